What follows belongs to an exercise in optimizing a design on an open flow for small area, a short achievable clock period and few clock cycles; a production flow would make more cautious choices. Where RTL was checked, it was by simulation tests only, not by an equivalence proof against the original. Order is by start time. A run may have started before the one above it ended, and the first run may already hold edits. The series may have gaps, and a smaller design here may also do less where the tests do not look. The RTL of runs 3 to 8, 11, 12 and 18 to 21 was laid out without a check of its function. In runs 15 to 20, 22 and 23 the design's own scripts or RTL, not TritonCTS, make the clock network. No driver is modelled on the clock port, so clock power and skew are understated where the tree is cut down; a real chip needs a root buffer or a tree.

--- flow/run.sh ---
#!/bin/bash
# synth_recipe.tcl (not shown) runs the flow's synth.tcl, then flattens the netlist and writes it again
# the make line also repeats each setting of config.mk as NAME=value (left out here)
make -C /OpenROAD-flow-scripts/flow DESIGN_CONFIG=/design/flow/config.mk WORK_HOME=/design/flow/orfs CLKGATE_MAP_FILE= SYNTH_SCRIPT=/design/flow/synth_recipe.tcl finish
--- flow/config.mk ---
export PLATFORM = sky130hd
export DESIGN_NAME = huffman
export DESIGN_NICKNAME = huffman
export VERILOG_FILES = /design/flow/design.v
export SDC_FILE = /design/flow/constraint.sdc
export NUM_CORES = 4
export LEC_CHECK = 0
export CAP_MARGIN = 20
export CORE_MARGIN = 2
export CORE_UTILIZATION = 40
export SLEW_MARGIN = 20
--- flow/constraint.sdc ---
create_clock -name core_clock -period 6.0 [get_ports {clk}]
set_input_delay 1.2000 -clock core_clock [delete_from_list [all_inputs] [get_ports {clk}]]
set_output_delay 1.2000 -clock core_clock [all_outputs]
set_load 0.01 [all_outputs]
--- flow/design.v ---
`timescale 1ns/10ps
module CNT_counter(output reg CNT_valid,
                   output reg [7:0] CNT1_tmp,
                   output reg [7:0] CNT2_tmp,
                   output reg [7:0] CNT3_tmp,
                   output reg [7:0] CNT4_tmp,
                   output reg [7:0] CNT5_tmp,
                   output reg [7:0] CNT6_tmp,
                   input gray_valid,
                   input [7:0] gray_data,
                   input clk,
                   input reset);
    localparam TRUE  = 1'b1;
    localparam FALSE = 1'b0;
    reg [6:0] pixel_num [5:0];  
    reg gray_valid_tmp;
    wire send_CNT_flg = gray_valid_tmp & !gray_valid;
    always @(posedge clk) begin
        if (reset) begin
            gray_valid_tmp <= FALSE;
        end
        else begin
            gray_valid_tmp <= gray_valid;
        end
    end
    always @(posedge clk) begin
        if (reset) begin
            CNT_valid <= FALSE;
        end
        else if (send_CNT_flg) begin
            CNT_valid <= TRUE;
        end
        else begin
            CNT_valid <= FALSE;
        end
    end
    always @(posedge clk) begin
        if (reset || send_CNT_flg) begin
            pixel_num[0] <= 7'd0;
            pixel_num[1] <= 7'd0;
            pixel_num[2] <= 7'd0;
            pixel_num[3] <= 7'd0;
            pixel_num[4] <= 7'd0;
            pixel_num[5] <= 7'd0;
        end
        else if (gray_valid) begin
            case(gray_data)
                8'h01: begin
                    pixel_num[0] <= pixel_num[0] + 7'd1;
                end
                8'h02: begin
                    pixel_num[1] <= pixel_num[1] + 7'd1;
                end
                8'h03: begin
                    pixel_num[2] <= pixel_num[2] + 7'd1;
                end
                8'h04: begin
                    pixel_num[3] <= pixel_num[3] + 7'd1;
                end
                8'h05: begin
                    pixel_num[4] <= pixel_num[4] + 7'd1;
                end
                8'h06: begin
                    pixel_num[5] <= pixel_num[5] + 7'd1;
                end
                default begin
                end
            endcase
        end
        else begin
        end
    end
    always @(posedge clk) begin
        if (reset) begin
            CNT1_tmp <= 8'd0;
            CNT2_tmp <= 8'd0;
            CNT3_tmp <= 8'd0;
            CNT4_tmp <= 8'd0;
            CNT5_tmp <= 8'd0;
            CNT6_tmp <= 8'd0;
        end
        else if (send_CNT_flg) begin
            CNT1_tmp <= {1'b0, pixel_num[0]};
            CNT2_tmp <= {1'b0, pixel_num[1]};
            CNT3_tmp <= {1'b0, pixel_num[2]};
            CNT4_tmp <= {1'b0, pixel_num[3]};
            CNT5_tmp <= {1'b0, pixel_num[4]};
            CNT6_tmp <= {1'b0, pixel_num[5]};
        end
        else begin
            CNT1_tmp <= 8'd0;
            CNT2_tmp <= 8'd0;
            CNT3_tmp <= 8'd0;
            CNT4_tmp <= 8'd0;
            CNT5_tmp <= 8'd0;
            CNT6_tmp <= 8'd0;
        end
    end
endmodule
`timescale 1ns/10ps
module order_gen(output reg [2:0] order1,
                 output reg [2:0] order2,
                 output reg [2:0] order3,
                 output reg [2:0] order4,
                 output reg [2:0] order5,
                 output reg [2:0] order6,
                 output order_cmp_flg,
                 input [7:0] CNT1,
                 input [7:0] CNT2,
                 input [7:0] CNT3,
                 input [7:0] CNT4,
                 input [7:0] CNT5,
                 input [7:0] CNT6,
                 input start_order_flg,
                 input clk,
                 input reset);
localparam TRUE  = 1'b1;
localparam FALSE = 1'b0;
reg [2:0] order_ptr;
reg [7:0] order_sel;
assign order_cmp_flg = (order_ptr == 6);
reg [7:0] CNT_tmp [5:0];
always @(*) begin
    CNT_tmp[0] = CNT1;
    CNT_tmp[1] = CNT2;
    CNT_tmp[2] = CNT3;
    CNT_tmp[3] = CNT4;
    CNT_tmp[4] = CNT5;
    CNT_tmp[5] = CNT6;
end
always @(*) begin
    order_sel = CNT_tmp[order_ptr];
end
reg started_flg;
always @(posedge clk) begin
    if (reset || order_cmp_flg) begin
        started_flg <= FALSE;
    end
    else if (start_order_flg) begin
        started_flg <= TRUE;
    end
    else begin
        started_flg <= started_flg;
    end
end
always @(posedge clk) begin
    if (reset || start_order_flg) begin
        order1    <= 3'd0;
        order2    <= 3'd0;
        order3    <= 3'd0;
        order4    <= 3'd0;
        order5    <= 3'd0;
        order6    <= 3'd0;
        order_ptr <= 0;
    end
    else if (started_flg) begin
        order_ptr <= order_ptr + 1;
        if (CNT_tmp[0] < order_sel) begin
            order1 <= order1 + 1;
        end
        else if (CNT_tmp[0] == order_sel) begin
            if (order_ptr < 0) begin
                order1 <= order1 + 1;
            end
        end
        else begin
        end
        if (CNT_tmp[1] < order_sel) begin
            order2 <= order2 + 1;
        end
        else if (CNT_tmp[1] == order_sel) begin
            if (order_ptr < 1) begin
                order2 <= order2 + 1;
            end
        end
        else begin
        end
        if (CNT_tmp[2] < order_sel) begin
            order3 <= order3 + 1;
        end
        else if (CNT_tmp[2] == order_sel) begin
            if (order_ptr < 2) begin
                order3 <= order3 + 1;
            end
        end
        else begin
        end
        if (CNT_tmp[3] < order_sel) begin
            order4 <= order4 + 1;
        end
        else if (CNT_tmp[3] == order_sel) begin
            if (order_ptr < 3) begin
                order4 <= order4 + 1;
            end
        end
        else begin
        end
        if (CNT_tmp[4] < order_sel) begin
            order5 <= order5 + 1;
        end
        else if (CNT_tmp[4] == order_sel) begin
            if (order_ptr < 4) begin
                order5 <= order5 + 1;
            end
        end
        else begin
        end
        if (CNT_tmp[5] < order_sel) begin
            order6 <= order6 + 1;
        end
        else if (CNT_tmp[5] == order_sel) begin
            if (order_ptr < 5) begin
                order6 <= order6 + 1;
            end
        end
        else begin
        end
    end
    else begin
    end
end
endmodule
`timescale 1ns/10ps
module tree_mem(output reg [3:0] node_l_o,
                output reg [3:0] node_r_o,
                input [3:0] node_l_i,
                input [3:0] node_r_i,
                input [3:0] root_sel,
                input w_r,
                input clear,
                input clk,
                input reset);
localparam WRITE      = 1;
localparam READ       = 0;
localparam LEFT       = 1;
localparam RIGHT      = 0;
localparam NODE_EMPTY = 11;
wire [3:0] root_ptr = root_sel-4'd6;
reg [3:0] root_left[4:0];
reg [3:0] root_right[4:0];
always @(negedge clk) begin
    if (reset || clear) begin
        node_l_o      <= NODE_EMPTY;
        node_r_o      <= NODE_EMPTY;
        root_left[0]  <= NODE_EMPTY;  
        root_left[1]  <= NODE_EMPTY;  
        root_left[2]  <= NODE_EMPTY;  
        root_left[3]  <= NODE_EMPTY;  
        root_left[4]  <= NODE_EMPTY;  
        root_right[0] <= NODE_EMPTY;  
        root_right[1] <= NODE_EMPTY;  
        root_right[2] <= NODE_EMPTY;  
        root_right[3] <= NODE_EMPTY;  
        root_right[4] <= NODE_EMPTY;  
    end
    else begin
        case(w_r)
            WRITE: begin
                root_left[root_ptr]  <= node_l_i;
                root_right[root_ptr] <= node_r_i;
            end
            READ: begin
                node_l_o <= root_left[root_ptr];
                node_r_o <= root_right[root_ptr];
            end
        endcase
    end
end
endmodule
`timescale 1ns/10ps
module Combination(output reg [3:0] node_l,
                   output reg [3:0] node_r,
                   output reg [3:0] root_sel,
                   output reg w_r,
                   output reg cmb_cmp_flg,
                   input [2:0] order1,
                   input [2:0] order2,
                   input [2:0] order3,
                   input [2:0] order4,
                   input [2:0] order5,
                   input [2:0] order6,
                   input [7:0] CNT1,
                   input [7:0] CNT2,
                   input [7:0] CNT3,
                   input [7:0] CNT4,
                   input [7:0] CNT5,
                   input [7:0] CNT6,
                   input start_cmb_flg,
                   input clk,
                   input reset);
localparam TRUE       = 1'b1;
localparam FALSE      = 1'b0;
localparam WRITE      = 1;
localparam READ       = 0;
localparam LEFT       = 1;
localparam RIGHT      = 0;
localparam NODE_EMPTY = 11;
reg started_flg;
reg [2:0] time_counter,order_ptr , root_ptr;
wire [7:0] CNT[5:0];
assign CNT[0] = CNT1;
assign CNT[1] = CNT2;
assign CNT[2] = CNT3;
assign CNT[3] = CNT4;
assign CNT[4] = CNT5;
assign CNT[5] = CNT6;
always @(posedge clk) begin
    if (reset) begin
        cmb_cmp_flg <= FALSE;
    end
    else begin
        cmb_cmp_flg <= (time_counter > 3'd4);
    end
end
always @(posedge clk) begin
    if (reset) begin
        started_flg <= FALSE;
    end
    else if (start_cmb_flg) begin
        started_flg <= TRUE;
    end
    else if (time_counter > 3'd4) begin
        started_flg <= FALSE;
    end
    else begin
        started_flg <= started_flg;
    end
end
reg [7:0] CNT_tmp[5:0];
reg [3:0] node[5:0];
reg order_flg;
always @(posedge clk) begin
    if (reset || start_cmb_flg) begin
        order_flg    <= FALSE;
        node_l       <= NODE_EMPTY;
        node_r       <= NODE_EMPTY;
        root_sel     <= 4'd6;
        w_r          <= READ;
        time_counter <= 3'd4;
        order_ptr    <= 3'd0;
        root_ptr     <= 3'd4;
        CNT_tmp[order1] <= CNT[0];
        CNT_tmp[order2] <= CNT[1];
        CNT_tmp[order3] <= CNT[2];
        CNT_tmp[order4] <= CNT[3];
        CNT_tmp[order5] <= CNT[4];
        CNT_tmp[order6] <= CNT[5];
        node[order1]    <= 4'd0;
        node[order2]    <= 4'd1;
        node[order3]    <= 4'd2;
        node[order4]    <= 4'd3;
        node[order5]    <= 4'd4;
        node[order6]    <= 4'd5;
    end
    else if (started_flg) begin
        if (!order_flg) begin
            order_flg             <= TRUE;
            w_r                   <= WRITE;
            time_counter          <= time_counter - 3'd1;
            order_ptr             <= time_counter;
            root_ptr              <= root_ptr - 3'd1;
            CNT_tmp[time_counter] <= CNT_tmp[time_counter] + CNT_tmp[time_counter + 1'd1];
            node[time_counter]    <= {1'b0, root_ptr} + 4'd6;
            node_l                <= node[time_counter + 3'd1];
            node_r                <= node[time_counter];
            root_sel              <= root_ptr + 3'd6;
        end
        else begin
            w_r <= READ;
            if (order_ptr != 3'd0 && CNT_tmp[order_ptr] > CNT_tmp[order_ptr - 3'd1]) begin
                CNT_tmp[order_ptr - 3'd1] <= CNT_tmp[order_ptr];
                CNT_tmp[order_ptr]        <= CNT_tmp[order_ptr - 3'd1];
                node[order_ptr - 3'd1]    <= node[order_ptr];
                node[order_ptr]           <= node[order_ptr - 3'd1];
                order_ptr                 <= order_ptr - 3'd1;
            end
            else begin
                order_flg <= FALSE;
            end
        end
    end
    else begin
        node_l   <= NODE_EMPTY;
        node_r   <= NODE_EMPTY;
        root_sel <= 4'd6;
        w_r      <= READ;
    end
end
endmodule
`timescale 1ns/10ps
module decorder(output reg code_valid,
                output [47:0] HC,
                output [47:0] M,
                output reg [3:0] root_sel,
                input [3:0] node_l_sel,
                input [3:0] node_r_sel,
                input cmb_cmp_flg,
                input clk,
                input reset);
    localparam TRUE       = 1'b1;
    localparam FALSE      = 1'b0;
    localparam WRITE      = 1;
    localparam READ       = 0;
    localparam LEFT       = 1;
    localparam RIGHT      = 0;
    localparam NODE_EMPTY = 11;
    reg [7:0] HC_tmp[5:0];
    reg [7:0] M_tmp[5:0];
    assign HC = {HC_tmp[0], HC_tmp[1], HC_tmp[2], HC_tmp[3], HC_tmp[4], HC_tmp[5]};
    assign M  = {M_tmp[0], M_tmp[1], M_tmp[2], M_tmp[3], M_tmp[4], M_tmp[5]};
    reg cmb_cmp_flg_tmp;
    wire started_flg = cmb_cmp_flg && !cmb_cmp_flg_tmp;
    always @(posedge clk) begin
        cmb_cmp_flg_tmp <= cmb_cmp_flg;
    end
    reg [6:0] now_code, now_mask;
    reg [3:0] node_stack[3:0];
    reg [2:0] layer;
    reg [2:0] layer_stack[3:0];
    reg [2:0] stack_ptr;
    reg detect_l_w;
    always @(posedge clk) begin
        if (reset || started_flg) begin
            code_valid     <= FALSE;
            detect_l_w     <= RIGHT;
            root_sel       <= 4'd6;
            HC_tmp[0]      <= 8'd0;
            HC_tmp[1]      <= 8'd0;
            HC_tmp[2]      <= 8'd0;
            HC_tmp[3]      <= 8'd0;
            HC_tmp[4]      <= 8'd0;
            HC_tmp[5]      <= 8'd0;
            M_tmp[0]       <= 8'd0;
            M_tmp[1]       <= 8'd0;
            M_tmp[2]       <= 8'd0;
            M_tmp[3]       <= 8'd0;
            M_tmp[4]       <= 8'd0;
            M_tmp[5]       <= 8'd0;
            now_code       <= 7'b000_0000;
            now_mask       <= 7'b000_0000;
            node_stack[0]  <= 4'd0;
            node_stack[1]  <= 4'd0;
            node_stack[2]  <= 4'd0;
            node_stack[3]  <= 4'd0;
            layer          <= 3'd0;
            layer_stack[0] <= 3'd0;
            layer_stack[1] <= 3'd0;
            layer_stack[2] <= 3'd0;
            layer_stack[3] <= 3'd0;
            stack_ptr      <= 3'd0;
        end
        else if (cmb_cmp_flg_tmp && !code_valid) begin
            if (detect_l_w == LEFT) begin
                if (node_l_sel < 6) begin  
                    HC_tmp[node_l_sel] <= {now_code, 1'b1};
                    M_tmp[node_l_sel]  <= {now_mask, 1'b1};
                    if (stack_ptr == 0)begin
                        code_valid <= TRUE;
                    end
                    else begin
                        layer      <= layer_stack[stack_ptr-3'd1];
                        root_sel   <= node_stack[stack_ptr-3'd1];
                        detect_l_w <= LEFT;
                        now_code   <= now_code >> (layer-layer_stack[stack_ptr-3'd1]);
                        now_mask   <= now_mask >> (layer-layer_stack[stack_ptr-3'd1]);
                        stack_ptr  <= stack_ptr - 3'd1;
                    end
                end
                else begin
                    layer      <= layer + 3'd1;
                    root_sel   <= node_l_sel;
                    detect_l_w <= RIGHT;
                    now_code   <= {now_code[5:0], 1'b1};
                    now_mask   <= {now_mask[5:0], 1'b1};
                end
            end
            else begin
                if (node_r_sel < 6) begin  
                    detect_l_w         <= LEFT;
                    HC_tmp[node_r_sel] <= {now_code, 1'b0};
                    M_tmp[node_r_sel]  <= {now_mask, 1'b1};
                end
                else begin
                    layer                  <= layer + 3'd1;
                    root_sel               <= node_r_sel;
                    detect_l_w             <= RIGHT;
                    now_code               <= {now_code[5:0], 1'b0};
                    now_mask               <= {now_mask[5:0], 1'b1};
                    node_stack[stack_ptr]  <= root_sel;
                    layer_stack[stack_ptr] <= layer;
                    stack_ptr              <= stack_ptr+3'd1;
                end
            end
        end
        else begin
        end
    end
endmodule
`timescale 1ns/10ps
module huffman(clk,
               reset,
               gray_valid,
               gray_data,
               CNT_valid,
               CNT1,
               CNT2,
               CNT3,
               CNT4,
               CNT5,
               CNT6,
               code_valid,
               HC1,
               HC2,
               HC3,
               HC4,
               HC5,
               HC6,
               M1,
               M2,
               M3,
               M4,
               M5,
               M6);
    input clk;
    input reset;
    input gray_valid;
    input [7:0] gray_data;
    output CNT_valid;
    output [7:0] CNT1, CNT2, CNT3, CNT4, CNT5, CNT6;
    output code_valid;
    output [7:0] HC1, HC2, HC3, HC4, HC5, HC6;
    output [7:0] M1, M2, M3, M4, M5, M6;
    localparam TRUE  = 1'b1;
    localparam FALSE = 1'b0;
    localparam WRITE = 1;
    localparam READ  = 0;
    reg [7:0] CNT1_tmp, CNT2_tmp, CNT3_tmp, CNT4_tmp, CNT5_tmp, CNT6_tmp;
    always @(posedge clk) begin
        if (reset) begin
            CNT1_tmp <= 8'd0;
            CNT2_tmp <= 8'd0;
            CNT3_tmp <= 8'd0;
            CNT4_tmp <= 8'd0;
            CNT5_tmp <= 8'd0;
            CNT6_tmp <= 8'd0;
        end
        else if (CNT_valid) begin
            CNT1_tmp <= CNT1;
            CNT2_tmp <= CNT2;
            CNT3_tmp <= CNT3;
            CNT4_tmp <= CNT4;
            CNT5_tmp <= CNT5;
            CNT6_tmp <= CNT6;
        end
        else begin
        end
    end
    CNT_counter CNT_counter1(
    .CNT_valid(CNT_valid),
    .CNT1_tmp(CNT1),
    .CNT2_tmp(CNT2),
    .CNT3_tmp(CNT3),
    .CNT4_tmp(CNT4),
    .CNT5_tmp(CNT5),
    .CNT6_tmp(CNT6),
    .gray_valid(gray_valid),
    .gray_data(gray_data),
    .clk(clk),
    .reset(reset)
    );
    wire start_order_flg = CNT_valid;
    wire [2:0] order1;
    wire [2:0] order2;
    wire [2:0] order3;
    wire [2:0] order4;
    wire [2:0] order5;
    wire [2:0] order6;
    wire order_cmp_flg;
    order_gen order_gen1(
    .order1(order1),
    .order2(order2),
    .order3(order3),
    .order4(order4),
    .order5(order5),
    .order6(order6),
    .order_cmp_flg(order_cmp_flg),
    .CNT1(CNT1_tmp),
    .CNT2(CNT2_tmp),
    .CNT3(CNT3_tmp),
    .CNT4(CNT4_tmp),
    .CNT5(CNT5_tmp),
    .CNT6(CNT6_tmp),
    .start_order_flg(start_order_flg),
    .clk(clk),
    .reset(reset)
    );
    reg order_cmp_flg_tmp;
    always @(posedge clk) begin
        order_cmp_flg_tmp <= order_cmp_flg;
    end
    wire node_w_r, cmb_cmp_flg;
    wire start_cmb_flg = order_cmp_flg && !order_cmp_flg_tmp;
    wire [3:0] root_sel_dcd;
    wire [3:0] node_l_o, node_r_o, node_l_i, node_r_i, root_sel_cmb;
    wire [3:0] root_sel_i = cmb_cmp_flg ? root_sel_dcd : root_sel_cmb;
    wire w_r              = cmb_cmp_flg ? READ : node_w_r;
    tree_mem tree_mem1(
    .node_l_o(node_l_o),
    .node_r_o(node_r_o),
    .node_l_i(node_l_i),
    .node_r_i(node_r_i),
    .root_sel(root_sel_i),
    .w_r(w_r),
    .clear(start_cmb_flg),
    .clk(clk),
    .reset(reset)
    );
    Combination Combination1(
    .node_l(node_l_i),
    .node_r(node_r_i),
    .root_sel(root_sel_cmb),
    .w_r(node_w_r),
    .cmb_cmp_flg(cmb_cmp_flg),
    .order1(order1),
    .order2(order2),
    .order3(order3),
    .order4(order4),
    .order5(order5),
    .order6(order6),
    .CNT1(CNT1_tmp),
    .CNT2(CNT2_tmp),
    .CNT3(CNT3_tmp),
    .CNT4(CNT4_tmp),
    .CNT5(CNT5_tmp),
    .CNT6(CNT6_tmp),
    .start_cmb_flg(start_cmb_flg),
    .clk(clk),
    .reset(reset));
    decorder decorder1(
    .code_valid(code_valid),
    .HC({HC1, HC2, HC3, HC4, HC5, HC6}),
    .M({M1, M2, M3, M4, M5, M6}),
    .root_sel(root_sel_dcd),
    .node_l_sel(node_l_o),
    .node_r_sel(node_r_o),
    .cmb_cmp_flg(cmb_cmp_flg),
    .clk(clk),
    .reset(reset));
endmodule
==> results.toml, run 1 <==
[critical_path]
cp_slowest_stage_delay_ns = 0.54
path_delay_family = "simple AND/OR/NAND/NOR gates"
cp.required_ns = 3.29
crit_arrival_ns = 2.88
worstSetupEndpointType = "register"
cpMaxStageDelayCell = "dfxtp_1"
critical_path_class = "reg2reg"
critical_path.max_fanout = 9
start_kind = "register"
crit_chain = "inv_1 > ha_1 > nand3b_4 > nand2_1 > nor2_1 > and3_1 > nand2b_1"
critPathBufInv = 1

[layout]
utilization_pct = 47.5
flow.area_growth_from_synthesis_pct = 17.6
fin_nets = 2888
n_antenna_cell = 0
drive_above_1_share_pct = 10.9

[routing]
drt_pass1_iterations = 8
drtIter0Drc = 2095
wl_mm = 86.5
ant_nets = 0
drc_errors = 0
post_drt_wl_per_cell_microns = 23.5
vias = 21600
routed_via_density = 5.87

[floorplanning]
die_h_microns = 259
io_pins = 157
start_util_pct = 40.4
die_area_sq_um = 67100
core_sq_um = 64300
die_x_microns = 259
core.rowCount = 93

[place]
place_worst_setup_slack_ns = 0.113
hpwlAfterDp_mm = 63.7
place_congestion = 0.976
numPortBuffers = 150

[global_routing]
grt_max_degree = 44
overflow = 0
grt_pass1_wl_mm = 129
grtUsageTotal_pct = 25.2
grt_pass1_vias = 20600
antenna_found_initial = 0

[clock_network]
clkTransAtPathRegs_ns = 0.06
htreeDepth = 2
post_cts_buffers = 0
hold_buffers = 0
cts_root_buffer = "clkbuf_16"
cts.sinks = 471
numCtsBuffers = 51
cts_tree = "yes"
clk_latency_ns = 0.65
cts_buffer_depth = 3
cts_resized = 0

[synthesis]
synth_cell_type_count = 100
ys_warn_count = 8
yosys.area.top_type = "edfxtp_1"
ys_seq_area_share_pct = 45.0
ys_ff_latch = 471
synth_top_area_share_pct = 26.1
avgSynthCellArea_sq_um = 10.1
synth-edff-count = 226
synth.area.top_cells = "edfxtp_1 (26%), dfxtp_1 (19%), mux2i_1 (6.4%)"
async_reset_ff_share_pct = 0
syn_area_sq_um = 26000
synth-main-ff-cell = "dfxtp_1"
synthCells = 2584

[timing]
fin_worst_skew_ns = 0.0525
fin_ws_ns = 0.409
setup_viol = 0
worst-slew-pin-transition_ns = 1.11
relSlewSlack_pct = 25.3
drv_slew = 0
rsz0062_at_grt = "no"
fin_tns_setup_ns = 0
hold_viol_final = 0

[job]
timing.max_cap.violations = 0

[worst_hold_path]
hold_path_class = "reg2reg"

[outcome]
status = "finished clean"
[registers in the layout (all words and copies together) (netlist names), 12 cells and up, named ones only]
| name | flops |
|---|---|
| CNT_counter1.pixel_num | 42 |
| Combination1.node | 24 |
| tree_mem1.root_left | 32 |
| decorder1.HC_tmp | 48 |
| Combination1.CNT_tmp | 48 |
| tree_mem1.root_right | 32 |
| decorder1.node_stack | 12 |
| decorder1.M_tmp | 48 |
| decorder1.layer_stack | 12 |
[per-stage QoR]
stage	hold slack, ns	instances	cell area (sq um)
finish	0.486	3677	30600
global route	0.496	3677	30600
CTS	0.487	3676	30600
detailed placement	0.468	3511	28500
global placement	0.460	3511	28500
floorplan	0.326	2589	26000
[synth_stat cells (13+ instances only)]
| master | instances |
|---|---|
| nand4_1 | 27 |
| xor2_1 | 26 |
| and3_1 | 46 |
| o21ai_0 | 86 |
| nor3_1 | 41 |
| o31ai_1 | 13 |
| inv_1 | 52 |
| o211ai_1 | 37 |
| and2_1 | 142 |
| nand2_1 | 199 |
| mux2i_1 | 165 |
| nor2_1 | 297 |
| dfxtp_1 | 245 |
| xnor2_1 | 25 |
| a21oi_1 | 150 |
| buf_2 | 31 |
| mux4_2 | 66 |
| clkbuf_1 | 117 |
| nand3_1 | 62 |
| a211oi_1 | 36 |
| edfxtp_1 | 226 |
| ha_1 | 94 |
| or3_1 | 13 |
| o21a_1 | 23 |
| buf_1 | 13 |
| a221oi_1 | 15 |
| nand2b_1 | 58 |
| nor2b_1 | 33 |
| a31oi_1 | 19 |
| a222oi_1 | 13 |
[final timing paths]
kind                           startpoint                          to  slack, ns  cells past startpoint
max               order_gen1.order_ptr[0]  tree_mem1.root_right[1][3]       0.41                      7
min          CNT_counter1.pixel_num[4][6]    CNT_counter1.CNT5_tmp[6]       0.49                      1
max reg2reg       order_gen1.order_ptr[0]  tree_mem1.root_right[1][3]       0.41                      7
min reg2reg  CNT_counter1.pixel_num[4][6]    CNT_counter1.CNT5_tmp[6]       0.49                      1
[per-layer routing]
layer / part of all wire, % / track usage (%)
met1: 42 / 33.4
met2: 47 / 41.2
met3: 8.1 / 4.87
met4: 3.1 / 8.90
met5: 0 / 0
[cells in the final DEF, fill, tap and decap left out, types with 10 or more instances in the layout]
cell             count
a211oi_1            35
a21o_1              10
a21oi_1            150
a221oi_1            15
a222oi_1            13
a22o_1              12
a31oi_1             19
and2_1             142
and3_1              46
buf_4               95
clkbuf_16           53
clkdlybuf4s50_1    149
dfxtp_1            242
edfxtp_1           226
ha_1                94
inv_1              123
mux2_2              10
mux2i_1            164
mux4_2              66
nand2_1            199
nand2b_1            58
nand3_1             62
nand4_1             27
nor2_1             296
nor2b_1             33
nor3_1              41
o211ai_1            37
o21a_1              23
o21ai_0             86
o221ai_1            12
o31ai_1             13
or3_1               13
xnor2_1             25
xor2_1              26
[kinds of logic (layout without fill, tap and decap cells)]
group / count (synthesis) / count (layout) / synth area share (%)
AOI/OAI and AO/OA: 512 / 512 / 13.4
muxes: 246 / 246 / 12.8
and+or+nand+nor: 976 / 976 / 18.7
buffers and inverters: 231 / 464 / 3.80
DFF: 471 / 471 / 45.0
other: 1 / 6 / 0.0144
xor gates and xnor gates: 51 / 51 / 1.72
adders and majority gates: 96 / 96 / 4.68
[final cells by class]
cell class	count	area [sq um]
well taps	855	1070
repair buffers	246	2230
inverters	52	195
multi-input cells	1887	13400
flip-flops and latches	471	11700
clock buffers	64	1410
clock inverters	102	627
fillers	5917	33800
Testbench counts, summed over its fixed seeds: cycles 26,185.
Power of run 1 is not shown: the default activity estimate is doubtful for this run.
==> run 2, diff against run 1 <==
==> flow/design.v (replaced) <==
`timescale 1ns/10ps
module huffman(clk,
               reset,
               gray_valid,
               gray_data,
               CNT_valid,
               CNT1,
               CNT2,
               CNT3,
               CNT4,
               CNT5,
               CNT6,
               code_valid,
               HC1,
               HC2,
               HC3,
               HC4,
               HC5,
               HC6,
               M1,
               M2,
               M3,
               M4,
               M5,
               M6);
    input clk;
    input reset;
    input gray_valid;
    input [7:0] gray_data;
    output reg CNT_valid;
    output [7:0] CNT1, CNT2, CNT3, CNT4, CNT5, CNT6;
    output reg code_valid;
    output [7:0] HC1, HC2, HC3, HC4, HC5, HC6;
    output [7:0] M1, M2, M3, M4, M5, M6;
    reg gv_d;
    reg run;
    reg [6:0] cnt [0:5];
    reg [2:0] pos [0:5];
    reg [4:0] hc  [0:5];
    reg [4:0] mk  [0:5];
    wire active = CNT_valid | run;
    wire [4:0] gt;
    wire [4:0] sw;
    genvar g;
    generate
        for (g = 0; g < 5; g = g + 1) begin : cmp
            assign gt[g] = cnt[g] > cnt[g+1];
            if (g == 0) begin : f
                assign sw[g] = gt[g];
            end else begin : n
                assign sw[g] = gt[g] & ~gt[g-1];
            end
        end
    endgenerate
    wire merge = active & ~|gt;
    wire two_left = (pos[0][2:1] == 2'b00) & (pos[1][2:1] == 2'b00) &
                    (pos[2][2:1] == 2'b00) & (pos[3][2:1] == 2'b00) &
                    (pos[4][2:1] == 2'b00) & (pos[5][2:1] == 2'b00);
    wire last = merge & two_left;
    wire [6:0] sum = cnt[0] + cnt[1];
    always @(posedge clk) begin
        if (reset) begin
            gv_d       <= 1'b0;
            CNT_valid  <= 1'b0;
            run        <= 1'b0;
            code_valid <= 1'b0;
        end else begin
            gv_d       <= gray_valid;
            CNT_valid  <= gv_d & ~gray_valid;
            run        <= active & ~last;
            code_valid <= last;
        end
    end
    integer i;
    always @(posedge clk) begin
        for (i = 0; i < 6; i = i + 1) begin
            if (reset || last)
                cnt[i] <= 7'd0;
            else if (active) begin
                if (merge) begin
                    if (i == 0)
                        cnt[i] <= sum;
                    else if (i == 5)
                        cnt[i] <= 7'h7f;
                    else
                        cnt[i] <= cnt[(i+1)%6];
                end else if (i < 5 && sw[i%5])
                    cnt[i] <= cnt[(i+1)%6];
                else if (i > 0 && sw[(i+4)%5])
                    cnt[i] <= cnt[(i+5)%6];
            end else if (gray_valid && gray_data == 6 - i)
                cnt[i] <= cnt[i] + 7'd1;
        end
    end
    always @(posedge clk) begin
        for (i = 0; i < 6; i = i + 1) begin
            if (gray_valid) begin
                pos[i] <= 3'd5 - i;
                hc[i]  <= 5'd0;
                mk[i]  <= 5'd0;
            end else if (active) begin
                if (merge) begin
                    if (pos[i] != 3'd0)
                        pos[i] <= pos[i] - 3'd1;
                    if (pos[i][2:1] == 2'b00) begin
                        mk[i] <= {mk[i][3:0], 1'b1};
                        if (pos[i][0] == 1'b0)
                            hc[i] <= hc[i] | (~mk[i] & {mk[i][3:0], 1'b1});
                    end
                end else begin
                    if (pos[i] != 3'd5 && sw[pos[i]])
                        pos[i] <= pos[i] + 3'd1;
                    else if (pos[i] != 3'd0 && sw[pos[i] - 3'd1])
                        pos[i] <= pos[i] - 3'd1;
                end
            end
        end
    end
    assign CNT1 = {1'b0, cnt[5]};
    assign CNT2 = {1'b0, cnt[4]};
    assign CNT3 = {1'b0, cnt[3]};
    assign CNT4 = {1'b0, cnt[2]};
    assign CNT5 = {1'b0, cnt[1]};
    assign CNT6 = {1'b0, cnt[0]};
    assign HC1 = {3'b0, hc[0]};
    assign HC2 = {3'b0, hc[1]};
    assign HC3 = {3'b0, hc[2]};
    assign HC4 = {3'b0, hc[3]};
    assign HC5 = {3'b0, hc[4]};
    assign HC6 = {3'b0, hc[5]};
    assign M1 = {3'b0, mk[0]};
    assign M2 = {3'b0, mk[1]};
    assign M3 = {3'b0, mk[2]};
    assign M4 = {3'b0, mk[3]};
    assign M5 = {3'b0, mk[4]};
    assign M6 = {3'b0, mk[5]};
endmodule
==> run 2 against run 1 <==
Effect of this change:
- core utilization rose by 1.1 points
- flip-flop and latch count shrank 347
- die area down 65%
- worst setup slack better by 1.6 ns
- synthesized cell count shrank 56%
- worst hold slack lost 0.014 ns
- non-clock buffer count shrank 121
- critical endpoint is now run
- highest routed layer unchanged
==> results.toml, run 2 <==
[routing]
routed_via_density = 5.58
drc_errors = 0
wl_mm = 26.1
vias = 8406
post_drt_wl_per_cell_microns = 17.3
drtIter0Drc = 473
drt_pass1_iterations = 6
ant_nets = 0

[place]
numPortBuffers = 114
hpwlAfterDp_mm = 18.3
place_congestion = 0.911

[layout]
final_common_cell = "dfxtp_1"
fin_nets = 1296
fill_cells = 2119
reg_top3 = "cnt x42, hc x30, mk x30"
final_cell_mix = "dfxtp_1 (124), nor2_1 (119), clkdlybuf4s50_1 (113)"
drive_above_1_share_pct = 6.12
largest_reg_flops = 42
n_antenna_cell = 0
flow.area_growth_from_synthesis_pct = 19.9
top_register = "cnt"

[timing]
fin_worst_skew_ns = 0.0120
fin_tns_setup_ns = 0
hold_viol_final = 0
setup_viol = 0
worst-slew-pin-transition_ns = 1.04
relSlewSlack_pct = 30.8
max_freq_mhz = 250
rsz0062_at_grt = "no"
period_minus_slack_ns = 3.99
post-route-period-util_pct = 66.5
drv_slew = 0

[synthesis]
synth_cell_type_count = 77
synth_top_area_share_pct = 28.2
ys_seq_area_share_pct = 28.2
async_reset_ff_share_pct = 0
synthCells = 1127
yosysMostFrequentCell = "dfxtp_1"
ys_ff_latch = 124
synth_commonest_cells = "dfxtp_1 (124), nor2_1 (119), inv_1 (88)"
synth-main-ff-cell = "dfxtp_1"
syn_area_sq_um = 8790
synth.area.top_cells = "dfxtp_1 (28%), ha_1 (10%), mux2i_1 (5.9%)"
ys_warn_count = 5
synth-edff-count = 0
yosys.area.top_type = "dfxtp_1"
avgSynthCellArea_sq_um = 7.80

[floorplanning]
die_x_microns = 152
start_util_pct = 40.5
die_area_sq_um = 23200
core.rowCount = 54
die_h_microns = 152
io_pins = 157
core_sq_um = 21700

[critical_path]
cpMostUsedCell = "and3_1"
path_delay_family = "compound AO/OA/AOI/OAI gates"
start_kind = "register"
rr_startpoint = "cnt[4][4]"
critical_path_class = "reg2reg"
critPathBufInv = 2
cpMaxStageDelayCell = "a21o_1"
worstSetupEndpointType = "register"
cp_slowest_stage_delay_ns = 0.77
crit_chain = "inv_1 > ha_1 > a21oi_1 > o21ai_0 > o22ai_2 > and3_1 > and3_1 > a21o_1 > buf_4 > nor2_1"
worstRegToRegCells = 10
r2r_slack_ns = 2.01
critical_path.max_fanout = 21
r2r-end = "run"
crit_arrival_ns = 4.28
cp.required_ns = 6.29

[clock_network]
numCtsBuffers = 17
htreeDepth = 4
clkTransAtPathRegs_ns = 0.07
cts_tree = "yes"
cts_resized = 0
cts_buffer_depth = 2
post_cts_buffers = 0
cts_root_buffer = "clkbuf_16"
hold_buffers = 0
cts.sinks = 124
clk_latency_ns = 0.43

[global_routing]
overflow = 0
grt_pass1_wl_mm = 42.9
grt_pass1_vias = 8032
grt_max_degree = 63
antenna_found_initial = 0
grtUsageTotal_pct = 22.4

[worst_hold_path]
hold_path_class = "reg2reg"
min_to = "hc[2][1]"
worstHoldPathCells = 2
hold_start = "hc[2][1]"

[job]
timing.max_cap.violations = 0

[outcome]
status = "finished clean"
[run 2: cell count changes in the layout (fill, tap and decap cells not counted), moves of 37 or more]
cell      before  now
o21ai_0       86   49
nand2b_1      58    6
dfxtp_1      242  124
a21oi_1      150   82
edfxtp_1     226    0
buf_4         95   11
nand2_1      199   69
nor2_1       296  119
mux2i_1      164   52
and2_1       142    2
mux4_2        66    0
[run 2: stage by stage]
stage | hold WS [ns] | instance area (sq um) | setup slack [ns] | utilization (%) | instances
3_3_place_gp | 0.446 | 9950 | 2.06 | 45.9 | 1474
3_5_place_dp | 0.460 | 9950 | 2.02 | 45.9 | 1474
4_1_cts | 0.479 | 10500 | 2.02 | 48.6 | 1506
5_1_grt | 0.494 | 10500 | 1.77 | 48.6 | 1506
2_1_floorplan | 0.438 | 8950 | 3.09 | - | 1168
6_report | 0.472 | 10500 | 2.01 | 48.6 | 1506
[run 2: worst max path at each step]
stage / startpoint / endpoint / cells after the start
detailed placement: cnt[1][4] / run / 10
finish: cnt[4][4] / run / 10
floorplan: gray_valid / cnt[3][1] / 7
global route: cnt[1][4] / run / 10
CTS: cnt[4][4] / run / 10
global placement: gray_data[3] / cnt[3][6] / 7
[run 2: layout make-up]
cell class / instances / area [sq um] / share of cell area, %
Sequential cell: 124 / 2480 / 23.5
Clock inverter: 15 / 170 / 1.61
Multi-Input combinational cell: 857 / 5570 / 52.8
Tap cell: 280 / 350 / 3.32
Timing Repair Buffer: 125 / 1220 / 11.6
Clock buffer: 17 / 425 / 4.04
Inverter: 88 / 330 / 3.13
[run 2: worst min-delay path, stage by stage, from the launching register on]
cell	delay (ns)
dfxtp_1	0.33
a31oi_1	0.04
nor2_1	0.07
[run 2: logic make-up after synthesis]
group	Yosys count	share of synthesized area [%]
other	1	0.0427
xor gates and xnor gates	14	1.39
buffers and inverters	187	10.3
AOI/OAI and AO/OA	286	21.3
adders and majority gates	72	10.3
and+or+nand+nor	383	21.5
DFF	124	28.2
muxes	60	6.94
[run 2: layer usage]
layer  track usage (%)  routed length (microns)
met5                 0                        0
met4              6.94                      478
met3              3.90                     1440
met2              36.7                    12000
met1              30.2                    12200
Testbench counts for the RTL of run 2, summed over its fixed seeds: cycles 22,423.
Power of run 2 is not shown: the default activity estimate is doubtful for this run.
==> run 3, diff against run 2 <==
--- a/flow/design.v
+++ b/flow/design.v
@@ -55,5 +55,4 @@
     wire merge = active & ~|gt;
-    wire two_left = (pos[0][2:1] == 2'b00) & (pos[1][2:1] == 2'b00) &
-                    (pos[2][2:1] == 2'b00) & (pos[3][2:1] == 2'b00) &
-                    (pos[4][2:1] == 2'b00) & (pos[5][2:1] == 2'b00);
+    wire two_left = ~|{pos[0][2:1], pos[1][2:1], pos[2][2:1],
+                       pos[3][2:1], pos[4][2:1], pos[5][2:1]};
     wire last = merge & two_left;
@@ -94,2 +93,6 @@
     end
+    function [5:0] jdec(input [2:0] p);
+        jdec = {p[2] & ~p[1], p[1] & ~p[0], p[2] & p[0],
+                ~p[2] & p[1], ~p[1] & p[0], ~p[2] & ~p[0]};
+    endfunction
     always @(posedge clk) begin
@@ -97,3 +100,5 @@
             if (gray_valid) begin
-                pos[i] <= 3'd5 - i;
+                pos[i] <= (i == 0) ? 3'b100 : (i == 1) ? 3'b110 :
+                          (i == 2) ? 3'b111 : (i == 3) ? 3'b011 :
+                          (i == 4) ? 3'b001 : 3'b000;
                 hc[i]  <= 5'd0;
@@ -102,14 +107,14 @@
                 if (merge) begin
-                    if (pos[i] != 3'd0)
-                        pos[i] <= pos[i] - 3'd1;
-                    if (pos[i][2:1] == 2'b00) begin
+                    if (~pos[i][2] & ~pos[i][1]) begin
+                        pos[i] <= 3'b000;
                         mk[i] <= {mk[i][3:0], 1'b1};
-                        if (pos[i][0] == 1'b0)
+                        if (~pos[i][0])
                             hc[i] <= hc[i] | (~mk[i] & {mk[i][3:0], 1'b1});
-                    end
+                    end else
+                        pos[i] <= {~pos[i][0], pos[i][2], pos[i][1]};
                 end else begin
-                    if (pos[i] != 3'd5 && sw[pos[i]])
-                        pos[i] <= pos[i] + 3'd1;
-                    else if (pos[i] != 3'd0 && sw[pos[i] - 3'd1])
-                        pos[i] <= pos[i] - 3'd1;
+                    if (|(jdec(pos[i]) & {1'b0, sw}))
+                        pos[i] <= {pos[i][1], pos[i][0], ~pos[i][2]};
+                    else if (|(jdec(pos[i]) & {sw, 1'b0}))
+                        pos[i] <= {~pos[i][0], pos[i][2], pos[i][1]};
                 end
--- a/flow/config.mk
+++ b/flow/config.mk
@@ -7,5 +7,7 @@
 export LEC_CHECK = 0
+export ABC_CLOCK_PERIOD_IN_PS = 3500
 export CAP_MARGIN = 20
 export CORE_MARGIN = 2
-export CORE_UTILIZATION = 40
+export CORE_UTILIZATION = 50
+export SETUP_SLACK_MARGIN = 2.5
 export SLEW_MARGIN = 20
==> run 3 against run 2 <==
Effect of this change:
- core utilization increased by 14 points
- area after synthesis down 5.7%
- die area decreased by 24%
- flip-flop and latch count is the same
- largest cell class unchanged
==> results.toml, run 3 <==
[layout]
register_area_sq_um = 2480
reg_top3 = "cnt x42, hc x30, mk x30"
fill_cells = 1547
n_antenna_cell = 0
final_common_cell = "nor2_1"
stdcell_count = 1438
largest_reg_flops = 42
top_register = "cnt"
multi_input_area_sq_um = 5260
fin_nets = 1264
final_cell_mix = "nor2_1 (132), dfxtp_1 (123), a21oi_1 (116)"
drive_above_1_share_pct = 8.87
flow.area_growth_from_synthesis_pct = 23.2

[critical_path]
critical_path.max_fanout = 9
cp_slowest_stage_delay_ns = 0.54
critical_path_class = "reg2reg"
crit_arrival_ns = 3.73
start_kind = "register"
cp.required_ns = 6.34
worstSetupEndpointType = "register"
cpMaxStageDelayCell = "dfxtp_1"
crit_chain = "inv_1 > ha_1 > a21oi_1 > o21ai_0 > o21a_1 > nor2_1 > a21oi_2 > mux2i_1 > nand2_1 > a31oi_1"

[timing]
hold_viol_final = 0
max_freq_mhz = 295
post-route-period-util_pct = 56.5
rsz0062_at_grt = "yes"
period_minus_slack_ns = 3.39
drv_slew = 0
fin_tns_setup_ns = 0
setup_viol = 0
fin_worst_skew_ns = 0.0143
worst-slew-pin-transition_ns = 0.805
relSlewSlack_pct = 45.9

[synthesis]
yosys.area_share.simple_pct = 20.9
synth_cell_type_count = 78
ys_warn_count = 5
synthCells = 1111
synth_top_area_share_pct = 30.0
synth-main-ff-cell = "dfxtp_1"
yosys.area.top_type = "dfxtp_1"
synth.area.top_cells = "dfxtp_1 (30%), a21oi_1 (7.2%), ha_1 (7.1%)"
ys_ff_latch = 124
yosysMostFrequentCell = "nor2_1"
ys_seq_area_share_pct = 30.0
synth_commonest_cells = "nor2_1 (138), dfxtp_1 (124), a21oi_1 (119)"
synth.mux.area_fraction_pct = 2.66
synth-xor-area-share_pct = 0.845
synth-compound-area-share_pct = 27.9
synth-edff-count = 0
synth_top_family_by_area = "compound AO/OA/AOI/OAI gates"
syn_area_sq_um = 8290
avgSynthCellArea_sq_um = 7.46
synth_adder_area_share_pct = 7.34
async_reset_ff_share_pct = 0

[clock_network]
clk_latency_ns = 0.43
cts_tree = "yes"
clkTransAtPathRegs_ns = 0.06
numCtsBuffers = 17
cts.sinks = 124
hold_buffers = 0
cts_buffer_depth = 2
htreeDepth = 4
cts_root_buffer = "clkbuf_16"

[global_routing]
grt_pass1_vias = 7540
grt_pass1_wl_mm = 38.9
grtUsageTotal_pct = 26.7
overflow = 0
antenna_found_initial = 0
grt_max_degree = 76

[routing]
post_drt_wl_per_cell_microns = 16.8
drc_errors = 0
drt_pass1_iterations = 7
routed_via_density = 5.88
ant_nets = 0
drtIter0Drc = 848
vias = 8454
wl_mm = 24.2

[floorplanning]
core.rowCount = 47
start_util_pct = 50.5
die_area_sq_um = 17600
die_x_microns = 133
io_pins = 157
core_sq_um = 16400
die_h_microns = 133

[outcome]
status = "finished clean"

[worst_hold_path]
hold_path_class = "reg2reg"

[job]
timing.max_cap.violations = 0

[place]
dp_cells = 1397
place_congestion = 0.874
numPortBuffers = 114
hpwlAfterDp_mm = 16.8
run 3: cell types whose count changed after synthesis, moves of 7 or more:
| cell | delta |
|---|---|
| a21oi_1 | +37 |
| mux2i_1 | -30 |
| ha_1 | -24 |
| or3_1 | -22 |
| nor2_1 | +19 |
| a21o_1 | +13 |
| nand2_1 | +12 |
| nor3_1 | -12 |
| o22ai_1 | +10 |
| o21ai_0 | -9 |
| nand4_1 | -8 |
| a31oi_1 | +7 |
| mux2_2 | -7 |
run 3: layer usage:
metal,routed length (microns),GRT usage [%],up-vias
li1,-,-,4127
met5,0,0,-
met4,445,8.42,0
met3,1830,5.36,36
met2,11000,41.9,336
met1,11000,37.0,3955
run 3: kinds of logic (layout without fill, tap and decap cells):
family,count (synthesis),after routing
AOI/OAI and AO/OA,355,356
xor gates and xnor gates,8,8
adders and majority gates,48,48
buffers and inverters,183,247
DFF,124,124
muxes,22,22
other,1,42
and+or+nand+nor,370,371
run 3: timing repair:
item / 4_1_cts / 5_1_grt
setup buffers: 3 / 4
resized for setup: 6 / 26
endpoints found under the hold margin: 0 / 0
endpoints found under the setup margin: 73 / 58
gates cloned: 1 / 1
pin swaps: 2 / 2
run 3: layout make-up:
| cell class | instances | area share [%] |
|---|---|---|
| Multi-Input combinational cell | 847 | 51.5 |
| Inverter | 85 | 3.12 |
| Clock buffer | 18 | 4.20 |
| Tap cell | 220 | 2.70 |
| Sequential cell | 124 | 24.3 |
| Timing Repair Buffer | 130 | 12.3 |
| Clock inverter | 14 | 1.79 |
run 3: through the flow:
| step | utilization [%] | setup WS, ns | hold slack (ns) | instance area [sq um] |
|---|---|---|---|---|
| finish | 62.2 | 2.61 | 0.459 | 10200 |
| global route | 62.2 | 2.47 | 0.475 | 10200 |
| CTS | 61.3 | 2.46 | 0.463 | 10100 |
| detailed placement | 57.2 | 1.60 | 0.456 | 9390 |
| global placement | 57.2 | 1.72 | 0.448 | 9390 |
| floorplan | - | 2.87 | 0.438 | 8440 |
run 3: path summary, 6_finish.rpt:
| path | depth (start not counted) | start | endpoint | slack [ns] |
|---|---|---|---|---|
| min | 1 | gv_d | CNT_valid | 0.46 |
| max | 10 | cnt[2][4] | cnt[2][4] | 2.61 |
| min reg2reg | 1 | gv_d | CNT_valid | 0.46 |
| max reg2reg | 10 | cnt[2][4] | cnt[2][4] | 2.61 |
run 3: worst max-delay path: cells and delay by family, from the launching register on:
family                   cells  cell delay (ns)
AO/OA/AOI/OAI                5             1.54
adder cells (fa/ha/maj)      1             0.33
buffers and inverters        1             0.15
flip-flops                   1             0.54
multiplexers                 1             0.36
AND/OR/NAND/NOR              2             0.38
Power of run 3 is not shown: the default activity estimate is doubtful for this run.
==> run 4, diff against run 3 <==
--- a/flow/config.mk
+++ b/flow/config.mk
@@ -7,3 +7,3 @@
 export LEC_CHECK = 0
-export ABC_CLOCK_PERIOD_IN_PS = 3500
+export ABC_CLOCK_PERIOD_IN_PS = 2500
 export CAP_MARGIN = 20
@@ -11,3 +11,3 @@
 export CORE_UTILIZATION = 50
-export SETUP_SLACK_MARGIN = 2.5
+export SETUP_SLACK_MARGIN = 3.5
 export SLEW_MARGIN = 20
==> run 4 against run 3 <==
Effect of this change:
- still clean on timing, DRC and antenna
- register-to-register slack gained 0.40 ns
- global-route usage rose by 8.4 points
- maximum frequency is 14% higher
- worst hold slack better by 0.0030 ns
- via count rose by 24%
- synthesized cell count unchanged
- non-clock buffer count increased by 183
- critical endpoint is now cnt[1][4]
- highest routed layer unchanged
==> results.toml, run 4 <==
[layout]
utilization_pct = 83.0
fin_nets = 1451
final_common_cell = "buf_4"
n_antenna_cell = 0
flow.area_growth_from_synthesis_pct = 64.3
final_cell_mix = "buf_4 (132), nor2_1 (106), dlygate4sd2_1 (106)"
reg_top3 = "cnt x42, hc x30, mk x30"
stdcell_count = 1625
largest_reg_flops = 42
drive_above_1_share_pct = 39.0
top_register = "cnt"

[floorplanning]
start_util_pct = 50.5
die_area_sq_um = 17600
io_pins = 157
die_h_microns = 133
core_sq_um = 16400
die_x_microns = 133
core.rowCount = 47

[outcome]
status = "finished clean"

[worst_hold_path]
hold_path_class = "reg2reg"

[global_routing]
grtUsageTotal_pct = 35.1
antenna_found_initial = 0
met2_usage_pct = 56.9
grt_use_met1_pct = 44.8
top_usage_layer = "met2"
grt_pass1_vias = 9188
overflow = 0
grt_pass1_wl_mm = 49.5
use_met3_pct = 7.20
grt_max_degree = 76

[synthesis]
synth_top_area_share_pct = 30.0
async_reset_ff_share_pct = 0
synth-main-ff-cell = "dfxtp_1"
synth_cell_type_count = 78
synth_commonest_cells = "nor2_1 (138), dfxtp_1 (124), a21oi_1 (119)"
yosys.area.top_type = "dfxtp_1"
synth-edff-count = 0
avgSynthCellArea_sq_um = 7.46
ys_ff_latch = 124
ys_warn_count = 5
ys_seq_area_share_pct = 30.0
syn_area_sq_um = 8290
synth.area.top_cells = "dfxtp_1 (30%), a21oi_1 (7.2%), ha_1 (7.1%)"
synthCells = 1111
yosysMostFrequentCell = "nor2_1"

[timing]
period_minus_slack_ns = 2.99
hold_viol_final = 0
drv_slew = 0
relSlewSlack_pct = 45.1
worst-slew-pin-transition_ns = 0.823
rsz0062_at_grt = "yes"
post-route-period-util_pct = 49.8
max_freq_mhz = 335
fin_tns_setup_ns = 0
setup_viol = 0
holdWs_ns = 0.462
fin_worst_skew_ns = 0.0158

[critical_path]
cp.depth = 12
crit_path_end = "cnt[1][4]"
cpMaxStageDelayCell = "dfxtp_4"
r2r_slack_ns = 3.01
start_kind = "register"
cp_slowest_stage_delay_ns = 0.37
critPathLaunch = "cnt[1][5]"
critical_path.max_fanout = 8
critPathBufInv = 3
crit_chain = "buf_6 > ha_4 > nand4_1 > or2_1 > o21a_4 > a211oi_4 > buf_12 > and2_4 > buf_12 > o21ai_1 > a21o_1 > a31oi_1"
path_delay_family = "compound AO/OA/AOI/OAI gates"
worstSetupEndpointType = "register"
cpMostUsedCell = "buf_12"
crit_arrival_ns = 3.34
critical_path_class = "reg2reg"
r2r-end = "cnt[1][4]"
rr_startpoint = "cnt[1][5]"
worstRegToRegCells = 12
cp.required_ns = 6.36

[routing]
drtIter0Drc = 1217
vias = 10500
drc_errors = 0
wl_mm = 37.1
drt_pass1_iterations = 7
post_drt_wl_per_cell_microns = 22.8
ant_nets = 0
routed_via_density = 6.43

[clock_network]
clkTransAtPathRegs_ns = 0.07
cts_root_buffer = "clkbuf_16"
clk_latency_ns = 0.44
htreeDepth = 4
cts.sinks = 124
numCtsBuffers = 17
cts_tree = "yes"
cts_buffer_depth = 2

[place]
dp_cells = 1395
numPortBuffers = 114
place_congestion = 0.873
hpwlAfterDp_mm = 18.1

[job]
timing.max_cap.violations = 0
-- run 4: cell counts after synthesis --
No cell type changed its count.
-- run 4: tightest hold or removal path, stage by stage, from the launching register on --
cell and delay (ns):
dfxtp_1 0.32, a31oi_1 0.04, nor2_1 0.07
-- run 4: cell families after synthesis --
group | synth area share (%)
AO/OA/AOI/OAI | 27.9
XOR/XNOR | 0.845
adder cells (fa/ha/maj) | 7.34
buffers and inverters | 10.4
flip-flops | 30.0
multiplexers | 2.66
other | 0.0452
AND/OR/NAND/NOR | 20.9
-- run 4: how the worst min path moves through the flow --
stage,startpoint,to,cells past startpoint
after detailed placement,gv_d,CNT_valid,1
after global placement,hc[3][1],hc[3][1],2
final,hc[3][1],hc[3][1],2
after global routing,hc[4][1],hc[4][1],2
after floorplan,gv_d,CNT_valid,1
after CTS,gv_d,CNT_valid,1
-- run 4: cell type report --
class | count | area (sq um)
clock inverters | 15 | 171
repair buffers | 313 | 3000
well taps | 220 | 275
inverters | 85 | 337
flip-flops and latches | 124 | 2640
fillers | 985 | 2790
clock buffers | 17 | 425
multi-input cells | 851 | 6780
-- run 4: routing by layer --
layer  wire, microns  part of all wire [%]
met1           13400                    36
met2           16900                    46
met3            4030                    11
met4            2760                   7.5
met5               0                     0
-- run 4: repair_timing --
| action | 4_1_cts | 5_1_grt |
|---|---|---|
| pin swaps | 75 | 88 |
| setup endpoints to repair | 221 | 125 |
| gates cloned | 9 | 1 |
| setup buffers | 123 | 65 |
| hold buffers | 0 | 0 |
| gates resized for setup | 292 | 138 |
-- run 4: through the flow --
stage | area, sq um | worst slack [ns]
CTS | 12400 | 3.26
global placement | 9950 | 2.43
floorplan | 9150 | 3.24
detailed placement | 9950 | 2.40
finish | 13600 | 3.01
global route | 13600 | 3.00
Power of run 4 is not shown: the default activity estimate is doubtful for this run.
==> run 5, diff against run 4 <==
--- a/flow/design.v
+++ b/flow/design.v
@@ -38,5 +38,13 @@
     reg [2:0] pos [0:5];
-    reg [4:0] hc  [0:5];
-    reg [4:0] mk  [0:5];
-    wire active = CNT_valid | run;
+    reg [5:0] cw  [0:5];
+    wire [5:0] ab [0:5];
+    genvar q;
+    generate
+        for (q = 0; q < 6; q = q + 1) begin : msk
+            assign ab[q] = {1'b0, ab[q][5:1] | cw[q][5:1]};
+        end
+    endgenerate
+    reg ph;
+    reg [4:0] gtr;
+    wire active = run & ph;
     wire [4:0] gt;
@@ -48,5 +56,5 @@
             if (g == 0) begin : f
-                assign sw[g] = gt[g];
+                assign sw[g] = gtr[g];
             end else begin : n
-                assign sw[g] = gt[g] & ~gt[g-1];
+                assign sw[g] = gtr[g] & ~gtr[g-1];
             end
@@ -54,3 +62,3 @@
     endgenerate
-    wire merge = active & ~|gt;
+    wire merge = active & ~|gtr;
     wire two_left = ~|{pos[0][2:1], pos[1][2:1], pos[2][2:1],
@@ -64,2 +72,3 @@
             run        <= 1'b0;
+            ph         <= 1'b0;
             code_valid <= 1'b0;
@@ -68,3 +77,4 @@
             CNT_valid  <= gv_d & ~gray_valid;
-            run        <= active & ~last;
+            run        <= (CNT_valid | run) & ~last;
+            ph         <= CNT_valid | (run & ~ph);
             code_valid <= last;
@@ -73,2 +83,3 @@
     integer i;
+    always @(posedge clk) gtr <= gt;
     always @(posedge clk) begin
@@ -103,4 +114,3 @@
                           (i == 4) ? 3'b001 : 3'b000;
-                hc[i]  <= 5'd0;
-                mk[i]  <= 5'd0;
+                cw[i]  <= 6'd1;
             end else if (active) begin
@@ -109,5 +119,5 @@
                         pos[i] <= 3'b000;
-                        mk[i] <= {mk[i][3:0], 1'b1};
-                        if (~pos[i][0])
-                            hc[i] <= hc[i] | (~mk[i] & {mk[i][3:0], 1'b1});
+                        cw[i] <= (ab[i] & cw[i]) |
+                                 (~ab[i] & cw[i] & {6{~pos[i][0]}}) |
+                                 (~ab[i] & ~cw[i] & {cw[i][4:0], 1'b0});
                     end else
@@ -129,14 +139,14 @@
     assign CNT6 = {1'b0, cnt[0]};
-    assign HC1 = {3'b0, hc[0]};
-    assign HC2 = {3'b0, hc[1]};
-    assign HC3 = {3'b0, hc[2]};
-    assign HC4 = {3'b0, hc[3]};
-    assign HC5 = {3'b0, hc[4]};
-    assign HC6 = {3'b0, hc[5]};
-    assign M1 = {3'b0, mk[0]};
-    assign M2 = {3'b0, mk[1]};
-    assign M3 = {3'b0, mk[2]};
-    assign M4 = {3'b0, mk[3]};
-    assign M5 = {3'b0, mk[4]};
-    assign M6 = {3'b0, mk[5]};
+    assign HC1 = {3'b0, cw[0][4:0] & ab[0][4:0]};
+    assign HC2 = {3'b0, cw[1][4:0] & ab[1][4:0]};
+    assign HC3 = {3'b0, cw[2][4:0] & ab[2][4:0]};
+    assign HC4 = {3'b0, cw[3][4:0] & ab[3][4:0]};
+    assign HC5 = {3'b0, cw[4][4:0] & ab[4][4:0]};
+    assign HC6 = {3'b0, cw[5][4:0] & ab[5][4:0]};
+    assign M1 = {3'b0, ab[0][4:0]};
+    assign M2 = {3'b0, ab[1][4:0]};
+    assign M3 = {3'b0, ab[2][4:0]};
+    assign M4 = {3'b0, ab[3][4:0]};
+    assign M5 = {3'b0, ab[4][4:0]};
+    assign M6 = {3'b0, ab[5][4:0]};
 endmodule
==> run 5 against run 4 <==
Effect of this change:
- still clean
- flip-flop and latch count is 18 lower
- via count is 12% lower
- first-iteration DRC count is 33% lower
- sequential share of layout area is 1.4 points higher
- synthesized cell count is 2.8% higher
- final cell count is 7.1% lower
- routed wire length is 24% lower
- area after synthesis is 4.6% higher
- largest cell class unchanged
==> results.toml, run 5 <==
[outcome]
status = "finished clean"

[critical_path]
critical_path_class = "reg2out"
critPathLaunch = "cw[1][3]"
crit_path_end = "HC2[0]"
r2r_slack_ns = 3.55
worstSetupEndpointType = "output pin"
r2r-end = "cnt[5][6]"
rr_startpoint = "gtr[0]"
start_kind = "register"
cp.required_ns = 4.80
worstRegToRegCells = 6
crit_arrival_ns = 1.68
critical_path.max_fanout = 5

[layout]
fill_cells = 1531
fin_nets = 1340
reg_top3 = "cnt x42, cw x36, pos x18"
largest_reg_flops = 42
final_common_cell = "a21oi_1"
n_antenna_cell = 0
top_register = "cnt"
flow.area_growth_from_synthesis_pct = 28.1
drive_above_1_share_pct = 25.7
final_cell_mix = "a21oi_1 (94), o21ai_0 (91), buf_4 (70)"

[routing]
routed_via_density = 6.07
drc_errors = 0
ant_nets = 0
post_drt_wl_per_cell_microns = 18.8
drtIter0Drc = 819
wl_mm = 28.3
drt_pass1_iterations = 5
vias = 9172

[global_routing]
overflow = 0
grt_pass1_wl_mm = 43.0
grtUsageTotal_pct = 29.2
antenna_found_initial = 0
grt_pass1_vias = 8076
grt_max_degree = 50

[synthesis]
synth-main-ff-cell = "dfxtp_1"
ys_seq_area_share_pct = 24.5
async_reset_ff_share_pct = 0
avgSynthCellArea_sq_um = 7.59
synth_commonest_cells = "dfxtp_1 (106), a21oi_1 (94), o21ai_0 (93)"
synthCells = 1142
synth_cell_type_count = 91
ys_ff_latch = 106
synth_top_area_share_pct = 24.5
synth.area.top_cells = "dfxtp_1 (24%), ha_1 (6.8%), a21oi_1 (5.4%)"
yosysMostFrequentCell = "dfxtp_1"
syn_area_sq_um = 8670
ys_warn_count = 4
synth-edff-count = 0
yosys.area.top_type = "dfxtp_1"

[timing]
rsz0062_at_grt = "yes"
setup_viol = 0
fin_worst_skew_ns = 0.0145
hold_viol_final = 0
drv_slew = 0
relSlewSlack_pct = 58.4
fin_tns_setup_ns = 0
period_minus_slack_ns = 2.88
max_freq_mhz = 347
post-route-period-util_pct = 48.0
worst-slew-pin-transition_ns = 0.623

[floorplanning]
core_sq_um = 17100
start_util_pct = 50.7
io_pins = 157
die_area_sq_um = 18400
die_h_microns = 136
core.rowCount = 48
die_x_microns = 136

[place]
hpwlAfterDp_mm = 17.7
numPortBuffers = 114
place_congestion = 0.854

[clock_network]
clkTransAtPathRegs_ns = 0.07
numCtsBuffers = 9
cts_buffer_depth = 2
clk_latency_ns = 0.37
htreeDepth = 3
cts.sinks = 106
cts_tree = "yes"
cts_root_buffer = "clkbuf_16"

[worst_hold_path]
hold_path_class = "reg2reg"

[job]
timing.max_cap.violations = 0
## run 5: kinds of logic after synthesis
family                   count (synthesis)  synth area share [%]
AND/OR/NAND/NOR                        418                  27.6
AO/OA/AOI/OAI                          350                  26.9
buffers and inverters                  196                  11.3
flip-flops                             106                  24.5
adder cells (fa/ha/maj)                 48                  7.01
multiplexers                            21                  2.44
XOR/XNOR                                 2                 0.202
other                                    1                0.0432
## run 5: layer usage
metal / up-vias / wire length, microns / global-route usage (%)
met5: - / 0 / 0
met2: 403 / 13200 / 47.4
li1: 4387 / - / -
met3: 52 / 2130 / 4.79
met4: 0 / 673 / 9.43
met1: 4330 / 12300 / 39.7
## run 5: through the flow
step / utilization [%] / std cells / cell area (sq um) / hold slack (ns) / setup WS [ns]
5_1_grt: 64.9 / 1510 / 11100 / 0.471 / 3.04
6_report: 64.9 / 1510 / 11100 / 0.458 / 3.12
3_3_place_gp: 56.2 / 1406 / 9620 / 0.445 / 2.49
2_1_floorplan: - / 1183 / 8850 / 0.438 / 3.47
3_5_place_dp: 56.2 / 1406 / 9620 / 0.450 / 2.46
4_1_cts: 61.8 / 1479 / 10600 / 0.460 / 3.07
## run 5: critical path, cell delays in order, from the launching register on
cell,delay [ns]
dfxtp_2,0.34
or3_4,0.41
nor2_4,0.10
inv_2,0.06
nor2_4,0.09
inv_2,0.04
and2_1,0.14
buf_2,0.13
## run 5: final cells by class
| cell class | count | area [sq um] | area share (%) |
|---|---|---|---|
| Multi-Input combinational cell | 883 | 6090 | 54.8 |
| Clock inverter | 6 | 52.6 | 0.473 |
| Tap cell | 225 | 282 | 2.53 |
| Timing Repair Buffer | 209 | 1890 | 17.0 |
| Clock buffer | 9 | 225 | 2.03 |
| Inverter | 72 | 270 | 2.43 |
| Sequential cell | 106 | 2300 | 20.7 |
## run 5: what timing repair did
item	CTS	global route
pin swaps	32	27
gates resized for setup	406	115
buffers inserted	55	30
cloned	3	1
hold buffers	0	0
endpoints found under the setup margin	178	87
## run 5: worst min path at each step
stage / end / cells after the start / startpoint
5_1_grt: CNT_valid / 1 / gv_d
3_5_place_dp: CNT_valid / 1 / gv_d
6_report: CNT_valid / 1 / gv_d
4_1_cts: CNT_valid / 1 / gv_d
2_1_floorplan: CNT_valid / 1 / gv_d
3_3_place_gp: CNT_valid / 1 / gv_d
Power of run 5 is not shown: the default activity estimate is doubtful for this run.
==> run 6, diff against run 5 <==
--- a/flow/design.v
+++ b/flow/design.v
@@ -38,10 +38,4 @@
     reg [2:0] pos [0:5];
-    reg [5:0] cw  [0:5];
-    wire [5:0] ab [0:5];
-    genvar q;
-    generate
-        for (q = 0; q < 6; q = q + 1) begin : msk
-            assign ab[q] = {1'b0, ab[q][5:1] | cw[q][5:1]};
-        end
-    endgenerate
+    reg [4:0] hc  [0:5];
+    reg [4:0] mk  [0:5];
     reg ph;
@@ -114,3 +108,4 @@
                           (i == 4) ? 3'b001 : 3'b000;
-                cw[i]  <= 6'd1;
+                hc[i]  <= 5'd0;
+                mk[i]  <= 5'd0;
             end else if (active) begin
@@ -119,5 +114,5 @@
                         pos[i] <= 3'b000;
-                        cw[i] <= (ab[i] & cw[i]) |
-                                 (~ab[i] & cw[i] & {6{~pos[i][0]}}) |
-                                 (~ab[i] & ~cw[i] & {cw[i][4:0], 1'b0});
+                        mk[i] <= {mk[i][3:0], 1'b1};
+                        if (~pos[i][0])
+                            hc[i] <= hc[i] | (~mk[i] & {mk[i][3:0], 1'b1});
                     end else
@@ -139,14 +134,14 @@
     assign CNT6 = {1'b0, cnt[0]};
-    assign HC1 = {3'b0, cw[0][4:0] & ab[0][4:0]};
-    assign HC2 = {3'b0, cw[1][4:0] & ab[1][4:0]};
-    assign HC3 = {3'b0, cw[2][4:0] & ab[2][4:0]};
-    assign HC4 = {3'b0, cw[3][4:0] & ab[3][4:0]};
-    assign HC5 = {3'b0, cw[4][4:0] & ab[4][4:0]};
-    assign HC6 = {3'b0, cw[5][4:0] & ab[5][4:0]};
-    assign M1 = {3'b0, ab[0][4:0]};
-    assign M2 = {3'b0, ab[1][4:0]};
-    assign M3 = {3'b0, ab[2][4:0]};
-    assign M4 = {3'b0, ab[3][4:0]};
-    assign M5 = {3'b0, ab[4][4:0]};
-    assign M6 = {3'b0, ab[5][4:0]};
+    assign HC1 = {3'b0, hc[0]};
+    assign HC2 = {3'b0, hc[1]};
+    assign HC3 = {3'b0, hc[2]};
+    assign HC4 = {3'b0, hc[3]};
+    assign HC5 = {3'b0, hc[4]};
+    assign HC6 = {3'b0, hc[5]};
+    assign M1 = {3'b0, mk[0]};
+    assign M2 = {3'b0, mk[1]};
+    assign M3 = {3'b0, mk[2]};
+    assign M4 = {3'b0, mk[3]};
+    assign M5 = {3'b0, mk[4]};
+    assign M6 = {3'b0, mk[5]};
 endmodule
==> run 6 against run 5 <==
Effect of this change:
- first-iteration DRC count down 6.2%
- global-route usage up 0.41 points
- worst hold slack better by 0.0013 ns
- critical endpoint is now cnt[1][3]
==> results.toml, run 6 <==
[timing]
drv_slew = 0
worst-slew-pin-transition_ns = 0.809
rsz0062_at_grt = "yes"
setup_viol = 0
max_freq_mhz = 410
relSlewSlack_pct = 45.7
post-route-period-util_pct = 40.7
fin_worst_skew_ns = 0.0135
period_minus_slack_ns = 2.44
fin_tns_setup_ns = 0
hold_viol_final = 0
holdWs_ns = 0.459

[layout]
top_register = "cnt"
reg_top3 = "cnt x42, hc x30, mk x30"
stdcell_count = 1469
flow.area_growth_from_synthesis_pct = 21.8
drive_above_1_share_pct = 12.1
final_common_cell = "nor2_1"
largest_reg_flops = 42
final_cell_mix = "nor2_1 (127), a21oi_1 (112), dlygate4sd2_1 (103)"
fin_nets = 1290
n_antenna_cell = 0

[place]
dp_cells = 1421
place_congestion = 0.907
hpwlAfterDp_mm = 18.2
numPortBuffers = 114

[global_routing]
overflow = 0
grt_pass1_wl_mm = 43.2
grt_max_degree = 80
grt_pass1_vias = 7983
antenna_found_initial = 0
grtUsageTotal_pct = 29.7

[clock_network]
clkTransAtPathRegs_ns = 0.06
clk_latency_ns = 0.43
cts.sinks = 130
cts_root_buffer = "clkbuf_16"
htreeDepth = 4
cts_tree = "yes"
cts_buffer_depth = 2
numCtsBuffers = 17

[floorplanning]
start_util_pct = 50.7
die_area_sq_um = 18500
io_pins = 157
core_sq_um = 17200
die_x_microns = 136
core.rowCount = 48
die_h_microns = 136

[critical_path]
cp_slowest_stage_delay_ns = 0.46
r2r_slack_ns = 3.56
critical_path.max_fanout = 28
path_delay_family = "compound AO/OA/AOI/OAI gates"
start_kind = "register"
crit_arrival_ns = 2.76
critPathBufInv = 1
cp.required_ns = 6.32
critical_path_class = "reg2reg"
cpMaxStageDelayCell = "dfxtp_1"
worstSetupEndpointType = "register"
crit_chain = "and2_4 > buf_4 > o21ai_1 > o32a_1 > a21oi_1 > nor3_1"

[synthesis]
synth-compound-area-share_pct = 27.6
async_reset_ff_share_pct = 0
yosysMostFrequentCell = "nor2_1"
synth_adder_area_share_pct = 6.98
syn_area_sq_um = 8710
avgSynthCellArea_sq_um = 7.60
yosys.area.top_type = "dfxtp_1"
synth_commonest_cells = "nor2_1 (131), dfxtp_1 (130), a21oi_1 (113)"
synth-xor-area-share_pct = 0.503
synth-main-ff-cell = "dfxtp_1"
ys_seq_area_share_pct = 29.9
synth_top_family_by_area = "compound AO/OA/AOI/OAI gates"
synth_top_area_share_pct = 29.9
synth.area.top_cells = "dfxtp_1 (30%), ha_1 (6.7%), a21oi_1 (6.5%)"
synthCells = 1146
ys_warn_count = 5
synth-edff-count = 0
ys_ff_latch = 130
synth_cell_type_count = 82
synth.mux.area_fraction_pct = 2.35
yosys.area_share.simple_pct = 21.6

[routing]
drc_errors = 0
wl_mm = 27.3
drtIter0Drc = 768
drt_pass1_iterations = 5
ant_nets = 0
post_drt_wl_per_cell_microns = 18.6
routed_via_density = 6.09
vias = 8947

[job]
timing.max_cap.violations = 0

[worst_hold_path]
hold_path_class = "reg2reg"

[outcome]
status = "finished clean"
==> run 6: area by class of cell <==
| type | instances | area (sq um) |
|---|---|---|
| clock buffers | 18 | 439 |
| clock inverters | 14 | 139 |
| fillers | 1683 | 6560 |
| inverters | 88 | 332 |
| multi-input cells | 855 | 5470 |
| flip-flops and latches | 130 | 2710 |
| well taps | 225 | 282 |
| repair buffers | 139 | 1240 |
==> run 6: logic make-up (layout without fill, tap and decap cells) <==
| logic type | count (synthesis) | in the layout |
|---|---|---|
| compound gates | 366 | 367 |
| xor+xnor | 5 | 5 |
| fa+ha+maj | 48 | 48 |
| buf+inv | 203 | 259 |
| flops | 130 | 130 |
| mux | 20 | 20 |
| other cells | 1 | 42 |
| simple gates | 373 | 373 |
==> run 6: path summary, 6_finish.rpt <==
kind              from   endpoint  cells after the start
hold reg to reg   gv_d  CNT_valid                      1
setup reg to reg   run  cnt[1][3]                      6
setup / recovery   run  cnt[1][3]                      6
hold / removal    gv_d  CNT_valid                      1
==> run 6: routing by layer <==
metal | track usage, % | routed length (microns) | vias up
li1 | - | - | 4284
met1 | 40.9 | 12000 | 4189
met2 | 45.1 | 12100 | 419
met3 | 6.52 | 2550 | 55
met4 | 11.5 | 636 | 0
met5 | 0 | 0 | -
==> run 6: timing repair <==
| action | 4_1_cts | 5_1_grt |
|---|---|---|
| endpoints found under the setup margin | 160 | 58 |
| pin swaps | 10 | 8 |
| cloned | 2 | 0 |
| hold buffers | 0 | 0 |
| gates resized for setup | 189 | 23 |
| buffers inserted | 12 | 2 |
==> run 6: per-stage QoR <==
step | instance area (sq um) | util (%) | worst slack [ns]
3_5_place_dp | 9780 | 57.0 | 2.57
2_1_floorplan | 8940 | - | 3.34
4_1_cts | 10500 | 61.3 | 3.50
5_1_grt | 10600 | 61.8 | 3.45
3_3_place_gp | 9780 | 57.0 | 2.59
6_report | 10600 | 61.8 | 3.56
Power of run 6 is not shown: the default activity estimate is doubtful for this run.
==> run 7, diff against run 6 <==
--- a/flow/design.v
+++ b/flow/design.v
@@ -35,3 +35,7 @@
     reg gv_d;
-    reg run;
+    reg run;                 
+    reg ph;                  
+    reg [4:0] swr;           
+    reg mg;                  
+    reg lst;                 
     reg [6:0] cnt [0:5];
@@ -40,5 +44,2 @@
     reg [4:0] mk  [0:5];
-    reg ph;
-    reg [4:0] gtr;
-    wire active = run & ph;
     wire [4:0] gt;
@@ -50,5 +51,5 @@
             if (g == 0) begin : f
-                assign sw[g] = gtr[g];
+                assign sw[g] = gt[g];
             end else begin : n
-                assign sw[g] = gtr[g] & ~gtr[g-1];
+                assign sw[g] = gt[g] & ~gt[g-1];
             end
@@ -56,6 +57,5 @@
     endgenerate
-    wire merge = active & ~|gtr;
+    wire decide = CNT_valid | (run & ~ph);
     wire two_left = ~|{pos[0][2:1], pos[1][2:1], pos[2][2:1],
                        pos[3][2:1], pos[4][2:1], pos[5][2:1]};
-    wire last = merge & two_left;
     wire [6:0] sum = cnt[0] + cnt[1];
@@ -67,2 +67,5 @@
             ph         <= 1'b0;
+            swr        <= 5'd0;
+            mg         <= 1'b0;
+            lst        <= 1'b0;
             code_valid <= 1'b0;
@@ -71,5 +74,8 @@
             CNT_valid  <= gv_d & ~gray_valid;
-            run        <= (CNT_valid | run) & ~last;
-            ph         <= CNT_valid | (run & ~ph);
-            code_valid <= last;
+            run        <= (CNT_valid | run) & ~lst;
+            ph         <= decide;
+            swr        <= decide ? sw : 5'd0;
+            mg         <= decide & ~|gt;
+            lst        <= decide & ~|gt & two_left;
+            code_valid <= lst;
         end
@@ -77,20 +83,18 @@
     integer i;
-    always @(posedge clk) gtr <= gt;
     always @(posedge clk) begin
         for (i = 0; i < 6; i = i + 1) begin
-            if (reset || last)
+            if (reset || lst)
                 cnt[i] <= 7'd0;
-            else if (active) begin
-                if (merge) begin
-                    if (i == 0)
-                        cnt[i] <= sum;
-                    else if (i == 5)
-                        cnt[i] <= 7'h7f;
-                    else
-                        cnt[i] <= cnt[(i+1)%6];
-                end else if (i < 5 && sw[i%5])
+            else if (mg) begin
+                if (i == 0)
+                    cnt[i] <= sum;
+                else if (i == 5)
+                    cnt[i] <= 7'h7f;
+                else
                     cnt[i] <= cnt[(i+1)%6];
-                else if (i > 0 && sw[(i+4)%5])
-                    cnt[i] <= cnt[(i+5)%6];
-            end else if (gray_valid && gray_data == 6 - i)
+            end else if (i < 5 && swr[i%5])
+                cnt[i] <= cnt[(i+1)%6];
+            else if (i > 0 && swr[(i+4)%5])
+                cnt[i] <= cnt[(i+5)%6];
+            else if (gray_valid && gray_data == 6 - i)
                 cnt[i] <= cnt[i] + 7'd1;
@@ -110,18 +114,14 @@
                 mk[i]  <= 5'd0;
-            end else if (active) begin
-                if (merge) begin
-                    if (~pos[i][2] & ~pos[i][1]) begin
-                        pos[i] <= 3'b000;
-                        mk[i] <= {mk[i][3:0], 1'b1};
-                        if (~pos[i][0])
-                            hc[i] <= hc[i] | (~mk[i] & {mk[i][3:0], 1'b1});
-                    end else
-                        pos[i] <= {~pos[i][0], pos[i][2], pos[i][1]};
-                end else begin
-                    if (|(jdec(pos[i]) & {1'b0, sw}))
-                        pos[i] <= {pos[i][1], pos[i][0], ~pos[i][2]};
-                    else if (|(jdec(pos[i]) & {sw, 1'b0}))
-                        pos[i] <= {~pos[i][0], pos[i][2], pos[i][1]};
-                end
-            end
+            end else if (mg) begin
+                if (~pos[i][2] & ~pos[i][1]) begin
+                    pos[i] <= 3'b000;
+                    mk[i] <= {mk[i][3:0], 1'b1};
+                    if (~pos[i][0])
+                        hc[i] <= hc[i] | (~mk[i] & {mk[i][3:0], 1'b1});
+                end else
+                    pos[i] <= {~pos[i][0], pos[i][2], pos[i][1]};
+            end else if (|(jdec(pos[i]) & {1'b0, swr}))
+                pos[i] <= {pos[i][1], pos[i][0], ~pos[i][2]};
+            else if (|(jdec(pos[i]) & {swr, 1'b0}))
+                pos[i] <= {~pos[i][0], pos[i][2], pos[i][1]};
         end
==> run 7 against run 6 <==
Effect of this change:
- still clean on timing, DRC and antenna
- maximum frequency fell by 4.5%
- core utilization increased by 1.0 points
- critical path depth fell by 5
- global-route usage down 4.8 points
- routed wire length is 18% lower
- clock-buffer cell count up 1
- synthesized cell count down 7.2%
- final cell count fell by 6.1%
- sequential share of layout area up 1.2 points
- register-to-register slack improved by 0.21 ns
- final area is 2.9% lower
- critical path type is now reg2out
==> results.toml, run 7 <==
[outcome]
status = "finished clean"

[critical_path]
worstSetupEndpointType = "output pin"
critical_path_class = "reg2out"
cp.required_ns = 4.80
crit_arrival_ns = 1.36
cpMaxStageDelayCell = "clkdlybuf4s50_1"
start_kind = "register"
path_delay_family = "buffers and inverters"
crit_chain = "clkdlybuf4s50_1"
critical_path.max_fanout = 6
cp_slowest_stage_delay_ns = 0.55
critPathBufInv = 1

[floorplanning]
start_util_pct = 50.5
io_pins = 157
die_h_microns = 133
core.rowCount = 47
die_x_microns = 133
die_area_sq_um = 17600
core_sq_um = 16400

[synthesis]
yosysMostFrequentCell = "nor2_1"
syn_area_sq_um = 8290
synth_cell_type_count = 75
ys_seq_area_share_pct = 31.9
synth_commonest_cells = "nor2_1 (133), dfxtp_1 (132), a21oi_1 (93)"
async_reset_ff_share_pct = 0
synth-xor-area-share_pct = 3.06
synth_top_family_by_area = "compound AO/OA/AOI/OAI gates"
synth-compound-area-share_pct = 22.6
avgSynthCellArea_sq_um = 7.79
ys_ff_latch = 132
synth.area.top_cells = "dfxtp_1 (32%), ha_1 (7.1%), nor2_1 (6.0%)"
synth-main-ff-cell = "dfxtp_1"
synthCells = 1064
ys_warn_count = 5
synth-edff-count = 0
synth_adder_area_share_pct = 7.33
yosys.area_share.simple_pct = 20.2
synth.mux.area_fraction_pct = 4.12
yosys.area.top_type = "dfxtp_1"
synth_top_area_share_pct = 31.9

[place]
place_congestion = 0.838
place_area_sq_um = 9300
dp_cells = 1337
numPortBuffers = 114
hpwlAfterDp_mm = 14.5

[routing]
drt_pass1_iterations = 5
routed_via_density = 5.56
drtIter0Drc = 556
drc_errors = 0
ant_nets = 0
vias = 7676
wl_mm = 22.3
post_drt_wl_per_cell_microns = 16.1

[layout]
final_cell_mix = "nor2_1 (131), a21oi_1 (93), dfxtp_1 (92)"
register_area_sq_um = 2760
largest_reg_flops = 42
top_register = "cnt"
fill_cells = 1514
reg_top3 = "cnt x42, hc x30, mk x30"
drive_above_1_share_pct = 11.6
stdcell_count = 1380
final_common_cell = "nor2_1"
flow.area_growth_from_synthesis_pct = 24.3
utilization_pct = 62.8
n_antenna_cell = 0
multi_input_area_sq_um = 5090
finish.instance_area_sq_um = 10300
fin_nets = 1207

[global_routing]
met2_usage_pct = 39.0
grtUsageTotal_pct = 24.8
grt_pass1_wl_mm = 35.9
use_met3_pct = 4.71
grt_use_met1_pct = 35.2
grt_pass1_vias = 6872
antenna_found_initial = 0
grt_max_degree = 77
top_usage_layer = "met2"
overflow = 0

[timing]
worst-slew-pin-transition_ns = 1.06
period_minus_slack_ns = 2.56
setup_viol = 0
post-route-period-util_pct = 42.6
hold_viol_final = 0
drv_slew = 0
fin_tns_setup_ns = 0
relSlewSlack_pct = 29.3
rsz0062_at_grt = "yes"
fin_worst_skew_ns = 0.0125
max_freq_mhz = 391

[clock_network]
numCtsBuffers = 17
cts.sinks = 132
clkTransAtPathRegs_ns = 0.06
cts_root_buffer = "clkbuf_16"
hold_buffers = 0
clk_latency_ns = 0.42
cts_tree = "yes"
htreeDepth = 4
cts_buffer_depth = 2

[worst_hold_path]
hold_path_class = "reg2reg"

[job]
timing.max_cap.violations = 0
==> run 7: cells by family (layout without fill, tap and decap cells) <==
family / count (synthesis) / after routing
other: 1 / 42
buffers and inverters: 186 / 240
adder cells (fa/ha/maj): 48 / 48
flip-flops: 132 / 132
AND/OR/NAND/NOR: 342 / 343
AO/OA/AOI/OAI: 292 / 292
XOR/XNOR: 29 / 29
multiplexers: 34 / 34
==> run 7: final cells by class <==
cell class | count | area share (%)
multi-input combinational | 788 | 49.4
clock buffer | 19 | 4.39
tap | 220 | 2.67
clock inverter | 12 | 1.49
sequential | 132 | 26.7
inverter | 80 | 2.91
timing repair buffer | 129 | 12.4
==> run 7: final timing paths <==
kind	from	endpoint	slack (ns)	cells after the start
setup / recovery	cnt[0][6]	CNT6[6]	3.44	1
hold reg to reg	gv_d	CNT_valid	0.46	1
hold / removal	gv_d	CNT_valid	0.46	1
setup reg to reg	mg	hc[1][3]	3.77	5
==> run 7: timing repair <==
action | in CTS | in global routing
setup buffers | 6 | 3
gates resized for setup | 180 | 31
endpoints found under the setup margin | 163 | 49
gates cloned | 1 | 2
pin swaps | 4 | 9
==> run 7: stage by stage <==
| stage | hold slack (ns) | setup WS (ns) |
|---|---|---|
| CTS | 0.459 | 3.35 |
| finish | 0.455 | 3.44 |
| floorplan | 0.427 | 3.51 |
| detailed placement | 0.447 | 2.53 |
| global route | 0.466 | 3.41 |
| global placement | 0.440 | 2.57 |
==> run 7: metal layers <==
layer | share of wire (%) | up-vias
li1 | - | 3868
met1 | 49 | 3600
met3 | 4.6 | 17
met5 | 0 | -
met4 | 1.1 | 0
met2 | 46 | 191
Power of run 7 is not shown: the default activity estimate is doubtful for this run.
==> run 8, diff against run 7 <==
--- a/flow/config.mk
+++ b/flow/config.mk
@@ -7,3 +7,3 @@
 export LEC_CHECK = 0
-export ABC_CLOCK_PERIOD_IN_PS = 2500
+export ABC_CLOCK_PERIOD_IN_PS = 2000
 export CAP_MARGIN = 20
@@ -11,3 +11,3 @@
 export CORE_UTILIZATION = 50
-export SETUP_SLACK_MARGIN = 3.5
+export SETUP_SLACK_MARGIN = 4.0
 export SLEW_MARGIN = 20
==> run 8 against run 7 <==
Effect of this change:
- still clean
- via count rose by 9.3%
- final cell count up 7.2%
- area after synthesis unchanged
- sequential share of layout area is 2.1 points lower
- die area unchanged
- synthesized cell count stayed put
- maximum frequency up 11%
- global-route usage increased by 2.5 points
- first-iteration DRC count grew 17%
- critical endpoint is now cnt[4][5]
==> results.toml, run 8 <==
[timing]
setup_viol = 0
rsz0062_at_grt = "yes"
drv_slew = 0
max_freq_mhz = 434
relSlewSlack_pct = 39.3
worst-slew-pin-transition_ns = 0.910
fin_tns_setup_ns = 0
hold_viol_final = 0
post-route-period-util_pct = 38.4
fin_ws_ns = 3.70
period_minus_slack_ns = 2.30
holdWs_ns = 0.451
fin_worst_skew_ns = 0.00738

[synthesis]
synth_commonest_cells = "nor2_1 (133), dfxtp_1 (132), a21oi_1 (93)"
synthCells = 1064
synth.area.top_cells = "dfxtp_1 (32%), ha_1 (7.1%), nor2_1 (6.0%)"
synth-compound-area-share_pct = 22.6
ys_warn_count = 5
synth.mux.area_fraction_pct = 4.12
syn_area_sq_um = 8290
synth_top_family_by_area = "compound AO/OA/AOI/OAI gates"
ys_seq_area_share_pct = 31.9
async_reset_ff_share_pct = 0
synth_cell_type_count = 75
ys_ff_latch = 132
synth-edff-count = 0
synth-xor-area-share_pct = 3.06
synth_top_area_share_pct = 31.9
yosys.area_share.simple_pct = 20.2
avgSynthCellArea_sq_um = 7.79
yosysMostFrequentCell = "nor2_1"
synth_adder_area_share_pct = 7.33
yosys.area.top_type = "dfxtp_1"
synth-main-ff-cell = "dfxtp_1"

[critical_path]
critical_path.max_fanout = 6
cp.required_ns = 6.34
cpMostUsedCell = "buf_6"
start_kind = "input port"
path_delay_family = "buffers and inverters"
rr_startpoint = "mg"
crit_chain = "buf_6 > nor4b_4 > buf_4 > nand3b_1 > buf_6 > o211ai_4 > buf_6 > buf_16 > nor2_2 > nor3_2"
critPathBufInv = 5
crit_arrival_ns = 2.64
cp_slowest_stage_delay_ns = 0.26
r2r_slack_ns = 3.91
critical_path_class = "in2reg"
r2r-end = "cnt[1][0]"
cpMaxStageDelayCell = "nor4b_4"
worstRegToRegCells = 7
worstSetupEndpointType = "register"

[clock_network]
cts_root_buffer = "clkbuf_16"
htreeDepth = 4
clkTransAtPathRegs_ns = 0.06
cts_buffer_depth = 2
numCtsBuffers = 17
cts_tree = "yes"
cts.sinks = 132
hold_buffers = 0
clk_latency_ns = 0.42

[layout]
fin_nets = 1307
reg_top3 = "cnt x42, hc x30, mk x30"
largest_reg_flops = 42
top_register = "cnt"
drive_above_1_share_pct = 37.1
n_antenna_cell = 0
final_common_cell = "nor2_1"
flow.area_growth_from_synthesis_pct = 41.3
final_cell_mix = "nor2_1 (128), buf_6 (120), buf_4 (89)"

[place]
numPortBuffers = 114
place_worst_setup_slack_ns = 2.65
place_congestion = 0.821
hpwlAfterDp_mm = 14.5

[worst_hold_path]
min_to = "CNT_valid"
hold_start = "gv_d"
hold_path_class = "reg2reg"
worstHoldPathCells = 1

[routing]
vias = 8388
wl_mm = 25.2
drtIter0Drc = 651
drc_errors = 0
routed_via_density = 5.67
drt_pass1_iterations = 5
post_drt_wl_per_cell_microns = 17.0
ant_nets = 0

[floorplanning]
io_pins = 157
die_h_microns = 133
core_sq_um = 16400
die_x_microns = 133
die_area_sq_um = 17600
core.rowCount = 47
start_util_pct = 50.5

[global_routing]
grt_pass1_vias = 7494
grt_pass1_wl_mm = 38.8
grt_max_degree = 77
antenna_found_initial = 0
grtUsageTotal_pct = 27.3
overflow = 0

[outcome]
status = "finished clean"

[job]
timing.max_cap.violations = 0
## run 8: cell counts after synthesis
No cell type changed its count.
## run 8: layer usage
layer  track usage, %  vias up  routed length [microns]
met5                0        -                        0
met4             9.68        0                      540
li1                 -     4078                        -
met3             6.44       46                     1630
met1             36.6     3951                    11200
met2             43.0      313                    11800
## run 8: worst register-to-register path, delay by kind of cell, from the launching register on
family | cells | cell delay [ns]
flip-flops | 1 | 0.41
AND/OR/NAND/NOR | 3 | 0.90
buffers and inverters | 2 | 0.45
AO/OA/AOI/OAI | 2 | 0.26
## run 8: logic make-up (layout without fill, tap and decap cells)
family          Yosys count  count (layout)
flops                   132             132
xor+xnor                 29              29
fa+ha+maj                48              48
simple gates            342             344
buf+inv                 186             337
compound gates          292             294
other cells               1              42
mux                      34              34
## run 8: stage by stage
stage | area (sq um) | std cells | utilization [%]
6_report | 11700 | 1480 | 71.4
5_1_grt | 11700 | 1480 | 71.4
4_1_cts | 11300 | 1463 | 69.0
3_5_place_dp | 9370 | 1339 | 57.1
3_3_place_gp | 9370 | 1339 | 57.1
2_1_floorplan | 8530 | 1105 | -
## run 8: repair_timing
item,4_1_cts,5_1_grt
setup endpoints to repair,205,182
setup buffers,86,17
gates resized for setup,751,62
pin swaps,36,25
gates cloned,7,0
endpoints found under the hold margin,0,0
## run 8: worst max path at each step
stage                     cells past startpoint        end    startpoint
after floorplan                               6  cnt[1][0]  gray_data[4]
after global placement                        6  cnt[4][1]  gray_data[4]
after detailed placement                      6  cnt[4][1]  gray_data[4]
after CTS                                     9  cnt[4][1]  gray_data[3]
after global routing                         10  cnt[4][5]  gray_data[5]
final                                        10  cnt[4][5]  gray_data[5]
## run 8: final cells by class
type                    instances  area [sq um]
inverters                      80           308
fillers                      1314          4690
repair buffers                226          2300
flip-flops and latches        132          2880
clock buffers                  19           453
clock inverters                12           106
well taps                     220           275
multi-input cells             791          5390
Power of run 8 is not shown: the default activity estimate is doubtful for this run.
==> run 9, diff against run 8 <==
--- a/flow/design.v
+++ b/flow/design.v
@@ -40,2 +40,3 @@
     reg lst;                 
+    reg lsw;                 
     reg [6:0] cnt [0:5];
@@ -57,3 +58,4 @@
     endgenerate
-    wire decide = CNT_valid | (run & ~ph);
+    wire start = gv_d & ~gray_valid;
+    wire decide = start | (run & ~ph);
     wire two_left = ~|{pos[0][2:1], pos[1][2:1], pos[2][2:1],
@@ -70,2 +72,3 @@
             lst        <= 1'b0;
+            lsw        <= 1'b0;
             code_valid <= 1'b0;
@@ -73,8 +76,9 @@
             gv_d       <= gray_valid;
-            CNT_valid  <= gv_d & ~gray_valid;
-            run        <= (CNT_valid | run) & ~lst;
+            CNT_valid  <= start;
+            run        <= (start | run) & ~lst;
             ph         <= decide;
-            swr        <= decide ? sw : 5'd0;
-            mg         <= decide & ~|gt;
-            lst        <= decide & ~|gt & two_left;
+            swr        <= (decide & ~two_left) ? sw : 5'd0;
+            mg         <= decide & (~|gt | two_left);
+            lst        <= decide & two_left;
+            lsw        <= gt[0];
             code_valid <= lst;
@@ -118,3 +122,3 @@
                     mk[i] <= {mk[i][3:0], 1'b1};
-                    if (~pos[i][0])
+                    if (pos[i][0] == (lst & lsw))
                         hc[i] <= hc[i] | (~mk[i] & {mk[i][3:0], 1'b1});
==> flow/flow/run.sh (new file) <==
#!/bin/bash
# Standard layout, with plain buffers on the ports.
set -o pipefail
export BUFFER_PORTS_ARGS="-buffer_cell sky130_fd_sc_hd__buf_2"
cp standard.sh synth_recipe.tcl config.mk flow/ 2>/dev/null
bash standard.sh 2>&1 | tee standard.log
==> flow/flow/synth_recipe.tcl (new file) <==
proc synth {args} { yosys synth -nofsm -noshare {*}$args }
source $::env(SCRIPTS_DIR)/synth.tcl
# left out here: clear keep_hierarchy, flatten, clean up, hide names made inside functions, write 1_2_yosys.v
==> flow/flow/config.mk (new file) <==
export PLATFORM = sky130hd
export DESIGN_NAME = huffman
export DESIGN_NICKNAME = bench
export VERILOG_FILES = /design/flow/design.v
export SDC_FILE = /design/flow/constraint.sdc
export NUM_CORES = 4
export LEC_CHECK = 0
export ABC_CLOCK_PERIOD_IN_PS = 2500
export CAP_MARGIN = 20
export CORE_MARGIN = 2
export CORE_UTILIZATION = 50
export SETUP_SLACK_MARGIN = 3.5
export SLEW_MARGIN = 20
==> flow/flow/standard.sh (new file) <==
#!/bin/bash
# The standard flow's own layout of this design, on the ORFS make targets given (by default finish). After
# finish it leaves the final layout's DEF at /design/flow/out/final.def.
set -euo pipefail
make -C /OpenROAD-flow-scripts/flow DESIGN_CONFIG=/design/flow/config.mk WORK_HOME=/design/flow/orfs CLKGATE_MAP_FILE= SYNTH_SCRIPT=/design/flow/synth_recipe.tcl ABC_CLOCK_PERIOD_IN_PS=2500 CAP_MARGIN=20 CORE_MARGIN=2 CORE_UTILIZATION=50 SETUP_SLACK_MARGIN=3.5 SLEW_MARGIN=20 "${@:-finish}"
if [[ -f /design/flow/orfs/results/sky130hd/huffman/base/6_final.odb ]]; then
  : # left out here: write the final layout as DEF
fi
==> flow/standard.sh (new file) <==
#!/bin/bash
# synth_recipe.tcl (not shown) runs the flow's synth.tcl, then flattens the netlist and writes it again
# the make line also repeats each setting of config.mk as NAME=value (left out here)
make -C /OpenROAD-flow-scripts/flow DESIGN_CONFIG=/design/flow/config.mk WORK_HOME=/design/flow/orfs CLKGATE_MAP_FILE= SYNTH_SCRIPT=/design/flow/synth_recipe.tcl "${@:-finish}"
--- a/flow/config.mk
+++ b/flow/config.mk
@@ -7,3 +7,3 @@
 export LEC_CHECK = 0
-export ABC_CLOCK_PERIOD_IN_PS = 2000
+export ABC_CLOCK_PERIOD_IN_PS = 2500
 export CAP_MARGIN = 20
@@ -11,3 +11,3 @@
 export CORE_UTILIZATION = 50
-export SETUP_SLACK_MARGIN = 4.0
+export SETUP_SLACK_MARGIN = 3.5
 export SLEW_MARGIN = 20
removed: flow/run.sh
==> run 9 against run 8 <==
Effect of this change:
- global-route usage down 3.5 points
- final cell count down 6.7%
- still clean
- maximum frequency down 12%
- final area down 19%
- routed wire length down 18%
- critical path depth down 4
- largest cell class unchanged
- synthesized cell count up 0.47%
==> results.toml, run 9 <==
[critical_path]
cp.required_ns = 6.29
worstSetupEndpointType = "register"
r2r_slack_ns = 3.73
critical_path_class = "in2reg"
r2r-end = "cnt[4][0]"
worstRegToRegCells = 5
critical_path.max_fanout = 6
start_kind = "input port"
crit_arrival_ns = 2.90
rr_startpoint = "mg"

[clock_network]
htreeDepth = 4
clkTransAtPathRegs_ns = 0.06
cts_buffer_depth = 2
cts_tree = "yes"
cts.sinks = 133
clk_latency_ns = 0.42
cts_root_buffer = "clkbuf_16"
numCtsBuffers = 17

[floorplanning]
start_util_pct = 51.3
die_x_microns = 132
die_h_microns = 132
die_area_sq_um = 17300
core_sq_um = 15900
core.rowCount = 46
io_pins = 157

[routing]
wl_mm = 20.6
top_layer_used = "met4"
route.met2.wl_mm = 9.25
ant_nets = 0
vias = 7454
drtIter0Drc = 398
met3WireLength_mm = 1.13
drt_pass1_iterations = 5
wirelength_met1_mm = 9.88
post_drt_wl_per_cell_microns = 14.9
drc_errors = 0
routed_via_density = 5.40

[layout]
largest_reg_flops = 42
top_register = "cnt"
final_common_cell = "nor2_1"
reg_top3 = "cnt x42, hc x30, mk x30"
flow.area_growth_from_synthesis_pct = 15.8
final_cell_mix = "nor2_1 (146), dfxtp_1 (126), buf_2 (113)"
fin_nets = 1212
n_antenna_cell = 0
drive_above_1_share_pct = 17.3

[global_routing]
antenna_found_initial = 0
grt_pass1_wl_mm = 34.1
grt_pass1_vias = 6806
grtUsageTotal_pct = 23.8
grt_max_degree = 80
overflow = 0

[synthesis]
synth_cell_type_count = 68
avgSynthCellArea_sq_um = 7.62
ys_warn_count = 5
syn_area_sq_um = 8150
ys_seq_area_share_pct = 32.7
synth-edff-count = 0
ys_ff_latch = 133
yosys.area.top_type = "dfxtp_1"
async_reset_ff_share_pct = 0
yosysMostFrequentCell = "nor2_1"
synth.area.top_cells = "dfxtp_1 (33%), ha_1 (7.2%), nor2_1 (6.8%)"
synthCells = 1069
synth-main-ff-cell = "dfxtp_1"
synth_commonest_cells = "nor2_1 (147), dfxtp_1 (133), inv_1 (87)"
synth_top_area_share_pct = 32.7

[worst_hold_path]
hold_start = "run"
min_to = "run"
hold_path_class = "reg2reg"
worstHoldPathCells = 2

[place]
hpwlAfterDp_mm = 14.1
place_congestion = 0.827
numPortBuffers = 114

[timing]
fin_worst_skew_ns = 0.00849
max_freq_mhz = 383
post-route-period-util_pct = 43.5
relSlewSlack_pct = 29.4
drv_slew = 0
setup_viol = 0
period_minus_slack_ns = 2.61
fin_tns_setup_ns = 0
hold_viol_final = 0
rsz0062_at_grt = "yes"
worst-slew-pin-transition_ns = 1.05

[outcome]
status = "finished clean"

[job]
timing.max_cap.violations = 0
[run 9: how the worst max path moves through the flow]
stage,startpoint,endpoint,slack [ns],cells past startpoint
floorplan,gray_valid,cnt[5][0],3.14,6
global placement,gray_valid,cnt[2][0],2.82,6
detailed placement,gray_data[3],cnt[2][0],2.79,6
CTS,gray_data[4],cnt[2][2],3.37,7
global route,gray_data[4],cnt[5][6],3.37,6
finish,gray_data[4],cnt[5][6],3.39,6
[run 9: critical path: stages]
cell,delay (ns)
buf_6,0.09
or4b_4,0.56
or2_4,0.25
or3_4,0.42
a21oi_4,0.27
a21oi_1,0.10
[run 9: metal layers]
layer / up-vias / global-route usage [%]
met5: - / 0
met4: 0 / 7.97
met3: 25 / 5.32
met2: 209 / 37.6
met1: 3431 / 32.2
li1: 3789 / -
[run 9: final cells by class]
cell class / instances / area (sq um)
clock inverters: 13 / 158
multi-input cells: 785 / 4860
well taps: 216 / 270
fillers: 1554 / 6450
repair buffers: 127 / 693
flip-flops and latches: 133 / 2670
inverters: 89 / 338
clock buffers: 18 / 439
[run 9: stage by stage]
stage	hold WS (ns)	instances	util [%]	area (sq um)	worst slack, ns
6_report	0.455	1381	59.4	9430	3.39
2_1_floorplan	0.426	1110	-	8350	3.14
5_1_grt	0.477	1381	59.4	9430	3.37
3_3_place_gp	0.439	1341	54.4	8640	2.82
4_1_cts	0.454	1380	58.8	9340	3.37
3_5_place_dp	0.445	1341	54.4	8640	2.79
[run 9: logic make-up (layout without fill, tap and decap cells)]
logic type               Yosys count  count (layout)  share of synthesized area (%)
other                              1              42                         0.0460
flip-flops                       133             133                           32.7
adder cells (fa/ha/maj)           48              48                           7.46
AND/OR/NAND/NOR                  345             345                           19.1
AO/OA/AOI/OAI                    274             274                           21.1
buffers and inverters            192             247                           10.9
multiplexers                      33              33                           4.05
XOR/XNOR                          43              43                           4.62
[run 9: repair_timing]
item	in CTS	in global routing
gates resized for setup	12	24
setup endpoints to repair	47	53
buffers inserted	8	0
endpoints found under the hold margin	0	0
pin swaps	7	11
cloned	0	0
hold buffers	0	0
Testbench counts for the RTL of run 9, summed over its fixed seeds: cycles 24,688.
Power of run 9 is not shown: the default activity estimate is doubtful for this run.
==> run 10, diff against run 9 <==
==> flow/run.sh (new file) <==
#!/bin/bash
# synth_recipe.tcl (not shown) runs the flow's synth.tcl, then flattens the netlist and writes it again
# the make line also repeats each setting of config.mk as NAME=value (left out here)
make -C /OpenROAD-flow-scripts/flow DESIGN_CONFIG=/design/flow/config.mk WORK_HOME=/design/flow/orfs CLKGATE_MAP_FILE= SYNTH_SCRIPT=/design/flow/synth_recipe.tcl finish
removed: flow/flow/run.sh
removed: flow/flow/synth_recipe.tcl
removed: flow/flow/config.mk
removed: flow/flow/standard.sh
removed: flow/standard.sh
==> run 10 against run 9 <==
Effect of this change:
- still clean
- critical path depth stayed put
- flip-flop and latch count stayed put
- non-clock buffer count is 6 higher
- global-route usage is 0.51 points higher
- clock-buffer cell count stayed put
- synthesized cell count stayed put
- area after synthesis stayed put
- core utilization is 4.3 points higher
- first-iteration DRC count is 5.8% higher
- largest cell class unchanged
==> results.toml, run 10 <==
[global_routing]
grt_max_degree = 80
antenna_found_initial = 0
overflow = 0
grtUsageTotal_pct = 24.3
grt_pass1_vias = 6826
grt_pass1_wl_mm = 34.6

[timing]
period_minus_slack_ns = 2.61
hold_viol_final = 0
fin_tns_setup_ns = 0
drv_slew = 0
fin_worst_skew_ns = 0.00794
relSlewSlack_pct = 31.4
post-route-period-util_pct = 43.6
rsz0062_at_grt = "yes"
worst-slew-pin-transition_ns = 1.02
max_freq_mhz = 383
setup_viol = 0

[synthesis]
ys_ff_latch = 133
ys_seq_area_share_pct = 32.7
synth_top_area_share_pct = 32.7
avgSynthCellArea_sq_um = 7.62
synth_cell_type_count = 68
synth_commonest_cells = "nor2_1 (147), dfxtp_1 (133), inv_1 (87)"
ys_warn_count = 5
synth-edff-count = 0
yosys.area.top_type = "dfxtp_1"
async_reset_ff_share_pct = 0
synthCells = 1069
yosysMostFrequentCell = "nor2_1"
synth.area.top_cells = "dfxtp_1 (33%), ha_1 (7.2%), nor2_1 (6.8%)"
syn_area_sq_um = 8150
synth-main-ff-cell = "dfxtp_1"

[layout]
reg_top3 = "cnt x42, hc x30, mk x30"
fill_cells = 1457
fin_nets = 1219
n_antenna_cell = 0
register_area_sq_um = 2790
largest_reg_flops = 42
flow.area_growth_from_synthesis_pct = 24.2
final_common_cell = "nor2_1"
top_register = "cnt"
finish.instance_area_sq_um = 10100
final_cell_mix = "nor2_1 (144), dlygate4sd2_1 (104), dfxtp_1 (88)"
multi_input_area_sq_um = 4910
drive_above_1_share_pct = 11.8

[worst_hold_path]
hold_path_class = "reg2reg"
hold_start = "run"

[clock_network]
cts.sinks = 133
cts_root_buffer = "clkbuf_16"
cts_tree = "yes"
clk_latency_ns = 0.43
clkTransAtPathRegs_ns = 0.06
htreeDepth = 4
cts_buffer_depth = 2
numCtsBuffers = 17

[routing]
routed_via_density = 5.44
drc_errors = 0
post_drt_wl_per_cell_microns = 15.3
ant_nets = 0
drtIter0Drc = 421
drt_pass1_iterations = 5
wl_mm = 21.3
vias = 7563

[critical_path]
critPathLaunch = "gray_data[3]"
crit_chain = "buf_6 > or4b_4 > or2_4 > or3_4 > a21oi_4 > a21oi_1"
worstRegToRegCells = 7
worstSetupEndpointType = "register"
r2r_slack_ns = 3.76
crit_arrival_ns = 2.91
cp.required_ns = 6.30
crit_path_end = "cnt[5][4]"
cpMaxStageDelayCell = "or4b_4"
cp_slowest_stage_delay_ns = 0.53
rr_startpoint = "swr[2]"
critical_path.max_fanout = 6
r2r-end = "cnt[2][1]"
critical_path_class = "in2reg"
start_kind = "input port"

[floorplanning]
start_util_pct = 51.3
core.rowCount = 46
die_h_microns = 132
core_sq_um = 15900
die_x_microns = 132
die_area_sq_um = 17300
io_pins = 157

[place]
place_area_sq_um = 9210
numPortBuffers = 114
place_congestion = 0.864
hpwlAfterDp_mm = 14.3

[outcome]
status = "finished clean"

[job]
timing.max_cap.violations = 0
==> run 10: how the worst min path moves through the flow <==
stage / cells past startpoint / endpoint / slack, ns
floorplan: 2 / run / 0.43
global placement: 2 / run / 0.44
detailed placement: 2 / run / 0.44
CTS: 2 / run / 0.45
global route: 2 / run / 0.48
finish: 2 / run / 0.45
==> run 10: metal layers <==
layer | up-vias | wire [microns] | GRT usage [%]
met4 | 0 | 226 | 7.25
met1 | 3485 | 9760 | 32.7
met5 | - | 0 | 0
li1 | 3820 | - | -
met2 | 235 | 9970 | 39.3
met3 | 23 | 1350 | 5.09
==> run 10: stage by stage <==
| step | instances | hold slack, ns | worst slack [ns] | utilization (%) |
|---|---|---|---|---|
| 2_1_floorplan | 1110 | 0.426 | 3.14 | - |
| 3_3_place_gp | 1342 | 0.438 | 2.52 | 58.0 |
| 3_5_place_dp | 1342 | 0.444 | 2.51 | 58.0 |
| 4_1_cts | 1388 | 0.452 | 3.37 | 63.0 |
| 5_1_grt | 1389 | 0.478 | 3.35 | 63.7 |
| 6_report | 1389 | 0.454 | 3.39 | 63.7 |
==> run 10: layout make-up <==
| cell class | instances | area share, % |
|---|---|---|
| flip-flops and latches | 133 | 27.6 |
| multi-input cells | 786 | 48.6 |
| inverters | 89 | 3.34 |
| clock buffers | 18 | 4.24 |
| repair buffers | 133 | 11.9 |
| clock inverters | 14 | 1.63 |
| well taps | 216 | 2.67 |
==> run 10: timing repair <==
item / CTS / global route
setup buffers: 12 / 1
hold buffers: 0 / 0
setup endpoints to repair: 148 / 45
cloned: 2 / 0
pin swaps: 13 / 12
gates resized for setup: 205 / 27
==> run 10: critical path: cells and delay by family <==
family / cells / cell delay, ns
and+or+nand+nor: 3 / 1.23
AOI/OAI and AO/OA: 2 / 0.39
buffers and inverters: 1 / 0.09
==> run 10: cell families after synthesis <==
kind of cell	share of synthesized area, %
mux	4.05
compound gates	21.1
xor+xnor	4.62
flops	32.7
buf+inv	10.9
simple gates	19.1
other cells	0.0460
fa+ha+maj	7.46
Power of run 10 is not shown: the default activity estimate is doubtful for this run.
==> run 11, diff against run 10 <==
--- a/flow/design.v
+++ b/flow/design.v
@@ -44,3 +44,3 @@
     reg [4:0] hc  [0:5];
-    reg [4:0] mk  [0:5];
+    reg [2:0] ln  [0:5];     
     wire [4:0] gt;
@@ -86,3 +86,21 @@
     end
+    reg [6:0] eng [0:5];
     integer i;
+    always @(*) begin
+        for (i = 0; i < 6; i = i + 1) begin
+            if (mg) begin
+                if (i == 0)
+                    eng[i] = sum;
+                else if (i == 5)
+                    eng[i] = 7'h7f;
+                else
+                    eng[i] = cnt[(i+1)%6];
+            end else if (i < 5 && swr[i%5])
+                eng[i] = cnt[(i+1)%6];
+            else if (i > 0 && swr[(i+4)%5])
+                eng[i] = cnt[(i+5)%6];
+            else
+                eng[i] = cnt[i];
+        end
+    end
     always @(posedge clk) begin
@@ -91,15 +109,6 @@
                 cnt[i] <= 7'd0;
-            else if (mg) begin
-                if (i == 0)
-                    cnt[i] <= sum;
-                else if (i == 5)
-                    cnt[i] <= 7'h7f;
-                else
-                    cnt[i] <= cnt[(i+1)%6];
-            end else if (i < 5 && swr[i%5])
-                cnt[i] <= cnt[(i+1)%6];
-            else if (i > 0 && swr[(i+4)%5])
-                cnt[i] <= cnt[(i+5)%6];
             else if (gray_valid && gray_data == 6 - i)
                 cnt[i] <= cnt[i] + 7'd1;
+            else
+                cnt[i] <= eng[i];
         end
@@ -117,3 +126,3 @@
                 hc[i]  <= 5'd0;
-                mk[i]  <= 5'd0;
+                ln[i]  <= 3'b000;
             end else if (mg) begin
@@ -121,5 +130,5 @@
                     pos[i] <= 3'b000;
-                    mk[i] <= {mk[i][3:0], 1'b1};
+                    ln[i] <= {ln[i][1], ln[i][0], ~ln[i][2]};
                     if (pos[i][0] == (lst & lsw))
-                        hc[i] <= hc[i] | (~mk[i] & {mk[i][3:0], 1'b1});
+                        hc[i] <= hc[i] | jdec(ln[i]);
                 end else
@@ -144,8 +153,8 @@
     assign HC6 = {3'b0, hc[5]};
-    assign M1 = {3'b0, mk[0]};
-    assign M2 = {3'b0, mk[1]};
-    assign M3 = {3'b0, mk[2]};
-    assign M4 = {3'b0, mk[3]};
-    assign M5 = {3'b0, mk[4]};
-    assign M6 = {3'b0, mk[5]};
+    assign M1 = {3'b0, ln[0][2] & ~ln[0][1], ln[0][2] & ~ln[0][0], ln[0][2], ln[0][2] | ln[0][1], ln[0][2] | ln[0][0]};
+    assign M2 = {3'b0, ln[1][2] & ~ln[1][1], ln[1][2] & ~ln[1][0], ln[1][2], ln[1][2] | ln[1][1], ln[1][2] | ln[1][0]};
+    assign M3 = {3'b0, ln[2][2] & ~ln[2][1], ln[2][2] & ~ln[2][0], ln[2][2], ln[2][2] | ln[2][1], ln[2][2] | ln[2][0]};
+    assign M4 = {3'b0, ln[3][2] & ~ln[3][1], ln[3][2] & ~ln[3][0], ln[3][2], ln[3][2] | ln[3][1], ln[3][2] | ln[3][0]};
+    assign M5 = {3'b0, ln[4][2] & ~ln[4][1], ln[4][2] & ~ln[4][0], ln[4][2], ln[4][2] | ln[4][1], ln[4][2] | ln[4][0]};
+    assign M6 = {3'b0, ln[5][2] & ~ln[5][1], ln[5][2] & ~ln[5][0], ln[5][2], ln[5][2] | ln[5][1], ln[5][2] | ln[5][0]};
 endmodule
==> flow/flow/run.sh (new file) <==
#!/bin/bash
# The standard layout (standard.sh) with two changes:
#  - ports are buffered with a small plain buffer instead of a delay buffer;
#  - clock tree synthesis inserts no dummy loads.
# Each tool's full output stays in orfs/logs; this script's own output goes
# to standard.log.
set -o pipefail
export BUFFER_PORTS_ARGS="-buffer_cell ${PORT_BUF:-sky130_fd_sc_hd__buf_1}"
export CTS_ARGS="-sink_clustering_enable -repair_clock_nets -dont_use_dummy_load ${CTS_EXTRA:--buf_list sky130_fd_sc_hd__clkbuf_8 -root_buf sky130_fd_sc_hd__clkbuf_16}"
bash standard.sh > standard.log 2>&1
==> flow/standard.sh (new file) <==
#!/bin/bash
# synth_recipe.tcl (not shown) runs the flow's synth.tcl, then flattens the netlist and writes it again
# the make line also repeats each setting of config.mk as NAME=value (left out here)
make -C /OpenROAD-flow-scripts/flow DESIGN_CONFIG=/design/flow/config.mk WORK_HOME=/design/flow/orfs CLKGATE_MAP_FILE= SYNTH_SCRIPT=/design/flow/synth_recipe.tcl "${@:-finish}"
removed: flow/run.sh
==> run 11 against run 10 <==
Effect of this change:
- still clean on timing, DRC and antenna
- die area decreased by 3.4%
- global-route usage is 1.2 points higher
- final area is 13% lower
- critical path depth rose by 1
- largest cell class unchanged
==> results.toml, run 11 <==
[critical_path]
cpMaxStageDelayCell = "or4_4"
critPathBufInv = 3
worstSetupEndpointType = "register"
path_delay_family = "simple AND/OR/NAND/NOR gates"
worstRegToRegCells = 7
critical_path_class = "in2reg"
cp.required_ns = 6.20
start_kind = "input port"
crit_arrival_ns = 2.87
rr_startpoint = "cnt[0][2]"
r2r_slack_ns = 3.70
r2r-end = "cnt[0][6]"
crit_chain = "buf_6 > or4_4 > or4_4 > buf_6 > buf_4 > a21oi_2 > a211oi_1"
critical_path.max_fanout = 8
cp_slowest_stage_delay_ns = 0.56

[layout]
largest_reg_flops = 42
flow.area_growth_from_synthesis_pct = 12.1
top_register = "cnt"
multi_input_area_sq_um = 4910
final_cell_mix = "nor2_1 (151), dfxtp_1 (117), buf_1 (106)"
n_antenna_cell = 0
reg_top3 = "cnt x42, hc x30"
final_common_cell = "nor2_1"
finish.instance_area_sq_um = 8810
fin_nets = 1212
register_area_sq_um = 2430
drive_above_1_share_pct = 7.99
fill_cells = 1570

[timing]
period_minus_slack_ns = 2.67
hold_viol_final = 0
worst-slew-pin-transition_ns = 0.843
max_freq_mhz = 374
post-route-period-util_pct = 44.6
drv_slew = 0
fin_tns_setup_ns = 0
rsz0062_at_grt = "yes"
relSlewSlack_pct = 43.7
setup_viol = 0
fin_worst_skew_ns = 0.0219

[synthesis]
synth.area.top_cells = "dfxtp_1 (31%), ha_1 (7.5%), nor2_1 (7.3%)"
synth.mux.area_fraction_pct = 2.56
synthCells = 1055
synth-edff-count = 0
synth_top_family_by_area = "compound AO/OA/AOI/OAI gates"
synth-compound-area-share_pct = 23.3
ys_seq_area_share_pct = 30.8
avgSynthCellArea_sq_um = 7.46
synth_cell_type_count = 60
async_reset_ff_share_pct = 0
syn_area_sq_um = 7870
yosysMostFrequentCell = "nor2_1"
ys_warn_count = 6
synth-xor-area-share_pct = 1.45
yosys.area.top_type = "dfxtp_1"
ys_ff_latch = 121
synth-main-ff-cell = "dfxtp_1"
synth_top_area_share_pct = 30.8
synth_commonest_cells = "nor2_1 (154), dfxtp_1 (121), inv_1 (75)"
synth_adder_area_share_pct = 7.73
yosys.area_share.simple_pct = 23.2

[outcome]
status = "finished clean"

[place]
place_area_sq_um = 8220
place_congestion = 0.886
hpwlAfterDp_mm = 14.9
numPortBuffers = 114

[worst_hold_path]
hold_path_class = "reg2reg"
worstHoldPathCells = 2
hold_start = "run"
min_to = "run"

[floorplanning]
io_pins = 157
die_h_microns = 129
start_util_pct = 51.4
die_area_sq_um = 16700
core.rowCount = 45
core_sq_um = 15300
die_x_microns = 129

[global_routing]
grt_pass1_wl_mm = 34.3
antenna_found_initial = 0
grtUsageTotal_pct = 25.5
grt_max_degree = 48
overflow = 0
grt_pass1_vias = 6790

[routing]
wl_mm = 21.4
vias = 7713
post_drt_wl_per_cell_microns = 15.7
routed_via_density = 5.66
drc_errors = 0
drt_pass1_iterations = 5
ant_nets = 0
drtIter0Drc = 463

[clock_network]
numCtsBuffers = 17
htreeDepth = 4
cts_tree = "yes"
clk_latency_ns = 0.37
cts.sinks = 121
cts_root_buffer = "clkbuf_16"
cts_buffer_depth = 2
clkTransAtPathRegs_ns = 0.05
hold_buffers = 0

[job]
timing.max_cap.violations = 0
run 11: repair_timing:
action	4_1_cts	5_1_grt
resized for setup	27	23
endpoints found under the setup margin	46	37
buffers inserted	14	8
pin swaps	12	14
endpoints found under the hold margin	0	0
run 11: per-layer routing:
metal	GRT usage, %	up-vias	share of wire [%]
met2	41.1	226	46
met4	7.65	0	2.0
met1	34.5	3590	46
met3	5.37	35	5.7
li1	-	3862	-
met5	0	-	0
run 11: final cells by class:
cell class                 count  share of cell area (%)
timing repair buffer         140                    7.76
sequential                   121                    27.5
inverter                      76                    3.24
tap                          211                    3.00
clock buffer                  17                    2.78
multi-input combinational    797                    55.7
run 11: cells by family after synthesis:
logic type	count (synthesis)
AND/OR/NAND/NOR	384
AO/OA/AOI/OAI	290
buffers and inverters	178
flip-flops	121
adder cells (fa/ha/maj)	48
multiplexers	20
XOR/XNOR	13
other	1
run 11: metrics by stage:
step / std cells / utilization (%) / setup WS (ns) / hold slack [ns]
2_1_floorplan: 1096 / - / 3.16 / 0.426
3_3_place_gp: 1323 / 53.7 / 2.60 / 0.435
3_5_place_dp: 1323 / 53.7 / 2.52 / 0.443
4_1_cts: 1354 / 56.6 / 3.30 / 0.451
5_1_grt: 1362 / 57.6 / 3.30 / 0.484
6_report: 1362 / 57.6 / 3.33 / 0.456
run 11: tightest hold or removal path, cell delays in order (launching register included):
cell	delay, ns
dfxtp_1	0.31
inv_1	0.05
a21oi_1	0.05
run 11: how the worst max path moves through the flow:
stage	startpoint	to	depth (start not counted)
final	gray_data[6]	cnt[1][0]	7
after global placement	gray_valid	cnt[2][2]	7
after global routing	gray_data[6]	cnt[1][0]	7
after CTS	gray_data[6]	cnt[1][3]	8
after floorplan	gray_data[5]	cnt[1][2]	6
after detailed placement	gray_valid	cnt[2][2]	7
Power of run 11 is not shown: the default activity estimate is doubtful for this run.
==> run 12, diff against run 11 <==
--- a/flow/flow/run.sh
+++ b/flow/flow/run.sh
@@ -8,3 +8,3 @@
 export BUFFER_PORTS_ARGS="-buffer_cell ${PORT_BUF:-sky130_fd_sc_hd__buf_1}"
-export CTS_ARGS="-sink_clustering_enable -repair_clock_nets -dont_use_dummy_load ${CTS_EXTRA:--buf_list sky130_fd_sc_hd__clkbuf_8 -root_buf sky130_fd_sc_hd__clkbuf_16}"
+export CTS_ARGS="-sink_clustering_enable -repair_clock_nets -dont_use_dummy_load ${CTS_EXTRA:-}"
 bash standard.sh > standard.log 2>&1
==> run 12 against run 11 <==
Effect of this change:
- register-to-register slack hardly changed
- area after synthesis stayed put
- clock-buffer cell count stayed put
- worst hold slack worse by 0.0023 ns
- highest routed layer unchanged
- clock skew is 0.0011 ns lower
- routed wire length hardly changed
- first-iteration DRC count is 2.2% lower
- largest cell class unchanged
- die area stayed put
==> results.toml, run 12 <==
[critical_path]
cp_slowest_stage_delay_ns = 0.56
critical_path.max_fanout = 8
path_delay_family = "simple AND/OR/NAND/NOR gates"
worstSetupEndpointType = "register"
critPathBufInv = 3
cpMaxStageDelayCell = "or4_4"
critical_path_class = "in2reg"
cp.required_ns = 6.25
start_kind = "input port"
crit_arrival_ns = 2.87
crit_chain = "buf_6 > or4_4 > or4_4 > buf_6 > buf_4 > a21oi_2 > a211oi_1"

[synthesis]
ys_warn_count = 6
synth_cell_type_count = 60
synth-xor-area-share_pct = 1.45
synth.area.top_cells = "dfxtp_1 (31%), ha_1 (7.5%), nor2_1 (7.3%)"
synth_adder_area_share_pct = 7.73
avgSynthCellArea_sq_um = 7.46
ys_seq_area_share_pct = 30.8
yosys.area.top_type = "dfxtp_1"
synth-edff-count = 0
ys_ff_latch = 121
synthCells = 1055
synth-main-ff-cell = "dfxtp_1"
yosys.area_share.simple_pct = 23.2
synth_top_family_by_area = "compound AO/OA/AOI/OAI gates"
syn_area_sq_um = 7870
yosysMostFrequentCell = "nor2_1"
synth_top_area_share_pct = 30.8
async_reset_ff_share_pct = 0
synth-compound-area-share_pct = 23.3
synth_commonest_cells = "nor2_1 (154), dfxtp_1 (121), inv_1 (75)"
synth.mux.area_fraction_pct = 2.56

[floorplanning]
die_x_microns = 129
start_util_pct = 51.4
core.rowCount = 45
die_h_microns = 129
io_pins = 157
die_area_sq_um = 16700
core_sq_um = 15300

[global_routing]
grt_pass1_wl_mm = 34.5
grt_max_degree = 48
antenna_found_initial = 0
grt_pass1_vias = 6828
grtUsageTotal_pct = 25.7
overflow = 0

[layout]
fin_nets = 1210
final_common_cell = "nor2_1"
reg_top3 = "cnt x42, hc x30"
n_antenna_cell = 0
top_register = "cnt"
flow.area_growth_from_synthesis_pct = 14.0
largest_reg_flops = 42
drive_above_1_share_pct = 7.83
final_cell_mix = "nor2_1 (151), dfxtp_1 (117), buf_1 (106)"

[timing]
period_minus_slack_ns = 2.62
worst-slew-pin-transition_ns = 0.843
fin_worst_skew_ns = 0.0208
hold_viol_final = 0
fin_tns_setup_ns = 0
rsz0062_at_grt = "yes"
max_freq_mhz = 382
drv_slew = 0
post-route-period-util_pct = 43.6
setup_viol = 0
relSlewSlack_pct = 43.8
holdWs_ns = 0.454

[clock_network]
cts_tree = "yes"
hold_buffers = 0
htreeDepth = 4
clk_latency_ns = 0.42
numCtsBuffers = 17
cts_buffer_depth = 2
cts.sinks = 121
cts_root_buffer = "clkbuf_16"
clkTransAtPathRegs_ns = 0.05

[routing]
wirelength_met1_mm = 9.89
post_drt_wl_per_cell_microns = 15.8
vias = 7698
drtIter0Drc = 453
drc_errors = 0
met3WireLength_mm = 1.27
top_layer_used = "met4"
ant_nets = 0
route.met2.wl_mm = 10.0
wl_mm = 21.4
routed_via_density = 5.66
drt_pass1_iterations = 6

[place]
numPortBuffers = 114
place_congestion = 0.886
hpwlAfterDp_mm = 14.9

[outcome]
status = "finished clean"

[job]
timing.max_cap.violations = 0

[worst_hold_path]
hold_path_class = "reg2reg"
==> run 12: cell counts after synthesis <==
No cell type changed its count.
==> run 12: final timing paths <==
kind	slack [ns]	from	to	cells past startpoint
worst max-delay path	3.38	gray_data[6]	cnt[1][0]	7
worst min-delay path	0.45	run	run	2
worst max register to register	3.69	cnt[1][4]	mg	7
worst min register to register	0.45	run	run	2
==> run 12: timing repair <==
action | in CTS | in global routing
gates resized for setup | 23 | 25
endpoints found under the setup margin | 41 | 37
pin swaps | 11 | 14
setup buffers | 13 | 7
==> run 12: per-layer routing <==
metal,GRT usage [%],up-vias
li1,-,3853
met5,0,-
met4,8.16,0
met2,41.4,239
met3,5.28,22
met1,34.7,3584
==> run 12: area by class of cell <==
cell class	instances	area, sq um
clock buffer	17	425
fill	1558	6350
inverter	76	285
multi-input combinational	797	4900
sequential	121	2430
tap	211	264
timing repair buffer	138	666
==> run 12: per-stage QoR <==
| step | setup slack (ns) | util (%) | cell area [sq um] | instances |
|---|---|---|---|---|
| 6_report | 3.38 | 58.5 | 8960 | 1360 |
| 3_3_place_gp | 2.60 | 53.7 | 8220 | 1323 |
| 2_1_floorplan | 3.16 | - | 8090 | 1096 |
| 3_5_place_dp | 2.52 | 53.7 | 8220 | 1323 |
| 5_1_grt | 3.35 | 58.5 | 8960 | 1360 |
| 4_1_cts | 3.36 | 57.7 | 8840 | 1353 |
==> run 12: logic make-up (layout without fill, tap and decap cells) <==
family          after synthesis  after routing
mux                          20             20
buf+inv                     178            231
xor+xnor                     13             13
fa+ha+maj                    48             48
other cells                   1             42
compound gates              290            290
flops                       121            121
simple gates                384            384
==> run 12: worst min-delay path, cell delays in order (launching register included) <==
cell and delay [ns]:
dfxtp_1 0.31, inv_1 0.05, a21oi_1 0.05
Power of run 12 is not shown: the default activity estimate is doubtful for this run.
==> run 13, diff against run 12 <==
--- a/flow/design.v
+++ b/flow/design.v
@@ -34,3 +34,4 @@
     output [7:0] M1, M2, M3, M4, M5, M6;
-    reg gv_d;
+    reg gv_d, gv_dd;
+    reg [2:0] lvl;           
     reg run;                 
@@ -58,3 +59,3 @@
     endgenerate
-    wire start = gv_d & ~gray_valid;
+    wire start = gv_dd & ~gv_d;
     wire decide = start | (run & ~ph);
@@ -66,2 +67,3 @@
             gv_d       <= 1'b0;
+            gv_dd      <= 1'b0;
             CNT_valid  <= 1'b0;
@@ -76,2 +78,3 @@
             gv_d       <= gray_valid;
+            gv_dd      <= gv_d;
             CNT_valid  <= start;
@@ -106,2 +109,8 @@
     always @(posedge clk) begin
+        if (gray_valid && gray_data >= 8'd1 && gray_data <= 8'd6)
+            lvl <= gray_data[2:0];
+        else
+            lvl <= 3'd0;
+    end
+    always @(posedge clk) begin
         for (i = 0; i < 6; i = i + 1) begin
@@ -109,3 +118,3 @@
                 cnt[i] <= 7'd0;
-            else if (gray_valid && gray_data == 6 - i)
+            else if (lvl == 6 - i)
                 cnt[i] <= cnt[i] + 7'd1;
==> run 13 against run 12 <==
Effect of this change:
- still clean on timing, DRC and antenna
- final cell count is essentially flat
- worst hold slack gained 0.0046 ns
- worst setup slack gained 0.22 ns
- die area grew 1.8%
- flip-flop and latch count grew 4
==> results.toml, run 13 <==
[clock_network]
cts.sinks = 125
cts_buffer_depth = 2
clkTransAtPathRegs_ns = 0.05
clk_latency_ns = 0.42
cts_tree = "yes"
htreeDepth = 4
hold_buffers = 0
cts_root_buffer = "clkbuf_16"
numCtsBuffers = 17

[worst_hold_path]
hold_path_class = "reg2reg"
worstHoldPathCells = 2
hold_start = "hc[2][3]"
min_to = "hc[2][3]"

[floorplanning]
core.rowCount = 46
die_x_microns = 131
io_pins = 157
die_area_sq_um = 17100
core_sq_um = 15800
start_util_pct = 50.8
die_h_microns = 131

[critical_path]
rr_startpoint = "swr[3]"
r2r_slack_ns = 3.72
critical_path_class = "reg2out"
r2r-end = "cnt[3][1]"
critical_path.max_fanout = 6
worstSetupEndpointType = "output pin"
cp.required_ns = 4.80
start_kind = "register"
worstRegToRegCells = 6
crit_arrival_ns = 1.20

[place]
hpwlAfterDp_mm = 14.7
place_congestion = 0.853
dp_cells = 1342
numPortBuffers = 114

[layout]
stdcell_count = 1359
fill_cells = 1670
reg_top3 = "cnt x42, hc x30"
fin_nets = 1204
n_antenna_cell = 0
final_common_cell = "nor2_1"
largest_reg_flops = 42
top_register = "cnt"
flow.area_growth_from_synthesis_pct = 8.71
final_cell_mix = "nor2_1 (138), dfxtp_1 (125), buf_1 (111)"
drive_above_1_share_pct = 3.67

[global_routing]
grtUsageTotal_pct = 24.7
overflow = 0
grt_pass1_vias = 6536
grt_pass1_wl_mm = 33.6
grt_max_degree = 74
antenna_found_initial = 0

[routing]
drc_errors = 0
drtIter0Drc = 433
ant_nets = 0
wl_mm = 20.9
routed_via_density = 5.60
post_drt_wl_per_cell_microns = 15.4
drt_pass1_iterations = 5
vias = 7609

[synthesis]
avgSynthCellArea_sq_um = 7.47
synth_commonest_cells = "nor2_1 (138), dfxtp_1 (125), a21oi_1 (96)"
synth-main-ff-cell = "dfxtp_1"
ys_warn_count = 6
synth.area.top_cells = "dfxtp_1 (31%), ha_1 (7.3%), nor2_1 (6.5%)"
ys_ff_latch = 125
synth_top_area_share_pct = 31.2
yosys.area.top_type = "dfxtp_1"
synth_cell_type_count = 73
async_reset_ff_share_pct = 0
synthCells = 1073
ys_seq_area_share_pct = 31.2
syn_area_sq_um = 8010
yosysMostFrequentCell = "nor2_1"
synth-edff-count = 0

[timing]
post-route-period-util_pct = 40.0
fin_tns_setup_ns = 0
rsz0062_at_grt = "no"
hold_viol_final = 0
setup_viol = 0
relSlewSlack_pct = 42.6
max_freq_mhz = 417
fin_worst_skew_ns = 0.0168
drv_slew = 0
worst-slew-pin-transition_ns = 0.861
period_minus_slack_ns = 2.40

[job]
timing.max_cap.violations = 0

[outcome]
status = "finished clean"
-- run 13: how the worst max path moves through the flow --
stage	from	end	cells after the start
finish	ln[3][2]	M4[3]	3
global route	ln[1][2]	M2[4]	3
CTS	ln[0][2]	M1[3]	3
detailed placement	reset	cnt[0][5]	5
global placement	reset	cnt[0][5]	5
floorplan	cnt[1][2]	cnt[0][6]	8
-- run 13: cell type report --
type | count | area (sq um) | share of cell area (%)
Clock buffer | 17 | 425 | 4.88
Inverter | 73 | 274 | 3.15
Multi-Input combinational cell | 811 | 4790 | 54.9
Sequential cell | 125 | 2500 | 28.7
Tap cell | 216 | 270 | 3.10
Timing Repair Buffer | 117 | 454 | 5.21
-- run 13: timing repair --
item | in CTS | in global routing
gates resized for setup | 0 | 2
buffers inserted | 0 | 0
endpoints found under the setup margin | 0 | 2
-- run 13: worst max-delay path, cell delays in order (launching register included) --
cell     delay (ns)
dfxtp_1        0.39
inv_1          0.12
nor2_1         0.11
buf_1          0.16
-- run 13: metal layers --
layer  share of wire (%)  routed length, microns  vias up  global-route usage [%]
met2                  45                    9460      230                    38.6
li1                    -                       -     3845                       -
met1                  47                    9900     3505                    34.7
met3                 5.6                    1170       29                    4.19
met4                 1.6                     335        0                    7.88
met5                   0                       0        -                       0
-- run 13: logic make-up after synthesis --
logic type / synth area share (%)
multiplexers: 2.81
flip-flops: 31.2
adder cells (fa/ha/maj): 7.59
other: 0.0468
AND/OR/NAND/NOR: 23.7
XOR/XNOR: 0.984
AO/OA/AOI/OAI: 22.7
buffers and inverters: 11.0
-- run 13: per-stage QoR --
stage          hold slack (ns)  area (sq um)  util, %  setup WS (ns)
3_5_place_dp             0.448          8280     52.5           3.35
6_report                 0.459          8710     55.2           3.60
5_1_grt                  0.485          8710     55.2           3.51
4_1_cts                  0.461          8710     55.2           3.58
3_3_place_gp             0.440          8280     52.5           3.39
2_1_floorplan            0.426          8170        -           3.96
Testbench counts for the RTL of run 13, summed over its fixed seeds: cycles 24,880.
Power of run 13 is not shown: the default activity estimate is doubtful for this run.
==> run 14, diff against run 13 <==
--- a/flow/flow/run.sh
+++ b/flow/flow/run.sh
@@ -8,3 +8,3 @@
 export BUFFER_PORTS_ARGS="-buffer_cell ${PORT_BUF:-sky130_fd_sc_hd__buf_1}"
-export CTS_ARGS="-sink_clustering_enable -repair_clock_nets -dont_use_dummy_load ${CTS_EXTRA:-}"
+export CTS_ARGS="-sink_clustering_enable -repair_clock_nets -dont_use_dummy_load ${CTS_EXTRA:--sink_clustering_size 40 -sink_clustering_max_diameter 200}"
 bash standard.sh > standard.log 2>&1
==> run 14 against run 13 <==
Effect of this change:
- first-iteration DRC count stayed put
- critical endpoint unchanged
- via count stayed put
- worst hold slack stayed put
- largest cell class unchanged
- highest routed layer unchanged
==> results.toml, run 14 <==
[critical_path]
critPathLaunch = "ln[3][2]"
crit_chain = "inv_1 > nor2_1 > buf_1"
crit_arrival_ns = 1.20
worstRegToRegCells = 6
rr_startpoint = "swr[3]"
critical_path_class = "reg2out"
cpMaxStageDelayCell = "dfxtp_1"
worstSetupEndpointType = "output pin"
critPathBufInv = 2
cp_slowest_stage_delay_ns = 0.39
cp.depth = 3
path_delay_family = "flip-flops"
cp.required_ns = 4.80
critical_path.max_fanout = 6
start_kind = "register"

[clock_network]
clk_latency_ns = 0.42
cts_tree = "yes"
numCtsBuffers = 17
clkTransAtPathRegs_ns = 0.05
htreeDepth = 4
cts_buffer_depth = 2
cts.sinks = 125
cts_root_buffer = "clkbuf_16"
hold_buffers = 0

[timing]
max_freq_mhz = 417
drv_slew = 0
setup_viol = 0
rsz0062_at_grt = "no"
fin_tns_setup_ns = 0
fin_worst_skew_ns = 0.0168
period_minus_slack_ns = 2.40
hold_viol_final = 0
relSlewSlack_pct = 42.6
worst-slew-pin-transition_ns = 0.861
post-route-period-util_pct = 40.0
fin_ws_ns = 3.60

[layout]
fin_nets = 1204
final_common_cell = "nor2_1"
flow.area_growth_from_synthesis_pct = 8.71
drive_above_1_share_pct = 3.67
top_register = "cnt"
largest_reg_flops = 42
reg_top3 = "cnt x42, hc x30"
final_cell_mix = "nor2_1 (138), dfxtp_1 (125), buf_1 (111)"
n_antenna_cell = 0
stdcell_count = 1359

[global_routing]
grt_pass1_vias = 6536
grt_max_degree = 74
antenna_found_initial = 0
grtUsageTotal_pct = 24.7
overflow = 0
grt_pass1_wl_mm = 33.6

[routing]
drtIter0Drc = 433
drt_pass1_iterations = 5
ant_nets = 0
vias = 7609
drc_errors = 0
wl_mm = 20.9
routed_via_density = 5.60
post_drt_wl_per_cell_microns = 15.4

[outcome]
status = "finished clean"

[place]
dp_cells = 1342
hpwlAfterDp_mm = 14.7
place_worst_setup_slack_ns = 3.35
numPortBuffers = 114
place_congestion = 0.853

[job]
timing.max_cap.violations = 0

[synthesis]
synthCells = 1073
async_reset_ff_share_pct = 0
ys_ff_latch = 125
avgSynthCellArea_sq_um = 7.47
yosys.area.top_type = "dfxtp_1"
ys_seq_area_share_pct = 31.2
yosysMostFrequentCell = "nor2_1"
synth.area.top_cells = "dfxtp_1 (31%), ha_1 (7.3%), nor2_1 (6.5%)"
ys_warn_count = 6
synth_cell_type_count = 73
synth-edff-count = 0
synth-main-ff-cell = "dfxtp_1"
syn_area_sq_um = 8010
synth_commonest_cells = "nor2_1 (138), dfxtp_1 (125), a21oi_1 (96)"
synth_top_area_share_pct = 31.2

[floorplanning]
die_area_sq_um = 17100
core_sq_um = 15800
start_util_pct = 50.8
die_h_microns = 131
io_pins = 157
die_x_microns = 131
core.rowCount = 46

[worst_hold_path]
hold_start = "hc[2][3]"
hold_path_class = "reg2reg"
worstHoldPathCells = 2
## run 14: kinds of logic (layout without fill, tap and decap cells)
kind of cell    after synthesis  in the layout  share of synthesized area (%)
fa+ha+maj                    48             48                           7.59
simple gates                391            391                           23.7
flops                       125            125                           31.2
mux                          22             22                           2.81
compound gates              299            299                           22.7
xor+xnor                      9              9                          0.984
buf+inv                     178            207                           11.0
other cells                   1             42                         0.0468
## run 14: worst reg2reg max path: cells and delay by family (launching register included)
kind | cells | cell delay, ns
buf+inv | 1 | 0.38
compound gates | 1 | 0.25
simple gates | 4 | 1.04
flops | 1 | 0.46
## run 14: path summary, 6_finish.rpt
| check | end | slack [ns] |
|---|---|---|
| max | M4[3] | 3.60 |
| min | hc[2][3] | 0.46 |
| max reg2reg | cnt[3][1] | 3.72 |
| min reg2reg | hc[2][3] | 0.46 |
## run 14: stage by stage
stage | utilization (%) | hold slack [ns] | instance area (sq um)
6_report | 55.2 | 0.459 | 8710
5_1_grt | 55.2 | 0.485 | 8710
4_1_cts | 55.2 | 0.461 | 8710
3_5_place_dp | 52.5 | 0.448 | 8280
3_3_place_gp | 52.5 | 0.440 | 8280
2_1_floorplan | - | 0.426 | 8170
## run 14: layer usage
layer  global-route usage, %  share of wire, %  vias up
met4                    7.88               1.6        0
met3                    4.19               5.6       29
met5                       0                 0        -
li1                        -                 -     3845
met1                    34.7                47     3505
met2                    38.6                45      230
## run 14: cell type report
class                   instances  area (sq um)
well taps                     216           270
multi-input cells             811          4790
inverters                      73           274
fillers                      1670          7060
clock buffers                  17           425
repair buffers                117           454
flip-flops and latches        125          2500
## run 14: timing repair
action	CTS	global route
endpoints found under the setup margin	0	2
setup buffers	0	0
gates resized for setup	0	2
Power of run 14 is not shown: the default activity estimate is doubtful for this run.
==> run 15, diff against run 14 <==
==> flow/flow/run.sh (replaced) <==
#!/bin/bash
# The standard layout (standard.sh) with three changes:
#  - ports are buffered with a small plain buffer instead of a delay buffer;
#  - the clock tree is one level of buffers made by flow/clock_tree.tcl,
#    which replaces clock_tree_synthesis in the CTS step;
#  - everything else is ORFS as standard.sh runs it.
# Each tool's full output stays in orfs/logs; this script's own output goes
# to standard.log.
set -o pipefail
export BUFFER_PORTS_ARGS="-buffer_cell ${PORT_BUF:-sky130_fd_sc_hd__buf_1}"
export PRE_CTS_TCL="$PWD/flow/clock_tree.tcl"
export CLK_GROUPS=${CLK_GROUPS:-4}
export CLK_BUF=${CLK_BUF:-sky130_fd_sc_hd__clkbuf_16}
bash standard.sh > standard.log 2>&1
==> flow/flow/clock_tree.tcl (new file) <==
# Clock tree made here instead of by clock_tree_synthesis: the flip-flops
# are split into CLK_GROUPS groups by position (k-means), and each group is
# clocked by one CLK_BUF buffer placed at the group's centre and driven by
# the clock port.  All flip-flops see one buffer between the port and their
# clock pin.
proc my_clock_tree { args } {
  set k $::env(CLK_GROUPS)
  set db [ord::get_db]
  set block [ord::get_db_block]
  set master [$db findMaster $::env(CLK_BUF)]
  set clk_net [$block findNet clk]
  set sinks {}
  foreach it [$clk_net getITerms] {
    if { [$it isInputSignal] } { lappend sinks $it }
  }
  set pts {}
  foreach it $sinks {
    set box [[$it getInst] getBBox]
    lappend pts [list [expr { ([$box xMin] + [$box xMax]) / 2 }] [expr { ([$box yMin] + [$box yMax]) / 2 }]]
  }
  set n [llength $sinks]
  # initial centres: a grid over the flip-flops' bounding box
  set xs [lmap p $pts { lindex $p 0 }]
  set ys [lmap p $pts { lindex $p 1 }]
  set x0 [tcl::mathfunc::min {*}$xs]; set x1 [tcl::mathfunc::max {*}$xs]
  set y0 [tcl::mathfunc::min {*}$ys]; set y1 [tcl::mathfunc::max {*}$ys]
  set gx [expr { int(ceil(sqrt($k))) }]
  set gy [expr { int(ceil(1.0 * $k / $gx)) }]
  set cent {}
  for { set c 0 } { $c < $k } { incr c } {
    set ix [expr { $c % $gx }]
    set iy [expr { $c / $gx }]
    lappend cent [list [expr { int($x0 + ($ix + 0.5) * ($x1 - $x0) / $gx) }] [expr { int($y0 + ($iy + 0.5) * ($y1 - $y0) / $gy) }]]
  }
  set asg [lrepeat $n 0]
  for { set iter 0 } { $iter < 30 } { incr iter } {
    # assign, with a cap on group size to keep the loads even
    set cap [expr { int(ceil(1.0 * $n / $k)) + 4 }]
    set cnt [lrepeat $k 0]
    set pairs {}
    for { set i 0 } { $i < $n } { incr i } {
      lassign [lindex $pts $i] x y
      for { set c 0 } { $c < $k } { incr c } {
        lassign [lindex $cent $c] cx cy
        lappend pairs [list [expr { abs($x - $cx) + abs($y - $cy) }] $i $c]
      }
    }
    set done [lrepeat $n 0]
    foreach pr [lsort -integer -index 0 $pairs] {
      lassign $pr d i c
      if { [lindex $done $i] || [lindex $cnt $c] >= $cap } { continue }
      lset done $i 1
      lset asg $i $c
      lset cnt $c [expr { [lindex $cnt $c] + 1 }]
    }
    set new {}
    for { set c 0 } { $c < $k } { incr c } {
      set sx 0; set sy 0; set m 0
      for { set i 0 } { $i < $n } { incr i } {
        if { [lindex $asg $i] == $c } {
          lassign [lindex $pts $i] x y
          incr sx $x; incr sy $y; incr m
        }
      }
      if { $m > 0 } { lappend new [list [expr { $sx / $m }] [expr { $sy / $m }]] } else { lappend new [lindex $cent $c] }
    }
    set cent $new
  }
  for { set c 0 } { $c < $k } { incr c } {
    set inst [odb::dbInst_create $block $master "clkbuf_bench_$c"]
    set net [odb::dbNet_create $block "clknet_bench_$c"]
    $net setSigType CLOCK
    lassign [lindex $cent $c] cx cy
    $inst setLocation [expr { $cx - [$master getWidth] / 2 }] $cy
    $inst setPlacementStatus PLACED
    [$inst findITerm A] connect $clk_net
    [$inst findITerm X] connect $net
    for { set i 0 } { $i < $n } { incr i } {
      if { [lindex $asg $i] == $c } {
        set it [lindex $sinks $i]
        $it disconnect
        $it connect $net
      }
    }
    puts "clock group $c: [lindex $cnt $c] flip-flops"
  }
  set_propagated_clock [all_clocks]
}
rename clock_tree_synthesis orfs_clock_tree_synthesis
proc clock_tree_synthesis { args } { my_clock_tree }
--- a/flow/config.mk
+++ b/flow/config.mk
@@ -10,3 +10,3 @@
 export CORE_MARGIN = 2
-export CORE_UTILIZATION = 50
+export CORE_UTILIZATION = 60
 export SETUP_SLACK_MARGIN = 3.5
==> run 15 against run 14 <==
Effect of this change:
- core utilization is 8.2 points higher
- largest cell class unchanged
- critical endpoint is now pos[3][1]
- sequential share of layout area rose by 1.3 points
- worst hold slack better by 0.0033 ns
- worst setup slack improved by 0.065 ns
- area after synthesis is the same
==> results.toml, run 15 <==
[floorplanning]
die_x_microns = 120
die_h_microns = 120
core.rowCount = 42
start_util_pct = 61.0
core_sq_um = 13100
die_area_sq_um = 14300
io_pins = 157

[routing]
drt_pass1_iterations = 6
wl_mm = 19.5
drtIter0Drc = 493
vias = 7560
routed_via_density = 5.79
wirelength_met1_mm = 9.39
drc_errors = 0
top_layer_used = "met4"
route.met2.wl_mm = 8.99
ant_nets = 0
post_drt_wl_per_cell_microns = 15.0
met3WireLength_microns = 986

[critical_path]
start_kind = "input port"
critical_path_class = "in2reg"
worstSetupEndpointType = "register"
critical_path.max_fanout = 41
crit_arrival_ns = 2.46
cp.required_ns = 6.12

[global_routing]
grt_pass1_wl_mm = 32.3
grt_max_degree = 42
grtUsageTotal_pct = 26.4
antenna_found_initial = 0
overflow = 0
grt_pass1_vias = 6449

[layout]
largest_reg_flops = 42
reg_top3 = "cnt x42, hc x30"
finish.instance_area_sq_um = 8340
fill_cells = 1245
final_common_cell = "nor2_1"
n_antenna_cell = 0
top_register = "cnt"
flow.area_growth_from_synthesis_pct = 4.03
fin_nets = 1191
drive_above_1_share_pct = 2.39
final_cell_mix = "nor2_1 (138), dfxtp_1 (125), buf_1 (113)"

[timing]
setup_viol = 0
drv_slew = 0
post-route-period-util_pct = 38.9
rsz0062_at_grt = "no"
hold_viol_final = 0
period_minus_slack_ns = 2.33
fin_worst_skew_ns = 0.0231
fin_tns_setup_ns = 0
relSlewSlack_pct = 46.6
max_freq_mhz = 429
fin_ws_ns = 3.67
worst-slew-pin-transition_ns = 0.800

[outcome]
status = "finished clean"

[worst_hold_path]
hold_path_class = "reg2reg"

[clock_network]
clkTransAtPathRegs_ns = 0.12
hold_buffers = 0
post_cts_buffers = 0
clk_latency_ns = 0.19
cts_resized = 0

[place]
hpwlAfterDp_mm = 14.0
numPortBuffers = 114
place_worst_setup_slack_ns = 3.36
place_congestion = 0.888
place_area_sq_um = 8230

[synthesis]
synth_cell_type_count = 73
ys_ff_latch = 125
synth_commonest_cells = "nor2_1 (138), dfxtp_1 (125), a21oi_1 (96)"
synth_top_area_share_pct = 31.2
async_reset_ff_share_pct = 0
avgSynthCellArea_sq_um = 7.47
ys_warn_count = 6
ys_seq_area_share_pct = 31.2
synth-edff-count = 0
yosys.area.top_type = "dfxtp_1"
synthCells = 1073
synth.area.top_cells = "dfxtp_1 (31%), ha_1 (7.3%), nor2_1 (6.5%)"
synth-main-ff-cell = "dfxtp_1"
syn_area_sq_um = 8010
yosysMostFrequentCell = "nor2_1"

[job]
timing.max_cap.violations = 0
-- run 15: cell type report --
type,count,area (sq um),area share (%)
multi-input cells,811,4790,57.4
well taps,176,220,2.64
flip-flops and latches,125,2500,30.0
repair buffers,117,452,5.42
plain buffers,4,100,1.20
inverters,73,274,3.29
-- run 15: cell families (layout without fill, tap and decap cells) --
family / after synthesis / after routing / share of synthesized area (%)
flops: 125 / 125 / 31.2
fa+ha+maj: 48 / 48 / 7.59
other cells: 1 / 42 / 0.0468
simple gates: 391 / 391 / 23.7
compound gates: 299 / 299 / 22.7
buf+inv: 178 / 194 / 11.0
xor+xnor: 9 / 9 / 0.984
mux: 22 / 22 / 2.81
-- run 15: worst max-delay path, cell delays in order --
cell	delay, ns
buf_2	0.57
buf_4	0.44
inv_1	0.10
a31oi_1	0.13
-- run 15: metrics by stage --
step                      util (%)  cells  hold slack (ns)
final                         63.5   1306            0.462
after detailed placement      62.7   1302            0.449
after CTS                     63.4   1306            0.468
after global placement        62.7   1302            0.436
after global routing          63.5   1306            0.486
after floorplan                  -   1114            0.426
-- run 15: path summary, 6_finish.rpt --
check,slack (ns),from,endpoint,cells after the start
hold reg to reg,0.46,run,run,2
hold / removal,0.46,run,run,2
setup reg to reg,3.69,cnt[1][2],cnt[0][6],8
setup / recovery,3.67,gray_valid,pos[3][1],4
-- run 15: routing by layer --
metal / vias to the layer above / GRT usage, %
met4: 0 / 2.35
met5: - / 0
met3: 13 / 1.19
met1: 3498 / 39.1
li1: 3822 / -
met2: 227 / 44.4
Power of run 15 is not shown: the default activity estimate is doubtful for this run.
==> run 16, diff against run 15 <==
--- a/flow/flow/run.sh
+++ b/flow/flow/run.sh
@@ -12,3 +12,3 @@
 export CLK_GROUPS=${CLK_GROUPS:-4}
-export CLK_BUF=${CLK_BUF:-sky130_fd_sc_hd__clkbuf_16}
+export CLK_BUF=${CLK_BUF:-sky130_fd_sc_hd__buf_16}
 bash standard.sh > standard.log 2>&1
--- a/flow/flow/clock_tree.tcl
+++ b/flow/flow/clock_tree.tcl
@@ -37,3 +37,3 @@
     # assign, with a cap on group size to keep the loads even
-    set cap [expr { int(ceil(1.0 * $n / $k)) + 4 }]
+    set cap [expr { int(ceil(1.0 * $n / $k)) + 1 }]
     set cnt [lrepeat $k 0]
--- a/flow/config.mk
+++ b/flow/config.mk
@@ -10,3 +10,3 @@
 export CORE_MARGIN = 2
-export CORE_UTILIZATION = 60
+export CORE_UTILIZATION = 70
 export SETUP_SLACK_MARGIN = 3.5
==> run 16 against run 15 <==
Effect of this change:
- worst hold slack improved by 0.0048 ns
- still clean
- final cell count fell by 2.5%
- critical path type is now reg2reg
- maximum frequency rose by 1.1%
- area after synthesis did not move
- first-iteration DRC count rose by 11%
- synthesized cell count did not move
- routed wire length fell by 2.2%
- register-to-register slack barely moved
- via count rose by 1.2%
- sequential share of layout area rose by 0.099 points
==> results.toml, run 16 <==
[floorplanning]
die_area_sq_um = 12300
die_x_microns = 111
die_h_microns = 111
start_util_pct = 71.1
core_sq_um = 11300
io_pins = 157
core.rowCount = 39

[global_routing]
grtUsageTotal_pct = 29.6
overflow = 0
antenna_found_initial = 0
grt_pass1_vias = 6614
grt_pass1_wl_mm = 31.8
top_usage_layer = "met2"
grt_use_met1_pct = 42.5
met2_usage_pct = 50.1
use_met3_pct = 1.86
grt_max_degree = 74

[layout]
n_antenna_cell = 0
largest_reg_flops = 42
drive_above_1_share_pct = 2.39
fin_nets = 1191
final_common_cell = "nor2_1"
top_register = "cnt"
final_cell_mix = "nor2_1 (138), dfxtp_1 (125), buf_1 (113)"
reg_top3 = "cnt x42, hc x30"
flow.area_growth_from_synthesis_pct = 3.68

[critical_path]
crit_chain = "inv_1 > ha_1 > nand2b_1 > a21oi_1 > o21ai_0 > a21oi_1 > mux2_2 > a31oi_1"
cp_slowest_stage_delay_ns = 0.45
critPathLaunch = "cnt[1][2]"
cpMostUsedCell = "a21oi_1"
worstRegToRegCells = 8
cp.required_ns = 6.08
rr_startpoint = "cnt[1][2]"
start_kind = "register"
cpMaxStageDelayCell = "dfxtp_1"
critical_path_class = "reg2reg"
crit_arrival_ns = 2.39
critical_path.max_fanout = 6
worstSetupEndpointType = "register"

[timing]
fin_worst_skew_ns = 0.00939
hold_viol_final = 0
max_freq_mhz = 433
setup_viol = 0
worst-slew-pin-transition_ns = 0.790
rsz0062_at_grt = "no"
period_minus_slack_ns = 2.31
relSlewSlack_pct = 47.2
fin_tns_setup_ns = 0
drv_slew = 0
post-route-period-util_pct = 38.4

[synthesis]
synth_top_area_share_pct = 31.2
synth-edff-count = 0
synth.area.top_cells = "dfxtp_1 (31%), ha_1 (7.3%), nor2_1 (6.5%)"
yosys.area.top_type = "dfxtp_1"
avgSynthCellArea_sq_um = 7.47
synthCells = 1073
ys_ff_latch = 125
async_reset_ff_share_pct = 0
synth_commonest_cells = "nor2_1 (138), dfxtp_1 (125), a21oi_1 (96)"
ys_seq_area_share_pct = 31.2
yosysMostFrequentCell = "nor2_1"
syn_area_sq_um = 8010
synth_cell_type_count = 73
ys_warn_count = 6
synth-main-ff-cell = "dfxtp_1"

[place]
numPortBuffers = 114
place_congestion = 0.893
hpwlAfterDp_mm = 13.5

[worst_hold_path]
worstHoldPathCells = 2
hold_start = "run"
hold_path_class = "reg2reg"

[clock_network]
clk_latency_ns = 0.15
clkTransAtPathRegs_ns = 0.12
hold_buffers = 0
post_cts_buffers = 0

[routing]
drt_pass1_iterations = 5
vias = 7652
drc_errors = 0
ant_nets = 0
post_drt_wl_per_cell_microns = 15.0
wl_mm = 19.1
routed_via_density = 6.01
drtIter0Drc = 547

[job]
timing.max_cap.violations = 0

[outcome]
status = "finished clean"
[run 16: changes by cell type in the layout (fill, tap and decap cells not counted), sizes merged]
cell / previous run / this run
buf: 117 / 120
clkbuf: 4 / 1
[run 16: cell families after synthesis]
group	share of synthesized area, %
simple gates	23.7
mux	2.81
compound gates	22.7
xor+xnor	0.984
flops	31.2
other cells	0.0468
buf+inv	11.0
fa+ha+maj	7.59
[run 16: worst paths after layout]
kind                     to  slack (ns)
hold reg to reg         run        0.47
hold / removal          run        0.47
setup reg to reg  cnt[0][6]        3.69
setup / recovery  cnt[0][6]        3.69
[run 16: timing repair]
action | CTS | global route
endpoints found under the hold margin | 0 | 0
gates resized for setup | 0 | 2
endpoints found under the setup margin | 0 | 5
[run 16: metrics by stage]
step	utilization, %	hold WS, ns	instance area (sq um)	setup WS [ns]	std cells
detailed placement	72.7	0.454	8190	3.40	1269
floorplan	-	0.426	8170	3.96	1114
global route	73.7	0.476	8310	3.56	1273
finish	73.7	0.467	8310	3.69	1273
CTS	73.7	0.472	8300	3.57	1273
global placement	72.7	0.438	8190	3.44	1269
[run 16: final cells by class]
| type | instances | area (sq um) |
|---|---|---|
| multi-input cells | 811 | 4790 |
| fillers | 990 | 2960 |
| flip-flops and latches | 125 | 2500 |
| repair buffers | 117 | 455 |
| inverters | 73 | 274 |
| well taps | 143 | 179 |
| plain buffers | 4 | 110 |
[run 16: worst max-delay path, delay by kind of cell, from the launching register on]
kind / cells / cell delay (ns)
AND/OR/NAND/NOR: 1 / 0.19
multiplexers: 1 / 0.36
buffers and inverters: 1 / 0.16
flip-flops: 1 / 0.45
adder cells (fa/ha/maj): 1 / 0.39
AO/OA/AOI/OAI: 4 / 0.70
[run 16: per-layer routing]
layer | wire, microns | share of wire [%]
met4 | 210 | 1.1
met2 | 8930 | 47
met3 | 1390 | 7.3
met1 | 8570 | 45
met5 | 0 | 0
Power of run 16 is not shown: the default activity estimate is doubtful for this run.
==> run 17, diff against run 16 <==
--- a/flow/flow/run.sh
+++ b/flow/flow/run.sh
@@ -12,3 +12,3 @@
 export CLK_GROUPS=${CLK_GROUPS:-4}
-export CLK_BUF=${CLK_BUF:-sky130_fd_sc_hd__buf_16}
+export CLK_BUF=${CLK_BUF:-sky130_fd_sc_hd__clkbuf_16}
 bash standard.sh > standard.log 2>&1
==> run 17 against run 16 <==
Effect of this change:
- critical path depth did not move
- flip-flop and latch count stayed put
- area after synthesis unchanged
- sequential share of layout area about the same
- via count shrank 0.10%
- register-to-register slack about the same
- highest routed layer unchanged
==> results.toml, run 17 <==
[outcome]
status = "finished clean"

[synthesis]
yosys.area.top_type = "dfxtp_1"
synth_cell_type_count = 73
synth-main-ff-cell = "dfxtp_1"
synth_top_area_share_pct = 31.2
synth_commonest_cells = "nor2_1 (138), dfxtp_1 (125), a21oi_1 (96)"
yosysMostFrequentCell = "nor2_1"
ys_ff_latch = 125
async_reset_ff_share_pct = 0
avgSynthCellArea_sq_um = 7.47
synthCells = 1073
ys_seq_area_share_pct = 31.2
ys_warn_count = 6
synth.area.top_cells = "dfxtp_1 (31%), ha_1 (7.3%), nor2_1 (6.5%)"
synth-edff-count = 0
syn_area_sq_um = 8010

[layout]
flow.area_growth_from_synthesis_pct = 3.56
n_antenna_cell = 0
top_register = "cnt"
final_common_cell = "nor2_1"
largest_reg_flops = 42
final_cell_mix = "nor2_1 (138), dfxtp_1 (125), buf_1 (113)"
fin_nets = 1191
reg_top3 = "cnt x42, hc x30"
drive_above_1_share_pct = 2.39
stdcell_count = 1273

[floorplanning]
io_pins = 157
core.rowCount = 39
die_area_sq_um = 12300
die_h_microns = 111
start_util_pct = 71.1
core_sq_um = 11300
die_x_microns = 111

[timing]
fin_worst_skew_ns = 0.0125
relSlewSlack_pct = 47.2
drv_slew = 0
fin_tns_setup_ns = 0
period_minus_slack_ns = 2.30
max_freq_mhz = 435
rsz0062_at_grt = "no"
setup_viol = 0
fin_ws_ns = 3.70
hold_viol_final = 0
post-route-period-util_pct = 38.3
worst-slew-pin-transition_ns = 0.791

[critical_path]
crit_arrival_ns = 2.40
path_delay_family = "compound AO/OA/AOI/OAI gates"
cpMaxStageDelayCell = "dfxtp_1"
start_kind = "register"
cp_slowest_stage_delay_ns = 0.44
critPathBufInv = 1
critical_path.max_fanout = 6
cpMostUsedCell = "a21oi_1"
worstSetupEndpointType = "register"
cp.required_ns = 6.11
crit_chain = "inv_1 > ha_1 > nand2b_1 > a21oi_1 > o21ai_0 > a21oi_1 > mux2_2 > a31oi_1"
critical_path_class = "reg2reg"

[clock_network]
clk_latency_ns = 0.18
post_cts_buffers = 0
clkTransAtPathRegs_ns = 0.12

[global_routing]
grt_max_degree = 74
grt_pass1_vias = 6596
grt_pass1_wl_mm = 31.8
overflow = 0
grtUsageTotal_pct = 29.6
antenna_found_initial = 0

[routing]
wl_mm = 19.2
drt_pass1_iterations = 6
routed_via_density = 6.00
drc_errors = 0
post_drt_wl_per_cell_microns = 15.0
ant_nets = 0
drtIter0Drc = 624
vias = 7644

[place]
numPortBuffers = 114
dp_cells = 1269
place_worst_setup_slack_ns = 3.40
hpwlAfterDp_mm = 13.5
place_congestion = 0.893

[worst_hold_path]
hold_path_class = "reg2reg"

[job]
timing.max_cap.violations = 0
run 17: tightest hold or removal path, stage by stage (launching register included):
cell and delay [ns]:
dfxtp_1 0.33, inv_1 0.05, a21oi_1 0.05
run 17: path summary, 6_finish.rpt:
| path | startpoint | to | slack, ns | cells past startpoint |
|---|---|---|---|---|
| hold reg to reg | run | run | 0.47 | 2 |
| setup reg to reg | cnt[1][2] | cnt[0][6] | 3.70 | 8 |
| hold / removal | run | run | 0.47 | 2 |
| setup / recovery | cnt[1][2] | cnt[0][6] | 3.70 | 8 |
run 17: repair_timing:
| action | 4_1_cts | 5_1_grt |
|---|---|---|
| hold buffers | 0 | 0 |
| hold endpoints to repair | 0 | 0 |
| endpoints found under the setup margin | 0 | 4 |
| resized for setup | 0 | 2 |
run 17: per-stage QoR:
stage	utilization [%]	cell area [sq um]	hold slack, ns
after floorplan	-	8170	0.426
after global placement	72.7	8190	0.438
after detailed placement	72.7	8190	0.454
after CTS	73.6	8290	0.471
after global routing	73.6	8300	0.476
final	73.6	8300	0.466
run 17: kinds of logic after synthesis:
group / after synthesis / share of synthesized area (%)
AND/OR/NAND/NOR: 391 / 23.7
AO/OA/AOI/OAI: 299 / 22.7
buffers and inverters: 178 / 11.0
flip-flops: 125 / 31.2
adder cells (fa/ha/maj): 48 / 7.59
multiplexers: 22 / 2.81
XOR/XNOR: 9 / 0.984
other: 1 / 0.0468
run 17: layout make-up:
type	instances	area [sq um]
plain buffers	4	100
fillers	991	2970
inverters	73	274
multi-input cells	811	4790
flip-flops and latches	125	2500
well taps	143	179
repair buffers	117	455
run 17: metal layers:
metal | GRT usage, % | vias up | wire length, microns | part of all wire [%]
met5 | 0 | - | 0 | 0
met4 | 4.67 | 0 | 195 | 1.0
met3 | 1.80 | 16 | 1320 | 6.9
met2 | 50.2 | 307 | 8970 | 47
met1 | 42.6 | 3500 | 8670 | 45
li1 | - | 3821 | - | -
Power of run 17 is not shown: the default activity estimate is doubtful for this run.
==> run 18, diff against run 17 <==
--- a/flow/design.v
+++ b/flow/design.v
@@ -35,2 +35,3 @@
     reg gv_d, gv_dd;
+    reg lv;                  
     reg [2:0] lvl;           
@@ -109,6 +110,4 @@
     always @(posedge clk) begin
-        if (gray_valid && gray_data >= 8'd1 && gray_data <= 8'd6)
-            lvl <= gray_data[2:0];
-        else
-            lvl <= 3'd0;
+        lv  <= gray_valid & ~|gray_data[7:3];
+        lvl <= gray_data[2:0];
     end
@@ -118,3 +117,3 @@
                 cnt[i] <= 7'd0;
-            else if (lvl == 6 - i)
+            else if (lv && lvl == 6 - i)
                 cnt[i] <= cnt[i] + 7'd1;
--- a/flow/config.mk
+++ b/flow/config.mk
@@ -7,3 +7,3 @@
 export LEC_CHECK = 0
-export ABC_CLOCK_PERIOD_IN_PS = 2500
+export ABC_CLOCK_PERIOD_IN_PS = 2200
 export CAP_MARGIN = 20
@@ -11,3 +11,3 @@
 export CORE_UTILIZATION = 70
-export SETUP_SLACK_MARGIN = 3.5
+export SETUP_SLACK_MARGIN = 3.8
 export SLEW_MARGIN = 20
==> run 18 against run 17 <==
Effect of this change:
- via count fell by 0.18%
- synthesized cell count fell by 2.1%
- register-to-register slack improved by 0.20 ns
- still clean
- first-iteration DRC count rose by 30%
- sequential share of layout area rose by 0.63 points
- routed wire length fell by 0.78%
==> results.toml, run 18 <==
[outcome]
status = "finished clean"

[critical_path]
worstSetupEndpointType = "register"
rr_startpoint = "cnt[1][3]"
crit_arrival_ns = 2.25
r2r_slack_ns = 3.90
cp.required_ns = 6.05
worstRegToRegCells = 7
crit_chain = "buf_1 > or2_2 > nor2_1"
cpMaxStageDelayCell = "or2_2"
critPathBufInv = 1
critical_path.max_fanout = 18
r2r-end = "mg"
cp_slowest_stage_delay_ns = 0.52
critical_path_class = "in2reg"
path_delay_family = "simple AND/OR/NAND/NOR gates"
start_kind = "input port"

[synthesis]
ys_ff_latch = 126
yosys.area.top_type = "dfxtp_1"
ys_warn_count = 6
synthCells = 1051
yosysMostFrequentCell = "nor2_1"
synth.area.top_cells = "dfxtp_1 (32%), ha_1 (7.5%), nor2_1 (7.0%)"
synth_cell_type_count = 59
synth-edff-count = 0
avgSynthCellArea_sq_um = 7.47
synth-main-ff-cell = "dfxtp_1"
synth_top_area_share_pct = 32.1
async_reset_ff_share_pct = 0
ys_seq_area_share_pct = 32.1
synth_commonest_cells = "nor2_1 (146), dfxtp_1 (126), a21oi_1 (81)"
syn_area_sq_um = 7860

[worst_hold_path]
hold_start = "ln[4][2]"
hold_path_class = "reg2reg"
min_to = "ln[4][0]"
worstHoldPathCells = 1

[floorplanning]
core_sq_um = 10900
start_util_pct = 72.1
die_x_microns = 110
die_h_microns = 110
die_area_sq_um = 12100
core.rowCount = 38
io_pins = 157

[clock_network]
clk_latency_ns = 0.18
clkTransAtPathRegs_ns = 0.11
hold_buffers = 0

[global_routing]
grtUsageTotal_pct = 29.8
antenna_found_initial = 0
grt_pass1_vias = 6326
grt_pass1_wl_mm = 30.0
overflow = 0
grt_max_degree = 51

[timing]
setup_viol = 0
period_minus_slack_ns = 2.20
fin_tns_setup_ns = 0
rsz0062_at_grt = "yes"
worst-slew-pin-transition_ns = 0.823
drv_slew = 0
post-route-period-util_pct = 36.7
hold_viol_final = 0
fin_worst_skew_ns = 0.0162
relSlewSlack_pct = 44.9
max_freq_mhz = 455

[layout]
final_common_cell = "nor2_1"
n_antenna_cell = 0
fill_cells = 901
flow.area_growth_from_synthesis_pct = 5.45
reg_top3 = "cnt x42, hc x30"
fin_nets = 1176
final_cell_mix = "nor2_1 (144), buf_1 (110), dfxtp_1 (106)"
top_register = "cnt"
largest_reg_flops = 42
drive_above_1_share_pct = 5.29

[routing]
ant_nets = 0
wl_mm = 19.0
drtIter0Drc = 810
vias = 7630
drc_errors = 0
routed_via_density = 6.08
post_drt_wl_per_cell_microns = 15.1
drt_pass1_iterations = 6

[job]
timing.max_cap.violations = 0

[place]
numPortBuffers = 114
place_congestion = 0.927
hpwlAfterDp_mm = 13.3
[run 18: cell count changes after synthesis, moves of 9 or more]
| cell | before | now |
|---|---|---|
| nand3_1 | 46 | 31 |
| o21ai_1 | 26 | 0 |
| a211oi_1 | 19 | 28 |
| o22ai_1 | 7 | 17 |
| o211ai_1 | 3 | 19 |
| a31oi_1 | 54 | 43 |
| a21oi_1 | 96 | 81 |
| o21ai_0 | 40 | 59 |
[run 18: final cells by class]
class                      count  area (sq um)  share of cell area (%)
multi-input combinational    786          4660                    56.3
sequential                   126          2550                    30.8
timing repair buffer         122           495                    5.98
inverter                      77           298                    3.60
tap                          140           175                    2.11
buffer                         4           100                    1.21
[run 18: timing repair]
item                       in CTS  in global routing
cloned                          0                  1
resized for setup              14                 26
setup endpoints to repair     111                 50
buffers inserted                0                  5
pin swaps                       0                  1
[run 18: metal layers]
metal	part of all wire, %	routed length, microns	track usage, %	vias to the layer above
met3	8.1	1550	2.13	24
met5	0	0	0	-
met2	47	8880	51.3	339
li1	-	-	-	3755
met4	1.3	244	5.06	0
met1	44	8330	41.4	3512
[run 18: cells by family after synthesis]
group,count (synthesis),share of synthesized area (%)
fa+ha+maj,48,7.74
compound gates,300,24.0
buf+inv,181,11.2
other cells,1,0.0477
xor+xnor,15,1.67
simple gates,359,20.5
flops,126,32.1
mux,21,2.68
[run 18: metrics by stage]
stage          hold WS, ns  utilization, %  worst slack [ns]  instance area (sq um)  instances
6_report             0.460            76.1              3.80                   8280       1255
5_1_grt              0.488            76.1              3.76                   8280       1255
4_1_cts              0.471            75.2              3.81                   8190       1248
3_5_place_dp         0.453            73.8              2.72                   8040       1244
3_3_place_gp         0.436            73.8              2.85                   8040       1244
2_1_floorplan        0.426               -              3.82                   8010       1092
[run 18: worst max-delay path by stage]
stage	startpoint	end	slack (ns)	depth (start not counted)
after global placement	mg	hc[5][3]	2.85	5
after floorplan	gray_valid	hc[2][1]	3.82	4
after detailed placement	mg	hc[5][0]	2.72	5
final	reset	cnt[0][1]	3.80	3
after global routing	reset	cnt[5][3]	3.76	4
after CTS	ln[3][2]	M4[4]	3.81	3
Power of run 18 is not shown: the default activity estimate is doubtful for this run.
==> run 19, diff against run 18 <==
--- a/flow/design.v
+++ b/flow/design.v
@@ -35,2 +35,3 @@
     reg gv_d, gv_dd;
+    reg rst_d;               
     reg lv;                  
@@ -110,2 +111,3 @@
     always @(posedge clk) begin
+        rst_d <= reset;
         lv  <= gray_valid & ~|gray_data[7:3];
@@ -115,3 +117,3 @@
         for (i = 0; i < 6; i = i + 1) begin
-            if (reset || lst)
+            if (rst_d || lst)
                 cnt[i] <= 7'd0;
@@ -129,3 +131,3 @@
         for (i = 0; i < 6; i = i + 1) begin
-            if (gray_valid) begin
+            if (gv_d) begin
                 pos[i] <= (i == 0) ? 3'b100 : (i == 1) ? 3'b110 :
--- a/flow/flow/run.sh
+++ b/flow/flow/run.sh
@@ -3,3 +3,3 @@
 #  - ports are buffered with a small plain buffer instead of a delay buffer;
-#  - the clock tree is one level of buffers made by flow/clock_tree.tcl,
+#  - the clock tree is made by flow/clock_tree.tcl (one or two levels),
 #    which replaces clock_tree_synthesis in the CTS step;
@@ -11,4 +11,6 @@
 export PRE_CTS_TCL="$PWD/flow/clock_tree.tcl"
-export CLK_GROUPS=${CLK_GROUPS:-4}
+export CLK_ROOTS=${CLK_ROOTS:-4}
+export CLK_LEAVES=${CLK_LEAVES:-2}
 export CLK_BUF=${CLK_BUF:-sky130_fd_sc_hd__clkbuf_16}
+export CLK_ROOT_BUF=${CLK_ROOT_BUF:-sky130_fd_sc_hd__clkbuf_16}
 bash standard.sh > standard.log 2>&1
==> flow/flow/clock_tree.tcl (replaced) <==
# Clock tree made here instead of by clock_tree_synthesis.
# The flip-flops are split by position (balanced k-means) into CLK_ROOTS
# groups, and each of those into CLK_LEAVES subgroups.  Each subgroup is
# clocked by one CLK_BUF buffer at its centre.  With CLK_LEAVES 1 the clock
# port drives those buffers; otherwise it drives one CLK_ROOT_BUF buffer per
# group, at the group's centre, which drives the group's subgroup buffers.
# Every flip-flop sees the same number of buffers between the port and its
# clock pin.

# balanced k-means: returns the group of each point and the group centres
proc my_kmeans { pts k } {
  set n [llength $pts]
  set xs [lmap p $pts { lindex $p 0 }]
  set ys [lmap p $pts { lindex $p 1 }]
  set x0 [tcl::mathfunc::min {*}$xs]; set x1 [tcl::mathfunc::max {*}$xs]
  set y0 [tcl::mathfunc::min {*}$ys]; set y1 [tcl::mathfunc::max {*}$ys]
  if { ($x1 - $x0) >= ($y1 - $y0) } {
    set gx [expr { int(ceil(sqrt($k))) }]
    set gy [expr { int(ceil(1.0 * $k / $gx)) }]
  } else {
    set gy [expr { int(ceil(sqrt($k))) }]
    set gx [expr { int(ceil(1.0 * $k / $gy)) }]
  }
  set cent {}
  for { set c 0 } { $c < $k } { incr c } {
    set ix [expr { $c % $gx }]
    set iy [expr { $c / $gx }]
    lappend cent [list [expr { $x0 + ($ix + 0.5) * ($x1 - $x0) / $gx }] [expr { $y0 + ($iy + 0.5) * ($y1 - $y0) / $gy }]]
  }
  set cap [expr { int(ceil(1.0 * $n / $k)) }]
  set asg [lrepeat $n 0]
  for { set iter 0 } { $iter < 40 } { incr iter } {
    set pairs {}
    for { set i 0 } { $i < $n } { incr i } {
      lassign [lindex $pts $i] x y
      for { set c 0 } { $c < $k } { incr c } {
        lassign [lindex $cent $c] cx cy
        lappend pairs [list [expr { abs($x - $cx) + abs($y - $cy) }] $i $c]
      }
    }
    set cnt [lrepeat $k 0]
    set done [lrepeat $n 0]
    foreach pr [lsort -real -index 0 $pairs] {
      lassign $pr d i c
      if { [lindex $done $i] || [lindex $cnt $c] >= $cap } { continue }
      lset done $i 1
      lset asg $i $c
      lset cnt $c [expr { [lindex $cnt $c] + 1 }]
    }
    set new {}
    for { set c 0 } { $c < $k } { incr c } {
      set sx 0.0; set sy 0.0; set m 0
      for { set i 0 } { $i < $n } { incr i } {
        if { [lindex $asg $i] == $c } {
          lassign [lindex $pts $i] x y
          set sx [expr { $sx + $x }]; set sy [expr { $sy + $y }]; incr m
        }
      }
      if { $m > 0 } { lappend new [list [expr { $sx / $m }] [expr { $sy / $m }]] } else { lappend new [lindex $cent $c] }
    }
    set cent $new
  }
  return [list $asg $cent]
}

proc my_buffer { name x y in_net cell } {
  set block [ord::get_db_block]
  set master [[ord::get_db] findMaster $cell]
  set inst [odb::dbInst_create $block $master "clkbuf_bench_$name"]
  set net [odb::dbNet_create $block "clknet_bench_$name"]
  $net setSigType CLOCK
  $inst setLocation [expr { int($x) - [$master getWidth] / 2 }] [expr { int($y) }]
  $inst setPlacementStatus PLACED
  [$inst findITerm A] connect $in_net
  [$inst findITerm X] connect $net
  return $net
}

proc my_clock_tree { args } {
  set roots $::env(CLK_ROOTS)
  set leaves $::env(CLK_LEAVES)
  set block [ord::get_db_block]
  set clk_net [$block findNet clk]
  set sinks {}
  foreach it [$clk_net getITerms] {
    if { [$it isInputSignal] } { lappend sinks $it }
  }
  set pts {}
  foreach it $sinks {
    set box [[$it getInst] getBBox]
    lappend pts [list [expr { ([$box xMin] + [$box xMax]) / 2.0 }] [expr { ([$box yMin] + [$box yMax]) / 2.0 }]]
  }
  lassign [my_kmeans $pts $roots] asg cent
  for { set r 0 } { $r < $roots } { incr r } {
    set sub_sinks {}
    set sub_pts {}
    for { set i 0 } { $i < [llength $sinks] } { incr i } {
      if { [lindex $asg $i] == $r } {
        lappend sub_sinks [lindex $sinks $i]
        lappend sub_pts [lindex $pts $i]
      }
    }
    if { $leaves > 1 } {
      lassign [lindex $cent $r] cx cy
      set root_net [my_buffer "r$r" $cx $cy $clk_net $::env(CLK_ROOT_BUF)]
      lassign [my_kmeans $sub_pts $leaves] sub_asg sub_cent
    } else {
      set root_net $clk_net
      set sub_asg [lrepeat [llength $sub_sinks] 0]
      set sub_cent [list [lindex $cent $r]]
    }
    for { set l 0 } { $l < $leaves } { incr l } {
      lassign [lindex $sub_cent $l] lx ly
      set net [my_buffer "${r}_$l" $lx $ly $root_net $::env(CLK_BUF)]
      set m 0
      for { set i 0 } { $i < [llength $sub_sinks] } { incr i } {
        if { [lindex $sub_asg $i] == $l } {
          set it [lindex $sub_sinks $i]
          $it disconnect
          $it connect $net
          incr m
        }
      }
      puts "clock buffer ${r}_$l: $m flip-flops"
    }
  }
  set_propagated_clock [all_clocks]
}
rename clock_tree_synthesis orfs_clock_tree_synthesis
proc clock_tree_synthesis { args } { my_clock_tree }
==> run 19 against run 18 <==
Effect of this change:
- flip-flop and latch count is 1 higher
- critical path depth is 2 lower
- final area is 3.6% higher
- synthesized cell count about the same
- via count is 0.17% higher
- core utilization decreased by 0.28 points
==> results.toml, run 19 <==
[floorplanning]
die_x_microns = 111
core_sq_um = 11300
die_area_sq_um = 12300
io_pins = 157
core.rowCount = 39
start_util_pct = 70.8
die_h_microns = 111

[outcome]
status = "finished clean"

[routing]
routed_via_density = 6.06
wl_mm = 19.7
ant_nets = 0
drt_pass1_iterations = 5
drc_errors = 0
drtIter0Drc = 593
post_drt_wl_per_cell_microns = 15.6
vias = 7643

[global_routing]
grt_pass1_wl_mm = 32.7
grt_pass1_vias = 6946
antenna_found_initial = 0
grt_max_degree = 66
overflow = 0
grtUsageTotal_pct = 30.4

[layout]
fin_nets = 1180
flow.area_growth_from_synthesis_pct = 7.02
utilization_pct = 75.8
drive_above_1_share_pct = 8.67
reg_top3 = "cnt x42, hc x30"
n_antenna_cell = 0
largest_reg_flops = 42
final_cell_mix = "nor2_1 (127), buf_1 (108), dfxtp_1 (87)"
final_common_cell = "nor2_1"
top_register = "cnt"

[synthesis]
synth-main-ff-cell = "dfxtp_1"
ys_warn_count = 6
synthCells = 1052
synth_top_area_share_pct = 31.7
synth_top_family_by_area = "compound AO/OA/AOI/OAI gates"
yosysMostFrequentCell = "nor2_1"
synth_adder_area_share_pct = 7.58
avgSynthCellArea_sq_um = 7.62
ys_ff_latch = 127
ys_seq_area_share_pct = 31.7
synth.mux.area_fraction_pct = 3.51
synth-edff-count = 0
synth-xor-area-share_pct = 1.53
synth.area.top_cells = "dfxtp_1 (32%), ha_1 (7.3%), nor2_1 (6.0%)"
yosys.area_share.simple_pct = 21.5
synth_commonest_cells = "nor2_1 (129), dfxtp_1 (127), nand2_1 (81)"
syn_area_sq_um = 8020
async_reset_ff_share_pct = 0
yosys.area.top_type = "dfxtp_1"
synth_cell_type_count = 74
synth-compound-area-share_pct = 22.7

[critical_path]
critPathLaunch = "cnt[3][2]"
path_delay_family = "flip-flops"
cp.required_ns = 4.80
critPathBufInv = 1
rr_startpoint = "cnt[0][0]"
critical_path.max_fanout = 7
cpMaxStageDelayCell = "dfxtp_1"
worstSetupEndpointType = "output pin"
crit_arrival_ns = 0.99
cp_slowest_stage_delay_ns = 0.52
critical_path_class = "reg2out"
r2r_slack_ns = 3.97
r2r-end = "cnt[0][6]"
crit_chain = "buf_1"
start_kind = "register"
worstRegToRegCells = 8

[place]
numPortBuffers = 114
hpwlAfterDp_mm = 13.9
place_worst_setup_slack_ns = 3.60
place_congestion = 0.914

[timing]
post-route-period-util_pct = 36.5
fin_tns_setup_ns = 0
period_minus_slack_ns = 2.19
fin_worst_skew_ns = 0.0260
fin_ws_ns = 3.81
worst-slew-pin-transition_ns = 0.854
max_freq_mhz = 457
holdWs_ns = 0.459
hold_viol_final = 0
rsz0062_at_grt = "yes"
setup_viol = 0
drv_slew = 0
relSlewSlack_pct = 42.6

[clock_network]
post_cts_buffers = 0
clk_latency_ns = 0.28
hold_buffers = 0
clkTransAtPathRegs_ns = 0.07

[worst_hold_path]
hold_start = "ln[3][2]"
min_to = "ln[3][0]"
hold_path_class = "reg2reg"
worstHoldPathCells = 1

[job]
timing.max_cap.violations = 0
run 19: cell types whose count changed after synthesis, moves of 5 or more:
cell / delta
clkbuf_1: -23
nor2_1: -17
o21ai_0: -12
o211ai_1: -9
o21a_1: -5
mux2i_1: +6
nand3_1: +10
a31oi_1: +14
o21bai_1: +5
o21ai_1: +8
buf_2: +24
run 19: logic make-up (layout without fill, tap and decap cells):
family,after synthesis,count (layout)
AOI/OAI and AO/OA,290,290
xor gates and xnor gates,14,14
adders and majority gates,48,48
buffers and inverters,180,206
DFF,127,127
muxes,28,28
other,1,42
and+or+nand+nor,364,364
run 19: cell type report:
cell class | instances | area, sq um
Buffer | 12 | 300
Fill cell | 942 | 2740
Inverter | 76 | 289
Multi-Input combinational cell | 786 | 4740
Sequential cell | 127 | 2610
Tap cell | 143 | 179
Timing Repair Buffer | 118 | 469
run 19: per-stage QoR:
| step | cells | cell area, sq um |
|---|---|---|
| after detailed placement | 1250 | 8180 |
| after global routing | 1262 | 8580 |
| after global placement | 1250 | 8180 |
| final | 1262 | 8580 |
| after floorplan | 1093 | 8170 |
| after CTS | 1262 | 8500 |
run 19: worst register-to-register path: stages (launching register included):
cell	delay [ns]
dfxtp_1	0.49
ha_1	0.25
fa_1	0.19
nand2b_1	0.08
a21oi_1	0.15
nor2_1	0.09
or4_1	0.40
a31oi_1	0.18
nor3_1	0.07
run 19: worst max-delay path by stage:
| stage | cells past startpoint | to |
|---|---|---|
| floorplan | 2 | lv |
| global placement | 5 | hc[3][1] |
| detailed placement | 6 | pos[0][2] |
| CTS | 6 | pos[0][2] |
| global route | 3 | M1[3] |
| finish | 1 | CNT3[2] |
run 19: metal layers:
metal  GRT usage [%]  vias to the layer above  share of wire (%)
li1                -                     3772                  -
met1            40.1                     3535                 42
met2            53.1                      298                 48
met3            3.39                       38                7.7
met4            8.56                        0                1.9
met5               0                        -                  0
run 19: repair_timing:
action | CTS | global route
setup endpoints to repair | 46 | 45
cloned | 0 | 0
resized for setup | 19 | 44
Power of run 19 is not shown: the default activity estimate is doubtful for this run.
==> run 20, diff against run 19 <==
--- a/flow/config.mk
+++ b/flow/config.mk
@@ -7,3 +7,3 @@
 export LEC_CHECK = 0
-export ABC_CLOCK_PERIOD_IN_PS = 2200
+export ABC_CLOCK_PERIOD_IN_PS = 2000
 export CAP_MARGIN = 20
@@ -11,3 +11,3 @@
 export CORE_UTILIZATION = 70
-export SETUP_SLACK_MARGIN = 3.8
+export SETUP_SLACK_MARGIN = 4.0
 export SLEW_MARGIN = 20
==> run 20 against run 19 <==
Effect of this change:
- flip-flop and latch count unchanged
- area after synthesis unchanged
- maximum frequency increased by 2.1%
- clock skew decreased by 0.0096 ns
- worst setup slack improved by 0.045 ns
- still clean
==> results.toml, run 20 <==
[layout]
multi_input_area_sq_um = 4860
top_register = "cnt"
reg_top3 = "cnt x42, hc x30"
fill_cells = 668
final_common_cell = "nor2_1"
drive_above_1_share_pct = 26.2
utilization_pct = 86.3
largest_reg_flops = 42
fin_nets = 1268
n_antenna_cell = 0
final_cell_mix = "nor2_1 (121), buf_4 (85), a21oi_1 (76)"
finish.instance_area_sq_um = 9770
register_area_sq_um = 2770
flow.area_growth_from_synthesis_pct = 21.8

[clock_network]
clkTransAtPathRegs_ns = 0.07
hold_buffers = 0
clk_latency_ns = 0.28

[place]
place_congestion = 0.896
numPortBuffers = 114
hpwlAfterDp_mm = 13.6
place_area_sq_um = 8180

[timing]
fin_worst_skew_ns = 0.0164
worst-slew-pin-transition_ns = 0.866
holdWs_ns = 0.470
fin_tns_setup_ns = 0
max_freq_mhz = 467
post-route-period-util_pct = 35.7
hold_viol_final = 0
relSlewSlack_pct = 42.1
drv_slew = 0
period_minus_slack_ns = 2.14
rsz0062_at_grt = "yes"
setup_viol = 0

[synthesis]
ys_ff_latch = 127
synth.area.top_cells = "dfxtp_1 (32%), ha_1 (7.3%), nor2_1 (6.0%)"
synth-edff-count = 0
synth_cell_type_count = 74
yosysMostFrequentCell = "nor2_1"
synthCells = 1052
yosys.area.top_type = "dfxtp_1"
synth_commonest_cells = "nor2_1 (129), dfxtp_1 (127), nand2_1 (81)"
avgSynthCellArea_sq_um = 7.62
async_reset_ff_share_pct = 0
synth_top_area_share_pct = 31.7
ys_warn_count = 6
ys_seq_area_share_pct = 31.7
synth-main-ff-cell = "dfxtp_1"
syn_area_sq_um = 8020

[critical_path]
worstSetupEndpointType = "output pin"
critical_path_class = "reg2out"
start_kind = "register"
cp.required_ns = 4.80
r2r_slack_ns = 4.03
critical_path.max_fanout = 6
crit_arrival_ns = 0.94

[global_routing]
grt_pass1_wl_mm = 36.4
grt_max_degree = 66
overflow = 0
grtUsageTotal_pct = 34.3
antenna_found_initial = 0
grt_pass1_vias = 7617

[routing]
post_drt_wl_per_cell_microns = 17.7
wl_mm = 23.9
vias = 8529
drt_pass1_iterations = 6
ant_nets = 0
drtIter0Drc = 776
drc_errors = 0
routed_via_density = 6.32

[job]
timing.max_cap.violations = 0

[floorplanning]
core.rowCount = 39
die_area_sq_um = 12300
start_util_pct = 70.8
io_pins = 157
die_h_microns = 111
core_sq_um = 11300
die_x_microns = 111

[outcome]
status = "finished clean"

[worst_hold_path]
hold_path_class = "reg2reg"
run 20: cell counts after synthesis:
Identical to the previous run, type by type.
run 20: layout make-up:
cell class | instances | area share [%]
timing repair buffer | 206 | 13.7
buffer | 12 | 3.07
tap | 143 | 1.83
sequential | 127 | 28.4
inverter | 76 | 3.34
multi-input combinational | 786 | 49.7
run 20: what timing repair did:
action                                  CTS  global route
buffers inserted                         68            21
pin swaps                                12             4
resized for setup                       216            74
endpoints found under the setup margin  134            69
run 20: metal layers:
metal	vias up	wire, microns	global-route usage (%)
li1	3962	-	-
met1	3960	9260	43.2
met4	0	771	11.6
met5	-	0	0
met3	97	2030	3.99
met2	510	11800	61.1
run 20: final timing paths:
check        cells after the start        end  startpoint
min                              2   hc[3][4]    hc[3][4]
max reg2reg                      8  cnt[0][4]   cnt[1][0]
min reg2reg                      2   hc[3][4]    hc[3][4]
max                              3      M5[4]    ln[4][2]
run 20: kinds of logic (layout without fill, tap and decap cells):
group / after synthesis / count (layout) / synth area share (%)
AOI/OAI and AO/OA: 290 / 290 / 22.7
xor gates and xnor gates: 14 / 14 / 1.53
adders and majority gates: 48 / 48 / 7.58
buffers and inverters: 180 / 294 / 11.4
DFF: 127 / 127 / 31.7
muxes: 28 / 28 / 3.51
other: 1 / 42 / 0.0468
and+or+nand+nor: 364 / 364 / 21.5
run 20: worst max-delay path, cell delays in order, from the launching register on:
cell and delay [ns]:
dfxtp_4 0.37, inv_4 0.05, nor2_2 0.12, buf_2 0.14
run 20: stage by stage:
stage,setup slack [ns],cells
2_1_floorplan,4.07,1093
3_3_place_gp,3.73,1249
3_5_place_dp,3.68,1249
4_1_cts,3.91,1329
5_1_grt,3.83,1350
6_report,3.86,1350
Power of run 20 is not shown: the default activity estimate is doubtful for this run.
==> run 21, diff against run 20 <==
--- a/flow/config.mk
+++ b/flow/config.mk
@@ -7,3 +7,3 @@
 export LEC_CHECK = 0
-export ABC_CLOCK_PERIOD_IN_PS = 2000
+export ABC_CLOCK_PERIOD_IN_PS = 1799
 export CAP_MARGIN = 20
@@ -11,3 +11,3 @@
 export CORE_UTILIZATION = 70
-export SETUP_SLACK_MARGIN = 4.0
+export SETUP_SLACK_MARGIN = 4.2
 export SLEW_MARGIN = 20
==> run 21 against run 20 <==
Effect of this change:
- the run now fails in global routing
- synthesized cell count stayed put
- area after synthesis unchanged
==> results.toml, run 21 <==
[place]
place_worst_setup_slack_ns = 3.75
numPortBuffers = 114
place_congestion = 0.934
hpwlAfterDp_mm = 14.0

[floorplanning]
io_pins = 157
core.rowCount = 39
start_util_pct = 70.8
die_h_microns = 111
die_x_microns = 111

[timing]
grt_worst_setup_endpoint = "M3[4]"
worstEpCategory = "primary output"

[outcome]
error = "[ERROR DPL-0038] Utilization greater than 100%, impossible to legalize"
status = "did not finish"
stop_stage = "global routing"

[synthesis]
synth-edff-count = 0
yosysMostFrequentCell = "nor2_1"
synth-main-ff-cell = "dfxtp_1"
synth_cell_type_count = 74
synth_top_area_share_pct = 31.7
synth_commonest_cells = "nor2_1 (129), dfxtp_1 (127), nand2_1 (81)"
async_reset_ff_share_pct = 0
ys_seq_area_share_pct = 31.7
synth.area.top_cells = "dfxtp_1 (32%), ha_1 (7.3%), nor2_1 (6.0%)"
syn_area_sq_um = 8020
yosys.area.top_type = "dfxtp_1"
ys_warn_count = 6
ys_ff_latch = 127
avgSynthCellArea_sq_um = 7.62
synthCells = 1052

[global_routing]
grt_max_degree = 66

[clock_network]
hold_buffers = 0
run 21: cell counts after synthesis:
Identical to the previous run, type by type.
run 21: kinds of logic after synthesis:
kind of cell | count (synthesis) | share of synthesized area [%]
AND/OR/NAND/NOR | 364 | 21.5
AO/OA/AOI/OAI | 290 | 22.7
buffers and inverters | 180 | 11.4
flip-flops | 127 | 31.7
adder cells (fa/ha/maj) | 48 | 7.58
multiplexers | 28 | 3.51
XOR/XNOR | 14 | 1.53
other | 1 | 0.0468
run 21: how the worst max path moves through the flow:
| stage | start | endpoint | slack [ns] | cells past startpoint |
|---|---|---|---|---|
| after CTS | ln[5][2] | M6[4] | 3.89 | 3 |
| after detailed placement | mg | hc[3][1] | 3.75 | 6 |
| after global placement | mg | pos[0][2] | 3.79 | 7 |
| after floorplan | gray_data[6] | lv | 4.07 | 2 |
run 21: per-stage QoR:
step                util, %  hold slack (ns)  area (sq um)  std cells
floorplan                 -            0.428          8230       1093
global placement       72.8            0.445          8240       1249
detailed placement     72.8            0.454          8240       1249
CTS                    89.3            0.469         10100       1330
run 21: what timing repair did:
item | 4_1_cts
endpoints found under the setup margin | 192
buffers inserted | 69
resized for setup | 389
pin swaps | 24
==> run 22, diff against run 21 <==
--- a/flow/design.v
+++ b/flow/design.v
@@ -35,4 +35,2 @@
     reg gv_d, gv_dd;
-    reg rst_d;               
-    reg lv;                  
     reg [2:0] lvl;           
@@ -111,5 +109,6 @@
     always @(posedge clk) begin
-        rst_d <= reset;
-        lv  <= gray_valid & ~|gray_data[7:3];
-        lvl <= gray_data[2:0];
+        if (gray_valid && gray_data >= 8'd1 && gray_data <= 8'd6)
+            lvl <= gray_data[2:0];
+        else
+            lvl <= 3'd0;
     end
@@ -117,5 +116,5 @@
         for (i = 0; i < 6; i = i + 1) begin
-            if (rst_d || lst)
+            if (reset || lst)
                 cnt[i] <= 7'd0;
-            else if (lv && lvl == 6 - i)
+            else if (lvl == 6 - i)
                 cnt[i] <= cnt[i] + 7'd1;
@@ -131,3 +130,3 @@
         for (i = 0; i < 6; i = i + 1) begin
-            if (gv_d) begin
+            if (gray_valid) begin
                 pos[i] <= (i == 0) ? 3'b100 : (i == 1) ? 3'b110 :
--- a/flow/flow/run.sh
+++ b/flow/flow/run.sh
@@ -3,3 +3,3 @@
 #  - ports are buffered with a small plain buffer instead of a delay buffer;
-#  - the clock tree is made by flow/clock_tree.tcl (one or two levels),
+#  - the clock tree is one level of buffers made by flow/clock_tree.tcl,
 #    which replaces clock_tree_synthesis in the CTS step;
@@ -11,6 +11,4 @@
 export PRE_CTS_TCL="$PWD/flow/clock_tree.tcl"
-export CLK_ROOTS=${CLK_ROOTS:-4}
-export CLK_LEAVES=${CLK_LEAVES:-2}
+export CLK_GROUPS=${CLK_GROUPS:-4}
 export CLK_BUF=${CLK_BUF:-sky130_fd_sc_hd__clkbuf_16}
-export CLK_ROOT_BUF=${CLK_ROOT_BUF:-sky130_fd_sc_hd__clkbuf_16}
 bash standard.sh > standard.log 2>&1
==> flow/flow/clock_tree.tcl: back to that of run 16 <==
--- a/flow/config.mk
+++ b/flow/config.mk
@@ -7,3 +7,3 @@
 export LEC_CHECK = 0
-export ABC_CLOCK_PERIOD_IN_PS = 1799
+export ABC_CLOCK_PERIOD_IN_PS = 2200
 export CAP_MARGIN = 20
@@ -11,3 +11,3 @@
 export CORE_UTILIZATION = 70
-export SETUP_SLACK_MARGIN = 4.2
+export SETUP_SLACK_MARGIN = 3.8
 export SLEW_MARGIN = 20
==> run 22 against run 21 <==
Effect of this change:
- the run now finishes clean
- synthesized cell count increased by 2.0%
- area after synthesis about the same
==> results.toml, run 22 <==
[routing]
drt_pass1_iterations = 5
wl_mm = 19.7
post_drt_wl_per_cell_microns = 15.4
drtIter0Drc = 680
drc_errors = 0
vias = 7702
routed_via_density = 6.02
ant_nets = 0

[job]
timing.max_cap.violations = 0

[timing]
fin_worst_skew_ns = 0.00971
period_minus_slack_ns = 2.16
max_freq_mhz = 463
hold_viol_final = 0
fin_tns_setup_ns = 0
rsz0062_at_grt = "no"
drv_slew = 0
worst-slew-pin-transition_ns = 0.679
setup_viol = 0
relSlewSlack_pct = 54.4
post-route-period-util_pct = 36.0

[layout]
drive_above_1_share_pct = 5.63
largest_reg_flops = 42
final_cell_mix = "nor2_1 (136), buf_1 (109), dfxtp_1 (106)"
final_common_cell = "nor2_1"
top_register = "cnt"
n_antenna_cell = 0
flow.area_growth_from_synthesis_pct = 5.07
fill_cells = 965
finish.instance_area_sq_um = 8420
reg_top3 = "cnt x42, hc x30"
fin_nets = 1198

[critical_path]
crit_arrival_ns = 0.96
cp_slowest_stage_delay_ns = 0.60
start_kind = "register"
cp.required_ns = 4.80
critical_path_class = "reg2out"
cpMaxStageDelayCell = "dfxtp_1"
crit_chain = "buf_1"
critical_path.max_fanout = 8
worstSetupEndpointType = "output pin"
path_delay_family = "flip-flops"
critPathBufInv = 1

[floorplanning]
die_h_microns = 111
core.rowCount = 39
core_sq_um = 11300
die_area_sq_um = 12300
io_pins = 157
die_x_microns = 111
start_util_pct = 71.1

[global_routing]
grt_use_met1_pct = 42.7
use_met3_pct = 1.75
grt_max_degree = 74
top_usage_layer = "met2"
grt_pass1_vias = 6610
grtUsageTotal_pct = 29.7
grt_pass1_wl_mm = 31.8
antenna_found_initial = 0
overflow = 0
met2_usage_pct = 50.4

[synthesis]
ys_warn_count = 6
synth_top_area_share_pct = 31.2
async_reset_ff_share_pct = 0
yosys.area_share.simple_pct = 23.7
synth-compound-area-share_pct = 22.7
synth_cell_type_count = 73
synth_adder_area_share_pct = 7.59
avgSynthCellArea_sq_um = 7.47
synth_commonest_cells = "nor2_1 (138), dfxtp_1 (125), a21oi_1 (96)"
synth.area.top_cells = "dfxtp_1 (31%), ha_1 (7.3%), nor2_1 (6.5%)"
synth-edff-count = 0
ys_seq_area_share_pct = 31.2
synth.mux.area_fraction_pct = 2.81
yosys.area.top_type = "dfxtp_1"
synth-xor-area-share_pct = 0.984
yosysMostFrequentCell = "nor2_1"
synth_top_family_by_area = "simple AND/OR/NAND/NOR gates"
syn_area_sq_um = 8010
ys_ff_latch = 125
synth-main-ff-cell = "dfxtp_1"
synthCells = 1073

[clock_network]
clk_latency_ns = 0.18
hold_buffers = 0
clkTransAtPathRegs_ns = 0.12

[worst_hold_path]
hold_path_class = "reg2reg"

[place]
hpwlAfterDp_mm = 13.5
numPortBuffers = 114
place_congestion = 0.893
place_area_sq_um = 8190

[outcome]
status = "finished clean"
[run 22: layout make-up]
class,count,area [sq um],share of cell area [%]
buffer,4,100,1.19
sequential,125,2530,30.0
timing repair buffer,122,507,6.02
tap,143,179,2.12
inverter,73,274,3.25
multi-input combinational,813,4830,57.4
[run 22: final timing paths]
kind	startpoint	to	slack (ns)	cells past startpoint
setup / recovery	cnt[1][5]	CNT5[5]	3.84	1
hold / removal	ln[0][2]	ln[0][0]	0.46	1
setup reg to reg	cnt[1][5]	mg	3.95	8
hold reg to reg	ln[0][2]	ln[0][0]	0.46	1
[run 22: kinds of logic after synthesis]
logic type | count (synthesis)
AOI/OAI and AO/OA | 299
other | 1
adders and majority gates | 48
and+or+nand+nor | 391
xor gates and xnor gates | 9
muxes | 22
buffers and inverters | 178
DFF | 125
[run 22: metrics by stage]
step           std cells  setup WS [ns]  hold slack (ns)  util [%]
6_report            1280           3.84            0.463      74.7
5_1_grt             1280           3.79            0.476      74.7
3_3_place_gp        1269           3.44            0.438      72.7
2_1_floorplan       1114           3.96            0.426         -
4_1_cts             1273           3.80            0.471      73.7
3_5_place_dp        1269           3.40            0.454      72.7
[run 22: repair_timing]
action                                  4_1_cts  5_1_grt
endpoints found under the setup margin       42       41
resized for setup                             4       32
cloned                                        0        2
pin swaps                                     0        1
setup buffers                                 0        5
[run 22: layer usage]
layer	part of all wire, %	wire length, microns
met1	44	8660
met2	47	9280
met3	7.3	1440
met4	1.3	264
met5	0	0
Testbench counts for the RTL of run 22, summed over its fixed seeds: cycles 24,880.
Power of run 22 is not shown: the default activity estimate is doubtful for this run.
==> run 23, diff against run 22 <==
--- a/flow/flow/run.sh
+++ b/flow/flow/run.sh
@@ -13,2 +13,3 @@
 export CLK_BUF=${CLK_BUF:-sky130_fd_sc_hd__clkbuf_16}
+export SKIP_REPAIR_TIE_FANOUT=1
 bash standard.sh > standard.log 2>&1
==> run 23 against run 22 <==
Effect of this change:
- final cell count fell by 3.8%
- highest routed layer unchanged
- critical path type is now in2reg
- register-to-register slack worse by 0.05 ns
- flip-flop and latch count unchanged
- first-iteration DRC count down 3.2%
- still clean on timing, DRC and antenna
- area after synthesis is the same
- routed wire length shrank 1.8%
- critical path depth up 4
- clock skew rose by 0.0023 ns
==> results.toml, run 23 <==
[timing]
fin_worst_skew_ns = 0.0120
fin_ws_ns = 3.83
rsz0062_at_grt = "yes"
fin_tns_setup_ns = 0
relSlewSlack_pct = 51.1
drv_slew = 0
hold_viol_final = 0
setup_viol = 0
worst-slew-pin-transition_ns = 0.728
period_minus_slack_ns = 2.17
post-route-period-util_pct = 36.1
max_freq_mhz = 461

[synthesis]
async_reset_ff_share_pct = 0
ys_warn_count = 6
synth_top_area_share_pct = 31.2
yosysMostFrequentCell = "nor2_1"
synth.area.top_cells = "dfxtp_1 (31%), ha_1 (7.3%), nor2_1 (6.5%)"
ys_seq_area_share_pct = 31.2
synth-edff-count = 0
synthCells = 1073
synth_commonest_cells = "nor2_1 (138), dfxtp_1 (125), a21oi_1 (96)"
syn_area_sq_um = 8010
synth_cell_type_count = 73
ys_ff_latch = 125
yosys.area.top_type = "dfxtp_1"
synth-main-ff-cell = "dfxtp_1"
avgSynthCellArea_sq_um = 7.47

[layout]
multi_input_area_sq_um = 4650
reg_top3 = "cnt x42, hc x30"
fill_cells = 1017
final_common_cell = "nor2_1"
final_cell_mix = "nor2_1 (137), buf_1 (111), dfxtp_1 (101)"
largest_reg_flops = 42
register_area_sq_um = 2530
top_register = "cnt"
drive_above_1_share_pct = 5.51
fin_nets = 1150
flow.area_growth_from_synthesis_pct = 2.33
n_antenna_cell = 0

[floorplanning]
die_area_sq_um = 12300
core.rowCount = 39
start_util_pct = 71.1
die_x_microns = 111
die_h_microns = 111
core_sq_um = 11300
io_pins = 157

[routing]
drtIter0Drc = 658
post_drt_wl_per_cell_microns = 15.7
routed_via_density = 6.19
vias = 7629
wl_mm = 19.3
drc_errors = 0
ant_nets = 0
drt_pass1_iterations = 5

[place]
place_worst_setup_slack_ns = 3.31
numPortBuffers = 114
place_congestion = 0.905
hpwlAfterDp_mm = 13.7

[critical_path]
worstSetupEndpointType = "register"
start_kind = "input port"
cpMaxStageDelayCell = "or2_4"
crit_chain = "buf_1 > or2_4 > nor2_1 > o311ai_1 > a31oi_1"
r2r_slack_ns = 3.90
critical_path.max_fanout = 38
crit_arrival_ns = 2.22
worstRegToRegCells = 8
critical_path_class = "in2reg"
cp.required_ns = 6.05
r2r-end = "cnt[0][6]"
rr_startpoint = "cnt[1][2]"
cp_slowest_stage_delay_ns = 0.50
critPathLaunch = "reset"
crit_path_end = "cnt[0][5]"

[job]
timing.max_cap.violations = 0

[global_routing]
grt_max_degree = 44
grtUsageTotal_pct = 29.9
antenna_found_initial = 0
overflow = 0
grt_pass1_wl_mm = 32.4
grt_pass1_vias = 6696

[clock_network]
post_cts_buffers = 0
clkTransAtPathRegs_ns = 0.11
clk_latency_ns = 0.18
hold_buffers = 0

[worst_hold_path]
hold_path_class = "reg2reg"

[outcome]
status = "finished clean"
-- run 23: cell counts after synthesis --
No cell type changed its count.
-- run 23: per-layer routing --
layer	global-route usage (%)	share of wire (%)
met5	0	0
met4	4.50	0.99
met3	2.13	6.7
met2	51.4	47
met1	42.4	45
-- run 23: layout make-up --
| cell class | instances | share of cell area (%) |
|---|---|---|
| Buffer | 4 | 1.22 |
| Inverter | 73 | 3.34 |
| Sequential cell | 125 | 30.9 |
| Timing Repair Buffer | 117 | 5.61 |
| Tap cell | 143 | 2.18 |
| Multi-Input combinational cell | 770 | 56.8 |
-- run 23: worst max-delay path, delay by kind of cell --
family / cells / cell delay, ns
simple gates: 2 / 0.61
compound gates: 2 / 0.15
buf+inv: 1 / 0.23
-- run 23: how the worst min path moves through the flow --
stage | startpoint | to | slack [ns] | cells after the start
floorplan | run | run | 0.43 | 2
global placement | run | run | 0.44 | 2
detailed placement | run | run | 0.44 | 2
CTS | run | run | 0.46 | 2
global route | ln[1][2] | ln[1][0] | 0.47 | 1
finish | ln[1][2] | ln[1][0] | 0.45 | 1
-- run 23: stage by stage --
step,cell area [sq um],instances,utilization [%],hold WS (ns)
floorplan,8010,1073,-,0.426
global placement,8040,1228,71.3,0.436
detailed placement,8040,1228,71.3,0.439
CTS,8150,1232,72.3,0.456
global route,8200,1232,72.7,0.475
finish,8200,1232,72.7,0.454
-- run 23: kinds of logic after synthesis --
family / synth area share [%]
buffers and inverters: 11.0
and+or+nand+nor: 23.7
other: 0.0468
AOI/OAI and AO/OA: 22.7
muxes: 2.81
xor gates and xnor gates: 0.984
adders and majority gates: 7.59
DFF: 31.2
-- run 23: repair_timing --
item | CTS | global route
endpoints found under the setup margin | 63 | 43
endpoints found under the hold margin | 0 | 0
cloned | 0 | 0
resized for setup | 5 | 32
Power of run 23 is not shown: the default activity estimate is doubtful for this run.

## afterwards: timing with drivers on the ports
The flow's constraints put no driver on any port. The routed layouts listed below were extracted and timed again, unchanged, in two steps.
Step 1 sets driving cells, clkbuf_16 on the clock port and buf_2 on the other inputs (assumed; they add their load-dependent delay and slew).
Step 2 times the ports against the registers' clock, not the clock port: input delays grow and output delays shrink by t, the midpoint of the rising clock arrivals with the driver on.
Three values: ideal ports, drivers, drivers and shift; two values: the first two.
run	shift t [ns]	setup WS [ns]	clock arrival spread, ns
run 2	0.475	2.007 / 2.007 / 1.941	0.012 / 0.012
run 3	0.471	2.611 / 2.611 / 2.202	0.015 / 0.014
run 4	0.484	3.015 / 3.015 / 2.739	0.016 / 0.016
run 5	0.404	3.118 / 3.074 / 3.166	0.015 / 0.015
run 6	0.472	3.559 / 3.559 / 3.109	0.013 / 0.013
run 7	0.461	3.443 / 3.401 / 3.049	0.013 / 0.013
run 8	0.460	3.695 / 3.693 / 3.233	0.010 / 0.010
run 9	0.463	3.392 / 3.406 / 2.944	0.009 / 0.009
run 10	0.470	3.386 / 3.397 / 2.928	0.009 / 0.009
run 11	0.398	3.326 / 3.338 / 2.940	0.026 / 0.026
run 12	0.458	3.383 / 3.395 / 2.937	0.021 / 0.021
run 13	0.450	3.602 / 3.560 / 3.349	0.020 / 0.020
run 14	0.450	3.602 / 3.560 / 3.349	0.020 / 0.020
run 15	0.260	3.667 / 3.694 / 3.469	0.024 / 0.024
run 16	0.258	3.693 / 3.693 / 3.586	0.010 / 0.010
run 17	0.264	3.703 / 3.703 / 3.592	0.012 / 0.013
run 18	0.269	3.801 / 3.738 / 3.607	0.017 / 0.017
run 19	0.362	3.812 / 3.720 / 3.715	0.026 / 0.026
run 20	0.361	3.857 / 3.765 / 3.862	0.017 / 0.018
run 22	0.266	3.839 / 3.746 / 3.660	0.010 / 0.011
run 23	0.257	3.831 / 3.758 / 3.634	0.014 / 0.014
After both steps every run listed still meets setup and hold. For run 8, which loses most, drivers alone change the setup slack by -0.002 ns; drivers and shift together by -0.462 ns.
